Source: an optimization exercise on an open RTL-to-GDS flow (aim: small area, a short achievable clock period and few clock cycles per item). Production flows keep margins and buffers that such runs may drop.
Where RTL was checked, it was by simulation tests only, not by an equivalence proof against the original.
Order is by start time. A run may have started before the one above it ended, and the first run may already hold edits.
Some runs may be left out. An edit can pass the tests and still lose a function that they never use.
For runs 1 to 7, 17, 19 and 20, only the layout was checked, not whether the RTL still works.
In runs 17 to 20 the design's own scripts or RTL, not TritonCTS, make the clock network.
The clock input has no modelled driver; a real chip could not lean on it and would need a root buffer or a full tree.

===== flow/design.v =====
module bits_mul(
input                   clk,
input                   rst_n,
input           [7:0]   count_a,
input           [7:0]   count_b,
output wire     [15:0]  result
);
reg [7:0]       count_t  [0:7];
wire [15:0]      result_t;
assign result[15:0] = result_t[15:0];   
always@(*)begin
        case(count_b[0])
                1'b1:
                        count_t[0][7:0] = count_a[7:0];
                default:
                        count_t[0][7:0] = 8'h00;
                        endcase
        case(count_b[1])
                1'b1:
                        count_t[1][7:0] = count_a[7:0];
                default:
                        count_t[1][7:0] = 8'h00;
                        endcase
        case(count_b[2])
                1'b1:
                        count_t[2][7:0] = count_a[7:0];
                default:
                        count_t[2][7:0] = 8'h00;
                        endcase
        case(count_b[3])
                1'b1:
                        count_t[3][7:0] = count_a[7:0];
                default:
                        count_t[3][7:0] = 8'h00;
                        endcase
        case(count_b[4])
                1'b1:
                        count_t[4][7:0] = count_a[7:0];
                default:
                        count_t[4][7:0] = 8'h00;
                        endcase
        case(count_b[5])
                1'b1:
                        count_t[5][7:0] = count_a[7:0];
                default:
                        count_t[5][7:0] = 8'h00;
                        endcase
        case(count_b[6])
                1'b1:
                        count_t[6][7:0] = count_a[7:0];
                default:
                        count_t[6][7:0] = 8'h00;
                        endcase
        case(count_b[7])
                1'b1:
                        count_t[7][7:0] = count_a[7:0];
                default:
                        count_t[7][7:0] = 8'h00;
                        endcase
end
assign result_t = {count_t[7],7'h0}  + {count_t[6],6'h0} + {count_t[5],5'h0} + {count_t[4],4'h0}
                                                + {count_t[3],3'h0}  + {count_t[2],2'h0}  + {count_t[1],1'h0} + {count_t[0]};
endmodule
module mul_32bits(
input                   clk,
input                   rst_n,
input wire [31:0]       count_a,
input wire [31:0]       count_b,
output wire [63:0]      result
);
wire [31:0]     count_a_abs;
wire [31:0]     count_b_abs;
wire            sign_a;
wire            sign_b;
wire [15:0]     result_t [0:16];
wire [63:0]     mul_result_t;
wire [30:0]     count_a_t;
wire [30:0]     count_b_t;
reg  [63:0]     mul_result;
assign          count_a_t = count_a - 1'b1;
assign          count_b_t = count_b - 1'b1;
assign          sign_a = 1'b0;
assign          sign_b = 1'b0;
assign          count_a_abs = sign_a ? ~count_a_t : count_a;
assign          count_b_abs = sign_b ? ~count_b_t : count_b;
assign          sign = sign_a + sign_b;
assign          mul_result_t =  {result_t[0] + {result_t[1],8'h0} + {result_t[2],16'h00} + {result_t[3],24'h000}} +
                                {{result_t[4] + {result_t[5],8'h0} + {result_t[6],16'h00} + {result_t[7],24'h000}},8'h0} +
                                {{result_t[8] + {result_t[9],8'h0} + {result_t[10],16'h00} + {result_t[11],24'h000}},16'h00} +
                                {{result_t[12] + {result_t[13],8'h0} + {result_t[14],16'h00} + {result_t[15],24'h000}},24'h00} ;
assign          result = mul_result;
always@(negedge clk or negedge rst_n)
        if(!rst_n)
                mul_result <= 64'h0;
        else if (sign)
                mul_result <= ~mul_result_t +1'b1;
        else 
                mul_result <= mul_result_t;     
bits_mul u_bits1_mul(.clk(clk), .rst_n(rst_n), .count_a(count_a_abs[7:0]), .count_b(count_b_abs[7:0]), .result(result_t[0]));
bits_mul u_bits2_mul(.clk(clk), .rst_n(rst_n), .count_a(count_a_abs[15:8]), .count_b(count_b_abs[7:0]), .result(result_t[1]));
bits_mul u_bits3_mul(.clk(clk), .rst_n(rst_n), .count_a(count_a_abs[23:16]), .count_b(count_b_abs[7:0]), .result(result_t[2]));
bits_mul u_bits4_mul(.clk(clk), .rst_n(rst_n), .count_a(count_a_abs[31:24]), .count_b(count_b_abs[7:0]), .result(result_t[3]));
bits_mul u_bits5_mul(.clk(clk), .rst_n(rst_n), .count_a(count_a_abs[7:0]), .count_b(count_b_abs[15:8]), .result(result_t[4]));
bits_mul u_bits6_mul(.clk(clk), .rst_n(rst_n), .count_a(count_a_abs[15:8]), .count_b(count_b_abs[15:8]), .result(result_t[5]));
bits_mul u_bits7_mul(.clk(clk), .rst_n(rst_n), .count_a(count_a_abs[23:16]), .count_b(count_b_abs[15:8]), .result(result_t[6]));
bits_mul u_bits8_mul(.clk(clk), .rst_n(rst_n), .count_a(count_a_abs[31:24]), .count_b(count_b_abs[15:8]), .result(result_t[7]));
bits_mul u_bits9_mul(.clk(clk), .rst_n(rst_n), .count_a(count_a_abs[7:0]), .count_b(count_b_abs[23:16]), .result(result_t[8]));
bits_mul u_bits10_mul(.clk(clk), .rst_n(rst_n), .count_a(count_a_abs[15:8]), .count_b(count_b_abs[23:16]), .result(result_t[9]));
bits_mul u_bits11_mul(.clk(clk), .rst_n(rst_n), .count_a(count_a_abs[23:16]), .count_b(count_b_abs[23:16]), .result(result_t[10]));
bits_mul u_bits12_mul(.clk(clk), .rst_n(rst_n), .count_a(count_a_abs[31:24]), .count_b(count_b_abs[23:16]), .result(result_t[11]));
bits_mul u_bits13_mul(.clk(clk), .rst_n(rst_n), .count_a(count_a_abs[7:0]), .count_b(count_b_abs[31:24]), .result(result_t[12]));
bits_mul u_bits14_mul(.clk(clk), .rst_n(rst_n), .count_a(count_a_abs[15:8]), .count_b(count_b_abs[31:24]), .result(result_t[13]));
bits_mul u_bits15_mul(.clk(clk), .rst_n(rst_n), .count_a(count_a_abs[23:16]), .count_b(count_b_abs[31:24]), .result(result_t[14]));
bits_mul u_bits16_mul(.clk(clk), .rst_n(rst_n), .count_a(count_a_abs[31:24]), .count_b(count_b_abs[31:24]), .result(result_t[15]));
endmodule
module sqrt #(parameter width=64)
(
input                                       clk,
input                                       rst_n,
input                                       start,
input   [width - 1'b1 : 0]          sqrt_data,
output  [width/2 - 1'b1 : 0]    sqrt_o,
output                          done
);
parameter   IDLE     =6'd0;
parameter   ST_1B    =6'd1;
parameter   ST_2B    =6'd2;
parameter   ST_3B    =6'd3;
parameter   ST_4B    =6'd4;
parameter   ST_5B    =6'd5;
parameter   ST_6B    =6'd6;
parameter   ST_7B    =6'd7;
parameter   ST_8B    =6'd8;
parameter   ST_9B    =6'd9;
parameter   ST_10B   =6'd10;
parameter   ST_11B   =6'd11;
parameter   ST_12B   =6'd12;
parameter   ST_13B   =6'd13;
parameter   ST_14B   =6'd14;
parameter   ST_15B   =6'd15;
parameter   ST_16B   =6'd16;
parameter   ST_17B   =6'd17;
parameter   ST_18B   =6'd18;
parameter   ST_19B   =6'd19;
parameter   ST_20B   =6'd20;
parameter   ST_21B   =6'd21;
parameter   ST_22B   =6'd22;
parameter   ST_23B   =6'd23;
parameter   ST_24B   =6'd24;
parameter   ST_25B   =6'd25;
parameter   ST_26B   =6'd26;
parameter   ST_27B   =6'd27;
parameter   ST_28B   =6'd28;
parameter   ST_29B   =6'd29;
parameter   ST_30B   =6'd30;
parameter   ST_31B   =6'd31;
parameter   ST_32B   =6'd32;
parameter   SQRT_END =6'd33;
reg     [width - 1'b1 : 0]      sqrt_data_r0;
reg     [width/2 - 1'b1: 0]     sqrt_t;
reg     [5:0]                   sqrt_t_wd;
reg     [5:0]                   sqrt_st;
reg     [5:0]                   sqrt_next_st;
reg     [5:0]                   sqrt_st_t;
reg                             done_t;
reg     [2:0]                   cnt;
reg                             sqrt_en;
reg                             sqrt_en_r;
reg     [width/2 - 1'b1: 0]     sqrt_o_t;
wire    [width - 1'b1 : 0]      mul_res;
reg                             busy;
wire                            accept;
assign accept = start & ~busy;
assign done = ~busy;
always @(posedge clk or negedge rst_n) begin
    if(!rst_n)
        busy <= 1'b0;
    else if (accept)
        busy <= 1'b1;
    else if (sqrt_st == SQRT_END && cnt == 3'h1)
        busy <= 1'b0;
end
always @(posedge clk or negedge rst_n) begin
    if(!rst_n)
        sqrt_data_r0 <= 0;
    else if (accept)
        sqrt_data_r0 <= sqrt_data; 
end
always @(posedge clk or negedge rst_n) begin
    if(!rst_n)
        sqrt_en <= 1'b0;
    else
        sqrt_en <= accept;
end
always @(posedge clk or negedge rst_n) 
    if(!rst_n)
        sqrt_en_r <= 1'b0;
    else
        sqrt_en_r <= sqrt_en;
always @(posedge clk or negedge rst_n) begin
    if(!rst_n)
        sqrt_t_wd <= 5'h00;
    else if (sqrt_en)
        if(sqrt_data_r0[63] || sqrt_data_r0[62])
            sqrt_t_wd <= 6'd32;
        else if(sqrt_data_r0[61] || sqrt_data_r0[60])
            sqrt_t_wd <= 6'd31;
        else if(sqrt_data_r0[59] || sqrt_data_r0[58])
            sqrt_t_wd <= 6'd30;
        else if(sqrt_data_r0[57] || sqrt_data_r0[56])
            sqrt_t_wd <= 6'd29;
        else if(sqrt_data_r0[55] || sqrt_data_r0[54])
            sqrt_t_wd <= 6'd28;
        else if(sqrt_data_r0[53] || sqrt_data_r0[52])
            sqrt_t_wd <= 6'd27;
        else if(sqrt_data_r0[51] || sqrt_data_r0[50])
            sqrt_t_wd <= 6'd26;
        else if(sqrt_data_r0[49] || sqrt_data_r0[48])
            sqrt_t_wd <= 6'd25;
        else if(sqrt_data_r0[47] || sqrt_data_r0[46])
            sqrt_t_wd <= 6'd24;
        else if(sqrt_data_r0[45] || sqrt_data_r0[44])
            sqrt_t_wd <= 6'd23;
        else if(sqrt_data_r0[43] || sqrt_data_r0[42])
            sqrt_t_wd <= 6'd22;
        else if(sqrt_data_r0[41] || sqrt_data_r0[40])
            sqrt_t_wd <= 6'd21;
        else if(sqrt_data_r0[39] || sqrt_data_r0[38])
            sqrt_t_wd <= 6'd20;
        else if(sqrt_data_r0[37] || sqrt_data_r0[36])
            sqrt_t_wd <= 6'd19;
        else if(sqrt_data_r0[35] || sqrt_data_r0[34])
            sqrt_t_wd <= 6'd18;
        else if(sqrt_data_r0[33] || sqrt_data_r0[32])
            sqrt_t_wd <= 6'd17;
        else if(sqrt_data_r0[31] || sqrt_data_r0[30])
            sqrt_t_wd <= 6'd16;
        else if(sqrt_data_r0[29] || sqrt_data_r0[28])
            sqrt_t_wd <= 6'd15;
        else if(sqrt_data_r0[27] || sqrt_data_r0[26])
            sqrt_t_wd <= 6'd14;
        else if(sqrt_data_r0[25] || sqrt_data_r0[24])
            sqrt_t_wd <= 6'd13;
        else if(sqrt_data_r0[23] || sqrt_data_r0[22])
            sqrt_t_wd <= 6'd12;
        else if(sqrt_data_r0[21] || sqrt_data_r0[20])
            sqrt_t_wd <= 6'd11;
        else if(sqrt_data_r0[19] || sqrt_data_r0[18])
            sqrt_t_wd <= 6'd10;
        else if(sqrt_data_r0[17] || sqrt_data_r0[16])
            sqrt_t_wd <= 6'd9;
        else if(sqrt_data_r0[15] || sqrt_data_r0[14])
            sqrt_t_wd <= 6'd8;
        else if(sqrt_data_r0[13] || sqrt_data_r0[12])
            sqrt_t_wd <= 6'd7;
        else if(sqrt_data_r0[11] || sqrt_data_r0[10])
            sqrt_t_wd <= 6'd6;
        else if(sqrt_data_r0[9] || sqrt_data_r0[8])
            sqrt_t_wd <= 6'd5;
        else if(sqrt_data_r0[7] || sqrt_data_r0[6])
            sqrt_t_wd <= 6'd4;
        else if(sqrt_data_r0[5] || sqrt_data_r0[4])
            sqrt_t_wd <= 6'd3;
        else if(sqrt_data_r0[3] || sqrt_data_r0[2])
            sqrt_t_wd <= 6'd2;
        else if(sqrt_data_r0[1] || sqrt_data_r0[0])
            sqrt_t_wd <= 6'd1;
        else
            sqrt_t_wd <= 6'd0;
    else
            sqrt_t_wd <= 6'd0;    
end
always @(negedge clk or negedge rst_n)begin
    if(!rst_n)
        sqrt_next_st <= IDLE;
    else if(sqrt_en_r) begin
        case(sqrt_t_wd)
            6'd32 : 
            sqrt_next_st <= ST_32B;
            6'd31 : 
            sqrt_next_st <= ST_31B;
            6'd30 : 
            sqrt_next_st <= ST_30B;
            6'd29 : 
            sqrt_next_st <= ST_29B;
            6'd28 : 
            sqrt_next_st <= ST_28B;
            6'd27 : 
            sqrt_next_st <= ST_27B;
            6'd26 : 
            sqrt_next_st <= ST_26B;
            6'd25 : 
            sqrt_next_st <= ST_25B;
            6'd24 : 
            sqrt_next_st <= ST_24B;
            6'd23 : 
            sqrt_next_st <= ST_23B;
            6'd22 : 
            sqrt_next_st <= ST_22B;
            6'd21 : 
            sqrt_next_st <= ST_21B;
            6'd20 : 
            sqrt_next_st <= ST_20B;
            6'd19 : 
            sqrt_next_st <= ST_19B;
            6'd18 : 
            sqrt_next_st <= ST_18B;
            6'd17 : 
            sqrt_next_st <= ST_17B;
            6'd16 : 
            sqrt_next_st <= ST_16B;
            6'd15 : 
            sqrt_next_st <= ST_15B;
            6'd14 : 
            sqrt_next_st <= ST_14B;
            6'd13 : 
            sqrt_next_st <= ST_13B;
            6'd12 : 
            sqrt_next_st <= ST_12B;
            6'd11 : 
            sqrt_next_st <= ST_11B;
            6'd10 : 
            sqrt_next_st <= ST_10B;
            6'd9 : 
            sqrt_next_st <= ST_9B;
            6'd8 : 
            sqrt_next_st <= ST_8B;
            6'd7 : 
            sqrt_next_st <= ST_7B;
            6'd6 : 
            sqrt_next_st <= ST_6B;
            6'd5 : 
            sqrt_next_st <= ST_5B;
            6'd4 : 
            sqrt_next_st <= ST_4B;
            6'd3 : 
            sqrt_next_st <= ST_3B;
            6'd2 : 
            sqrt_next_st <= ST_2B;
            6'd1 : 
            sqrt_next_st <= ST_1B;
            default :
            sqrt_next_st <= SQRT_END;
        endcase
    end
    else begin
        if(cnt == 3'h1)
        case(sqrt_st)
            ST_32B :
            if(mul_res == sqrt_data_r0)
                sqrt_next_st <= SQRT_END;  
            else           
                sqrt_next_st <= ST_31B;
            ST_31B :  
            if(mul_res == sqrt_data_r0)
                sqrt_next_st <= SQRT_END;  
            else           
                sqrt_next_st <= ST_30B;
            ST_30B :
            if(mul_res == sqrt_data_r0)
                sqrt_next_st <= SQRT_END;  
            else
                sqrt_next_st <= ST_29B;
            ST_29B :
            if(mul_res == sqrt_data_r0)
                sqrt_next_st <= SQRT_END;  
            else 
                sqrt_next_st <= ST_28B;            
            ST_28B : 
            if(mul_res == sqrt_data_r0)
                sqrt_next_st <= SQRT_END;  
            else
                sqrt_next_st <= ST_27B;
            ST_27B : 
            if(mul_res == sqrt_data_r0)
                sqrt_next_st <= SQRT_END;  
            else
                sqrt_next_st <= ST_26B;
            ST_26B : 
            if(mul_res == sqrt_data_r0)
                sqrt_next_st <= SQRT_END;  
            else
                sqrt_next_st <= ST_25B;
            ST_25B : 
            if(mul_res == sqrt_data_r0)
                sqrt_next_st <= SQRT_END;  
            else
                sqrt_next_st <= ST_24B;
            ST_24B : 
            if(mul_res == sqrt_data_r0)
                sqrt_next_st <= SQRT_END;  
            else
                sqrt_next_st <= ST_23B;
            ST_23B : 
            if(mul_res == sqrt_data_r0)
                sqrt_next_st <= SQRT_END;  
            else
                sqrt_next_st <= ST_22B;
            ST_22B : 
            if(mul_res == sqrt_data_r0)
                sqrt_next_st <= SQRT_END;  
            else
                sqrt_next_st <= ST_21B;
            ST_21B : 
            if(mul_res == sqrt_data_r0)
                sqrt_next_st <= SQRT_END;  
            else
                sqrt_next_st <= ST_20B;
            ST_20B : 
            if(mul_res == sqrt_data_r0)
                sqrt_next_st <= SQRT_END;  
            else
                sqrt_next_st <= ST_19B;
            ST_19B : 
            if(mul_res == sqrt_data_r0)
                sqrt_next_st <= SQRT_END;  
            else
                sqrt_next_st <= ST_18B;
            ST_18B : 
            if(mul_res == sqrt_data_r0)
                sqrt_next_st <= SQRT_END;  
            else
                sqrt_next_st <= ST_17B;
            ST_17B : 
            if(mul_res == sqrt_data_r0)
                sqrt_next_st <= SQRT_END;  
            else
                sqrt_next_st <= ST_16B;
            ST_16B : 
            if(mul_res == sqrt_data_r0)
                sqrt_next_st <= SQRT_END;  
            else
                sqrt_next_st <= ST_15B;
            ST_15B : 
            if(mul_res == sqrt_data_r0)
                sqrt_next_st <= SQRT_END;  
            else
                sqrt_next_st <= ST_14B;
            ST_14B : 
            if(mul_res == sqrt_data_r0)
                sqrt_next_st <= SQRT_END;  
            else
                sqrt_next_st <= ST_13B;
            ST_13B : 
            if(mul_res == sqrt_data_r0)
                sqrt_next_st <= SQRT_END;  
            else
                sqrt_next_st <= ST_12B;
            ST_12B : 
            if(mul_res == sqrt_data_r0)
                sqrt_next_st <= SQRT_END;  
            else
                sqrt_next_st <= ST_11B;
            ST_11B : 
            if(mul_res == sqrt_data_r0)
                sqrt_next_st <= SQRT_END;  
            else
                sqrt_next_st <= ST_10B;
            ST_10B : 
            if(mul_res == sqrt_data_r0)
                sqrt_next_st <= SQRT_END;  
            else
                sqrt_next_st <= ST_9B;
            ST_9B : 
            if(mul_res == sqrt_data_r0)
                sqrt_next_st <= SQRT_END;  
            else
                sqrt_next_st <= ST_8B;
            ST_8B : 
            if(mul_res == sqrt_data_r0)
                sqrt_next_st <= SQRT_END;  
            else
                sqrt_next_st <= ST_7B;
            ST_7B : 
            if(mul_res == sqrt_data_r0)
                sqrt_next_st <= SQRT_END;  
            else
                sqrt_next_st <= ST_6B;
            ST_6B : 
            if(mul_res == sqrt_data_r0)
                sqrt_next_st <= SQRT_END;  
            else
                sqrt_next_st <= ST_5B;
            ST_5B : 
            if(mul_res == sqrt_data_r0)
                sqrt_next_st <= SQRT_END;  
            else
                sqrt_next_st <= ST_4B;
            ST_4B : 
            if(mul_res == sqrt_data_r0)
                sqrt_next_st <= SQRT_END;  
            else
                sqrt_next_st <= ST_3B;
            ST_3B : 
            if(mul_res == sqrt_data_r0)
                sqrt_next_st <= SQRT_END;  
            else
                sqrt_next_st <= ST_2B;
            ST_2B : 
            if(mul_res == sqrt_data_r0)
                sqrt_next_st <= SQRT_END;  
            else
                sqrt_next_st <= ST_1B;
            ST_1B : 
            if(mul_res == sqrt_data_r0)
                sqrt_next_st <= SQRT_END;  
            else
                sqrt_next_st <= SQRT_END;
            SQRT_END :
                sqrt_next_st <= IDLE;
            default :
                sqrt_next_st <= IDLE;
        endcase
    end
end
always @(posedge clk or negedge rst_n) 
    if(!rst_n)begin
        sqrt_st <= IDLE;
        sqrt_st_t <= IDLE; 
        end
    else begin
        sqrt_st <= sqrt_next_st;
        sqrt_st_t <= sqrt_st;
        end
assign cnt_en = (sqrt_st == IDLE) ? 1'b0 : 1'b1; 
assign cnt_rst = (sqrt_st == sqrt_next_st) ? 1'b0 : 1'b1; 
always @(posedge clk or negedge rst_n) 
    if(!rst_n)
        cnt <= 3'h0;
    else if (cnt_rst)
        cnt <= 3'h0;
    else if(cnt_en)
        if(cnt < 3'h2)
            cnt <= cnt + 1'b1;
always @(posedge clk or negedge rst_n) begin
    if (!rst_n) begin
        sqrt_t <= 32'h0;
        sqrt_o_t <= 32'h0;
        done_t <= 1'b1;
        end
    else begin
        case(sqrt_st)
            IDLE   :begin
                sqrt_t <= 32'h0;                
                done_t <= 1'b1;
                end
            ST_32B : begin
                if(cnt == 3'h0 )
                sqrt_t <= sqrt_t + 32'h8000_0000;
                done_t <= 1'b0;
                end
            ST_31B : begin
                if(cnt == 3'h0 )
                sqrt_t <= sqrt_t + 32'h4000_0000;
                else if(cnt == 3'h1 )
                    if(mul_res > sqrt_data_r0)
                        sqrt_t <= sqrt_t - 32'h4000_0000;
                done_t <= 1'b0;
                end 
            ST_30B :begin
                if(cnt == 3'h0 )
                sqrt_t <= sqrt_t + 32'h2000_0000;
                else if(cnt == 3'h1  )
                    if(mul_res > sqrt_data_r0)
                        sqrt_t <= sqrt_t - 32'h2000_0000;
                done_t <= 1'b0;
                end                
            ST_29B :begin
                if(cnt == 3'h0 )
                sqrt_t <= sqrt_t + 32'h1000_0000;
                else if(cnt == 3'h1  )
                    if(mul_res > sqrt_data_r0)
                        sqrt_t <= sqrt_t - 32'h1000_0000;
                done_t <= 1'b0;
                end                          
            ST_28B :begin
                if(cnt == 3'h0 )
                sqrt_t <= sqrt_t + 32'h0800_0000;
                else if(cnt == 3'h1  )
                    if(mul_res > sqrt_data_r0)
                        sqrt_t <= sqrt_t - 32'h0800_0000;
                done_t <= 1'b0;
                end                 
            ST_27B :begin
                if(cnt == 3'h0 )
                sqrt_t <= sqrt_t + 32'h0400_0000;
                else if(cnt == 3'h1  )
                    if(mul_res > sqrt_data_r0)
                        sqrt_t <= sqrt_t - 32'h0400_0000;
                done_t <= 1'b0;
                end                 
            ST_26B :begin
                if(cnt == 3'h0 )
                sqrt_t <= sqrt_t + 32'h0200_0000;
                else if(cnt == 3'h1  )
                    if(mul_res > sqrt_data_r0)
                        sqrt_t <= sqrt_t - 32'h0200_0000;
                done_t <= 1'b0;
                end                
            ST_25B :begin
                if(cnt == 3'h0 )
                sqrt_t <= sqrt_t + 32'h0100_0000;
                else if(cnt == 3'h1  )
                    if(mul_res > sqrt_data_r0)
                        sqrt_t <= sqrt_t - 32'h0100_0000;
                done_t <= 1'b0;
                end                 
            ST_24B :begin
                if(cnt == 3'h0 )
                sqrt_t <= sqrt_t + 32'h0080_0000;
                else if(cnt == 3'h1  )
                    if(mul_res > sqrt_data_r0)
                        sqrt_t <= sqrt_t - 32'h0080_0000;
                done_t <= 1'b0;
                end               
            ST_23B :begin
                if(cnt == 3'h0 )
                sqrt_t <= sqrt_t + 32'h0040_0000;
                else if(cnt == 3'h1  )
                    if(mul_res > sqrt_data_r0)
                        sqrt_t <= sqrt_t - 32'h0040_0000;
                done_t <= 1'b0;
                end                 
            ST_22B :begin
                if(cnt == 3'h0 )
                sqrt_t <= sqrt_t + 32'h0020_0000;
                else if(cnt == 3'h1  )
                    if(mul_res > sqrt_data_r0)
                        sqrt_t <= sqrt_t - 32'h0020_0000;
                done_t <= 1'b0;
                end
            ST_21B :begin
                if(cnt == 3'h0 )
                sqrt_t <= sqrt_t + 32'h0010_0000;
                else if(cnt == 3'h1  )
                    if(mul_res > sqrt_data_r0)
                        sqrt_t <= sqrt_t - 32'h0010_0000;
                done_t <= 1'b0;
                end
            ST_20B :begin
                if(cnt == 3'h0 )
                sqrt_t <= sqrt_t + 32'h0008_0000;
                else if(cnt == 3'h1  )
                    if(mul_res > sqrt_data_r0)
                        sqrt_t <= sqrt_t - 32'h0008_0000;
                done_t <= 1'b0;
                end                
            ST_19B :begin
                if(cnt == 3'h0 )
                sqrt_t <= sqrt_t + 32'h0004_0000;
                else if(cnt == 3'h1  )
                    if(mul_res > sqrt_data_r0)
                        sqrt_t <= sqrt_t - 32'h0004_0000;
                done_t <= 1'b0;
                end
            ST_18B :begin
                if(cnt == 3'h0 )
                sqrt_t <= sqrt_t + 32'h0002_0000;
                else if(cnt == 3'h1  )
                    if(mul_res > sqrt_data_r0)
                        sqrt_t <= sqrt_t - 32'h0002_0000;
                done_t <= 1'b0;
                end
            ST_17B :begin
                if(cnt == 3'h0 )
                sqrt_t <= sqrt_t + 32'h0001_0000;
                else if(cnt == 3'h1  )
                    if(mul_res > sqrt_data_r0)
                        sqrt_t <= sqrt_t - 32'h0001_0000;
                done_t <= 1'b0;
                end
            ST_16B :begin
                if(cnt == 3'h0 )
                sqrt_t <= sqrt_t + 32'h0000_8000;
                else if(cnt == 3'h1  )
                    if(mul_res > sqrt_data_r0)
                        sqrt_t <= sqrt_t - 32'h0000_8000;
                done_t <= 1'b0;
                end
            ST_15B :begin
                if(cnt == 3'h0 )
                sqrt_t <= sqrt_t + 32'h0000_4000;
                else if(cnt == 3'h1  )
                    if(mul_res > sqrt_data_r0)
                        sqrt_t <= sqrt_t - 32'h0000_4000;
                done_t <= 1'b0;
                end
            ST_14B : begin
                if(cnt == 3'h0 )
                sqrt_t <= sqrt_t + 32'h0000_2000;
                else if(cnt == 3'h1  )
                    if(mul_res > sqrt_data_r0)
                        sqrt_t <= sqrt_t - 32'h0000_2000;
                done_t <= 1'b0;
                end                
            ST_13B : begin
                if(cnt == 3'h0 )
                sqrt_t <= sqrt_t + 32'h0000_1000;
                else if(cnt == 3'h1  )
                    if(mul_res > sqrt_data_r0)
                        sqrt_t <= sqrt_t - 32'h0000_1000;
                done_t <= 1'b0;
                end                
            ST_12B :begin
                if(cnt == 3'h0 )
                sqrt_t <= sqrt_t + 32'h0000_0800;
                else if(cnt == 3'h1  )
                    if(mul_res > sqrt_data_r0)
                        sqrt_t <= sqrt_t - 32'h0000_0800;
                done_t <= 1'b0;
                end                 
            ST_11B :begin
                if(cnt == 3'h0 )
                sqrt_t <= sqrt_t + 32'h0000_0400;
                else if(cnt == 3'h1  )
                    if(mul_res > sqrt_data_r0)
                        sqrt_t <= sqrt_t - 32'h0000_0400;
                done_t <= 1'b0;
                end                
            ST_10B :begin
                if(cnt == 3'h0 )
                sqrt_t <= sqrt_t + 32'h0000_0200;
                else if(cnt == 3'h1  )
                    if(mul_res > sqrt_data_r0)
                        sqrt_t <= sqrt_t - 32'h0000_0200;
                done_t <= 1'b0;
                end                
            ST_9B :begin
                if(cnt == 3'h0 )
                sqrt_t <= sqrt_t + 32'h0000_0100;
                else if(cnt == 3'h1  )
                    if(mul_res > sqrt_data_r0)
                        sqrt_t <= sqrt_t - 32'h0000_0100;
                done_t <= 1'b0;
                end                 
            ST_8B :begin
                if(cnt == 3'h0 )
                sqrt_t <= sqrt_t + 32'h0000_0080;
                else if(cnt == 3'h1  )
                    if(mul_res > sqrt_data_r0)
                        sqrt_t <= sqrt_t - 32'h0000_0080;
                done_t <= 1'b0;
                end                
            ST_7B :begin
                if(cnt == 3'h0 )
                sqrt_t <= sqrt_t + 32'h0000_0040;
                else if(cnt == 3'h1  )
                    if(mul_res > sqrt_data_r0)
                        sqrt_t <= sqrt_t - 32'h0000_0040;
                done_t <= 1'b0;
                end
            ST_6B :begin
                if(cnt == 3'h0 )
                sqrt_t <= sqrt_t + 32'h0000_0020;
                else if(cnt == 3'h1  )
                    if(mul_res > sqrt_data_r0)
                        sqrt_t <= sqrt_t - 32'h0000_0020;
                done_t <= 1'b0;
                end
            ST_5B :begin
                if(cnt == 3'h0 )
                sqrt_t <= sqrt_t + 32'h0000_0010;
                else if(cnt == 3'h1  )
                    if(mul_res > sqrt_data_r0)
                        sqrt_t <= sqrt_t - 32'h0000_0010;
                done_t <= 1'b0;
                end 
            ST_4B :begin
                if(cnt == 3'h0 )
                sqrt_t <= sqrt_t + 32'h0000_0008;
                else if(cnt == 3'h1  )
                    if(mul_res > sqrt_data_r0)
                        sqrt_t <= sqrt_t - 32'h0000_0008;
                done_t <= 1'b0;
                end
            ST_3B : begin
                if(cnt == 3'h0 )
                sqrt_t <= sqrt_t + 32'h0000_0004;
                else if(cnt == 3'h1  )
                    if(mul_res > sqrt_data_r0)
                        sqrt_t <= sqrt_t - 32'h0000_0004;
                done_t <= 1'b0;
                end
            ST_2B : begin
                if(cnt == 3'h0 )
                sqrt_t <= sqrt_t + 32'h0000_0002;
                else if(cnt == 3'h1  )
                    if(mul_res > sqrt_data_r0)
                        sqrt_t <= sqrt_t - 32'h0000_0002;
                done_t <= 1'b0;
                end
            ST_1B :begin
                if(cnt == 3'h0 )
                sqrt_t <= sqrt_t + 32'h0000_0001;
                else if(cnt == 3'h1  )
                    if(mul_res > sqrt_data_r0)
                        sqrt_t <= sqrt_t - 32'h0000_0001;
                done_t <= 1'b0;
                end                
            SQRT_END : begin
                if(cnt == 3'h1  )begin
                    sqrt_t <= 32'h0;
                    sqrt_o_t <= sqrt_t;
                    done_t <= 1'b1;
                    end
                end
            default :begin
                sqrt_t <= 32'h0;
                sqrt_o_t <= 32'h0;
                done_t <= 1'b1;
                end   
        endcase          
    end
end
assign sqrt_o = sqrt_o_t;
mul_32bits u_mul_32bits(
    .clk    (clk),
    .rst_n  (rst_n),
    .count_a(sqrt_t),
    .count_b(sqrt_t),
    .result (mul_res)
);
endmodule

===== flow/run.sh =====
#!/bin/bash
# synth_recipe.tcl (not shown) runs the flow's synth.tcl, then flattens the netlist and writes it again
# the make line also repeats each setting of config.mk as NAME=value (left out here)
make -C /OpenROAD-flow-scripts/flow DESIGN_CONFIG=/design/flow/config.mk WORK_HOME=/design/flow/orfs CLKGATE_MAP_FILE= SYNTH_SCRIPT=/design/flow/synth_recipe.tcl finish

===== flow/config.mk =====
export PLATFORM = sky130hd
export DESIGN_NAME = sqrt
export DESIGN_NICKNAME = sqrt
export VERILOG_FILES = /design/flow/design.v
export SDC_FILE = /design/flow/constraint.sdc
export NUM_CORES = 4
export LEC_CHECK = 0
export CAP_MARGIN = 20
export CORE_MARGIN = 2
export CORE_UTILIZATION = 40
export SLEW_MARGIN = 20

===== flow/constraint.sdc =====
create_clock -name core_clock -period 30.0 [get_ports {clk}]
set_input_delay 6.0000 -clock core_clock [delete_from_list [all_inputs] [get_ports {clk}]]
set_output_delay 6.0000 -clock core_clock [all_outputs]
set_load 0.01 [all_outputs]

==> impl_results.md, run 1 <==
- Initial antenna violation count: 12
- Asr flop ratio synth: 1.00
- CTS tree: built
- First-pass GRT wire length: 353 mm
- Total track usage: 0.324
- Num CTS Buffers: 29
- GRT Max-Usage Layer: met2
- Antenna Violating Nets Remaining: 0
- Worst Path Arrival: 14.77 ns
- Die area: roughly 140,000 um^2
- Post-cts sizing count: 0
- Grt met2 use: 0.474
- Cts hold-fix bufs: 0
- Die Height: approximately 380 um
- Commonest non-fill, non-tap cell in the layout: ha_1
- Worst reg-to-reg path cell count: 57
- Final Instance Area: 61,100 um^2
- Max incr delay on CP: 0.59 ns
- HPWL after DPL: about 190 mm
- Initial Util: 0.404
- Layout Skew: around 0.056 ns
- Worst Hold Class: register to register
- Req. time, crit path: between 15 and 20 ns
- Maxcap violations: 0
- Worst Path Buf+Inv: 4
- Critical path's slowest cell: fa_1
- M1 GR Usage: 0.450
- M3 GR Usage: 0.0884
- Row count: around 140
- Crit path depth: 57
- CP top delay family: adder cells
- Crit-path most repeated cell: ha_1
- Grt ovf: 0
- Synth Cell Area: around 56,000 um^2
- Vias in the first global route: about 53k
- Root Buffer: clkbuf_16
- GPL Wtd Cong: 1.05
- Number of flops mapped to enable cells by yosys: 0
- Slew Limit Fails: 0
- Setup crit start kind: register
- DRT iter0 DRCs: about 6.2k
- CP Capture Type: register
- DRT Pass-1 Iters: 6
- DP Worst Slack: around 0.52 ns
- Clock latency (worst-skew pair): ~0.68 ns
- Via count: 54.5k
- Area post-placement: roughly 60,000 um^2
- Status: finished clean
- Finish-stage setup viols: 0
- Critical Path Fanout Max: 11
- Worst slew pin tran: 1.34 ns
- Clock-pin transition on the worst setup and hold timing paths: ~0.070 ns
- Fill cell count: ~14k
- I/O pin cnt: 100
- Area grow syn2layout: 8.34%
- Post-CTS Setup Bufs: 0
- Fin nets: about 8.4k
- Most frequent cells in the layout: ha_1, nor2_1, inv_1
- Core box area: between 100,000 and 150,000 um^2
- Routed wire per std cell: 27.2 um
- Synth cell types: between 100 and 150
- H-tree depth: 1
- Largest net degree at the start of global routing: ~130
- Vias per cell: between 6 and 7
- Worst-case clock buffer depth: 3
- Fraction of final layout cells sized beyond drive strength 1: 0.0518
- Drt drc: 0
- Syn. warnings: 8
- Die width: 380 um
- Routed wire length: about 240 mm
- Syn_nets: ~8.5k
- Final hold violation count: 0
- Slew margin rel.: 0.106
- Syn Area/Cell: just over 8 um^2
- CP Class: register to register
- Mapped Cells: 6,973
- Seq/Total Area, Yosys: 0.0954
- Worst hold stages: 2
- Worst Slack Setup Final: 0.683 ns
- # clock sinks: between 200 and 250
- FF+latch count, synth: 215
- Port buffer count: 99
- Top_reg_cell synth: dfrtp_1
-- synth_stat cells (69+ instances only) --
library cell	number	area, um^2
o22ai_1	84	526
xor2_1	116	1020
a21o_1	161	1210
dfrtp_1	146	3650
nand2_1	599	2250
nor3_1	88	440
clkbuf_1	234	878
nand3_1	73	365
o21ai_0	484	2420
ha_1	812	10200
a21oi_1	566	2830
and2_1	70	438
xnor2_1	278	2430
fa_1	600	12000
dfrtn_1	69	1730
nor2_1	763	2860
inv_1	659	2470
o21bai_1	71	533
-- path summary, 6_finish.rpt --
path | slack, ns | endpoint | from
min in group asynchronous | 5.38 | sqrt_data_r0[63] | rst_n
worst max-delay path | 0.68 | u_mul_32bits.mul_result[61] | sqrt_t[0]
worst min register to register | 0.48 | sqrt_o_t[14] | sqrt_o_t[14]
worst max register to register | 0.68 | u_mul_32bits.mul_result[61] | sqrt_t[0]
worst min-delay path | 0.48 | sqrt_o_t[14] | sqrt_o_t[14]
max in group asynchronous | 8.38 | u_mul_32bits.mul_result[0] | rst_n
-- cell type report --
cell class	instances	area [um^2]	share of cell area
well taps	1876	2350	0.0384
flip-flops and latches	215	5380	0.0881
repair buffers	277	2340	0.0384
diodes	3	7.51	0.000123
multi-input cells	5767	47400	0.776
inverters	679	2550	0.0418
clock inverters	23	300	0.00491
clock buffers	31	764	0.0125
-- flip-flops by register name, indices dropped and copies added (netlist names) --
name	count
sqrt_en_r	1
cnt	3
sqrt_st	6
sqrt_en	1
sqrt_o_t	32
sqrt_data_r0	64
sqrt_t	32
sqrt_t_wd	6
busy	1
sqrt_next_st	6
u_mul_32bits.mul_result	63
-- metal layers --
metal / vias to the layer above / wire, um
met1: 26800 / 103000
met3: 598 / 26000
met2: 2764 / 100000
li1: 24300 / -
met4: 8 / 11800
met5: - / 42
-- worst min-delay path, stage by stage (launching register included) --
cell and delay, ns:
dfrtp_1 0.34, nand2_1 0.05, o31ai_1 0.05
-- cell families after synthesis --
kind of cell	Yosys count	synth area share
compound gates	1950	0.217
xor+xnor	394	0.0612
fa+ha+maj	1413	0.393
buf+inv	991	0.0672
flops	215	0.0954
mux	52	0.00992
simple gates	1958	0.156
-- per-stage QoR --
stage | setup TNS [ns] | cells | utilization | hold WS [ns]
floorplan | 0 | 6973 | - | 0.367
global placement | 0 | 8814 | 0.429 | 0.463
detailed placement | 0 | 8814 | 0.429 | 0.470
CTS | 0 | 8868 | 0.437 | 0.484
global route | -0.0101 | 8868 | 0.437 | 0.498
finish | 0 | 8871 | 0.437 | 0.476
Power of run 1 is left out: the tool's default activity adds up to more than one toggle a clock period on the data nets, which glitch-free logic cannot reach.
==> run 2, diff against run 1 <==
==> flow/design.v (replaced) <==
module sqrt #(parameter width=64)
(
input                           clk,
input                           rst_n,
input                           start,
input   [width - 1'b1 : 0]      sqrt_data,
output  [width/2 - 1'b1 : 0]    sqrt_o,
output                          done
);
localparam R  = 2;                   
localparam GW = 2*R;                 
localparam NG = (32 + R - 1) / R;    
localparam XW = NG*GW;
localparam IW = (NG > 1) ? $clog2(NG) : 1;
reg                 idle;        
reg                 first;       
reg  [63:0]         x;           
reg  [IW-1:0]       idx;         
reg  [32:0]         rem;         
reg  [31:0]         root;        
wire busy   = ~idle;
wire accept = start & idle;
wire last   = (idx == {IW{1'b0}});
assign done   = idle;
assign sqrt_o = root;
wire [XW-1:0] din = {{(XW-64){1'b0}}, sqrt_data};
reg  [IW-1:0] lead;
integer i;
always @* begin
    lead = {IW{1'b0}};
    for (i = 0; i < NG; i = i + 1)
        if (|din[i*GW +: GW]) lead = i;
end
wire [XW-1:0] xp = {{(XW-64){1'b0}}, x};
wire [GW-1:0] grp = xp[idx*GW +: GW];
reg  [32:0] rr;
reg  [31:0] qq;
reg  [34:0] rp;
reg  [35:0] d;
integer j;
always @* begin
    rr = rem;
    qq = first ? 32'd0 : root;
    for (j = 0; j < R; j = j + 1) begin
        rp = {rr, grp[GW-1-2*j -: 2]};
        d  = {1'b0, rp} - {2'b00, qq, 2'b01};
        if (!d[35]) begin
            rr = d[32:0];
            qq = {qq[30:0], 1'b1};
        end else begin
            rr = rp[32:0];
            qq = {qq[30:0], 1'b0};
        end
    end
end
always @(posedge clk or negedge rst_n) begin
    if (!rst_n)
        idle <= 1'b1;
    else if (accept)
        idle <= 1'b0;
    else if (last)
        idle <= 1'b1;
end
always @(posedge clk) begin
    first <= idle;
    if (idle) begin
        x    <= sqrt_data;
        idx  <= lead;
        rem  <= 33'd0;
    end else begin
        idx  <= idx - 1'b1;
        rem  <= rr;
        root <= qq;
    end
end
endmodule
==> impl_results.md, run 2 <==
- Fill cell count: 2,149 (-85%)
- CP Capture Type: output port
- Req. time, crit path: 24.00 ns (+8.54 ns)
- HPWL after DPL: 19.6 mm (-90%)
- Syn_nets: 1,096 (-87%)
- Worst reg-to-reg path cell count: 22 (-61%)
- DRT Pass-1 Iters: 5 (-1)
- FF+latch count, synth: 135 (-37%)
- Sequential standard cell area: 3670 um^2 (-32%)
- Routed wire length: 25.5 mm (-89%)
- GPL Wtd Cong: 0.911 (-13%)
- Most frequent cells in the layout: clkdlybuf4s50_1, edfxtp_1, a21oi_1
- CP top delay family: flip-flops
- Initial Util: 0.409 (+0.00542)
- Largest regs: x (64), rem (33), root (32)
- Most common cell in the netlist: edfxtp_1
- Row count: 55 (-60%)
- Final hold violation count: 0 (unchanged)
- Largest register FFs: 64 (unchanged)
- Crit path depth: 1 (-98%)
- Clock latency (worst-skew pair): 0.43 ns (-0.25 ns)
- Crit path time final: 8.17 ns
- Syn. warnings: 1 (-7)
- Vias in the first global route: 7,601 (-86%)
- Worst Hold Class: register to register
- Die Height: 156 um (-59%)
- Slew Limit Fails: 0 (unchanged)
- CP Class: register to output port
- Non-Filler Instances: 1,347 (-85%)
- # diodes: 0 (-3)
- Die area: 24,500 um^2 (-83%)
- Clock-pin transition on the worst setup and hold timing paths: 0.07 ns (about the same)
- Critical path's slowest cell: dfstp_4
- Fin nets: 1,183 (-86%)
- Area contributors post-synth: edfxtp_1, ha_1, dfxtp_1
- Slew margin rel.: 0.479 (+0.373)
- Grt ovf: 0 (unchanged)
- Initial antenna violation count: 0 (-12)
- Asr flop ratio synth: 0.00741 (-0.993)
- Maxcap violations: 0 (unchanged)
- Worst Path Arrival: 2.17 ns (-12.60 ns)
- Post-cts sizing count: 0 (unchanged)
- Finish-stage setup viols: 0 (unchanged)
- Total track usage: 0.216 (-0.108)
- H-tree depth: 4 (+3)
- Root Buffer: clkbuf_16
- Num CTS Buffers: 17 (-41%)
- Layout Skew: 0.0107 ns (-0.0449 ns)
- First-pass GRT wire length: 41.0 mm (-88%)
- Share of the synthesized area in the top cell type: 0.310 (+0.0973)
- Synth area leader: edfxtp_1
- Multi-input logic area: 5220 um^2 (-89%)
- Period utilization: 0.272
- Top_reg_cell synth: edfxtp_1
- Largest net degree at the start of global routing: 58 (-54%)
- Biggest register: x
- Syn Area/Cell: 9.66 um^2 (+19%)
- Commonest non-fill, non-tap cell in the layout: clkdlybuf4s50_1
- Core box area: 22,700 um^2 (-84%)
- Port buffer count: 99 (unchanged)
- Post-CTS Setup Bufs: 0 (unchanged)
- Cts hold-fix bufs: 0 (unchanged)
- Mapped Cells: 962 (-86%)
- DRT iter0 DRCs: 521 (-92%)
- Max incr delay on CP: 1.04 ns (+0.45 ns)
- Worst-path cell chain: clkdlybuf4s50_1
- CTS tree: built
- Vias per cell: 5.80 (-5.7%)
- Die width: 156 um (-59%)
- Drt drc: 0 (unchanged)
- Synth cell count leaders: edfxtp_1, a21oi_1, o21ai_0, nand2_1, ha_1
- Routed wire per std cell: 18.9 um (-30%)
- Worst slew pin tran: 0.778 ns (-0.559 ns)
- Inst Count DP: 1,314 (-85%)
- Fraction of final layout cells sized beyond drive strength 1: 0.0687 (+0.0170)
- Fmax achieved: about 120 MHz
- Area grow syn2layout: 20.3%
- Via count: 7,807 (-86%)
- Antenna Violating Nets Remaining: 0 (unchanged)
- Fin Setup TNS: 0 ns (unchanged)
- Status: finished clean
- Number of flops mapped to enable cells by yosys: 96 (+96)
- Setup crit start kind: register
- # clock sinks: 135 (-37%)
- RSZ-0062 raised after global routing: no
- Synth cell types: 75 (-26%)
- Worst-case clock buffer depth: 2 (-1)
- Worst Path Buf+Inv: 1 (-3)
- I/O pin cnt: 100 (unchanged)
- Critical Path Fanout Max: 57 (+46)
- Seq/Total Area, Yosys: 0.395 (+0.300)
- Synth Cell Area: 9290 um^2 (-84%)
- Worst hold stages: 2 (unchanged)
==> run 2: final timing paths <==
| check | slack (ns) | endpoint | start |
|---|---|---|---|
| setup reg to reg | 22.86 | rem[15] | idx[0] |
| max in group asynchronous | 24.04 | idle | rst_n |
| hold / removal | 0.61 | root[4] | root[2] |
| min in group asynchronous | 5.94 | idle | rst_n |
| hold reg to reg | 0.61 | root[4] | root[2] |
| setup / recovery | 21.83 | done | idle |
==> run 2: final cells by class <==
cell class	count	area share
clock buffers	17	0.0381
clock inverters	15	0.0179
inverters	62	0.0208
flip-flops and latches	135	0.329
multi-input cells	724	0.467
repair buffers	109	0.0960
well taps	285	0.0319
==> run 2: per-layer routing <==
metal	track usage	up-vias	wire length (um)
li1	-	3806	-
met1	0.302	3731	12200
met2	0.339	234	11200
met3	0.0324	36	1460
met4	0.0808	0	636
met5	0	-	0
==> run 2: cell families (layout without fill, tap and decap cells) <==
family	Yosys count	count (layout)	synth area share
compound gates	306	306	0.217
simple gates	271	271	0.152
flops	135	135	0.395
buf+inv	103	203	0.0450
fa+ha+maj	67	67	0.0902
xor+xnor	57	57	0.0537
mux	23	23	0.0475
==> run 2: through the flow <==
stage	instance area, um^2	hold slack [ns]	utilization	worst slack (ns)
floorplan	9290	0.591	-	22.38
global placement	10500	0.603	0.464	21.81
detailed placement	10500	0.598	0.464	21.75
CTS	11200	0.615	0.492	21.82
global route	11200	0.649	0.492	21.77
finish	11200	0.605	0.492	21.83
==> run 2: worst register-to-register path, stage by stage (launching register included) <==
cell and delay [ns]:
dfxtp_1 0.64, buf_4 0.35, mux4_1 0.67, mux2i_1 0.17
mux2_2 0.23, a2111o_2 0.20, nand3_1 0.25, a21boi_4 0.62
buf_4 0.49, o21ai_0 0.28, ha_1 0.41, a21o_1 0.19
a21oi_1 0.18, o21bai_1 0.10, a21oi_1 0.18, o211ai_1 0.12
a21oi_1 0.28, o21ai_0 0.20, a31oi_1 0.26, o211a_1 0.18
buf_4 0.35, nand2_1 0.33, a311oi_1 0.35
Power of run 2 is left out for the same reason.
==> run 3, diff against run 2 <==
==> flow/design.v (replaced) <==
module sqrt #(parameter width=64)
(
input                           clk,
input                           rst_n,
input                           start,
input   [width - 1'b1 : 0]      sqrt_data,
output  [width/2 - 1'b1 : 0]    sqrt_o,
output                          done
);
reg                 busy;        
reg                 done_r;      
reg                 first;       
reg  [63:0]         x;           
reg  [3:0]          idx;         
reg  [30:0]         rem;         
reg  [31:0]         root;        
wire idle   = ~busy;
wire accept = start & idle;
wire last   = (idx == 4'd0);
assign done   = done_r;
assign sqrt_o = root;
wire [15:0] nz;
genvar gi;
generate
    for (gi = 0; gi < 16; gi = gi + 1) begin : g_nz
        assign nz[gi] = |sqrt_data[gi*4 +: 4];
    end
endgenerate
wire [7:0] lv1;
wire [7:0] lp1;
generate
    for (gi = 0; gi < 8; gi = gi + 1) begin : g_l1
        assign lv1[gi] = nz[2*gi+1] | nz[2*gi];
        assign lp1[gi] = nz[2*gi+1];
    end
endgenerate
wire [3:0] lv2;
wire [1:0] lp2 [0:3];
generate
    for (gi = 0; gi < 4; gi = gi + 1) begin : g_l2
        assign lv2[gi] = lv1[2*gi+1] | lv1[2*gi];
        assign lp2[gi] = lv1[2*gi+1] ? {1'b1, lp1[2*gi+1]} : {1'b0, lp1[2*gi]};
    end
endgenerate
wire [1:0] lv3;
wire [2:0] lp3 [0:1];
generate
    for (gi = 0; gi < 2; gi = gi + 1) begin : g_l3
        assign lv3[gi] = lv2[2*gi+1] | lv2[2*gi];
        assign lp3[gi] = lv2[2*gi+1] ? {1'b1, lp2[2*gi+1]} : {1'b0, lp2[2*gi]};
    end
endgenerate
wire [3:0] lead = lv3[1] ? {1'b1, lp3[1]} : {1'b0, lp3[0]};
wire [3:0] grp = x[idx*4 +: 4];
wire [29:0] q0 = first ? 30'd0 : root[29:0];
wire [32:0] rp1 = {rem, grp[3:2]};
wire [33:0] d1  = {1'b0, rp1} - {2'b00, q0, 2'b01};
wire        b1  = d1[33];
wire [31:0] rem1 = b1 ? rp1[31:0] : d1[31:0];
wire [30:0] q1   = {q0, ~b1};
wire [33:0] rp2 = {rem1, grp[1:0]};
wire [34:0] d2  = {1'b0, rp2} - {2'b00, q1, 2'b01};
wire        b2  = d2[34];
wire [30:0] rem2 = b2 ? rp2[30:0] : d2[30:0];
wire idle_nx = accept ? 1'b0 : (idle | last);
always @(posedge clk or negedge rst_n) begin
    if (!rst_n) begin
        busy   <= 1'b0;
        done_r <= 1'b1;
    end else begin
        busy   <= ~idle_nx;
        done_r <= idle_nx;
    end
end
always @(posedge clk) begin
    first <= idle;
    if (idle) begin
        x    <= sqrt_data;
        idx  <= lead;
        rem  <= 31'd0;
    end else begin
        idx  <= idx - 1'b1;
        rem  <= rem2;
        root <= {q1, ~b2};
    end
end
endmodule
==> flow/flow/run.sh (new file) <==
#!/bin/bash
# The standard layout, with each port buffered by a small buf_1 cell instead
# of the cell buffer_ports picks by default (clkdlybuf4s50_1).
set -euo pipefail
export BUFFER_PORTS_ARGS="-buffer_cell sky130_fd_sc_hd__buf_1"
bash standard.sh > standard.log 2>&1
==> flow/standard.sh (new file) <==
#!/bin/bash
# synth_recipe.tcl (not shown) runs the flow's synth.tcl, then flattens the netlist and writes it again
# the make line also repeats each setting of config.mk as NAME=value (left out here)
make -C /OpenROAD-flow-scripts/flow DESIGN_CONFIG=/design/flow/config.mk WORK_HOME=/design/flow/orfs CLKGATE_MAP_FILE= SYNTH_SCRIPT=/design/flow/synth_recipe.tcl "${@:-finish}"
removed: flow/run.sh
==> impl_results.md, run 3 <==
- RSZ-0062 raised after global routing: no
- Fin nets: 1,126 (-4.8%)
- Vias per cell: 5.57 (-3.9%)
- Share of the synthesized area in the top cell type: 0.322 (+0.0118)
- Mux share of post-synthesis cell area: 0.0709 (+0.0233)
- HPWL after DPL: 17.9 mm (-8.5%)
- Post-synthesis compound-gate area fraction: 0.178 (-0.0385)
- GPL Wtd Cong: 0.881 (-3.3%)
- Area post-placement: 9530 um^2 (-9.5%)
- Final Instance Area: 10,200 um^2 (-9.1%)
- DRT Pass-1 Iters: 6 (+1)
- Period utilization: 0.264 (-0.00794)
- Xor and xnor area share after synthesis: 0.0499 (-0.00383)
- Via count: 7,171 (-8.1%)
- Status: finished clean
- # clock sinks: 134 (-0.74%)
- Area grow syn2layout: 13.5%
- Post-cts sizing count: 0 (unchanged)
- Die Height: 154 um (-1.8%)
- Initial antenna violation count: 0 (unchanged)
- Critical Path Fanout Max: 55 (-3.5%)
- Worst Hold Class: register to register
- CP Capture Type: register
- Area contributors post-synth: edfxtp_1, ha_1, dfxtp_1
- Num CTS Buffers: 17 (unchanged)
- Routed wire length: 23.6 mm (-7.4%)
- I/O pin cnt: 100 (unchanged)
- Worst slew pin tran: 1.01 ns (+0.229 ns)
- Worst-case clock buffer depth: 2 (unchanged)
- Row count: 54 (-1.8%)
- Drt drc: 0 (unchanged)
- Synth Area in Adders: 0.0894 (-0.000776)
- Fmax achieved: 126 MHz (+3.0%)
- Die width: 154 um (-1.8%)
- CP Class: register to register
- Synth area leader: edfxtp_1
- Synth cell count leaders: edfxtp_1, nand2_1, a21oi_1, ha_1, nor2_1
- Total track usage: 0.204 (-0.0120)
- # diodes: 0 (unchanged)
- Finish-stage setup viols: 0 (unchanged)
- FF+latch count, synth: 134 (-0.74%)
- Layout Skew: 0.0105 ns (-0.000192 ns)
- Most frequent cells in the layout: buf_1, edfxtp_1, nand2_1
- Simple-Gate Fraction of Synth Area: 0.158 (+0.00645)
- Die area: 23,600 um^2 (-3.6%)
- Asr flop ratio synth: 0.0149 (+0.00752)
- Slew Limit Fails: 0 (unchanged)
- Worst Path Arrival: 8.26 ns (+6.09 ns)
- Number of flops mapped to enable cells by yosys: 96 (unchanged)
- Synth cell types: 76 (+1.3%)
- Syn_nets: 1,038 (-5.3%)
- Syn. warnings: 1 (unchanged)
- Top_reg_cell synth: edfxtp_1
- Port buffer count: 99 (unchanged)
- Fin Setup TNS: 0 ns (unchanged)
- Initial Util: 0.409 (about the same)
- Largest register FFs: 64 (unchanged)
- Largest net degree at the start of global routing: 67 (+16%)
- Final hold violation count: 0 (unchanged)
- Grt ovf: 0 (unchanged)
- Routed wire per std cell: 18.3 um (-3.2%)
- Cts hold-fix bufs: 0 (unchanged)
- Syn Area/Cell: 9.87 um^2 (+2.2%)
- Post-layout util: 0.464 (-0.0281)
- Root Buffer: clkbuf_16
- Slew margin rel.: 0.328 (-0.151)
- Core box area: 21,900 um^2 (-3.6%)
- Biggest register: x
- DRT iter0 DRCs: 644 (+24%)
- First-pass GRT wire length: 38.4 mm (-6.3%)
- Post-CTS Setup Bufs: 0 (unchanged)
- Most common cell in the netlist: edfxtp_1
- Req. time, crit path: 30.33 ns (+6.33 ns)
- Final hold slack: 0.610 ns (+0.00494 ns)
- Clock-pin transition on the worst setup and hold timing paths: 0.07 ns (about the same)
- Commonest non-fill, non-tap cell in the layout: buf_1
- Clock latency (worst-skew pair): 0.43 ns (about the same)
- Fraction of final layout cells sized beyond drive strength 1: 0.0665 (-0.00227)
- Vias in the first global route: 7,020 (-7.6%)
- Crit path time final: 7.93 ns (-0.238 ns)
- Antenna Violating Nets Remaining: 0 (unchanged)
- CTS tree: built
- Largest regs: x (64), root (32), rem (31)
- Seq/Total Area, Yosys: 0.408 (+0.0133)
- Mapped Cells: 907 (-5.7%)
- Setup crit start kind: register
- Synth Cell Area: 8950 um^2 (-3.6%)
- Maxcap violations: 0 (unchanged)
- Largest family of logic cells by synthesized area: compound AO/OA/AOI/OAI gates
- H-tree depth: 4 (unchanged)
[run 3: cells by family after synthesis]
group,count (synthesis)
AO/OA/AOI/OAI,246
XOR/XNOR,51
adder cells (fa/ha/maj),64
buffers and inverters,94
flip-flops,134
multiplexers,36
AND/OR/NAND/NOR,282
[run 3: final timing paths]
check / slack [ns] / from / cells after the start / to
hold / removal: 0.61 / root[22] / 2 / root[24]
hold reg to reg: 0.61 / root[22] / 2 / root[24]
max in group asynchronous: 24.45 / rst_n / 1 / done_r
min in group asynchronous: 5.34 / rst_n / 1 / busy
setup reg to reg: 22.07 / first / 23 / rem[30]
setup / recovery: 22.07 / first / 23 / rem[30]
[run 3: metrics by stage]
step,setup WS [ns],instances
after floorplan,22.63,907
after CTS,22.12,1288
after detailed placement,22.13,1256
after global placement,22.15,1256
final,22.07,1288
after global routing,21.47,1288
[run 3: cell type report]
type / instances / area, um^2
clock inverters: 15 / 201
repair buffers: 103 / 402
clock buffers: 17 / 425
well taps: 280 / 350
multi-input cells: 679 / 4890
inverters: 60 / 229
flip-flops and latches: 134 / 3660
fillers: 2146 / 11700
[run 3: metal layers]
layer	vias up	track usage	wire, um
li1	3547	-	-
met5	-	0	0
met3	29	0.0378	1190
met4	0	0.0485	285
met1	3369	0.293	11500
met2	226	0.321	10600
[run 3: worst max-delay path: stages, from the launching register on]
cell and delay (ns):
dfxtp_1 0.98, nand2b_1 0.28, ha_1 0.23, nand4_1 0.22, or4_1 0.59, nor3_1 0.23
a211oi_1 0.10, o32ai_2 0.44, or2_1 0.58, inv_4 0.37, o21ai_0 0.43, ha_1 0.39
a21oi_1 0.35, a21oi_1 0.18, o211ai_1 0.26, a31oi_1 0.15, a41o_1 0.28, a211o_1 0.31
a211oi_1 0.40, o221ai_4 0.13, buf_4 0.31, inv_2 0.33, nor3_1 0.11, a31o_1 0.20
Power of run 3 is left out for the same reason.
==> run 4, diff against run 3 <==
==> flow/run.sh (new file) <==
#!/bin/bash
# synth_recipe.tcl (not shown) runs the flow's synth.tcl, then flattens the netlist and writes it again
# the make line also repeats each setting of config.mk as NAME=value (left out here)
make -C /OpenROAD-flow-scripts/flow DESIGN_CONFIG=/design/flow/config.mk WORK_HOME=/design/flow/orfs CLKGATE_MAP_FILE= SYNTH_SCRIPT=/design/flow/synth_recipe.tcl finish
removed: flow/flow/run.sh
removed: flow/standard.sh
==> impl_results.md, run 4 <==
- CP Capture Type: register
- R2R Path Start: first
- Post-CTS Setup Bufs: 0 (unchanged)
- Crit path time final: 7.88 ns (-0.0553 ns)
- Critical path's slowest cell: dfxtp_1
- Syn Area/Cell: 9.87 um^2 (unchanged)
- Fraction of final layout cells sized beyond drive strength 1: 0.0665 (unchanged)
- Slew Limit Fails: 0 (unchanged)
- Area contributors post-synth: edfxtp_1, ha_1, dfxtp_1
- Port buffer count: 99 (unchanged)
- Seq/Total Area, Yosys: 0.408 (unchanged)
- Synth cell count leaders: edfxtp_1, nand2_1, a21oi_1, ha_1, nor2_1
- Fin nets: 1,126 (unchanged)
- Largest regs: x (64), root (32), rem (31)
- Critical Path Fanout Max: 55 (unchanged)
- Syn_nets: 1,038 (unchanged)
- Initial Util: 0.409 (unchanged)
- Vias per cell: 5.67 (+1.8%)
- Worst-path cell chain: nand2b_1 > ha_1 > nand4_1 > or4_1 > nor3_1 > a211oi_1 > o32ai_2 > or2_1 > inv_4 > o31ai_1 > ha_1 > a21o_1 > a21o_1 > o211ai_1 > a31oi_1 > a41o_1 > a211o_1 > a211oi_1 > o221ai_4 > buf_4 > inv_2 > nor3_1 > a31o_1
- # diodes: 0 (unchanged)
- GPL Wtd Cong: 0.887 (+0.64%)
- Setup crit start kind: register
- Initial antenna violation count: 0 (unchanged)
- Clock-pin transition on the worst setup and hold timing paths: 0.07 ns (about the same)
- H-tree depth: 4 (unchanged)
- Vias in the first global route: 7,002 (-0.26%)
- Largest net degree at the start of global routing: 95 (+42%)
- Drt drc: 0 (unchanged)
- DRT iter0 DRCs: 559 (-13%)
- Most frequent cells in the layout: clkdlybuf4s50_1, edfxtp_1, nand2_1
- HPWL after DPL: 18.1 mm (+1.4%)
- Antenna Violating Nets Remaining: 0 (unchanged)
- Worst slew pin tran: 1.05 ns (+0.0465 ns)
- Worst Path Buf+Inv: 3 (unchanged)
- Worst hold stages: 3 (+1)
- DRT Pass-1 Iters: 5 (-1)
- Syn. warnings: 1 (unchanged)
- Worst reg-to-reg path cell count: 23 (unchanged)
- Crit path depth: 23 (unchanged)
- Fmax achieved: 127 MHz (+0.70%)
- Root Buffer: clkbuf_16
- Die area: 23,600 um^2 (unchanged)
- First-pass GRT wire length: 37.9 mm (-1.3%)
- CTS tree: built
- CP top delay family: compound AO/OA/AOI/OAI gates
- FF+latch count, synth: 134 (unchanged)
- Worst Path Arrival: 8.20 ns (-0.06 ns)
- Max incr delay on CP: 1.01 ns (+0.03 ns)
- Hold Path End: rem[16]
- Req. time, crit path: 30.32 ns (about the same)
- Most common cell in the netlist: edfxtp_1
- Status: finished clean
- Finish-stage setup viols: 0 (unchanged)
- Top_reg_cell synth: edfxtp_1
- CP Class: register to register
- Routed wire length: 24.1 mm (+1.8%)
- Final hold slack: 0.608 ns (-0.00266 ns)
- Non-Filler Instances: 1,288 (unchanged)
- Commonest non-fill, non-tap cell in the layout: clkdlybuf4s50_1
- Synth cell types: 76 (unchanged)
- Worst Hold Class: register to register
- Final hold violation count: 0 (unchanged)
- Worst-case clock buffer depth: 2 (unchanged)
- I/O pin cnt: 100 (unchanged)
- RSZ-0062 raised after global routing: no
- Inst Count DP: 1,256 (unchanged)
- Num CTS Buffers: 17 (unchanged)
- Maxcap violations: 0 (unchanged)
- Routed wire per std cell: 18.7 um (+1.8%)
- Number of flops mapped to enable cells by yosys: 96 (unchanged)
- Grt ovf: 0 (unchanged)
- Layout Skew: 0.0138 ns (+0.00326 ns)
- Synth area leader: edfxtp_1
- Fin Setup TNS: 0 ns (unchanged)
- Slew margin rel.: 0.297 (-0.0310)
- Synth Cell Area: 8950 um^2 (unchanged)
- Clock latency (worst-skew pair): 0.43 ns (about the same)
- # clock sinks: 134 (unchanged)
- Period utilization: 0.263 (-0.00184)
- Mapped Cells: 907 (unchanged)
- Asr flop ratio synth: 0.0149 (unchanged)
- R2R setup slack: 22.12 ns (+0.06 ns)
- Row count: 54 (unchanged)
- Biggest register: x
- Largest register FFs: 64 (unchanged)
- Share of the synthesized area in the top cell type: 0.322 (unchanged)
- Post-cts sizing count: 0 (unchanged)
- Fill cell count: 2,090 (-2.6%)
- Die width: 154 um (unchanged)
- Sequential standard cell area: 3660 um^2 (unchanged)
- R2R Path End: rem[30]
- Die Height: 154 um (unchanged)
- Area grow syn2layout: 20.4%
- Core box area: 21,900 um^2 (unchanged)
- Multi-input logic area: 4890 um^2 (unchanged)
- Total track usage: 0.204 (+0.000485)
- Via count: 7,301 (+1.8%)
- Hold Crit Start: rem[12]
- Cts hold-fix bufs: 0 (unchanged)
-- run 4: cell types whose count changed in the layout (fill, tap and decap cells not counted), sizes merged --
cell / previous run / this run
clkdlybuf4s50: 0 / 99
clkinv: 4 / 2
buf: 103 / 4
clkinvlp: 0 / 1
inv: 69 / 70
-- run 4: how the worst max path moves through the flow --
stage	start	endpoint	slack [ns]
floorplan	sqrt_data[45]	idx[0]	22.63
global placement	sqrt_data[45]	idx[0]	21.77
global route	first	rem[30]	21.43
detailed placement	sqrt_data[45]	idx[0]	21.78
CTS	first	rem[30]	22.07
finish	first	rem[30]	22.12
-- run 4: kinds of logic (layout without fill, tap and decap cells) --
| logic type | count (synthesis) | in the layout | share of synthesized area |
|---|---|---|---|
| AND/OR/NAND/NOR | 282 | 282 | 0.158 |
| adder cells (fa/ha/maj) | 64 | 64 | 0.0894 |
| AO/OA/AOI/OAI | 246 | 246 | 0.178 |
| XOR/XNOR | 51 | 51 | 0.0499 |
| buffers and inverters | 94 | 195 | 0.0450 |
| flip-flops | 134 | 134 | 0.408 |
| multiplexers | 36 | 36 | 0.0709 |
-- run 4: layout make-up --
| type | instances | area share |
|---|---|---|
| inverters | 60 | 0.0212 |
| multi-input cells | 679 | 0.454 |
| repair buffers | 103 | 0.0951 |
| clock inverters | 15 | 0.0183 |
| clock buffers | 17 | 0.0395 |
| well taps | 280 | 0.0325 |
| flip-flops and latches | 134 | 0.339 |
-- run 4: per-stage QoR --
| step | cell area [um^2] | worst slack, ns | utilization |
|---|---|---|---|
| global placement | 10200 | 21.77 | 0.464 |
| detailed placement | 10200 | 21.78 | 0.464 |
| CTS | 10800 | 22.07 | 0.492 |
| global route | 10800 | 21.43 | 0.492 |
| floorplan | 8950 | 22.63 | - |
| finish | 10800 | 22.12 | 0.492 |
-- run 4: metal layers --
metal	part of all wire	routed length, um	global-route usage	up-vias
li1	-	-	-	3549
met1	0.47	11300	0.288	3504
met2	0.45	10900	0.325	222
met3	0.065	1560	0.0409	26
met4	0.013	316	0.0502	0
met5	0	0	0	-
-- run 4: worst reg2reg max path, stage by stage (launching register included) --
cell	delay (ns)
dfxtp_1	1.01
nand2b_1	0.28
ha_1	0.22
nand4_1	0.21
or4_1	0.58
nor3_1	0.24
a211oi_1	0.10
o32ai_2	0.42
or2_1	0.55
inv_4	0.34
o31ai_1	0.51
ha_1	0.38
a21o_1	0.19
a21o_1	0.24
o211ai_1	0.27
a31oi_1	0.14
a41o_1	0.28
a211o_1	0.31
a211oi_1	0.41
o221ai_4	0.13
buf_4	0.30
inv_2	0.33
nor3_1	0.09
a31o_1	0.21
Power of run 4 is left out for the same reason.
==> run 5, diff against run 4 <==
--- a/flow/design.v
+++ b/flow/design.v
@@ -12,18 +12,18 @@
 reg                 first;       
 reg  [63:0]         x;           
 reg  [3:0]          idx;         
+reg  [3:0]          grp;         
 reg  [30:0]         rem;         
 reg  [31:0]         root;        
 wire idle   = ~busy;
 wire accept = start & idle;
-wire last   = (idx == 4'd0);
 assign done   = done_r;
 assign sqrt_o = root;
 wire [15:0] nz;
 genvar gi;
 generate
     for (gi = 0; gi < 16; gi = gi + 1) begin : g_nz
-        assign nz[gi] = |sqrt_data[gi*4 +: 4];
+        assign nz[gi] = |x[gi*4 +: 4];
     end
 endgenerate
 wire [7:0] lv1;
@@ -51,8 +51,26 @@
     end
 endgenerate
 wire [3:0] lead = lv3[1] ? {1'b1, lp3[1]} : {1'b0, lp3[0]};
-wire [3:0] grp = x[idx*4 +: 4];
-wire [29:0] q0 = first ? 30'd0 : root[29:0];
+wire [3:0] cur  = first ? lead : idx;
+wire [3:0] nidx = cur - 1'b1;
+wire       last = (cur == 4'd0);
+wire [2:0] esel = cur[3:1];
+wire [2:0] osel = cur[0] ? cur[3:1] : cur[3:1] - 1'b1;
+wire [31:0] xe, xo;
+generate
+    for (gi = 0; gi < 8; gi = gi + 1) begin : g_bank
+        assign xe[gi*4 +: 4] = x[(2*gi)*4 +: 4];
+        assign xo[gi*4 +: 4] = x[(2*gi+1)*4 +: 4];
+    end
+endgenerate
+wire [3:0] ge = xe[esel*4 +: 4];
+wire [3:0] go = xo[osel*4 +: 4];
+wire [3:0] gcur = cur[0] ? go : ge;
+wire [3:0] gnxt = cur[0] ? ge : go;
+wire [3:0] g0 = gcur;
+wire [1:0] s0 = (g0 >= 4'd9) ? 2'd3 : (g0 >= 4'd4) ? 2'd2 : (g0 != 4'd0) ? 2'd1 : 2'd0;
+wire [2:0] r0 = g0 - s0 * s0;
+wire [29:0] q0 = root[29:0];
 wire [32:0] rp1 = {rem, grp[3:2]};
 wire [33:0] d1  = {1'b0, rp1} - {2'b00, q0, 2'b01};
 wire        b1  = d1[33];
@@ -74,14 +92,12 @@
 end
 always @(posedge clk) begin
     first <= idle;
-    if (idle) begin
-        x    <= sqrt_data;
-        idx  <= lead;
-        rem  <= 31'd0;
-    end else begin
-        idx  <= idx - 1'b1;
-        rem  <= rem2;
-        root <= {q1, ~b2};
-    end
+    if (idle)
+        x <= sqrt_data;
+    idx <= nidx;
+    grp <= gnxt;
+    rem <= first ? {28'd0, r0} : rem2;
+    if (busy)
+        root <= first ? {30'd0, s0} : {q1, ~b2};
 end
 endmodule
==> flow/flow/run.sh (new file) <==
#!/bin/bash
# The standard layout, with each port buffered by a small buf_1 cell instead
# of the cell buffer_ports picks by default (clkdlybuf4s50_1).
set -euo pipefail
export BUFFER_PORTS_ARGS="-buffer_cell sky130_fd_sc_hd__buf_1"
bash standard.sh > standard.log 2>&1
==> flow/standard.sh (new file) <==
#!/bin/bash
# synth_recipe.tcl (not shown) runs the flow's synth.tcl, then flattens the netlist and writes it again
# the make line also repeats each setting of config.mk as NAME=value (left out here)
make -C /OpenROAD-flow-scripts/flow DESIGN_CONFIG=/design/flow/config.mk WORK_HOME=/design/flow/orfs CLKGATE_MAP_FILE= SYNTH_SCRIPT=/design/flow/synth_recipe.tcl "${@:-finish}"
removed: flow/run.sh
==> impl_results.md, run 5 <==
- Crit path time final: 7.10 ns (-0.775 ns)
- Clock-pin transition on the worst setup and hold timing paths: 0.08 ns (about the same)
- Total track usage: 0.206 (+0.00103)
- Port buffer count: 99 (unchanged)
- Clock latency (worst-skew pair): 0.44 ns (about the same)
- Root Buffer: clkbuf_16
- Synth Cell Area: 9560 um^2 (+6.8%)
- Largest register FFs: 64 (unchanged)
- I/O pin cnt: 100 (unchanged)
- Antenna Violating Nets Remaining: 0 (unchanged)
- Worst Hold Class: register to register
- Fraction of final layout cells sized beyond drive strength 1: 0.0674 (+0.000967)
- # diodes: 0 (unchanged)
- Maxcap violations: 0 (unchanged)
- WL met1: 11.4 mm (+0.71%)
- Die Height: 159 um (+3.2%)
- Worst Path Buf+Inv: 1 (-2)
- Fmax achieved: 141 MHz (+11%)
- Most common cell in the netlist: nor2_1
- Req. time, crit path: 24.00 ns (-6.32 ns)
- Fill cell count: 2,279 (+9.0%)
- Worst Path Arrival: 1.10 ns (-7.10 ns)
- Cts hold-fix bufs: 0 (unchanged)
- # clock sinks: 138 (+3.0%)
- Seq/Total Area, Yosys: 0.391 (-0.0175)
- Inst Count DP: 1,414 (+13%)
- Area contributors post-synth: edfxtp_1, ha_1, dfxtp_1
- Largest net degree at the start of global routing: 73 (-23%)
- Num CTS Buffers: 17 (unchanged)
- Syn Area/Cell: 9.36 um^2 (-5.1%)
- Area grow syn2layout: 13.9%
- Status: finished clean
- Syn. warnings: 1 (unchanged)
- Top sig layer: met4
- Asr flop ratio synth: 0.0145 (-0.000433)
- Grt ovf: 0 (unchanged)
- GPL Wtd Cong: 0.847 (-4.6%)
- Synth cell types: 86 (+13%)
- Biggest register: x
- Fin nets: 1,249 (+11%)
- Non-Filler Instances: 1,446 (+12%)
- Worst-case clock buffer depth: 2 (unchanged)
- Critical path's slowest cell: dfstp_2
- Worst-path cell chain: buf_1
- Most frequent cells in the layout: nor2_1, buf_1, edfxtp_1
- Synth area leader: edfxtp_1
- RSZ-0062 raised after global routing: no
- Met2 WL: 12.0 mm (+10%)
- CP Capture Type: output port
- Share of the synthesized area in the top cell type: 0.302 (-0.0204)
- Critical Path Fanout Max: 1 (-98%)
- DRT Pass-1 Iters: 5 (unchanged)
- Largest regs: x (64), root (32), rem (31)
- H-tree depth: 4 (unchanged)
- Die width: 159 um (+3.2%)
- Metal3 WL: 924 um (-41%)
- Top_reg_cell synth: edfxtp_1
- Slew Limit Fails: 0 (unchanged)
- Row count: 56 (+3.7%)
- Core box area: 23,500 um^2 (+7.2%)
- Die area: 25,200 um^2 (+6.6%)
- Fin Setup TNS: 0 ns (unchanged)
- Setup crit start kind: register
- Layout Skew: 0.0219 ns (+0.00811 ns)
- Routed wire length: 24.7 mm (+2.7%)
- DRT iter0 DRCs: 560 (+0.18%)
- Syn_nets: 1,156 (+11%)
- Finish-stage setup viols: 0 (unchanged)
- CTS tree: built
- FF+latch count, synth: 138 (+3.0%)
- First-pass GRT wire length: 40.5 mm (+6.9%)
- CP top delay family: flip-flops
- Vias in the first global route: 7,856 (+12%)
- Final hold violation count: 0 (unchanged)
- Period utilization: 0.237 (-0.0258)
- Synth cell count leaders: nor2_1, edfxtp_1, a21oi_1, nand2_1, ha_1
- Number of flops mapped to enable cells by yosys: 96 (unchanged)
- Max incr delay on CP: 0.52 ns (-0.49 ns)
- Mapped Cells: 1,021 (+13%)
- Post-cts sizing count: 0 (unchanged)
- HPWL after DPL: 18.3 mm (+0.64%)
- Slew margin rel.: 0.451 (+0.154)
- Worst slew pin tran: 0.823 ns (-0.230 ns)
- Initial antenna violation count: 0 (unchanged)
- Vias per cell: 5.56 (-2.0%)
- Routed wire per std cell: 17.1 um (-8.5%)
- Drt drc: 0 (unchanged)
- Commonest non-fill, non-tap cell in the layout: nor2_1
- CP Class: register to output port
- Initial Util: 0.407 (-0.00170)
- Post-CTS Setup Bufs: 0 (unchanged)
- Via count: 8,036 (+10%)
==> run 5: cell type report <==
class	count	area, um^2	share of cell area
clock buffers	17	425	0.0391
clock inverters	15	199	0.0183
inverters	61	229	0.0210
multi-input cells	789	5460	0.502
flip-flops and latches	138	3740	0.343
well taps	319	399	0.0367
repair buffers	107	432	0.0397
==> run 5: cells by family after synthesis <==
group           synth area share
simple gates               0.180
flops                      0.391
fa+ha+maj                 0.0890
buf+inv                   0.0378
compound gates             0.215
xor+xnor                  0.0385
mux                       0.0492
==> run 5: final timing paths <==
kind	from	endpoint	slack, ns	depth (start not counted)
setup / recovery	done_r	done	22.90	1
hold / removal	first	root[4]	0.59	1
setup reg to reg	root[24]	rem[26]	23.23	22
hold reg to reg	first	root[4]	0.59	1
max in group asynchronous	rst_n	done_r	24.48	1
min in group asynchronous	rst_n	busy	5.31	1
==> run 5: per-stage QoR <==
stage               utilization  hold slack [ns]  cell area [um^2]  worst slack [ns]
CTS                       0.464            0.607             10900             22.88
detailed placement        0.437            0.585             10300             23.26
finish                    0.464            0.592             10900             22.90
floorplan                     -            0.546              9560             23.48
global route              0.464            0.641             10900             22.65
global placement          0.437            0.584             10300             23.35
==> run 5: routing by layer <==
metal / track usage / up-vias
met5: 0 / -
met3: 0.0346 / 33
li1: - / 4040
met2: 0.348 / 203
met1: 0.269 / 3760
met4: 0.0635 / 0
Power of run 5 is left out for the same reason.
==> run 6, diff against run 5 <==
--- a/flow/design.v
+++ b/flow/design.v
@@ -13,7 +13,7 @@
 reg  [63:0]         x;           
 reg  [3:0]          idx;         
 reg  [3:0]          grp;         
-reg  [30:0]         rem;         
+reg  [31:0]         rem;         
 reg  [31:0]         root;        
 wire idle   = ~busy;
 wire accept = start & idle;
@@ -69,17 +69,15 @@
 wire [3:0] gnxt = cur[0] ? ge : go;
 wire [3:0] g0 = gcur;
 wire [1:0] s0 = (g0 >= 4'd9) ? 2'd3 : (g0 >= 4'd4) ? 2'd2 : (g0 != 4'd0) ? 2'd1 : 2'd0;
-wire [2:0] r0 = g0 - s0 * s0;
-wire [29:0] q0 = root[29:0];
-wire [32:0] rp1 = {rem, grp[3:2]};
-wire [33:0] d1  = {1'b0, rp1} - {2'b00, q0, 2'b01};
-wire        b1  = d1[33];
-wire [31:0] rem1 = b1 ? rp1[31:0] : d1[31:0];
-wire [30:0] q1   = {q0, ~b1};
-wire [33:0] rp2 = {rem1, grp[1:0]};
-wire [34:0] d2  = {1'b0, rp2} - {2'b00, q1, 2'b01};
-wire        b2  = d2[34];
-wire [30:0] rem2 = b2 ? rp2[30:0] : d2[30:0];
+wire [3:0] rr0 = g0 - s0 * s0;
+wire [3:0] r0  = s0[0] ? rr0 : rr0 - {s0, 1'b1};
+wire [29:0] q0   = root[29:0];
+wire        neg0 = rem[31];
+wire [32:0] r1   = {rem[30:0], grp[3:2]} + {~neg0, q0 ^ {30{~neg0}}, 2'b11};
+wire        neg1 = r1[32];
+wire [30:0] q1   = {q0, ~neg1};
+wire [33:0] r2   = {r1[31:0], grp[1:0]} + {~neg1, q1 ^ {31{~neg1}}, 2'b11};
+wire        neg2 = r2[33];
 wire idle_nx = accept ? 1'b0 : (idle | last);
 always @(posedge clk or negedge rst_n) begin
     if (!rst_n) begin
@@ -96,8 +94,8 @@
         x <= sqrt_data;
     idx <= nidx;
     grp <= gnxt;
-    rem <= first ? {28'd0, r0} : rem2;
+    rem <= first ? {{28{r0[3]}}, r0} : r2[31:0];
     if (busy)
-        root <= first ? {30'd0, s0} : {q1, ~b2};
+        root <= first ? {30'd0, s0} : {q1, ~neg2};
 end
 endmodule
==> impl_results.md, run 6 <==
- Top sig layer: met4
- Root Buffer: clkbuf_16
- Routed wire per std cell: 16.9 um (-1.2%)
- Top_reg_cell synth: edfxtp_1
- Period utilization: 0.238 (+0.00119)
- Slew margin rel.: 0.372 (-0.0789)
- Critical Path Fanout Max: 32 (+31)
- Share of the synthesized area in the top cell type: 0.309 (+0.00753)
- Synth area leader: edfxtp_1
- Die area: 24,600 um^2 (-2.4%)
- R2R setup slack: 22.86 ns (-0.37 ns)
- Antenna Violating Nets Remaining: 0 (unchanged)
- Most frequent cells in the layout: buf_1, edfxtp_1, ha_1
- Worst-path cell chain: buf_4 > xnor2_1 > ha_1 > a21o_1 > a211oi_1 > nand3b_1 > o211ai_1 > o311ai_1 > a31oi_1 > nor4b_1 > a211o_1 > buf_4 > xor2_1 > ha_1 > and3_1 > nand3_1 > nor2_1 > a211oi_1 > o22a_1 > a211oi_1 > a41o_1 > o41ai_1 > xnor3_1 > mux2i_1
- Row count: 55 (-1.8%)
- DRT iter0 DRCs: 470 (-16%)
- Fmax achieved: 140 MHz (-0.50%)
- Seq/Total Area, Yosys: 0.403 (+0.0119)
- Synth Cell Area: 9330 um^2 (-2.4%)
- Crit-path most repeated cell: a211oi_1
- Cts hold-fix bufs: 0 (unchanged)
- CP Class: register to register
- Area grow syn2layout: 13.5%
- Syn_nets: 1,034 (-11%)
- Grt ovf: 0 (unchanged)
- Vias in the first global route: 6,809 (-13%)
- Number of flops mapped to enable cells by yosys: 96 (unchanged)
- Clock latency (worst-skew pair): 0.43 ns (about the same)
- I/O pin cnt: 100 (unchanged)
- Crit path time final: 7.14 ns (+0.0357 ns)
- CTS tree: built
- Initial Util: 0.409 (+0.00220)
- Req. time, crit path: 30.28 ns (+6.28 ns)
- Worst-case clock buffer depth: 2 (unchanged)
- Finish-stage setup viols: 0 (unchanged)
- Worst Hold Class: register to register
- Biggest register: x
- Clock-pin transition on the worst setup and hold timing paths: 0.07 ns (about the same)
- Final hold violation count: 0 (unchanged)
- GPL Wtd Cong: 0.876 (+3.5%)
- Fin Setup TNS: 0 ns (unchanged)
- Worst Path Arrival: 7.42 ns (+6.32 ns)
- Total track usage: 0.186 (-0.0195)
- Largest register FFs: 64 (unchanged)
- Critical path's slowest cell: buf_4
- Die Height: 157 um (-1.2%)
- Num CTS Buffers: 17 (unchanged)
- Core box area: 22,800 um^2 (-3.0%)
- Post-cts sizing count: 0 (unchanged)
- Initial antenna violation count: 0 (unchanged)
- Fraction of final layout cells sized beyond drive strength 1: 0.0939 (+0.0265)
- Worst slew pin tran: 0.941 ns (+0.118 ns)
- Mapped Cells: 897 (-12%)
- Largest net degree at the start of global routing: 72 (-1.4%)
- Synth cell types: 73 (-15%)
- Most common cell in the netlist: edfxtp_1
- Routed wire length: 22.2 mm (-10%)
- Synth cell count leaders: edfxtp_1, ha_1, xnor2_1, a21oi_1, xor2_1
- # clock sinks: 139 (+0.72%)
- WL met1: 10.2 mm (-10%)
- Max incr delay on CP: 0.46 ns (-0.06 ns)
- Layout Skew: 0.0106 ns (-0.0113 ns)
- Syn. warnings: 1 (unchanged)
- Port buffer count: 99 (unchanged)
- First-pass GRT wire length: 35.9 mm (-11%)
- CP Capture Type: register
- DRT Pass-1 Iters: 5 (unchanged)
- # diodes: 0 (unchanged)
- Maxcap violations: 0 (unchanged)
- Drt drc: 0 (unchanged)
- Met2 WL: 10.8 mm (-9.6%)
- Largest regs: x (64), rem (32), root (32)
- Fin nets: 1,125 (-9.9%)
- Asr flop ratio synth: 0.0144 (-0.000104)
- Metal3 WL: 872 um (-5.6%)
- Area contributors post-synth: edfxtp_1, ha_1, dfxtp_1
- Setup crit start kind: register
- Slew Limit Fails: 0 (unchanged)
- Status: finished clean
- Syn Area/Cell: 10.4 um^2 (+11%)
- Via count: 7,015 (-13%)
- Commonest non-fill, non-tap cell in the layout: buf_1
- HPWL after DPL: 16.2 mm (-11%)
- H-tree depth: 4 (unchanged)
- Vias per cell: 5.34 (-3.9%)
- RSZ-0062 raised after global routing: no
- Post-CTS Setup Bufs: 0 (unchanged)
- Die width: 157 um (-1.2%)
- FF+latch count, synth: 139 (+0.72%)
run 6: changes by cell type after synthesis, moves of 10 or more:
| cell | before | now |
|---|---|---|
| nand2_1 | 84 | 36 |
| nor3_1 | 25 | 14 |
| xnor2_1 | 28 | 62 |
| inv_1 | 58 | 35 |
| a21o_1 | 36 | 26 |
| a21oi_1 | 88 | 57 |
| xor2_1 | 14 | 57 |
| clkbuf_1 | 23 | 13 |
| nor2_1 | 120 | 37 |
| o21ai_0 | 32 | 51 |
| mux2i_1 | 10 | 23 |
| nor2b_1 | 10 | 35 |
| a211oi_1 | 23 | 10 |
run 6: routing by layer:
metal / vias to the layer above / global-route usage
li1: 3526 / -
met1: 3311 / 0.242
met2: 157 / 0.321
met3: 21 / 0.0327
met4: 0 / 0.0446
met5: - / 0
run 6: path summary, 6_finish.rpt:
path	from	endpoint	cells after the start
max	rem[31]	root[0]	24
min	grp[0]	rem[0]	1
max reg2reg	rem[31]	root[0]	24
min reg2reg	grp[0]	rem[0]	1
max in group asynchronous	rst_n	done_r	1
min in group asynchronous	rst_n	busy	1
run 6: cell type report:
type	count	area, um^2
clock buffers	17	425
fillers	2140	12200
flip-flops and latches	139	3760
multi-input cells	689	5260
repair buffers	106	424
clock inverters	15	190
well taps	313	392
inverters	35	131
run 6: cells by family after synthesis:
| group | after synthesis | synth area share |
|---|---|---|
| AO/OA/AOI/OAI | 237 | 0.171 |
| AND/OR/NAND/NOR | 225 | 0.138 |
| flip-flops | 139 | 0.403 |
| XOR/XNOR | 120 | 0.114 |
| adder cells (fa/ha/maj) | 70 | 0.0939 |
| buffers and inverters | 69 | 0.0330 |
| multiplexers | 37 | 0.0476 |
run 6: critical path, delay by kind of cell, from the launching register on:
family,cells,cell delay (ns)
compound gates,11,3.18
xor+xnor,3,0.69
fa+ha+maj,2,0.76
buf+inv,2,0.91
flops,1,0.31
mux,1,0.14
simple gates,5,0.94
run 6: metrics by stage:
step	hold slack [ns]	instance area (um^2)	utilization	setup WS (ns)	instances
after global routing	0.506	10600	0.465	22.31	1314
after floorplan	0.435	9330	-	23.48	897
after global placement	0.488	9970	0.438	23.04	1282
after detailed placement	0.478	9970	0.438	22.94	1282
final	0.487	10600	0.465	22.86	1314
after CTS	0.494	10600	0.465	22.85	1314
Power of run 6 is left out for the same reason.
==> run 7, diff against run 6 <==
--- a/flow/design.v
+++ b/flow/design.v
@@ -7,17 +7,17 @@
 output  [width/2 - 1'b1 : 0]    sqrt_o,
 output                          done
 );
-reg                 busy;        
-reg                 done_r;      
+reg                 idle;        
+reg                 busy_o;      
 reg                 first;       
 reg  [63:0]         x;           
 reg  [3:0]          idx;         
 reg  [3:0]          grp;         
 reg  [31:0]         rem;         
 reg  [31:0]         root;        
-wire idle   = ~busy;
+wire busy   = ~idle;
 wire accept = start & idle;
-assign done   = done_r;
+assign done   = ~busy_o;
 assign sqrt_o = root;
 wire [15:0] nz;
 genvar gi;
@@ -81,11 +81,11 @@
 wire idle_nx = accept ? 1'b0 : (idle | last);
 always @(posedge clk or negedge rst_n) begin
     if (!rst_n) begin
-        busy   <= 1'b0;
-        done_r <= 1'b1;
+        idle   <= 1'b1;
+        busy_o <= 1'b0;
     end else begin
-        busy   <= ~idle_nx;
-        done_r <= idle_nx;
+        idle   <= idle_nx;
+        busy_o <= ~idle_nx;
     end
 end
 always @(posedge clk) begin
--- a/flow/config.mk
+++ b/flow/config.mk
@@ -5,6 +5,7 @@
 export SDC_FILE = /design/flow/constraint.sdc
 export NUM_CORES = 4
 export LEC_CHECK = 0
+export ABC_AREA = 1
 export CAP_MARGIN = 20
 export CORE_MARGIN = 2
 export CORE_UTILIZATION = 40
==> impl_results.md, run 7 <==
- Status: finished clean
- Fin nets: 1,380 (+23%)
- Synth Cell Area: 9460 um^2 (+1.5%)
- R2R Path End: rem[30]
- Syn Area/Cell: 8.27 um^2 (-21%)
- Post-CTS Setup Bufs: 0 (unchanged)
- Critical path's slowest cell: edfxtp_1
- Most frequent cells in the layout: nand2_1, inv_1, nor2_1, a21oi_1, buf_1
- FF+latch count, synth: 139 (unchanged)
- M3 GR Usage: 0.0293 (-0.00339)
- Root Buffer: clkbuf_16
- Routed wire per std cell: 15.2 um (-9.8%)
- Largest net degree at the start of global routing: 60 (-17%)
- Drt drc: 0 (unchanged)
- Layout Skew: 0.0137 ns (+0.00307 ns)
- Grt met2 use: 0.340 (+0.0186)
- Cts hold-fix bufs: 0 (unchanged)
- CTS tree: built
- Worst-path cell chain: buf_1
- Area grow syn2layout: 13.7%
- Fraction of final layout cells sized beyond drive strength 1: 0.0725 (-0.0215)
- H-tree depth: 4 (unchanged)
- Initial Util: 0.406 (-0.00383)
- I/O pin cnt: 100 (unchanged)
- Asr flop ratio synth: 0.0144 (unchanged)
- Synth cell count leaders: nand2_1, inv_1, a21oi_1, nor2_1, edfxtp_1
- Initial antenna violation count: 0 (unchanged)
- Antenna Violating Nets Remaining: 0 (unchanged)
- DRT iter0 DRCs: 542 (+15%)
- DP Worst Slack: 23.38 ns (+0.440 ns)
- GRT Max-Usage Layer: met2
- Die area: 24,900 um^2 (+1.4%)
- RSZ-0062 raised after global routing: no
- Crit. Startpoint: root[24]
- Worst Hold Class: register to register
- Largest register FFs: 64 (unchanged)
- Setup crit end: sqrt_o[24]
- Max incr delay on CP: 0.48 ns (+0.02 ns)
- Largest regs: x (64), rem (32), root (32)
- Routed wire length: 24.0 mm (+8.1%)
- Slew margin rel.: 0.516 (+0.144)
- Synth area leader: edfxtp_1
- Clock latency (worst-skew pair): 0.44 ns (about the same)
- Seq/Total Area, Yosys: 0.397 (-0.00585)
- Vias in the first global route: 7,836 (+15%)
- Multi-input logic area: 5110 um^2 (-2.9%)
- Sequential standard cell area: 3760 um^2 (about the same)
- Worst slew pin tran: 0.726 ns (-0.216 ns)
- Hold Crit Start: grp[0]
- Final hold slack: 0.617 ns (+0.130 ns)
- Core box area: 23,300 um^2 (+2.4%)
- Worst Path Arrival: 1.08 ns (-6.34 ns)
- Finish-stage setup viols: 0 (unchanged)
- # clock sinks: 139 (unchanged)
- Crit path time final: 7.08 ns (-0.0563 ns)
- Biggest register: x
- Syn_nets: 1,282 (+24%)
- GPL Wtd Cong: 0.896 (+2.3%)
- Req. time, crit path: 24.00 ns (-6.28 ns)
- Fin Setup TNS: 0 ns (unchanged)
- Grt ovf: 0 (unchanged)
- Final hold violation count: 0 (unchanged)
- Synth cell types: 51 (-30%)
- Worst-case clock buffer depth: 2 (unchanged)
- CP top delay family: flip-flops
- Vias per cell: 5.05 (-5.3%)
- First-pass GRT wire length: 38.8 mm (+8.1%)
- Crit path depth: 1 (-96%)
- Maxcap violations: 0 (unchanged)
- Worst Slack Setup Final: 22.92 ns (+0.0563 ns)
- Die Height: 158 um (+0.72%)
- R2R Path Start: rem[31]
- Worst reg-to-reg path cell count: 26 (+8.3%)
- Share of the synthesized area in the top cell type: 0.305 (-0.00450)
- Non-Filler Instances: 1,575 (+20%)
- Area contributors post-synth: edfxtp_1, nand2_1, ha_1
- Total track usage: 0.200 (+0.0135)
- Mapped Cells: 1,145 (+28%)
- Port buffer count: 99 (unchanged)
- HPWL after DPL: 18.2 mm (+12%)
- R2R setup slack: 23.68 ns (+0.82 ns)
- Die width: 158 um (+0.72%)
- CP Class: register to output port
- Most common cell in the netlist: nand2_1
- Inst Count DP: 1,543 (+20%)
- Commonest non-fill, non-tap cell in the layout: nand2_1
- Syn. warnings: 1 (unchanged)
- Critical Path Fanout Max: 4 (-88%)
- # diodes: 0 (unchanged)
- Clock-pin transition on the worst setup and hold timing paths: 0.07 ns (about the same)
- Row count: 56 (+1.8%)
- Via count: 7,959 (+13%)
- Post-cts sizing count: 0 (unchanged)
- Setup crit start kind: register
- CP Capture Type: output port
- Period utilization: 0.236 (-0.00188)
- Fmax achieved: 141 MHz (+0.79%)
- Slew Limit Fails: 0 (unchanged)
- M1 GR Usage: 0.252 (+0.0102)
- Num CTS Buffers: 17 (unchanged)
- DRT Pass-1 Iters: 5 (unchanged)
- Fill cell count: 2,359 (+10%)
- Worst Path Buf+Inv: 1 (-1)
- Top_reg_cell synth: edfxtp_1
- Number of flops mapped to enable cells by yosys: 96 (unchanged)
run 7: changes by cell type in the layout (fill, tap and decap cells not counted), moves of 10 or more:
cell      change
nor2b_1      -35
a21o_1       -19
inv_1        +78
a21oi_1      +44
nand2_1     +202
nand3_1      +33
o21ai_0      +21
a211oi_1     -10
nand2b_1     -12
xnor2_1      -21
nor2_1       +64
nand2_2      +19
and3_1       -12
mux2i_1      -17
run 7: through the flow:
step | area, um^2 | utilization
5_1_grt | 10800 | 0.461
2_1_floorplan | 9460 | -
4_1_cts | 10800 | 0.461
3_5_place_dp | 10100 | 0.434
3_3_place_gp | 10100 | 0.434
6_report | 10800 | 0.461
run 7: cell type report:
class | instances | area share
sequential | 139 | 0.349
timing repair buffer | 105 | 0.0387
multi-input combinational | 862 | 0.475
clock buffer | 17 | 0.0395
clock inverter | 15 | 0.0185
tap | 319 | 0.0371
inverter | 118 | 0.0416
run 7: logic make-up after synthesis:
logic type / after synthesis / synth area share
flops: 139 / 0.397
simple gates: 462 / 0.216
buf+inv: 144 / 0.0632
xor+xnor: 97 / 0.0898
mux: 6 / 0.00635
fa+ha+maj: 70 / 0.0925
compound gates: 227 / 0.135
run 7: worst min-delay path by stage:
stage / endpoint / cells after the start / slack, ns
floorplan: rem[0] / 3 / 0.50
global placement: rem[0] / 3 / 0.61
detailed placement: rem[0] / 3 / 0.61
CTS: rem[0] / 3 / 0.63
global route: rem[0] / 3 / 0.68
finish: rem[0] / 3 / 0.62
run 7: routing by layer:
layer  vias up  part of all wire
met5         -                 0
met4         0             0.032
met3        49             0.040
met2       193              0.48
met1      3647              0.45
li1       4070                 -
Power of run 7 is left out for the same reason.
==> run 8, diff against run 7 <==
--- a/flow/design.v
+++ b/flow/design.v
@@ -73,10 +73,12 @@
 wire [3:0] r0  = s0[0] ? rr0 : rr0 - {s0, 1'b1};
 wire [29:0] q0   = root[29:0];
 wire        neg0 = rem[31];
-wire [32:0] r1   = {rem[30:0], grp[3:2]} + {~neg0, q0 ^ {30{~neg0}}, 2'b11};
+wire [32:0] r1;
+bk_add #(.W(33)) u_add1 (.a({rem[30:0], grp[3:2]}), .b({~neg0, q0 ^ {30{~neg0}}, 2'b11}), .s(r1));
 wire        neg1 = r1[32];
 wire [30:0] q1   = {q0, ~neg1};
-wire [33:0] r2   = {r1[31:0], grp[1:0]} + {~neg1, q1 ^ {31{~neg1}}, 2'b11};
+wire [33:0] r2;
+bk_add #(.W(34)) u_add2 (.a({r1[31:0], grp[1:0]}), .b({~neg1, q1 ^ {31{~neg1}}, 2'b11}), .s(r2));
 wire        neg2 = r2[33];
 wire idle_nx = accept ? 1'b0 : (idle | last);
 always @(posedge clk or negedge rst_n) begin
@@ -99,3 +101,30 @@
         root <= first ? {30'd0, s0} : {q1, ~neg2};
 end
 endmodule
+module bk_add #(parameter W=33)
+(
+input   [W-1:0] a,
+input   [W-1:0] b,
+output  [W-1:0] s
+);
+wire [W-1:0] g = a & b;
+wire [W-1:0] p = a ^ b;
+reg  [W-1:0] G, P;
+integer i, k;
+always @* begin
+    G = g;
+    P = p;
+    for (k = 1; k < W; k = k*2)
+        for (i = 2*k-1; i < W; i = i + 2*k) begin
+            G[i] = G[i] | (P[i] & G[i-k]);
+            P[i] = P[i] & P[i-k];
+        end
+    for (k = 32; k >= 1; k = k/2)
+        if (2*k < W)
+            for (i = 3*k-1; i < W; i = i + 2*k) begin
+                G[i] = G[i] | (P[i] & G[i-k]);
+                P[i] = P[i] & P[i-k];
+            end
+end
+assign s = p ^ {G[W-2:0], 1'b0};
+endmodule
--- a/flow/config.mk
+++ b/flow/config.mk
@@ -9,4 +9,6 @@
 export CAP_MARGIN = 20
 export CORE_MARGIN = 2
 export CORE_UTILIZATION = 40
+export CTS_CLUSTER_DIAMETER = 150
+export CTS_CLUSTER_SIZE = 40
 export SLEW_MARGIN = 20
==> impl_results.md, run 8 <==
- Status: finished clean
- Final hold violation count: 0 (unchanged)
- Number of flops mapped to enable cells by yosys: 96 (unchanged)
- Worst Hold Class: register to register
- Most frequent cells in the layout: inv_1, nand2_1, buf_1
- Syn Area/Cell: 9.58 um^2 (+16%)
- Clock latency (worst-skew pair): 0.43 ns (about the same)
- DRT iter0 DRCs: 339 (-37%)
- Maxcap violations: 0 (unchanged)
- Die area: 23,700 um^2 (-5.0%)
- Area post-placement: 9610 um^2 (-5.2%)
- Layout Skew: 0.0149 ns (+0.00118 ns)
- Via count: 6,487 (-18%)
- CTS tree: built
- Syn. warnings: 3 (+2)
- Fraction of final layout cells sized beyond drive strength 1: 0.0916 (+0.0192)
- Worst reg-to-reg path cell count: 28 (+7.7%)
- Worst-path cell chain: buf_1
- Antenna Violating Nets Remaining: 0 (unchanged)
- Worst Path Arrival: 1.06 ns (-0.02 ns)
- Synth area leader: edfxtp_1
- Biggest register: x
- CP top delay family: flip-flops
- # clock sinks: 139 (unchanged)
- Worst-case clock buffer depth: 2 (unchanged)
- Setup crit start kind: register
- Vias per cell: 4.88 (-3.3%)
- Root Buffer: clkbuf_16
- Worst Path Buf+Inv: 1 (unchanged)
- Clock-pin transition on the worst setup and hold timing paths: 0.07 ns (about the same)
- Largest register FFs: 64 (unchanged)
- Fin Setup TNS: 0 ns (unchanged)
- Core box area: 22,000 um^2 (-5.9%)
- H-tree depth: 4 (unchanged)
- Synth cell types: 50 (-2.0%)
- Slew margin rel.: 0.305 (-0.211)
- Total track usage: 0.176 (-0.0236)
- RSZ-0062 raised after global routing: no
- Routed wire length: 19.5 mm (-19%)
- Syn_nets: 1,105 (-14%)
- First-pass GRT wire length: 32.9 mm (-15%)
- Worst slew pin tran: 1.04 ns (+0.313 ns)
- CP Class: register to output port
- Critical path's slowest cell: edfxtp_1
- Port buffer count: 99 (unchanged)
- Seq/Total Area, Yosys: 0.418 (+0.0214)
- Req. time, crit path: 24.00 ns (about the same)
- Post-CTS Setup Bufs: 0 (unchanged)
- Cts hold-fix bufs: 0 (unchanged)
- Initial Util: 0.409 (+0.00333)
- Drt drc: 0 (unchanged)
- Period utilization: 0.235 (-0.000777)
- I/O pin cnt: 100 (unchanged)
- Finish-stage setup viols: 0 (unchanged)
- Row count: 54 (-3.6%)
- Routed wire per std cell: 14.7 um (-3.4%)
- FF+latch count, synth: 139 (unchanged)
- Most common cell in the netlist: inv_1
- Post-cts sizing count: 0 (unchanged)
- Die Height: 154 um (-2.5%)
- Slew Limit Fails: 0 (unchanged)
- DRT Pass-1 Iters: 7 (+2)
- Worst hold stages: 3 (unchanged)
- Area grow syn2layout: 13.6% (about the same)
- Grt ovf: 0 (unchanged)
- Crit path time final: 7.06 ns (-0.0233 ns)
- Fin nets: 1,203 (-13%)
- Largest net degree at the start of global routing: 67 (+12%)
- Crit path depth: 1 (unchanged)
- CP Capture Type: output port
- Mapped Cells: 937 (-18%)
- HPWL after DPL: 14.5 mm (-20%)
- Commonest non-fill, non-tap cell in the layout: inv_1
- Vias in the first global route: 6,684 (-15%)
- Share of the synthesized area in the top cell type: 0.321 (+0.0164)
- Synth Cell Area: 8980 um^2 (-5.1%)
- Final Instance Area: 10,200 um^2 (-5.2%)
- Largest regs: x (64), rem (32), root (32)
- Fmax achieved: 142 MHz (+0.33%)
- Critical Path Fanout Max: 4 (unchanged)
- Num CTS Buffers: 17 (unchanged)
- Area contributors post-synth: edfxtp_1, ha_1, dfxtp_1
- Top_reg_cell synth: edfxtp_1
- Asr flop ratio synth: 0.0144 (unchanged)
- GPL Wtd Cong: 0.819 (-8.6%)
- Synth cell count leaders: inv_1, nand2_1, edfxtp_1, nor2_1, ha_1
- Die width: 154 um (-2.5%)
- # diodes: 0 (unchanged)
- Initial antenna violation count: 0 (unchanged)
- Max incr delay on CP: 0.47 ns (about the same)
[run 8: cell types whose count changed in the layout (fill, tap and decap cells not counted), moves of 5 or more]
cell	previous run	this run
fa_1	0	29
o211ai_1	14	3
nor2_1	101	86
nand2_2	20	25
o21ai_0	72	44
nand2_1	238	107
nand3b_1	1	7
a21oi_1	101	42
inv_1	112	123
xnor2_1	41	31
[run 8: stage by stage]
stage / utilization / worst slack (ns) / hold WS [ns] / cells
CTS: 0.465 / 22.92 / 0.506 / 1328
global route: 0.465 / 22.70 / 0.559 / 1328
global placement: 0.437 / 23.40 / 0.483 / 1296
finish: 0.465 / 22.94 / 0.498 / 1328
detailed placement: 0.437 / 23.39 / 0.491 / 1296
floorplan: - / 23.55 / 0.458 / 937
[run 8: logic make-up (layout without fill, tap and decap cells)]
| kind of cell | Yosys count | in the layout | share of synthesized area |
|---|---|---|---|
| xor gates and xnor gates | 84 | 84 | 0.0819 |
| DFF | 139 | 139 | 0.418 |
| and+or+nand+nor | 320 | 320 | 0.171 |
| adders and majority gates | 101 | 101 | 0.165 |
| muxes | 8 | 8 | 0.00892 |
| AOI/OAI and AO/OA | 132 | 132 | 0.0862 |
| buffers and inverters | 153 | 264 | 0.0687 |
[run 8: area by class of cell]
class	count	area (um^2)
Clock buffer	17	425
Inverter	129	487
Timing Repair Buffer	103	402
Tap cell	280	350
Clock inverter	15	170
Fill cell	2118	11800
Sequential cell	139	3760
Multi-Input combinational cell	645	4610
[run 8: path summary, 6_finish.rpt]
kind | startpoint | endpoint | slack, ns
max in group asynchronous | rst_n | idle | 24.46
min | grp[0] | rem[0] | 0.50
max reg2reg | x[57] | rem[22] | 23.44
min reg2reg | grp[0] | rem[0] | 0.50
min in group asynchronous | rst_n | busy_o | 5.33
max | root[6] | sqrt_o[6] | 22.94
[run 8: worst min-delay path: stages, from the launching register on]
cell and delay, ns:
dfxtp_1 0.30, inv_1 0.06, nand2_1 0.05, o21ai_0 0.06
[run 8: per-layer routing]
metal,share of wire,GRT usage,vias up
met1,0.47,0.231,2990
met3,0.039,0.0318,27
met5,0,0,-
li1,-,-,3329
met2,0.47,0.295,141
met4,0.019,0.0574,0
Testbench counts for the RTL of run 8, summed over its fixed seeds: cycles 44,815, ops 4,800.
Power of run 8 is left out for the same reason.
==> run 9, diff against run 8 <==
--- a/flow/config.mk
+++ b/flow/config.mk
@@ -9,6 +9,4 @@
 export CAP_MARGIN = 20
 export CORE_MARGIN = 2
 export CORE_UTILIZATION = 40
-export CTS_CLUSTER_DIAMETER = 150
-export CTS_CLUSTER_SIZE = 40
 export SLEW_MARGIN = 20
==> impl_results.md, run 9 <==
- Status: finished clean
- Fin nets: 1,203 (unchanged)
- Largest regs: x (64), rem (32), root (32)
- Seq/Total Area, Yosys: 0.418 (unchanged)
- First-pass GRT wire length: 32.9 mm (unchanged)
- Syn Area/Cell: 9.58 um^2 (unchanged)
- Mapped Cells: 937 (unchanged)
- Largest register FFs: 64 (unchanged)
- Vias per cell: 4.88 (unchanged)
- HPWL after DPL: 14.5 mm (unchanged)
- Synth cell types: 50 (unchanged)
- CP Capture Type: output port
- Biggest register: x
- Number of flops mapped to enable cells by yosys: 96 (unchanged)
- Core box area: 22,000 um^2 (unchanged)
- Post-cts sizing count: 0 (unchanged)
- Worst-path cell chain: buf_1
- Routed wire length: 19.5 mm (unchanged)
- RSZ-0062 raised after global routing: no
- Synth cell count leaders: inv_1, nand2_1, edfxtp_1, nor2_1, ha_1
- Drt drc: 0 (unchanged)
- DRT iter0 DRCs: 339 (unchanged)
- Worst Path Buf+Inv: 1 (unchanged)
- Setup crit start kind: register
- Commonest non-fill, non-tap cell in the layout: inv_1
- Synth Cell Area: 8980 um^2 (unchanged)
- # diodes: 0 (unchanged)
- Die Height: 154 um (unchanged)
- Worst Path Arrival: 1.06 ns (about the same)
- Finish-stage setup viols: 0 (unchanged)
- Multi-input logic area: 4610 um^2 (unchanged)
- Critical path's slowest cell: edfxtp_1
- Crit path time final: 7.06 ns (unchanged)
- Layout Skew: 0.0149 ns (unchanged)
- Slew margin rel.: 0.305 (unchanged)
- Largest net degree at the start of global routing: 67 (unchanged)
- Final hold violation count: 0 (unchanged)
- Initial Util: 0.409 (unchanged)
- Antenna Violating Nets Remaining: 0 (unchanged)
- # clock sinks: 139 (unchanged)
- FF+latch count, synth: 139 (unchanged)
- Non-Filler Instances: 1,328 (unchanged)
- Clock latency (worst-skew pair): 0.43 ns (about the same)
- Asr flop ratio synth: 0.0144 (unchanged)
- CP top delay family: flip-flops
- H-tree depth: 4 (unchanged)
- Slew Limit Fails: 0 (unchanged)
- Initial antenna violation count: 0 (unchanged)
- Area grow syn2layout: 13.6% (unchanged)
- Root Buffer: clkbuf_16
- Syn_nets: 1,105 (unchanged)
- Row count: 54 (unchanged)
- Total track usage: 0.176 (unchanged)
- Most frequent cells in the layout: inv_1, nand2_1, buf_1
- Port buffer count: 99 (unchanged)
- Post-CTS Setup Bufs: 0 (unchanged)
- Fraction of final layout cells sized beyond drive strength 1: 0.0916 (unchanged)
- Die width: 154 um (unchanged)
- Die area: 23,700 um^2 (unchanged)
- Most common cell in the netlist: inv_1
- Routed wire per std cell: 14.7 um (unchanged)
- Post-layout util: 0.465 (unchanged)
- Synth area leader: edfxtp_1
- Grt ovf: 0 (unchanged)
- Maxcap violations: 0 (unchanged)
- CP Class: register to output port
- I/O pin cnt: 100 (unchanged)
- DRT Pass-1 Iters: 7 (unchanged)
- Clock-pin transition on the worst setup and hold timing paths: 0.07 ns (about the same)
- Share of the synthesized area in the top cell type: 0.321 (unchanged)
- Vias in the first global route: 6,684 (unchanged)
- Req. time, crit path: 24.00 ns (about the same)
- Inst Count DP: 1,296 (unchanged)
- Worst Hold Class: register to register
- Fmax achieved: 142 MHz (unchanged)
- Worst-case clock buffer depth: 2 (unchanged)
- Critical Path Fanout Max: 4 (unchanged)
- Fin Setup TNS: 0 ns (unchanged)
- Top_reg_cell synth: edfxtp_1
- Worst slew pin tran: 1.04 ns (unchanged)
- Max incr delay on CP: 0.47 ns (about the same)
- GPL Wtd Cong: 0.819 (unchanged)
- Sequential standard cell area: 3760 um^2 (unchanged)
- Via count: 6,487 (unchanged)
- CTS tree: built
- Cts hold-fix bufs: 0 (unchanged)
- Num CTS Buffers: 17 (unchanged)
- Syn. warnings: 3 (unchanged)
- Period utilization: 0.235 (unchanged)
- Area contributors post-synth: edfxtp_1, ha_1, dfxtp_1
- Fill cell count: 2,118 (unchanged)
run 9: cell counts in the layout (fill, tap and decap cells not counted):
Identical to the previous run, type by type.
run 9: kinds of logic (layout without fill, tap and decap cells):
group | Yosys count | count (layout) | synth area share
AO/OA/AOI/OAI | 132 | 132 | 0.0862
AND/OR/NAND/NOR | 320 | 320 | 0.171
multiplexers | 8 | 8 | 0.00892
adder cells (fa/ha/maj) | 101 | 101 | 0.165
XOR/XNOR | 84 | 84 | 0.0819
buffers and inverters | 153 | 264 | 0.0687
flip-flops | 139 | 139 | 0.418
run 9: path summary, 6_finish.rpt:
kind                        endpoint  slack, ns  cells past startpoint    start
hold reg to reg               rem[0]       0.50                      3   grp[0]
max in group asynchronous       idle      24.46                      1    rst_n
setup reg to reg             rem[22]      23.44                     28    x[57]
setup / recovery           sqrt_o[6]      22.94                      1  root[6]
hold / removal                rem[0]       0.50                      3   grp[0]
min in group asynchronous     busy_o       5.33                      1    rst_n
run 9: layout make-up:
cell class	instances	share of cell area
Multi-Input combinational cell	645	0.452
Inverter	129	0.0477
Clock buffer	17	0.0417
Sequential cell	139	0.368
Tap cell	280	0.0343
Clock inverter	15	0.0167
Timing Repair Buffer	103	0.0394
run 9: metrics by stage:
stage	hold WS, ns	instance area (um^2)	worst slack [ns]
after CTS	0.506	10200	22.92
final	0.498	10200	22.94
after detailed placement	0.491	9610	23.39
after global placement	0.483	9610	23.40
after global routing	0.559	10200	22.70
after floorplan	0.458	8980	23.55
run 9: per-layer routing:
layer	track usage	wire length, um
met5	0	0
met4	0.0574	379
met3	0.0318	770
met2	0.295	9200
met1	0.231	9180
Power of run 9 is left out for the same reason.
==> run 10, diff against run 9 <==
--- a/flow/config.mk
+++ b/flow/config.mk
@@ -9,4 +9,5 @@
 export CAP_MARGIN = 20
 export CORE_MARGIN = 2
 export CORE_UTILIZATION = 40
+export CTS_BUF_LIST = sky130_fd_sc_hd__clkbuf_8 sky130_fd_sc_hd__clkbuf_16
 export SLEW_MARGIN = 20
==> impl_results.md, run 10 <==
- DRT Pass-1 Iters: 7 (unchanged)
- Largest regs: x (64), rem (32), root (32)
- RSZ-0062 raised after global routing: no
- Worst reg-to-reg path cell count: 28 (unchanged)
- Finish-stage setup viols: 0 (unchanged)
- CP Capture Type: output port
- CP Class: register to output port
- R2R setup slack: 23.44 ns (about the same)
- Root Buffer: clkbuf_16
- Initial Util: 0.409 (unchanged)
- R2R Path Start: x[57]
- Number of flops mapped to enable cells by yosys: 96 (unchanged)
- Hold Crit Start: grp[0]
- R2R Path End: rem[22]
- Drt drc: 0 (unchanged)
- FF+latch count, synth: 139 (unchanged)
- # diodes: 0 (unchanged)
- CTS tree: built
- Seq/Total Area, Yosys: 0.418 (unchanged)
- Row count: 54 (unchanged)
- Fill cell count: 2,118 (unchanged)
- Largest family of logic cells by synthesized area: simple AND/OR/NAND/NOR gates
- Most frequent cells in the layout: inv_1, nand2_1, buf_1
- Routed wire per std cell: 14.7 um (unchanged)
- Worst Hold Class: register to register
- Vias in the first global route: 6,684 (unchanged)
- Hold Path End: rem[0]
- Xor and xnor area share after synthesis: 0.0819 (unchanged)
- Worst-case clock buffer depth: 2 (unchanged)
- Initial antenna violation count: 0 (unchanged)
- Maxcap violations: 0 (unchanged)
- Worst hold stages: 3 (unchanged)
- Worst-path cell chain: buf_1
- Fin Setup TNS: 0 ns (unchanged)
- Fmax achieved: 142 MHz (unchanged)
- Final hold violation count: 0 (unchanged)
- Vias per cell: 4.88 (unchanged)
- Routed wire length: 19.5 mm (unchanged)
- First-pass GRT wire length: 32.9 mm (unchanged)
- Area grow syn2layout: 13.6% (unchanged)
- Post-CTS Setup Bufs: 0 (unchanged)
- Req. time, crit path: 24.00 ns (about the same)
- Slew Limit Fails: 0 (unchanged)
- Fraction of final layout cells sized beyond drive strength 1: 0.0916 (unchanged)
- Synth area leader: edfxtp_1
- HPWL after DPL: 14.5 mm (unchanged)
- Setup crit start kind: register
- Crit path time final: 7.06 ns (unchanged)
- Clock-pin transition on the worst setup and hold timing paths: 0.07 ns (about the same)
- Area contributors post-synth: edfxtp_1, ha_1, dfxtp_1
- Synth cell count leaders: inv_1, nand2_1, edfxtp_1, nor2_1, ha_1
- Max incr delay on CP: 0.47 ns (about the same)
- DRT iter0 DRCs: 339 (unchanged)
- Antenna Violating Nets Remaining: 0 (unchanged)
- Synth Area in Adders: 0.165 (unchanged)
- Via count: 6,487 (unchanged)
- I/O pin cnt: 100 (unchanged)
- GPL Wtd Cong: 0.819 (unchanged)
- Syn Area/Cell: 9.58 um^2 (unchanged)
- Status: finished clean
- Share of the synthesized area in the top cell type: 0.321 (unchanged)
- Port buffer count: 99 (unchanged)
- Critical Path Fanout Max: 4 (unchanged)
- Num CTS Buffers: 17 (unchanged)
- H-tree depth: 4 (unchanged)
- Fin nets: 1,203 (unchanged)
- Total track usage: 0.176 (unchanged)
- Largest register FFs: 64 (unchanged)
- Most common cell in the netlist: inv_1
- Largest net degree at the start of global routing: 67 (unchanged)
- Grt ovf: 0 (unchanged)
- Period utilization: 0.235 (unchanged)
- # clock sinks: 139 (unchanged)
- Commonest non-fill, non-tap cell in the layout: inv_1
- Simple-Gate Fraction of Synth Area: 0.171 (unchanged)
- Core box area: 22,000 um^2 (unchanged)
- Worst Path Buf+Inv: 1 (unchanged)
- Synth Cell Area: 8980 um^2 (unchanged)
- Top_reg_cell synth: edfxtp_1
- Critical path's slowest cell: edfxtp_1
- Cts hold-fix bufs: 0 (unchanged)
- Syn. warnings: 3 (unchanged)
- Slew margin rel.: 0.305 (unchanged)
- Worst Path Arrival: 1.06 ns (about the same)
- Syn_nets: 1,105 (unchanged)
- Mux share of post-synthesis cell area: 0.00892 (unchanged)
- Asr flop ratio synth: 0.0144 (unchanged)
- Die width: 154 um (unchanged)
- Crit path depth: 1 (unchanged)
- Synth cell types: 50 (unchanged)
- Clock latency (worst-skew pair): 0.43 ns (about the same)
- Mapped Cells: 937 (unchanged)
- Post-cts sizing count: 0 (unchanged)
- Layout Skew: 0.0149 ns (unchanged)
- Die Height: 154 um (unchanged)
- Post-synthesis compound-gate area fraction: 0.0862 (unchanged)
- CP top delay family: flip-flops
- Worst slew pin tran: 1.04 ns (unchanged)
- Die area: 23,700 um^2 (unchanged)
- Biggest register: x
==> run 10: cell counts in the layout (fill, tap and decap cells not counted) <==
Identical to the previous run, type by type.
==> run 10: final cells by class <==
| type | instances | area (um^2) | area share |
|---|---|---|---|
| sequential | 139 | 3760 | 0.368 |
| inverter | 129 | 487 | 0.0477 |
| timing repair buffer | 103 | 402 | 0.0394 |
| clock buffer | 17 | 425 | 0.0417 |
| multi-input combinational | 645 | 4610 | 0.452 |
| clock inverter | 15 | 170 | 0.0167 |
| tap | 280 | 350 | 0.0343 |
==> run 10: how the worst max path moves through the flow <==
| stage | start | end | slack [ns] |
|---|---|---|---|
| 2_1_floorplan | root[0] | sqrt_o[0] | 23.55 |
| 3_3_place_gp | root[0] | sqrt_o[0] | 23.40 |
| 3_5_place_dp | root[23] | sqrt_o[23] | 23.39 |
| 4_1_cts | root[6] | sqrt_o[6] | 22.92 |
| 5_1_grt | x[53] | rem[16] | 22.70 |
| 6_report | root[6] | sqrt_o[6] | 22.94 |
==> run 10: cells by family after synthesis <==
family,Yosys count
flops,139
buf+inv,153
simple gates,320
fa+ha+maj,101
xor+xnor,84
compound gates,132
mux,8
==> run 10: stage by stage <==
step	setup slack (ns)	util	hold slack, ns	std cells	instance area [um^2]
floorplan	23.55	-	0.458	937	8980
CTS	22.92	0.465	0.506	1328	10200
detailed placement	23.39	0.437	0.491	1296	9610
global route	22.70	0.465	0.559	1328	10200
global placement	23.40	0.437	0.483	1296	9610
finish	22.94	0.465	0.498	1328	10200
==> run 10: worst reg2reg max path, delay by kind of cell, from the launching register on <==
| kind | cells | cell delay [ns] |
|---|---|---|
| adders and majority gates | 5 | 1.66 |
| and+or+nand+nor | 14 | 2.41 |
| buffers and inverters | 3 | 0.75 |
| DFF | 1 | 0.39 |
| AOI/OAI and AO/OA | 6 | 1.25 |
==> run 10: layer usage <==
metal / GRT usage / share of wire / routed length [um] / vias up
met4: 0.0574 / 0.019 / 379 / 0
met5: 0 / 0 / 0 / -
li1: - / - / - / 3329
met1: 0.231 / 0.47 / 9180 / 2990
met3: 0.0318 / 0.039 / 770 / 27
met2: 0.295 / 0.47 / 9200 / 141
Power of run 10 is left out for the same reason.
==> run 11, diff against run 10 <==
--- a/flow/config.mk
+++ b/flow/config.mk
@@ -9,5 +9,5 @@
 export CAP_MARGIN = 20
 export CORE_MARGIN = 2
 export CORE_UTILIZATION = 40
-export CTS_BUF_LIST = sky130_fd_sc_hd__clkbuf_8 sky130_fd_sc_hd__clkbuf_16
+export CTS_BUF_LIST = sky130_fd_sc_hd__clkbuf_8
 export SLEW_MARGIN = 20
==> impl_results.md, run 11 <==
- Fill cell count: 2,129 (+0.52%)
- M1 GR Usage: 0.231 (-0.000637)
- # diodes: 0 (unchanged)
- Antenna Violating Nets Remaining: 0 (unchanged)
- Synth area leader: edfxtp_1
- Initial antenna violation count: 0 (unchanged)
- Routed wire per std cell: 14.5 um (-1.2%)
- Num CTS Buffers: 17 (unchanged)
- Worst-path cell chain: buf_1
- Req. time, crit path: 24.00 ns (about the same)
- Largest regs: x (64), rem (32), root (32)
- Via count: 6,505 (+0.28%)
- DRT iter0 DRCs: 316 (-6.8%)
- Commonest non-fill, non-tap cell in the layout: inv_1
- Biggest register: x
- Worst Path Arrival: 1.10 ns (+0.04 ns)
- Syn_nets: 1,105 (unchanged)
- CP top delay family: flip-flops
- Crit path time final: 7.10 ns (+0.0356 ns)
- Top_reg_cell synth: edfxtp_1
- Synth cell count leaders: inv_1, nand2_1, edfxtp_1, nor2_1, ha_1
- Layout Skew: 0.0190 ns (+0.00413 ns)
- Critical path's slowest cell: edfxtp_1
- Row count: 54 (unchanged)
- M3 GR Usage: 0.0316 (-0.000282)
- Syn Area/Cell: 9.58 um^2 (unchanged)
- Mapped Cells: 937 (unchanged)
- FF+latch count, synth: 139 (unchanged)
- I/O pin cnt: 100 (unchanged)
- CP Capture Type: output port
- Slew Limit Fails: 0 (unchanged)
- Synth Cell Area: 8980 um^2 (unchanged)
- Crit path depth: 1 (unchanged)
- Die Height: 154 um (unchanged)
- Worst-case clock buffer depth: 2 (unchanged)
- Number of flops mapped to enable cells by yosys: 96 (unchanged)
- DRT Pass-1 Iters: 5 (-2)
- Critical Path Fanout Max: 4 (unchanged)
- Largest register FFs: 64 (unchanged)
- First-pass GRT wire length: 32.6 mm (-0.92%)
- Worst reg-to-reg path cell count: 28 (unchanged)
- Vias per cell: 4.90 (+0.28%)
- Share of the synthesized area in the top cell type: 0.321 (unchanged)
- H-tree depth: 4 (unchanged)
- Area contributors post-synth: edfxtp_1, ha_1, dfxtp_1
- Finish-stage setup viols: 0 (unchanged)
- Max incr delay on CP: 0.48 ns (about the same)
- Worst slew pin tran: 1.05 ns (+0.00781 ns)
- Worst Slack Setup Final: 22.90 ns (-0.0356 ns)
- Post-cts sizing count: 0 (unchanged)
- CTS tree: built
- Drt drc: 0 (unchanged)
- Post-layout util: 0.456 (-0.00872)
- Fin Setup TNS: 0 ns (unchanged)
- Post-CTS Setup Bufs: 0 (unchanged)
- Vias in the first global route: 6,707 (+0.34%)
- Fraction of final layout cells sized beyond drive strength 1: 0.0916 (unchanged)
- Period utilization: 0.237 (+0.00119)
- Synth cell types: 50 (unchanged)
- Final hold violation count: 0 (unchanged)
- Clock latency (worst-skew pair): 0.45 ns (+0.02 ns)
- CP Class: register to output port
- Initial Util: 0.409 (unchanged)
- Die width: 154 um (unchanged)
- Cts hold-fix bufs: 0 (unchanged)
- RSZ-0062 raised after global routing: no
- HPWL after DPL: 14.5 mm (unchanged)
- Most common cell in the netlist: inv_1
- Routed wire length: 19.3 mm (-1.2%)
- Worst hold stages: 3 (unchanged)
- Asr flop ratio synth: 0.0144 (unchanged)
- Core box area: 22,000 um^2 (unchanged)
- Worst Hold Class: register to register
- Slew margin rel.: 0.300 (-0.00522)
- Syn. warnings: 3 (unchanged)
- Largest net degree at the start of global routing: 67 (unchanged)
- Clock-pin transition on the worst setup and hold timing paths: 0.10 ns (+0.03 ns)
- Most frequent cells in the layout: inv_1, nand2_1, buf_1
- Area grow syn2layout: 11.5%
- GRT Max-Usage Layer: met2
- Port buffer count: 99 (unchanged)
- Die area: 23,700 um^2 (unchanged)
- Worst Path Buf+Inv: 1 (unchanged)
- GPL Wtd Cong: 0.819 (unchanged)
- Maxcap violations: 0 (unchanged)
- Setup crit start kind: register
- Total track usage: 0.174 (-0.00210)
- Grt ovf: 0 (unchanged)
- DP Worst Slack: 23.39 ns (unchanged)
- Fin nets: 1,203 (unchanged)
- Grt met2 use: 0.287 (-0.00751)
- # clock sinks: 139 (unchanged)
- Fmax achieved: 141 MHz (-0.50%)
- Seq/Total Area, Yosys: 0.418 (unchanged)
- Status: finished clean
- Root Buffer: clkbuf_8
## run 11: area by class of cell
cell class                 count  area (um^2)  share of cell area
inverter                     129          487              0.0486
multi-input combinational    645         4610               0.461
tap                          280          350              0.0350
clock buffer                  17          234              0.0234
clock inverter                15          170              0.0170
timing repair buffer         103          402              0.0401
sequential                   139         3760               0.375
## run 11: kinds of logic after synthesis
kind of cell    count (synthesis)  share of synthesized area
compound gates                132                     0.0862
xor+xnor                       84                     0.0819
fa+ha+maj                     101                      0.165
buf+inv                       153                     0.0687
flops                         139                      0.418
mux                             8                    0.00892
simple gates                  320                      0.171
## run 11: worst paths after layout
| path | from | to | slack, ns |
|---|---|---|---|
| worst min-delay path | grp[0] | rem[0] | 0.50 |
| max in group asynchronous | rst_n | idle | 24.50 |
| worst min register to register | grp[0] | rem[0] | 0.50 |
| worst max-delay path | root[6] | sqrt_o[6] | 22.90 |
| worst max register to register | x[57] | rem[22] | 23.42 |
| min in group asynchronous | rst_n | busy_o | 5.30 |
## run 11: routing by layer
metal  vias up  routed length (um)
met2       155                9040
met1      3009                9110
li1       3319                   -
met5         -                   0
met4         0                 352
met3        22                 787
## run 11: metrics by stage
stage / instances / instance area [um^2] / hold WS (ns)
6_report: 1328 / 10000 / 0.504
3_5_place_dp: 1296 / 9610 / 0.491
2_1_floorplan: 937 / 8980 / 0.458
5_1_grt: 1328 / 10000 / 0.565
4_1_cts: 1328 / 10000 / 0.511
3_3_place_gp: 1296 / 9610 / 0.483
Power of run 11 is left out for the same reason.
==> run 12, diff against run 11 <==
--- a/flow/design.v
+++ b/flow/design.v
@@ -11,7 +11,7 @@
 reg                 busy_o;      
 reg                 first;       
 reg  [63:0]         x;           
-reg  [3:0]          idx;         
+reg  [3:0]          n;           
 reg  [3:0]          grp;         
 reg  [31:0]         rem;         
 reg  [31:0]         root;        
@@ -51,26 +51,287 @@
     end
 endgenerate
 wire [3:0] lead = lv3[1] ? {1'b1, lp3[1]} : {1'b0, lp3[0]};
-wire [3:0] cur  = first ? lead : idx;
-wire [3:0] nidx = cur - 1'b1;
-wire       last = (cur == 4'd0);
-wire [2:0] esel = cur[3:1];
-wire [2:0] osel = cur[0] ? cur[3:1] : cur[3:1] - 1'b1;
-wire [31:0] xe, xo;
-generate
-    for (gi = 0; gi < 8; gi = gi + 1) begin : g_bank
-        assign xe[gi*4 +: 4] = x[(2*gi)*4 +: 4];
-        assign xo[gi*4 +: 4] = x[(2*gi+1)*4 +: 4];
-    end
-endgenerate
-wire [3:0] ge = xe[esel*4 +: 4];
-wire [3:0] go = xo[osel*4 +: 4];
-wire [3:0] gcur = cur[0] ? go : ge;
-wire [3:0] gnxt = cur[0] ? ge : go;
-wire [3:0] g0 = gcur;
-wire [1:0] s0 = (g0 >= 4'd9) ? 2'd3 : (g0 >= 4'd4) ? 2'd2 : (g0 != 4'd0) ? 2'd1 : 2'd0;
-wire [3:0] rr0 = g0 - s0 * s0;
-wire [3:0] r0  = s0[0] ? rr0 : rr0 - {s0, 1'b1};
+wire [3:0] lead1 = {lead[3:1], lead[0] | (lead[3:1] == 3'd0)};
+wire [3:0] c    = first ? lead1 : n;
+wire       last = (c[3:1] == 3'd0);
+wire [3:0] bo [0:3];
+generate
+    for (gi = 0; gi < 4; gi = gi + 1) begin : g_bank
+        wire [15:0] bank = {x[(12+gi)*4 +: 4], x[(8+gi)*4 +: 4], x[(4+gi)*4 +: 4], x[gi*4 +: 4]};
+        wire [1:0]  bsel = c[3:2] - (gi > c[1:0]);
+        assign bo[gi] = bank[bsel*4 +: 4];
+    end
+endgenerate
+wire [1:0] c0 = c[1:0];
+wire [1:0] c1 = c[1:0] - 2'd1;
+wire [1:0] c2 = c[1:0] - 2'd2;
+wire [3:0] ghi  = bo[c0];
+wire [3:0] glo  = bo[c1];
+wire [3:0] gpre = bo[c2];
+wire [7:0] v8 = {ghi, glo};
+reg  [3:0] s8;
+reg  [5:0] r0;
+always @* begin
+    case (v8)
+        8'd0: {s8, r0} = {4'd0, 6'd63};
+        8'd1: {s8, r0} = {4'd1, 6'd0};
+        8'd2: {s8, r0} = {4'd1, 6'd1};
+        8'd3: {s8, r0} = {4'd1, 6'd2};
+        8'd4: {s8, r0} = {4'd2, 6'd59};
+        8'd5: {s8, r0} = {4'd2, 6'd60};
+        8'd6: {s8, r0} = {4'd2, 6'd61};
+        8'd7: {s8, r0} = {4'd2, 6'd62};
+        8'd8: {s8, r0} = {4'd2, 6'd63};
+        8'd9: {s8, r0} = {4'd3, 6'd0};
+        8'd10: {s8, r0} = {4'd3, 6'd1};
+        8'd11: {s8, r0} = {4'd3, 6'd2};
+        8'd12: {s8, r0} = {4'd3, 6'd3};
+        8'd13: {s8, r0} = {4'd3, 6'd4};
+        8'd14: {s8, r0} = {4'd3, 6'd5};
+        8'd15: {s8, r0} = {4'd3, 6'd6};
+        8'd16: {s8, r0} = {4'd4, 6'd55};
+        8'd17: {s8, r0} = {4'd4, 6'd56};
+        8'd18: {s8, r0} = {4'd4, 6'd57};
+        8'd19: {s8, r0} = {4'd4, 6'd58};
+        8'd20: {s8, r0} = {4'd4, 6'd59};
+        8'd21: {s8, r0} = {4'd4, 6'd60};
+        8'd22: {s8, r0} = {4'd4, 6'd61};
+        8'd23: {s8, r0} = {4'd4, 6'd62};
+        8'd24: {s8, r0} = {4'd4, 6'd63};
+        8'd25: {s8, r0} = {4'd5, 6'd0};
+        8'd26: {s8, r0} = {4'd5, 6'd1};
+        8'd27: {s8, r0} = {4'd5, 6'd2};
+        8'd28: {s8, r0} = {4'd5, 6'd3};
+        8'd29: {s8, r0} = {4'd5, 6'd4};
+        8'd30: {s8, r0} = {4'd5, 6'd5};
+        8'd31: {s8, r0} = {4'd5, 6'd6};
+        8'd32: {s8, r0} = {4'd5, 6'd7};
+        8'd33: {s8, r0} = {4'd5, 6'd8};
+        8'd34: {s8, r0} = {4'd5, 6'd9};
+        8'd35: {s8, r0} = {4'd5, 6'd10};
+        8'd36: {s8, r0} = {4'd6, 6'd51};
+        8'd37: {s8, r0} = {4'd6, 6'd52};
+        8'd38: {s8, r0} = {4'd6, 6'd53};
+        8'd39: {s8, r0} = {4'd6, 6'd54};
+        8'd40: {s8, r0} = {4'd6, 6'd55};
+        8'd41: {s8, r0} = {4'd6, 6'd56};
+        8'd42: {s8, r0} = {4'd6, 6'd57};
+        8'd43: {s8, r0} = {4'd6, 6'd58};
+        8'd44: {s8, r0} = {4'd6, 6'd59};
+        8'd45: {s8, r0} = {4'd6, 6'd60};
+        8'd46: {s8, r0} = {4'd6, 6'd61};
+        8'd47: {s8, r0} = {4'd6, 6'd62};
+        8'd48: {s8, r0} = {4'd6, 6'd63};
+        8'd49: {s8, r0} = {4'd7, 6'd0};
+        8'd50: {s8, r0} = {4'd7, 6'd1};
+        8'd51: {s8, r0} = {4'd7, 6'd2};
+        8'd52: {s8, r0} = {4'd7, 6'd3};
+        8'd53: {s8, r0} = {4'd7, 6'd4};
+        8'd54: {s8, r0} = {4'd7, 6'd5};
+        8'd55: {s8, r0} = {4'd7, 6'd6};
+        8'd56: {s8, r0} = {4'd7, 6'd7};
+        8'd57: {s8, r0} = {4'd7, 6'd8};
+        8'd58: {s8, r0} = {4'd7, 6'd9};
+        8'd59: {s8, r0} = {4'd7, 6'd10};
+        8'd60: {s8, r0} = {4'd7, 6'd11};
+        8'd61: {s8, r0} = {4'd7, 6'd12};
+        8'd62: {s8, r0} = {4'd7, 6'd13};
+        8'd63: {s8, r0} = {4'd7, 6'd14};
+        8'd64: {s8, r0} = {4'd8, 6'd47};
+        8'd65: {s8, r0} = {4'd8, 6'd48};
+        8'd66: {s8, r0} = {4'd8, 6'd49};
+        8'd67: {s8, r0} = {4'd8, 6'd50};
+        8'd68: {s8, r0} = {4'd8, 6'd51};
+        8'd69: {s8, r0} = {4'd8, 6'd52};
+        8'd70: {s8, r0} = {4'd8, 6'd53};
+        8'd71: {s8, r0} = {4'd8, 6'd54};
+        8'd72: {s8, r0} = {4'd8, 6'd55};
+        8'd73: {s8, r0} = {4'd8, 6'd56};
+        8'd74: {s8, r0} = {4'd8, 6'd57};
+        8'd75: {s8, r0} = {4'd8, 6'd58};
+        8'd76: {s8, r0} = {4'd8, 6'd59};
+        8'd77: {s8, r0} = {4'd8, 6'd60};
+        8'd78: {s8, r0} = {4'd8, 6'd61};
+        8'd79: {s8, r0} = {4'd8, 6'd62};
+        8'd80: {s8, r0} = {4'd8, 6'd63};
+        8'd81: {s8, r0} = {4'd9, 6'd0};
+        8'd82: {s8, r0} = {4'd9, 6'd1};
+        8'd83: {s8, r0} = {4'd9, 6'd2};
+        8'd84: {s8, r0} = {4'd9, 6'd3};
+        8'd85: {s8, r0} = {4'd9, 6'd4};
+        8'd86: {s8, r0} = {4'd9, 6'd5};
+        8'd87: {s8, r0} = {4'd9, 6'd6};
+        8'd88: {s8, r0} = {4'd9, 6'd7};
+        8'd89: {s8, r0} = {4'd9, 6'd8};
+        8'd90: {s8, r0} = {4'd9, 6'd9};
+        8'd91: {s8, r0} = {4'd9, 6'd10};
+        8'd92: {s8, r0} = {4'd9, 6'd11};
+        8'd93: {s8, r0} = {4'd9, 6'd12};
+        8'd94: {s8, r0} = {4'd9, 6'd13};
+        8'd95: {s8, r0} = {4'd9, 6'd14};
+        8'd96: {s8, r0} = {4'd9, 6'd15};
+        8'd97: {s8, r0} = {4'd9, 6'd16};
+        8'd98: {s8, r0} = {4'd9, 6'd17};
+        8'd99: {s8, r0} = {4'd9, 6'd18};
+        8'd100: {s8, r0} = {4'd10, 6'd43};
+        8'd101: {s8, r0} = {4'd10, 6'd44};
+        8'd102: {s8, r0} = {4'd10, 6'd45};
+        8'd103: {s8, r0} = {4'd10, 6'd46};
+        8'd104: {s8, r0} = {4'd10, 6'd47};
+        8'd105: {s8, r0} = {4'd10, 6'd48};
+        8'd106: {s8, r0} = {4'd10, 6'd49};
+        8'd107: {s8, r0} = {4'd10, 6'd50};
+        8'd108: {s8, r0} = {4'd10, 6'd51};
+        8'd109: {s8, r0} = {4'd10, 6'd52};
+        8'd110: {s8, r0} = {4'd10, 6'd53};
+        8'd111: {s8, r0} = {4'd10, 6'd54};
+        8'd112: {s8, r0} = {4'd10, 6'd55};
+        8'd113: {s8, r0} = {4'd10, 6'd56};
+        8'd114: {s8, r0} = {4'd10, 6'd57};
+        8'd115: {s8, r0} = {4'd10, 6'd58};
+        8'd116: {s8, r0} = {4'd10, 6'd59};
+        8'd117: {s8, r0} = {4'd10, 6'd60};
+        8'd118: {s8, r0} = {4'd10, 6'd61};
+        8'd119: {s8, r0} = {4'd10, 6'd62};
+        8'd120: {s8, r0} = {4'd10, 6'd63};
+        8'd121: {s8, r0} = {4'd11, 6'd0};
+        8'd122: {s8, r0} = {4'd11, 6'd1};
+        8'd123: {s8, r0} = {4'd11, 6'd2};
+        8'd124: {s8, r0} = {4'd11, 6'd3};
+        8'd125: {s8, r0} = {4'd11, 6'd4};
+        8'd126: {s8, r0} = {4'd11, 6'd5};
+        8'd127: {s8, r0} = {4'd11, 6'd6};
+        8'd128: {s8, r0} = {4'd11, 6'd7};
+        8'd129: {s8, r0} = {4'd11, 6'd8};
+        8'd130: {s8, r0} = {4'd11, 6'd9};
+        8'd131: {s8, r0} = {4'd11, 6'd10};
+        8'd132: {s8, r0} = {4'd11, 6'd11};
+        8'd133: {s8, r0} = {4'd11, 6'd12};
+        8'd134: {s8, r0} = {4'd11, 6'd13};
+        8'd135: {s8, r0} = {4'd11, 6'd14};
+        8'd136: {s8, r0} = {4'd11, 6'd15};
+        8'd137: {s8, r0} = {4'd11, 6'd16};
+        8'd138: {s8, r0} = {4'd11, 6'd17};
+        8'd139: {s8, r0} = {4'd11, 6'd18};
+        8'd140: {s8, r0} = {4'd11, 6'd19};
+        8'd141: {s8, r0} = {4'd11, 6'd20};
+        8'd142: {s8, r0} = {4'd11, 6'd21};
+        8'd143: {s8, r0} = {4'd11, 6'd22};
+        8'd144: {s8, r0} = {4'd12, 6'd39};
+        8'd145: {s8, r0} = {4'd12, 6'd40};
+        8'd146: {s8, r0} = {4'd12, 6'd41};
+        8'd147: {s8, r0} = {4'd12, 6'd42};
+        8'd148: {s8, r0} = {4'd12, 6'd43};
+        8'd149: {s8, r0} = {4'd12, 6'd44};
+        8'd150: {s8, r0} = {4'd12, 6'd45};
+        8'd151: {s8, r0} = {4'd12, 6'd46};
+        8'd152: {s8, r0} = {4'd12, 6'd47};
+        8'd153: {s8, r0} = {4'd12, 6'd48};
+        8'd154: {s8, r0} = {4'd12, 6'd49};
+        8'd155: {s8, r0} = {4'd12, 6'd50};
+        8'd156: {s8, r0} = {4'd12, 6'd51};
+        8'd157: {s8, r0} = {4'd12, 6'd52};
+        8'd158: {s8, r0} = {4'd12, 6'd53};
+        8'd159: {s8, r0} = {4'd12, 6'd54};
+        8'd160: {s8, r0} = {4'd12, 6'd55};
+        8'd161: {s8, r0} = {4'd12, 6'd56};
+        8'd162: {s8, r0} = {4'd12, 6'd57};
+        8'd163: {s8, r0} = {4'd12, 6'd58};
+        8'd164: {s8, r0} = {4'd12, 6'd59};
+        8'd165: {s8, r0} = {4'd12, 6'd60};
+        8'd166: {s8, r0} = {4'd12, 6'd61};
+        8'd167: {s8, r0} = {4'd12, 6'd62};
+        8'd168: {s8, r0} = {4'd12, 6'd63};
+        8'd169: {s8, r0} = {4'd13, 6'd0};
+        8'd170: {s8, r0} = {4'd13, 6'd1};
+        8'd171: {s8, r0} = {4'd13, 6'd2};
+        8'd172: {s8, r0} = {4'd13, 6'd3};
+        8'd173: {s8, r0} = {4'd13, 6'd4};
+        8'd174: {s8, r0} = {4'd13, 6'd5};
+        8'd175: {s8, r0} = {4'd13, 6'd6};
+        8'd176: {s8, r0} = {4'd13, 6'd7};
+        8'd177: {s8, r0} = {4'd13, 6'd8};
+        8'd178: {s8, r0} = {4'd13, 6'd9};
+        8'd179: {s8, r0} = {4'd13, 6'd10};
+        8'd180: {s8, r0} = {4'd13, 6'd11};
+        8'd181: {s8, r0} = {4'd13, 6'd12};
+        8'd182: {s8, r0} = {4'd13, 6'd13};
+        8'd183: {s8, r0} = {4'd13, 6'd14};
+        8'd184: {s8, r0} = {4'd13, 6'd15};
+        8'd185: {s8, r0} = {4'd13, 6'd16};
+        8'd186: {s8, r0} = {4'd13, 6'd17};
+        8'd187: {s8, r0} = {4'd13, 6'd18};
+        8'd188: {s8, r0} = {4'd13, 6'd19};
+        8'd189: {s8, r0} = {4'd13, 6'd20};
+        8'd190: {s8, r0} = {4'd13, 6'd21};
+        8'd191: {s8, r0} = {4'd13, 6'd22};
+        8'd192: {s8, r0} = {4'd13, 6'd23};
+        8'd193: {s8, r0} = {4'd13, 6'd24};
+        8'd194: {s8, r0} = {4'd13, 6'd25};
+        8'd195: {s8, r0} = {4'd13, 6'd26};
+        8'd196: {s8, r0} = {4'd14, 6'd35};
+        8'd197: {s8, r0} = {4'd14, 6'd36};
+        8'd198: {s8, r0} = {4'd14, 6'd37};
+        8'd199: {s8, r0} = {4'd14, 6'd38};
+        8'd200: {s8, r0} = {4'd14, 6'd39};
+        8'd201: {s8, r0} = {4'd14, 6'd40};
+        8'd202: {s8, r0} = {4'd14, 6'd41};
+        8'd203: {s8, r0} = {4'd14, 6'd42};
+        8'd204: {s8, r0} = {4'd14, 6'd43};
+        8'd205: {s8, r0} = {4'd14, 6'd44};
+        8'd206: {s8, r0} = {4'd14, 6'd45};
+        8'd207: {s8, r0} = {4'd14, 6'd46};
+        8'd208: {s8, r0} = {4'd14, 6'd47};
+        8'd209: {s8, r0} = {4'd14, 6'd48};
+        8'd210: {s8, r0} = {4'd14, 6'd49};
+        8'd211: {s8, r0} = {4'd14, 6'd50};
+        8'd212: {s8, r0} = {4'd14, 6'd51};
+        8'd213: {s8, r0} = {4'd14, 6'd52};
+        8'd214: {s8, r0} = {4'd14, 6'd53};
+        8'd215: {s8, r0} = {4'd14, 6'd54};
+        8'd216: {s8, r0} = {4'd14, 6'd55};
+        8'd217: {s8, r0} = {4'd14, 6'd56};
+        8'd218: {s8, r0} = {4'd14, 6'd57};
+        8'd219: {s8, r0} = {4'd14, 6'd58};
+        8'd220: {s8, r0} = {4'd14, 6'd59};
+        8'd221: {s8, r0} = {4'd14, 6'd60};
+        8'd222: {s8, r0} = {4'd14, 6'd61};
+        8'd223: {s8, r0} = {4'd14, 6'd62};
+        8'd224: {s8, r0} = {4'd14, 6'd63};
+        8'd225: {s8, r0} = {4'd15, 6'd0};
+        8'd226: {s8, r0} = {4'd15, 6'd1};
+        8'd227: {s8, r0} = {4'd15, 6'd2};
+        8'd228: {s8, r0} = {4'd15, 6'd3};
+        8'd229: {s8, r0} = {4'd15, 6'd4};
+        8'd230: {s8, r0} = {4'd15, 6'd5};
+        8'd231: {s8, r0} = {4'd15, 6'd6};
+        8'd232: {s8, r0} = {4'd15, 6'd7};
+        8'd233: {s8, r0} = {4'd15, 6'd8};
+        8'd234: {s8, r0} = {4'd15, 6'd9};
+        8'd235: {s8, r0} = {4'd15, 6'd10};
+        8'd236: {s8, r0} = {4'd15, 6'd11};
+        8'd237: {s8, r0} = {4'd15, 6'd12};
+        8'd238: {s8, r0} = {4'd15, 6'd13};
+        8'd239: {s8, r0} = {4'd15, 6'd14};
+        8'd240: {s8, r0} = {4'd15, 6'd15};
+        8'd241: {s8, r0} = {4'd15, 6'd16};
+        8'd242: {s8, r0} = {4'd15, 6'd17};
+        8'd243: {s8, r0} = {4'd15, 6'd18};
+        8'd244: {s8, r0} = {4'd15, 6'd19};
+        8'd245: {s8, r0} = {4'd15, 6'd20};
+        8'd246: {s8, r0} = {4'd15, 6'd21};
+        8'd247: {s8, r0} = {4'd15, 6'd22};
+        8'd248: {s8, r0} = {4'd15, 6'd23};
+        8'd249: {s8, r0} = {4'd15, 6'd24};
+        8'd250: {s8, r0} = {4'd15, 6'd25};
+        8'd251: {s8, r0} = {4'd15, 6'd26};
+        8'd252: {s8, r0} = {4'd15, 6'd27};
+        8'd253: {s8, r0} = {4'd15, 6'd28};
+        8'd254: {s8, r0} = {4'd15, 6'd29};
+        8'd255: {s8, r0} = {4'd15, 6'd30};
+        default: {s8, r0} = 10'd0;
+    endcase
+end
 wire [29:0] q0   = root[29:0];
 wire        neg0 = rem[31];
 wire [32:0] r1;
@@ -94,11 +355,11 @@
     first <= idle;
     if (idle)
         x <= sqrt_data;
-    idx <= nidx;
-    grp <= gnxt;
-    rem <= first ? {{28{r0[3]}}, r0} : r2[31:0];
+    n   <= c - 1'b1;
+    grp <= gpre;
+    rem <= first ? {{26{r0[5]}}, r0} : r2[31:0];
     if (busy)
-        root <= first ? {30'd0, s0} : {q1, ~neg2};
+        root <= first ? {28'd0, s8} : {q1, ~neg2};
 end
 endmodule
 module bk_add #(parameter W=33)
==> impl_results.md, run 12 <==
- Largest register FFs: 64 (unchanged)
- Area grow syn2layout: 11.1%
- Crit. Startpoint: root[0]
- Slew Limit Fails: 0 (unchanged)
- Non-Filler Instances: 1,465 (+10%)
- Largest net degree at the start of global routing: 67 (unchanged)
- Status: finished clean
- CP Class: register to output port
- Mapped Cells: 1,038 (+11%)
- Synth cell count leaders: nand2_1, inv_1, nand3_1, edfxtp_1, nor2_1
- Initial Util: 0.410 (+0.000652)
- Asr flop ratio synth: 0.0144 (unchanged)
- Synth area leader: edfxtp_1
- HPWL after DPL: 16.6 mm (+14%)
- Maxcap violations: 0 (unchanged)
- Grt ovf: 0 (unchanged)
- Worst Hold Class: register to register
- Initial antenna violation count: 0 (unchanged)
- Fmax achieved: 141 MHz (-0.29%)
- Routed wire per std cell: 14.8 um (+2.1%)
- Period utilization: 0.237 (+0.000697)
- First-pass GRT wire length: 36.3 mm (+11%)
- Routed wire length: 21.7 mm (+13%)
- Layout Skew: 0.0188 ns (-0.000182 ns)
- Drt drc: 0 (unchanged)
- Biggest register: x
- Root Buffer: clkbuf_8
- Inst Count DP: 1,433 (+11%)
- Most frequent cells in the layout: nand2_1, buf_1, inv_1, nand3_1, edfxtp_1
- Setup crit start kind: register
- Crit path time final: 7.12 ns (+0.0209 ns)
- Vias in the first global route: 7,391 (+10%)
- Worst Path Arrival: 1.12 ns (+0.02 ns)
- FF+latch count, synth: 139 (unchanged)
- CP top delay family: flip-flops
- Worst-case clock buffer depth: 2 (unchanged)
- Worst slew pin tran: 1.03 ns (-0.0202 ns)
- Final hold violation count: 0 (unchanged)
- Finish-stage setup viols: 0 (unchanged)
- H-tree depth: 4 (unchanged)
- Max incr delay on CP: 0.48 ns (about the same)
- Worst Slack Setup Final: 22.88 ns (-0.0209 ns)
- RSZ-0062 raised after global routing: no
- Syn_nets: 1,210 (+9.5%)
- Critical path's slowest cell: edfxtp_1
- CP Capture Type: output port
- Final hold slack: 0.449 ns (-0.0542 ns)
- Commonest non-fill, non-tap cell in the layout: nand2_1
- Clock latency (worst-skew pair): 0.45 ns (about the same)
- Clock-pin transition on the worst setup and hold timing paths: 0.10 ns (about the same)
- R2R Path Start: rem[31]
- Post-CTS Setup Bufs: 0 (unchanged)
- CTS tree: built
- Antenna Violating Nets Remaining: 0 (unchanged)
- I/O pin cnt: 100 (unchanged)
- Port buffer count: 99 (unchanged)
- Fin Setup TNS: 0 ns (unchanged)
- Synth cell types: 56 (+12%)
- Top_reg_cell synth: edfxtp_1
- Synth Cell Area: 9640 um^2 (+7.4%)
- Hold Crit Start: grp[0]
- Seq/Total Area, Yosys: 0.389 (-0.0288)
- Worst reg-to-reg path cell count: 30 (+7.1%)
- Die Height: 159 um (+3.5%)
- Most common cell in the netlist: nand2_1
- Syn Area/Cell: 9.29 um^2 (-3.1%)
- GPL Wtd Cong: 0.865 (+5.6%)
- Fraction of final layout cells sized beyond drive strength 1: 0.101 (+0.00962)
- Cts hold-fix bufs: 0 (unchanged)
- # diodes: 0 (unchanged)
- Worst hold stages: 1 (-2)
- # clock sinks: 139 (unchanged)
- DRT Pass-1 Iters: 5 (unchanged)
- Via count: 7,258 (+12%)
- Num CTS Buffers: 17 (unchanged)
- Die width: 159 um (+3.5%)
- Vias per cell: 4.95 (+1.1%)
- Worst-path cell chain: buf_1
- Core box area: 23,500 um^2 (+7.2%)
- Slew margin rel.: 0.316 (+0.0160)
- Largest regs: x (64), rem (32), root (32)
- Syn. warnings: 3 (unchanged)
- Row count: 56 (+3.7%)
- Total track usage: 0.178 (+0.00378)
- Req. time, crit path: 24.00 ns (about the same)
- DP Worst Slack: 23.13 ns (-0.257 ns)
- Post-cts sizing count: 0 (unchanged)
- Critical Path Fanout Max: 4 (unchanged)
- DRT iter0 DRCs: 451 (+43%)
- Crit path depth: 1 (unchanged)
- Share of the synthesized area in the top cell type: 0.299 (-0.0221)
- Die area: 25,400 um^2 (+7.2%)
- Fin nets: 1,305 (+8.5%)
- Number of flops mapped to enable cells by yosys: 96 (unchanged)
- Worst Path Buf+Inv: 1 (unchanged)
- Area contributors post-synth: edfxtp_1, ha_1, dfxtp_1
[run 12: per-stage QoR]
stage / cell area [um^2] / utilization
floorplan: 9640 / -
global placement: 10300 / 0.437
detailed placement: 10300 / 0.437
CTS: 10700 / 0.455
global route: 10700 / 0.455
finish: 10700 / 0.455
[run 12: final cells by class]
class / instances / area [um^2]
timing repair buffer: 104 / 409
tap: 319 / 399
multi-input combinational: 769 / 5340
inverter: 102 / 383
clock inverter: 15 / 195
sequential: 139 / 3760
fill: 2319 / 12800
clock buffer: 17 / 234
[run 12: path summary, 6_finish.rpt]
check | to | slack (ns)
worst max-delay path | sqrt_o[0] | 22.88
worst min-delay path | rem[0] | 0.45
worst max register to register | rem[30] | 23.18
worst min register to register | rem[0] | 0.45
max in group asynchronous | idle | 24.46
min in group asynchronous | busy_o | 5.33
[run 12: per-layer routing]
metal / global-route usage / wire [um] / vias to the layer above
li1: - / - / 3693
met2: 0.314 / 11000 / 167
met5: 0 / 0 / -
met1: 0.220 / 9650 / 3373
met3: 0.0302 / 690 / 25
met4: 0.0583 / 403 / 0
[run 12: kinds of logic after synthesis]
group                      synth area share
AOI/OAI and AO/OA                    0.0824
xor gates and xnor gates             0.0718
adders and majority gates             0.159
buffers and inverters                0.0575
DFF                                   0.389
muxes                                0.0240
and+or+nand+nor                       0.216
Testbench counts for the RTL of run 12, summed over its fixed seeds: cycles 40,378, ops 4,800.
Power of run 12 is left out for the same reason.
==> run 13, diff against run 12 <==
--- a/flow/config.mk
+++ b/flow/config.mk
@@ -8,6 +8,6 @@
 export ABC_AREA = 1
 export CAP_MARGIN = 20
 export CORE_MARGIN = 2
-export CORE_UTILIZATION = 40
+export CORE_UTILIZATION = 65
 export CTS_BUF_LIST = sky130_fd_sc_hd__clkbuf_8
 export SLEW_MARGIN = 20
==> impl_results.md, run 13 <==
- Grt ovf: 0 (unchanged)
- Syn. warnings: 3 (unchanged)
- Initial antenna violation count: 0 (unchanged)
- Met2 WL: 10.3 mm (-6.0%)
- Total track usage: 0.272 (+0.0943)
- Fmax achieved: 139 MHz (-0.86%)
- Port buffer count: 99 (unchanged)
- # diodes: 0 (unchanged)
- Area grow syn2layout: 9.29%
- Routed wire per std cell: 15.6 um (+5.2%)
- Final hold violation count: 0 (unchanged)
- Fin nets: 1,305 (unchanged)
- DP Worst Slack: 22.95 ns (-0.184 ns)
- Slew margin rel.: 0.453 (+0.137)
- CP Class: register to output port
- Status: finished clean
- GPL Wtd Cong: 0.925 (+6.8%)
- First-pass GRT wire length: 34.2 mm (-5.9%)
- Fin Setup TNS: 0 ns (unchanged)
- Maxcap violations: 0 (unchanged)
- Synth area leader: edfxtp_1
- Req. time, crit path: 24.00 ns (about the same)
- Vias in the first global route: 7,372 (-0.26%)
- Most common cell in the netlist: nand2_1
- Die area: 15,800 um^2 (-38%)
- Crit path time final: 7.18 ns (+0.0614 ns)
- Drt drc: 0 (unchanged)
- Max incr delay on CP: 0.48 ns (about the same)
- Routed wire length: 20.7 mm (-4.5%)
- Biggest register: x
- Top_reg_cell synth: edfxtp_1
- Critical path's slowest cell: edfxtp_1
- Multi-input logic area: 5330 um^2 (about the same)
- CP top delay family: flip-flops
- Finish-stage setup viols: 0 (unchanged)
- Slew Limit Fails: 0 (unchanged)
- Synth cell count leaders: nand2_1, inv_1, nand3_1, edfxtp_1, nor2_1
- Worst-path cell chain: buf_1
- Layout Skew: 0.0130 ns (-0.00585 ns)
- Largest net degree at the start of global routing: 67 (unchanged)
- Worst Path Buf+Inv: 1 (unchanged)
- Largest register FFs: 64 (unchanged)
- RSZ-0062 raised after global routing: no
- Sequential standard cell area: 3760 um^2 (unchanged)
- Worst Slack Setup Final: 22.82 ns (-0.0614 ns)
- WL met1: 8.73 mm (-9.5%)
- Worst Hold Class: register to register
- Core box area: 14,500 um^2 (-38%)
- Antenna Violating Nets Remaining: 0 (unchanged)
- Cts hold-fix bufs: 0 (unchanged)
- HPWL after DPL: 15.8 mm (-4.3%)
- Worst slew pin tran: 0.820 ns (-0.206 ns)
- Commonest non-fill, non-tap cell in the layout: nand2_1
- Seq/Total Area, Yosys: 0.389 (unchanged)
- DRT Pass-1 Iters: 4 (-1)
- Clock latency (worst-skew pair): 0.46 ns (about the same)
- Inst Count DP: 1,298 (-9.4%)
- Via count: 7,460 (+2.8%)
- Critical Path Fanout Max: 4 (unchanged)
- Fraction of final layout cells sized beyond drive strength 1: 0.0995 (-0.00175)
- Metal3 WL: 818 um (+19%)
- Post-cts sizing count: 0 (unchanged)
- Post-CTS Setup Bufs: 0 (unchanged)
- Row count: 44 (-21%)
- Area contributors post-synth: edfxtp_1, ha_1, dfxtp_1
- Number of flops mapped to enable cells by yosys: 96 (unchanged)
- CP Capture Type: output port
- Syn Area/Cell: 9.29 um^2 (unchanged)
- Vias per cell: 5.61 (+13%)
- Initial Util: 0.663 (+0.254)
- I/O pin cnt: 100 (unchanged)
- Worst-case clock buffer depth: 2 (unchanged)
- CTS tree: built
- Die width: 126 um (-21%)
- Non-Filler Instances: 1,330 (-9.2%)
- H-tree depth: 4 (unchanged)
- Die Height: 126 um (-21%)
- Mapped Cells: 1,038 (unchanged)
- Top sig layer: met4
- FF+latch count, synth: 139 (unchanged)
- Setup crit start kind: register
- Share of the synthesized area in the top cell type: 0.299 (unchanged)
- Period utilization: 0.239 (+0.00205)
- Clock-pin transition on the worst setup and hold timing paths: 0.09 ns (about the same)
- Asr flop ratio synth: 0.0144 (unchanged)
- Largest regs: x (64), rem (32), root (32)
- Worst Path Arrival: 1.18 ns (+0.06 ns)
- DRT iter0 DRCs: 507 (+12%)
- # clock sinks: 139 (unchanged)
- Most frequent cells in the layout: nand2_1, buf_1, inv_1
- Num CTS Buffers: 17 (unchanged)
- Syn_nets: 1,210 (unchanged)
- Root Buffer: clkbuf_8
- Synth cell types: 56 (unchanged)
- Synth Cell Area: 9640 um^2 (unchanged)
- Fill cell count: 1,120 (-52%)
-- run 13: through the flow --
| stage | hold slack (ns) | utilization | cell area [um^2] |
|---|---|---|---|
| 2_1_floorplan | 0.411 | - | 9640 |
| 3_3_place_gp | 0.422 | 0.696 | 10100 |
| 3_5_place_dp | 0.444 | 0.696 | 10100 |
| 4_1_cts | 0.463 | 0.725 | 10500 |
| 5_1_grt | 0.457 | 0.725 | 10500 |
| 6_report | 0.461 | 0.725 | 10500 |
-- run 13: routing by layer --
| layer | vias to the layer above | track usage |
|---|---|---|
| li1 | 3707 | - |
| met1 | 3491 | 0.321 |
| met2 | 202 | 0.481 |
| met3 | 60 | 0.0527 |
| met4 | 0 | 0.125 |
| met5 | - | 0 |
-- run 13: cells by family after synthesis --
logic type,count (synthesis),synth area share
adders and majority gates,105,0.159
muxes,23,0.0240
buffers and inverters,130,0.0575
and+or+nand+nor,440,0.216
xor gates and xnor gates,79,0.0718
AOI/OAI and AO/OA,122,0.0824
DFF,139,0.389
-- run 13: worst paths after layout --
check / from / to / slack [ns] / cells past startpoint
max: root[1] / sqrt_o[1] / 22.82 / 1
min: grp[0] / rem[0] / 0.46 / 1
max in group asynchronous: rst_n / idle / 24.48 / 1
max reg2reg: rem[31] / rem[30] / 22.92 / 33
min reg2reg: grp[0] / rem[0] / 0.46 / 1
min in group asynchronous: rst_n / busy_o / 5.31 / 1
-- run 13: final cells by class --
| class | instances | area share |
|---|---|---|
| clock inverter | 15 | 0.0182 |
| sequential | 139 | 0.357 |
| clock buffer | 17 | 0.0222 |
| inverter | 102 | 0.0363 |
| multi-input combinational | 769 | 0.506 |
| timing repair buffer | 104 | 0.0388 |
| tap | 184 | 0.0218 |
Power of run 13 is left out for the same reason.
==> run 14, diff against run 13 <==
--- a/flow/config.mk
+++ b/flow/config.mk
@@ -8,6 +8,6 @@
 export ABC_AREA = 1
 export CAP_MARGIN = 20
 export CORE_MARGIN = 2
-export CORE_UTILIZATION = 65
+export CORE_UTILIZATION = 30
 export CTS_BUF_LIST = sky130_fd_sc_hd__clkbuf_8
 export SLEW_MARGIN = 20
==> impl_results.md, run 14 <==
- RSZ-0062 raised after global routing: no
- CP top delay family: flip-flops
- Fin Setup TNS: 0 ns (unchanged)
- Post-cts sizing count: 0 (unchanged)
- Crit path time final: 7.20 ns (+0.0229 ns)
- Fill cell count: 3,280 (+190%)
- Finish-stage setup viols: 0 (unchanged)
- Syn. warnings: 3 (unchanged)
- Root Buffer: clkbuf_8
- Largest register FFs: 64 (unchanged)
- # clock sinks: 139 (unchanged)
- Syn Area/Cell: 9.29 um^2 (unchanged)
- Area grow syn2layout: 11.6%
- Fraction of final layout cells sized beyond drive strength 1: 0.0995 (unchanged)
- Die width: 183 um (+46%)
- Total track usage: 0.147 (-0.125)
- Worst-path cell chain: buf_1
- Req. time, crit path: 24.00 ns (about the same)
- Vias in the first global route: 7,336 (-0.49%)
- Final Instance Area: 10,800 um^2 (+2.1%)
- Die Height: 183 um (+46%)
- Post-CTS Setup Bufs: 0 (unchanged)
- First-pass GRT wire length: 38.6 mm (+13%)
- Final hold slack: 0.442 ns (-0.0195 ns)
- Maxcap violations: 0 (unchanged)
- GPL Wtd Cong: 0.849 (-8.1%)
- Mapped Cells: 1,038 (unchanged)
- I/O pin cnt: 100 (unchanged)
- Synth cell count leaders: nand2_1, inv_1, nand3_1, edfxtp_1, nor2_1
- Port buffer count: 99 (unchanged)
- H-tree depth: 4 (unchanged)
- Metal3 WL: 1.06 mm (+30%)
- Max incr delay on CP: 0.44 ns (-0.04 ns)
- Antenna Violating Nets Remaining: 0 (unchanged)
- DRT Pass-1 Iters: 5 (+1)
- # diodes: 0 (unchanged)
- WL met1: 10.9 mm (+24%)
- Routed wire length: 23.5 mm (+13%)
- FF+latch count, synth: 139 (unchanged)
- DRT iter0 DRCs: 367 (-28%)
- Sequential standard cell area: 3760 um^2 (unchanged)
- Row count: 65 (+48%)
- Setup crit start kind: register
- Commonest non-fill, non-tap cell in the layout: nand2_1
- Die area: 33,600 um^2 (+110%)
- Clock latency (worst-skew pair): 0.48 ns (+0.02 ns)
- Worst Path Arrival: 1.20 ns (+0.02 ns)
- Worst Path Buf+Inv: 1 (unchanged)
- Area post-placement: 10,400 um^2 (+2.7%)
- Slew margin rel.: 0.309 (-0.144)
- Drt drc: 0 (unchanged)
- Synth area leader: edfxtp_1
- Largest net degree at the start of global routing: 67 (unchanged)
- Top_reg_cell synth: edfxtp_1
- Slew Limit Fails: 0 (unchanged)
- Synth cell types: 56 (unchanged)
- Vias per cell: 4.75 (-15%)
- Via count: 7,348 (-1.5%)
- Fin nets: 1,305 (unchanged)
- Biggest register: x
- Area contributors post-synth: edfxtp_1, ha_1, dfxtp_1
- Routed wire per std cell: 15.2 um (-2.6%)
- Asr flop ratio synth: 0.0144 (unchanged)
- Worst slew pin tran: 1.04 ns (+0.216 ns)
- Top sig layer: met4
- Most frequent cells in the layout: nand2_1, buf_1, inv_1
- Worst Hold Class: register to register
- Num CTS Buffers: 17 (unchanged)
- Layout Skew: 0.0143 ns (+0.00129 ns)
- Fmax achieved: 139 MHz (-0.32%)
- Period utilization: 0.240 (+0.000763)
- Worst-case clock buffer depth: 2 (unchanged)
- Critical path's slowest cell: edfxtp_1
- Met2 WL: 11.1 mm (+7.6%)
- Cts hold-fix bufs: 0 (unchanged)
- Initial Util: 0.305 (-0.359)
- Status: finished clean
- Clock-pin transition on the worst setup and hold timing paths: 0.09 ns (about the same)
- Seq/Total Area, Yosys: 0.389 (unchanged)
- Grt ovf: 0 (unchanged)
- Number of flops mapped to enable cells by yosys: 96 (unchanged)
- Most common cell in the netlist: nand2_1
- Largest regs: x (64), rem (32), root (32)
- CP Class: register to output port
- HPWL after DPL: 18.1 mm (+14%)
- CP Capture Type: output port
- Share of the synthesized area in the top cell type: 0.299 (unchanged)
- Critical Path Fanout Max: 4 (unchanged)
- Initial antenna violation count: 0 (unchanged)
- Core box area: 31,600 um^2 (+120%)
- CTS tree: built
- Syn_nets: 1,210 (unchanged)
- Multi-input logic area: 5330 um^2 (unchanged)
- Synth Cell Area: 9640 um^2 (unchanged)
- Final hold violation count: 0 (unchanged)
run 14: cell counts after synthesis:
Identical to the previous run, type by type.
run 14: kinds of logic after synthesis:
group | Yosys count | share of synthesized area
simple gates | 440 | 0.216
xor+xnor | 79 | 0.0718
compound gates | 122 | 0.0824
buf+inv | 130 | 0.0575
flops | 139 | 0.389
mux | 23 | 0.0240
fa+ha+maj | 105 | 0.159
run 14: stage by stage:
| stage | setup WS, ns | utilization | cells |
|---|---|---|---|
| 6_report | 22.80 | 0.340 | 1548 |
| 5_1_grt | 22.59 | 0.340 | 1548 |
| 4_1_cts | 22.77 | 0.340 | 1548 |
| 3_5_place_dp | 23.31 | 0.328 | 1516 |
| 3_3_place_gp | 23.30 | 0.328 | 1516 |
| 2_1_floorplan | 23.55 | - | 1038 |
run 14: path summary, 6_finish.rpt:
path	slack [ns]	from	cells past startpoint	end
hold reg to reg	0.44	grp[0]	1	rem[0]
setup reg to reg	23.38	rem[31]	29	rem[30]
min in group asynchronous	5.28	rst_n	1	busy_o
hold / removal	0.44	grp[0]	1	rem[0]
max in group asynchronous	24.51	rst_n	1	idle
setup / recovery	22.80	root[0]	1	sqrt_o[0]
run 14: area by class of cell:
| class | instances | share of cell area |
|---|---|---|
| repair buffers | 104 | 0.0380 |
| inverters | 102 | 0.0356 |
| clock inverters | 15 | 0.0133 |
| well taps | 402 | 0.0467 |
| multi-input cells | 769 | 0.496 |
| flip-flops and latches | 139 | 0.349 |
| clock buffers | 17 | 0.0217 |
run 14: metal layers:
metal / up-vias / global-route usage
li1: 3697 / -
met1: 3462 / 0.191
met2: 156 / 0.243
met3: 33 / 0.0330
met4: 0 / 0.0486
met5: - / 0
Power of run 14 is left out for the same reason.
==> run 15, diff against run 14 <==
--- a/flow/config.mk
+++ b/flow/config.mk
@@ -8,6 +8,6 @@
 export ABC_AREA = 1
 export CAP_MARGIN = 20
 export CORE_MARGIN = 2
-export CORE_UTILIZATION = 30
-export CTS_BUF_LIST = sky130_fd_sc_hd__clkbuf_8
+export CORE_UTILIZATION = 40
+export CTS_BUF_LIST = sky130_fd_sc_hd__clkbuf_4 sky130_fd_sc_hd__clkbuf_8
 export SLEW_MARGIN = 20
==> impl_results.md, run 15 <==
- Hold Crit Start: grp[0]
- Xor and xnor area share after synthesis: 0.0718 (unchanged)
- Area contributors post-synth: edfxtp_1, ha_1, dfxtp_1
- Crit path time final: 7.12 ns (-0.0843 ns)
- Fmax achieved: 141 MHz (+1.2%)
- Slew margin rel.: 0.316 (+0.00745)
- Most frequent cells in the layout: nand2_1, buf_1, inv_1, nand3_1, edfxtp_1
- Routed wire length: 21.7 mm (-7.6%)
- Vias per cell: 4.95 (+4.4%)
- Synth Cell Area: 9640 um^2 (unchanged)
- Finish-stage setup viols: 0 (unchanged)
- Layout Skew: 0.0188 ns (+0.00456 ns)
- Root Buffer: clkbuf_8
- Critical Path Fanout Max: 4 (unchanged)
- Syn_nets: 1,210 (unchanged)
- Maxcap violations: 0 (unchanged)
- Vias in the first global route: 7,391 (+0.75%)
- Largest net degree at the start of global routing: 67 (unchanged)
- First-pass GRT wire length: 36.3 mm (-5.7%)
- Worst Hold Class: register to register
- Largest register FFs: 64 (unchanged)
- R2R Path Start: rem[31]
- Die width: 159 um (-13%)
- Core box area: 23,500 um^2 (-26%)
- Crit path depth: 1 (unchanged)
- DRT Pass-1 Iters: 5 (unchanged)
- Syn Area/Cell: 9.29 um^2 (unchanged)
- Most common cell in the netlist: nand2_1
- Seq/Total Area, Yosys: 0.389 (unchanged)
- Fin Setup TNS: 0 ns (unchanged)
- Critical path's slowest cell: edfxtp_1
- Mux share of post-synthesis cell area: 0.0240 (unchanged)
- Antenna Violating Nets Remaining: 0 (unchanged)
- Synth cell count leaders: nand2_1, inv_1, nand3_1, edfxtp_1, nor2_1
- Req. time, crit path: 24.00 ns (about the same)
- Cts hold-fix bufs: 0 (unchanged)
- Number of flops mapped to enable cells by yosys: 96 (unchanged)
- Via count: 7,258 (-1.2%)
- # diodes: 0 (unchanged)
- Die area: 25,400 um^2 (-24%)
- Die Height: 159 um (-13%)
- Area grow syn2layout: 11.1%
- Syn. warnings: 3 (unchanged)
- I/O pin cnt: 100 (unchanged)
- Commonest non-fill, non-tap cell in the layout: nand2_1
- Post-cts sizing count: 0 (unchanged)
- Clock-pin transition on the worst setup and hold timing paths: 0.10 ns (about the same)
- Post-CTS Setup Bufs: 0 (unchanged)
- Total track usage: 0.178 (+0.0305)
- Simple-Gate Fraction of Synth Area: 0.216 (unchanged)
- Final hold violation count: 0 (unchanged)
- Fraction of final layout cells sized beyond drive strength 1: 0.101 (+0.00175)
- R2R setup slack: 23.18 ns (-0.20 ns)
- # clock sinks: 139 (unchanged)
- Mapped Cells: 1,038 (unchanged)
- Worst hold stages: 1 (unchanged)
- FF+latch count, synth: 139 (unchanged)
- R2R Path End: rem[30]
- Num CTS Buffers: 17 (unchanged)
- Initial Util: 0.410 (+0.105)
- CP top delay family: flip-flops
- Biggest register: x
- CP Capture Type: output port
- Worst reg-to-reg path cell count: 30 (+3.4%)
- Worst-path cell chain: buf_1
- DRT iter0 DRCs: 451 (+23%)
- Port buffer count: 99 (unchanged)
- HPWL after DPL: 16.6 mm (-8.6%)
- RSZ-0062 raised after global routing: no
- Slew Limit Fails: 0 (unchanged)
- Hold Path End: rem[0]
- Period utilization: 0.237 (-0.00281)
- Grt ovf: 0 (unchanged)
- Worst slew pin tran: 1.03 ns (-0.0100 ns)
- Row count: 56 (-14%)
- Drt drc: 0 (unchanged)
- Initial antenna violation count: 0 (unchanged)
- Worst-case clock buffer depth: 2 (unchanged)
- Largest family of logic cells by synthesized area: simple AND/OR/NAND/NOR gates
- Worst Path Buf+Inv: 1 (unchanged)
- Synth cell types: 56 (unchanged)
- GPL Wtd Cong: 0.865 (+1.9%)
- Worst Path Arrival: 1.12 ns (-0.08 ns)
- Post-synthesis compound-gate area fraction: 0.0824 (unchanged)
- Synth Area in Adders: 0.159 (unchanged)
- Status: finished clean
- H-tree depth: 4 (unchanged)
- CP Class: register to output port
- Setup crit start kind: register
- Share of the synthesized area in the top cell type: 0.299 (unchanged)
- Routed wire per std cell: 14.8 um (-2.4%)
- Fin nets: 1,305 (unchanged)
- Synth area leader: edfxtp_1
- Largest regs: x (64), rem (32), root (32)
- Top_reg_cell synth: edfxtp_1
- CTS tree: built
- Clock latency (worst-skew pair): 0.45 ns (-0.03 ns)
- Asr flop ratio synth: 0.0144 (unchanged)
- Max incr delay on CP: 0.48 ns (+0.04 ns)
run 15: cell counts after synthesis:
Identical to the previous run, type by type.
run 15: cell type report:
| type | instances | area [um^2] |
|---|---|---|
| fill | 2319 | 12800 |
| multi-input combinational | 769 | 5340 |
| sequential | 139 | 3760 |
| timing repair buffer | 104 | 409 |
| tap | 319 | 399 |
| inverter | 102 | 383 |
| clock buffer | 17 | 234 |
| clock inverter | 15 | 195 |
run 15: cell families after synthesis:
logic type / after synthesis
simple gates: 440
flops: 139
mux: 23
fa+ha+maj: 105
compound gates: 122
buf+inv: 130
xor+xnor: 79
run 15: worst register-to-register path: cells and delay by family, from the launching register on:
| kind | cells | cell delay, ns |
|---|---|---|
| simple gates | 16 | 2.03 |
| compound gates | 7 | 1.95 |
| fa+ha+maj | 3 | 1.13 |
| flops | 1 | 1.02 |
| xor+xnor | 2 | 0.49 |
| buf+inv | 2 | 0.13 |
run 15: per-layer routing:
| layer | part of all wire | vias to the layer above | global-route usage |
|---|---|---|---|
| li1 | - | 3693 | - |
| met2 | 0.51 | 167 | 0.314 |
| met3 | 0.032 | 25 | 0.0302 |
| met4 | 0.019 | 0 | 0.0583 |
| met1 | 0.44 | 3373 | 0.220 |
| met5 | 0 | - | 0 |
run 15: per-stage QoR:
step | worst slack [ns] | cells | util | hold WS, ns | area (um^2)
2_1_floorplan | 23.55 | 1038 | - | 0.411 | 9640
3_3_place_gp | 23.26 | 1433 | 0.437 | 0.440 | 10300
3_5_place_dp | 23.13 | 1433 | 0.437 | 0.451 | 10300
4_1_cts | 22.85 | 1465 | 0.455 | 0.455 | 10700
5_1_grt | 22.52 | 1465 | 0.455 | 0.464 | 10700
6_report | 22.88 | 1465 | 0.455 | 0.449 | 10700
run 15: worst max path at each step:
| stage | to | slack (ns) | from |
|---|---|---|---|
| 4_1_cts | sqrt_o[10] | 22.85 | root[10] |
| 3_3_place_gp | rem[30] | 23.26 | rem[31] |
| 6_report | sqrt_o[0] | 22.88 | root[0] |
| 5_1_grt | rem[30] | 22.52 | rem[31] |
| 2_1_floorplan | sqrt_o[1] | 23.55 | root[1] |
| 3_5_place_dp | rem[30] | 23.13 | rem[31] |
Power of run 15 is left out for the same reason.
==> run 16, diff against run 15 <==
--- a/flow/design.v
+++ b/flow/design.v
@@ -335,11 +335,13 @@
 wire [29:0] q0   = root[29:0];
 wire        neg0 = rem[31];
 wire [32:0] r1;
-bk_add #(.W(33)) u_add1 (.a({rem[30:0], grp[3:2]}), .b({~neg0, q0 ^ {30{~neg0}}, 2'b11}), .s(r1));
+wire [29:0] qx0  = q0 ^ {30{~neg0}};
+bk_add #(.W(33)) u_add1 (.a({rem[30:0], grp[3:2]}), .b({~neg0, qx0, 2'b11}), .s(r1));
 wire        neg1 = r1[32];
 wire [30:0] q1   = {q0, ~neg1};
 wire [33:0] r2;
-bk_add #(.W(34)) u_add2 (.a({r1[31:0], grp[1:0]}), .b({~neg1, q1 ^ {31{~neg1}}, 2'b11}), .s(r2));
+wire        t1   = neg0 ^ neg1;
+bk_add #(.W(34)) u_add2 (.a({r1[31:0], grp[1:0]}), .b({~neg1, qx0 ^ {30{t1}}, 3'b011}), .s(r2));
 wire        neg2 = r2[33];
 wire idle_nx = accept ? 1'b0 : (idle | last);
 always @(posedge clk or negedge rst_n) begin
--- a/flow/config.mk
+++ b/flow/config.mk
@@ -9,5 +9,5 @@
 export CAP_MARGIN = 20
 export CORE_MARGIN = 2
 export CORE_UTILIZATION = 40
-export CTS_BUF_LIST = sky130_fd_sc_hd__clkbuf_4 sky130_fd_sc_hd__clkbuf_8
+export CTS_BUF_LIST = sky130_fd_sc_hd__clkbuf_8
 export SLEW_MARGIN = 20
==> impl_results.md, run 16 <==
- Status: finished clean
- Synth cell count leaders: nand2_1, edfxtp_1, inv_1, nand3_1, nor2_1
- # diodes: 0 (unchanged)
- Total track usage: 0.183 (+0.00503)
- Initial Util: 0.409 (-0.00106)
- RSZ-0062 raised after global routing: no
- Synth Cell Area: 9620 um^2 (-0.26%)
- Initial antenna violation count: 0 (unchanged)
- Die width: 159 um (-0.13%)
- Worst slew pin tran: 0.810 ns (-0.216 ns)
- Grt ovf: 0 (unchanged)
- Clock-pin transition on the worst setup and hold timing paths: 0.09 ns (about the same)
- Num CTS Buffers: 17 (unchanged)
- Area grow syn2layout: 11.5%
- Vias in the first global route: 7,366 (-0.34%)
- Slew Limit Fails: 0 (unchanged)
- Finish-stage setup viols: 0 (unchanged)
- GPL Wtd Cong: 0.896 (+3.5%)
- Drt drc: 0 (unchanged)
- Worst Hold Class: register to register
- Fin Setup TNS: 0 ns (unchanged)
- Port buffer count: 99 (unchanged)
- Fill cell count: 2,331 (+0.52%)
- Syn Area/Cell: 9.31 um^2 (+0.22%)
- Critical path's slowest cell: edfxtp_1
- Routed wire per std cell: 15.4 um (+3.5%)
- GRT Max-Usage Layer: met2
- Multi-input logic area: 5350 um^2 (+0.16%)
- Crit path time final: 7.08 ns (-0.0388 ns)
- Synth cell types: 55 (-1.8%)
- Slew margin rel.: 0.460 (+0.144)
- Syn. warnings: 3 (unchanged)
- Seq/Total Area, Yosys: 0.390 (+0.00101)
- Worst Path Arrival: 1.08 ns (-0.04 ns)
- Syn_nets: 1,205 (-0.41%)
- Post-CTS Setup Bufs: 0 (unchanged)
- Die Height: 159 um (-0.13%)
- M3 GR Usage: 0.0302 (unchanged)
- FF+latch count, synth: 139 (unchanged)
- Final hold violation count: 0 (unchanged)
- Largest register FFs: 64 (unchanged)
- Synth area leader: edfxtp_1
- DRT Pass-1 Iters: 5 (unchanged)
- Most common cell in the netlist: nand2_1
- Period utilization: 0.236 (-0.00129)
- Worst-case clock buffer depth: 2 (unchanged)
- CP top delay family: flip-flops
- Antenna Violating Nets Remaining: 0 (unchanged)
- DRT iter0 DRCs: 459 (+1.8%)
- Fmax achieved: 141 MHz (+0.55%)
- Req. time, crit path: 24.00 ns (about the same)
- Worst Path Buf+Inv: 1 (unchanged)
- Commonest non-fill, non-tap cell in the layout: nand2_1
- CTS tree: built
- Worst-path cell chain: buf_1
- Area contributors post-synth: edfxtp_1, ha_1, dfxtp_1
- Core box area: 23,500 um^2 (unchanged)
- Biggest register: x
- Maxcap violations: 0 (unchanged)
- Row count: 56 (unchanged)
- Via count: 7,400 (+2.0%)
- Setup crit start kind: register
- Largest net degree at the start of global routing: 67 (unchanged)
- Share of the synthesized area in the top cell type: 0.300 (+0.000778)
- Mapped Cells: 1,033 (-0.48%)
- CP Class: register to output port
- Largest regs: x (64), rem (32), root (32)
- Routed wire length: 22.4 mm (+3.3%)
- I/O pin cnt: 100 (unchanged)
- Grt met2 use: 0.308 (-0.00593)
- Layout Skew: 0.0220 ns (+0.00314 ns)
- Most frequent cells in the layout: nand2_1, buf_1, inv_1, nand3_1, edfxtp_1
- Post-cts sizing count: 0 (unchanged)
- M1 GR Usage: 0.241 (+0.0212)
- Fraction of final layout cells sized beyond drive strength 1: 0.104 (+0.00289)
- Sequential standard cell area: 3760 um^2 (unchanged)
- Critical Path Fanout Max: 3 (-1)
- Max incr delay on CP: 0.46 ns (-0.02 ns)
- Cts hold-fix bufs: 0 (unchanged)
- Asr flop ratio synth: 0.0144 (unchanged)
- CP Capture Type: output port
- Root Buffer: clkbuf_8
- HPWL after DPL: 17.1 mm (+3.5%)
- H-tree depth: 4 (unchanged)
- Top_reg_cell synth: edfxtp_1
- First-pass GRT wire length: 37.0 mm (+1.9%)
- Die area: 25,300 um^2 (-0.25%)
- Clock latency (worst-skew pair): 0.47 ns (+0.02 ns)
- # clock sinks: 139 (unchanged)
- Vias per cell: 5.06 (+2.2%)
- Number of flops mapped to enable cells by yosys: 96 (unchanged)
- Fin nets: 1,302 (-0.23%)
[run 16: cell types whose count changed after synthesis, sizes merged, moves of 3 or more]
cell | previous run | this run
nand3 | 105 | 108
a21oi | 38 | 46
a31o | 5 | 2
o21ai | 39 | 35
nand2 | 207 | 202
clkbuf | 10 | 7
xnor2 | 31 | 60
xor2 | 48 | 20
nor2 | 103 | 98
a21o | 8 | 4
[run 16: area by class of cell]
cell class              count  share of cell area
inverters                 101              0.0356
repair buffers            105              0.0389
flip-flops and latches    139               0.350
well taps                 319              0.0372
clock inverters            15              0.0176
clock buffers              17              0.0218
multi-input cells         766               0.498
[run 16: cell families (layout without fill, tap and decap cells)]
logic type / Yosys count / after routing / share of synthesized area
simple gates: 436 / 436 / 0.220
flops: 139 / 139 / 0.390
buf+inv: 128 / 238 / 0.0558
compound gates: 120 / 120 / 0.0757
fa+ha+maj: 105 / 105 / 0.159
xor+xnor: 80 / 80 / 0.0729
mux: 25 / 25 / 0.0261
[run 16: metal layers]
metal,share of wire,wire length (um)
met1,0.46,10300
met2,0.48,10800
met3,0.044,984
met4,0.017,372
met5,0,0
[run 16: final timing paths]
path                             endpoint  slack [ns]     from  depth (start not counted)
worst min register to register     rem[0]        0.44   grp[0]                          1
worst min-delay path               rem[0]        0.44   grp[0]                          1
max in group asynchronous            idle       24.49    rst_n                          1
worst max register to register    rem[31]       23.21  rem[31]                         32
min in group asynchronous          busy_o        5.30    rst_n                          1
worst max-delay path            sqrt_o[2]       22.92  root[2]                          1
[run 16: per-stage QoR]
step           hold slack, ns  instances  cell area (um^2)  setup WS, ns   util
6_report                0.444       1462             10700         22.92  0.455
5_1_grt                 0.470       1462             10700         22.54  0.455
4_1_cts                 0.446       1462             10700         22.88  0.455
3_5_place_dp            0.435       1430             10300         23.16  0.438
3_3_place_gp            0.424       1430             10300         23.21  0.438
2_1_floorplan           0.411       1033              9620         23.57      -
Testbench counts for the RTL of run 16, summed over its fixed seeds: cycles 40,378, ops 4,800.
Power of run 16 is left out for the same reason.
==> run 17, diff against run 16 <==
--- a/flow/design.v
+++ b/flow/design.v
@@ -14,6 +14,7 @@
 reg  [3:0]          n;           
 reg  [3:0]          grp;         
 reg  [31:0]         rem;         
+reg                 neg_b;       
 reg  [31:0]         root;        
 wire busy   = ~idle;
 wire accept = start & idle;
@@ -335,7 +336,7 @@
 wire [29:0] q0   = root[29:0];
 wire        neg0 = rem[31];
 wire [32:0] r1;
-wire [29:0] qx0  = q0 ^ {30{~neg0}};
+wire [29:0] qx0  = q0 ^ {{15{~neg_b}}, {15{~neg0}}};
 bk_add #(.W(33)) u_add1 (.a({rem[30:0], grp[3:2]}), .b({~neg0, qx0, 2'b11}), .s(r1));
 wire        neg1 = r1[32];
 wire [30:0] q1   = {q0, ~neg1};
@@ -360,6 +361,7 @@
     n   <= c - 1'b1;
     grp <= gpre;
     rem <= first ? {{26{r0[5]}}, r0} : r2[31:0];
+    neg_b <= first ? r0[5] : r2[33];
     if (busy)
         root <= first ? {28'd0, s8} : {q1, ~neg2};
 end
==> flow/flow/run.sh (replaced) <==
#!/bin/bash
# The standard layout, except for two steps:
#  - each port is buffered by a small buf_1 cell instead of the cell that
#    buffer_ports picks by default (clkdlybuf4s50_1);
#  - the clock tree is built by flow/my_cts.tcl instead of TritonCTS: the
#    clock port drives 4 clkbuf_8 cells, each at the centre of a quarter of
#    the flip-flops, and each of them drives 2 clkbuf_16 leaf buffers at the
#    centres of smaller clusters.
# Each step's output goes to a log file of its own in this folder.
set -euo pipefail
export BUFFER_PORTS_ARGS="-buffer_cell sky130_fd_sc_hd__buf_1"
RES=orfs/results/${FLOW_PLATFORM}/sqrt/base
bash standard.sh place > standard_place.log 2>&1
RES=$RES CTS_NSUB=2 CTS_L1=sky130_fd_sc_hd__clkbuf_8 CTS_BUF=sky130_fd_sc_hd__clkbuf_16 \
  LIB=$(ls ${FLOW_HOME}/platforms/${FLOW_PLATFORM}/lib/sky130_fd_sc_hd__tt_025C_1v80.lib) \
  PLATFORM_DIR=${FLOW_HOME}/platforms/${FLOW_PLATFORM} \
  openroad -no_init -exit flow/my_cts.tcl > my_cts.log 2>&1
cp $RES/4_1_cts.odb $RES/4_cts.odb
touch $RES/4_cts.sdc
bash standard.sh > standard_finish.log 2>&1
==> flow/flow/my_cts.tcl (new file) <==
# A two-level clock tree built by hand: the clock port drives 4 buffers
# (CTS_L1), each at the centre of a quarter of the flip-flops; each of them
# drives CTS_NSUB leaf buffers (CTS_BUF) at the centres of smaller clusters.
# Reads RES/3_place.odb and RES/3_place.sdc, writes RES/4_1_cts.odb and
# RES/4_cts.sdc.
set res  $::env(RES)
set nsub $::env(CTS_NSUB)
read_db $res/3_place.odb
read_liberty $::env(LIB)
read_sdc $res/3_place.sdc
source $::env(PLATFORM_DIR)/setRC.tcl

# k-means with a size limit; pts is a list of {x y}; returns the cluster
# index of each point and the centres
proc kmeans {pts nb} {
  set n [llength $pts]
  set order [lsort -real -indices [lmap p $pts {expr {[lindex $p 0] + 2 * [lindex $p 1]}}]]
  set cs {}
  for {set k 0} {$k < $nb} {incr k} {
    lappend cs [lindex $pts [lindex $order [expr {int(($k + 0.5) * $n / $nb)}]]]
  }
  set cap [expr {int(ceil(1.1 * $n / $nb))}]
  for {set iter 0} {$iter < 30} {incr iter} {
    set pairs {}
    for {set i 0} {$i < $n} {incr i} {
      lassign [lindex $pts $i] x y
      for {set k 0} {$k < $nb} {incr k} {
        lassign [lindex $cs $k] cx cy
        lappend pairs [list [expr {abs($x - $cx) + abs($y - $cy)}] $i $k]
      }
    }
    set cnt [lrepeat $nb 0]
    set asg [lrepeat $n -1]
    foreach p [lsort -real -index 0 $pairs] {
      lassign $p d i k
      if {[lindex $asg $i] >= 0 || [lindex $cnt $k] >= $cap} continue
      lset asg $i $k
      lset cnt $k [expr {[lindex $cnt $k] + 1}]
    }
    set sx [lrepeat $nb 0.0]; set sy [lrepeat $nb 0.0]
    for {set i 0} {$i < $n} {incr i} {
      set k [lindex $asg $i]
      lassign [lindex $pts $i] x y
      lset sx $k [expr {[lindex $sx $k] + $x}]
      lset sy $k [expr {[lindex $sy $k] + $y}]
    }
    for {set k 0} {$k < $nb} {incr k} {
      if {[lindex $cnt $k] > 0} {
        lset cs $k [list [expr {[lindex $sx $k] / [lindex $cnt $k]}] [expr {[lindex $sy $k] / [lindex $cnt $k]}]]
      }
    }
  }
  return [list $asg $cs $cnt]
}

set block [ord::get_db_block]
set clknet [$block findNet clk]
set sinks {}
set pts {}
foreach it [$clknet getITerms] {
  if {![$it isInputSignal]} continue
  lappend sinks $it
  set b [[$it getInst] getBBox]
  lappend pts [list [expr {([$b xMin] + [$b xMax]) / 2.0}] [expr {([$b yMin] + [$b yMax]) / 2.0}]]
}
puts "clock sinks: [llength $sinks]"

proc add_buf {block name master x y in_net} {
  set inst [odb::dbInst_create $block $master $name]
  $inst setLocation [expr {int($x)}] [expr {int($y)}]
  $inst setPlacementStatus PLACED
  set net [odb::dbNet_create $block "net_$name"]
  $net setSigType CLOCK
  [$inst findITerm A] connect $in_net
  [$inst findITerm X] connect $net
  return $net
}

set m1 [[ord::get_db] findMaster $::env(CTS_L1)]
set m2 [[ord::get_db] findMaster $::env(CTS_BUF)]
lassign [kmeans $pts 4] asg cs cnt
puts "level 1 clusters: $cnt"
for {set k 0} {$k < 4} {incr k} {
  set idx {}
  set sub {}
  for {set i 0} {$i < [llength $sinks]} {incr i} {
    if {[lindex $asg $i] == $k} { lappend idx $i; lappend sub [lindex $pts $i] }
  }
  lassign [lindex $cs $k] x y
  set n1 [add_buf $block "clkbuf_l1_$k" $m1 $x $y $clknet]
  lassign [kmeans $sub $nsub] asg2 cs2 cnt2
  puts "  level 2 clusters of $k: $cnt2"
  for {set j 0} {$j < $nsub} {incr j} {
    lassign [lindex $cs2 $j] x2 y2
    set leaf($j) [add_buf $block "clkbuf_l2_${k}_$j" $m2 $x2 $y2 $n1]
  }
  for {set t 0} {$t < [llength $idx]} {incr t} {
    set it [lindex $sinks [lindex $idx $t]]
    $it disconnect
    $it connect $leaf([lindex $asg2 $t])
  }
}
$clknet setSigType CLOCK
detailed_placement
check_placement -verbose
estimate_parasitics -placement
set_propagated_clock [all_clocks]
report_clock_latency
puts "worst setup [worst_slack -max] hold [worst_slack -min]"
write_db $res/4_1_cts.odb
unset_propagated_clock [all_clocks]
write_sdc $res/4_cts.sdc
--- a/flow/config.mk
+++ b/flow/config.mk
@@ -9,5 +9,4 @@
 export CAP_MARGIN = 20
 export CORE_MARGIN = 2
 export CORE_UTILIZATION = 40
-export CTS_BUF_LIST = sky130_fd_sc_hd__clkbuf_8
 export SLEW_MARGIN = 20
==> impl_results.md, run 17 <==
- Maxcap violations: 0 (unchanged)
- M3 GR Usage: 0.0134 (-0.0168)
- Total track usage: 0.169 (-0.0132)
- Syn Area/Cell: 9.30 um^2 (about the same)
- CP Class: register to output port
- M1 GR Usage: 0.231 (-0.0105)
- DP Worst Slack: 23.09 ns (-0.0747 ns)
- Routed wire length: 21.8 mm (-3.0%)
- Non-Filler Instances: 1,467 (+0.34%)
- Number of flops mapped to enable cells by yosys: 96 (unchanged)
- Synth area leader: edfxtp_1
- Synth Cell Area: 9800 um^2 (+1.9%)
- Final hold violation count: 0 (unchanged)
- Fill cell count: 2,380 (+2.1%)
- Mapped Cells: 1,053 (+1.9%)
- Asr flop ratio synth: 0.0143 (-0.000103)
- GRT Max-Usage Layer: met2
- Drt drc: 0 (unchanged)
- Worst Path Arrival: 0.99 ns (-0.09 ns)
- Sequential standard cell area: 3780 um^2 (+0.50%)
- Fin Setup TNS: 0 ns (unchanged)
- Biggest register: x
- HPWL after DPL: 16.8 mm (-1.9%)
- Grt ovf: 0 (unchanged)
- Worst-path cell chain: buf_1
- FF+latch count, synth: 140 (+0.72%)
- Max incr delay on CP: 0.50 ns (+0.04 ns)
- DRT iter0 DRCs: 393 (-14%)
- Row count: 57 (+1.8%)
- Req. time, crit path: 24.00 ns (about the same)
- Syn. warnings: 3 (unchanged)
- Period utilization: 0.233 (-0.00303)
- Core box area: 24,200 um^2 (+2.7%)
- Worst Path Buf+Inv: 1 (unchanged)
- Area post-placement: 10,500 um^2 (+1.5%)
- Clock-pin transition on the worst setup and hold timing paths: 0.09 ns (about the same)
- Vias in the first global route: 7,135 (-3.1%)
- Die area: 25,800 um^2 (+1.8%)
- Seq/Total Area, Yosys: 0.385 (-0.00514)
- Largest regs: x (64), rem (32), root (32)
- Inst Count DP: 1,455 (+1.7%)
- Grt met2 use: 0.298 (-0.0105)
- Port buffer count: 99 (unchanged)
- I/O pin cnt: 100 (unchanged)
- Worst slew pin tran: 1.03 ns (+0.219 ns)
- Multi-input logic area: 5460 um^2 (+2.1%)
- First-pass GRT wire length: 36.1 mm (-2.6%)
- Setup crit start kind: register
- CP Capture Type: output port
- Clock latency (worst-skew pair): 0.31 ns (-0.16 ns)
- Fmax achieved: 143 MHz (+1.3%)
- Final Instance Area: 10,700 um^2 (about the same)
- Slew Limit Fails: 0 (unchanged)
- Area grow syn2layout: 9.35%
- Synth cell types: 59 (+7.3%)
- Share of the synthesized area in the top cell type: 0.294 (-0.00551)
- Commonest non-fill, non-tap cell in the layout: nand2_1
- Vias per cell: 4.97 (-1.8%)
- Area contributors post-synth: edfxtp_1, ha_1, dfxtp_1
- Die Height: 161 um (+0.91%)
- CP top delay family: flip-flops
- Syn_nets: 1,225 (+1.7%)
- Status: finished clean
- Antenna Violating Nets Remaining: 0 (unchanged)
- GPL Wtd Cong: 0.883 (-1.4%)
- # diodes: 0 (unchanged)
- Via count: 7,291 (-1.5%)
- Finish-stage setup viols: 0 (unchanged)
- Critical path's slowest cell: edfxtp_1
- DRT Pass-1 Iters: 5 (unchanged)
- Routed wire per std cell: 14.8 um (-3.4%)
- Worst Slack Setup Final: 23.01 ns (+0.0908 ns)
- Worst Hold Class: register to register
- RSZ-0062 raised after global routing: no
- Critical Path Fanout Max: 3 (unchanged)
- Fin nets: 1,317 (+1.2%)
- Synth cell count leaders: nand2_1, inv_1, edfxtp_1, nand3_1, nor2_1
- Largest net degree at the start of global routing: 67 (unchanged)
- Top_reg_cell synth: edfxtp_1
- Layout Skew: 0.0309 ns (+0.00894 ns)
- Crit path time final: 6.99 ns (-0.0908 ns)
- Initial antenna violation count: 0 (unchanged)
- Most frequent cells in the layout: nand2_1, inv_1, buf_1
- Most common cell in the netlist: nand2_1
- Fraction of final layout cells sized beyond drive strength 1: 0.104 (unchanged)
- Largest register FFs: 64 (unchanged)
- Slew margin rel.: 0.313 (-0.147)
- Die width: 161 um (+0.91%)
- Initial Util: 0.405 (-0.00327)
==> run 17: per-layer routing <==
metal | up-vias | wire length [um]
met1 | 3365 | 9940
met4 | 0 | 440
met5 | - | 0
met3 | 30 | 903
met2 | 177 | 10500
li1 | 3719 | -
==> run 17: cell type report <==
| class | instances | area share |
|---|---|---|
| Multi-Input combinational cell | 781 | 0.509 |
| Timing Repair Buffer | 105 | 0.0389 |
| Inverter | 105 | 0.0376 |
| Tap cell | 324 | 0.0378 |
| Sequential cell | 140 | 0.352 |
| Buffer | 12 | 0.0238 |
==> run 17: cell families (layout without fill, tap and decap cells) <==
| family | count (synthesis) | in the layout | synth area share |
|---|---|---|---|
| AO/OA/AOI/OAI | 128 | 128 | 0.0757 |
| AND/OR/NAND/NOR | 448 | 448 | 0.231 |
| adder cells (fa/ha/maj) | 105 | 105 | 0.156 |
| flip-flops | 140 | 140 | 0.385 |
| XOR/XNOR | 79 | 79 | 0.0706 |
| multiplexers | 21 | 21 | 0.0216 |
| buffers and inverters | 132 | 222 | 0.0596 |
==> run 17: stage by stage <==
step / hold WS, ns / util
2_1_floorplan: 0.411 / -
3_3_place_gp: 0.444 / 0.433
3_5_place_dp: 0.446 / 0.433
5_1_grt: 0.469 / 0.443
6_report: 0.424 / 0.443
==> run 17: final timing paths <==
path	slack (ns)	cells past startpoint	to	startpoint
setup / recovery	23.01	1	sqrt_o[0]	root[0]
hold / removal	0.42	1	rem[0]	grp[0]
setup reg to reg	23.14	33	rem[31]	rem[31]
hold reg to reg	0.42	1	rem[0]	grp[0]
max in group asynchronous	24.29	1	idle	rst_n
min in group asynchronous	5.50	1	busy_o	rst_n
Power of run 17 is left out for the same reason.
==> run 18, diff against run 17 <==
--- a/flow/design.v
+++ b/flow/design.v
@@ -15,6 +15,7 @@
 reg  [3:0]          grp;         
 reg  [31:0]         rem;         
 reg                 neg_b;       
+reg                 neg_c;
 reg  [31:0]         root;        
 wire busy   = ~idle;
 wire accept = start & idle;
@@ -336,7 +337,7 @@
 wire [29:0] q0   = root[29:0];
 wire        neg0 = rem[31];
 wire [32:0] r1;
-wire [29:0] qx0  = q0 ^ {{15{~neg_b}}, {15{~neg0}}};
+wire [29:0] qx0  = q0 ^ {{10{~neg_c}}, {10{~neg_b}}, {10{~neg0}}};
 bk_add #(.W(33)) u_add1 (.a({rem[30:0], grp[3:2]}), .b({~neg0, qx0, 2'b11}), .s(r1));
 wire        neg1 = r1[32];
 wire [30:0] q1   = {q0, ~neg1};
@@ -362,6 +363,7 @@
     grp <= gpre;
     rem <= first ? {{26{r0[5]}}, r0} : r2[31:0];
     neg_b <= first ? r0[5] : r2[33];
+    neg_c <= first ? r0[5] : r2[32];
     if (busy)
         root <= first ? {28'd0, s8} : {q1, ~neg2};
 end
==> impl_results.md, run 18 <==
- Vias per cell: 4.99 (+0.39%)
- Worst-path cell chain: buf_1
- Seq/Total Area, Yosys: 0.395 (+0.00966)
- Antenna Violating Nets Remaining: 0 (unchanged)
- Top_reg_cell synth: edfxtp_1
- Syn_nets: 1,205 (-1.6%)
- Clock-pin transition on the worst setup and hold timing paths: 0.09 ns (about the same)
- Area post-placement: 10,200 um^2 (-2.0%)
- Synth cell types: 58 (-1.7%)
- Initial Util: 0.408 (+0.00289)
- Finish-stage setup viols: 0 (unchanged)
- Fin Setup TNS: 0 ns (unchanged)
- Commonest non-fill, non-tap cell in the layout: nand2_1
- Synth Cell Area: 9610 um^2 (-1.9%)
- I/O pin cnt: 100 (unchanged)
- CP top delay family: flip-flops
- Share of the synthesized area in the top cell type: 0.300 (+0.00578)
- Grt ovf: 0 (unchanged)
- Req. time, crit path: 24.00 ns (about the same)
- Largest register FFs: 64 (unchanged)
- Worst hold stages: 1 (unchanged)
- Most frequent cells in the layout: nand2_1, buf_1, edfxtp_1
- Crit. Startpoint: root[3]
- Drt drc: 0 (unchanged)
- Slew margin rel.: 0.350 (+0.0368)
- DP Worst Slack: 23.10 ns (+0.0128 ns)
- Maxcap violations: 0 (unchanged)
- Worst Path Arrival: 0.99 ns (about the same)
- R2R setup slack: 23.11 ns (-0.03 ns)
- DRT Pass-1 Iters: 5 (unchanged)
- Hold Path End: rem[0]
- Worst slew pin tran: 0.975 ns (-0.0549 ns)
- Worst Hold Class: register to register
- # diodes: 0 (unchanged)
- Mapped Cells: 1,033 (-1.9%)
- GPL Wtd Cong: 0.916 (+3.7%)
- Critical path's slowest cell: edfxtp_1
- Number of flops mapped to enable cells by yosys: 96 (unchanged)
- Clock latency (worst-skew pair): 0.31 ns (about the same)
- Die width: 159 um (-0.94%)
- Fmax achieved: 143 MHz (about the same)
- CP Class: register to output port
- First-pass GRT wire length: 36.9 mm (+2.4%)
- Most common cell in the netlist: nand2_1
- Routed wire length: 22.2 mm (+2.0%)
- Worst reg-to-reg path cell count: 36 (+9.1%)
- Total track usage: 0.176 (+0.00625)
- Area contributors post-synth: edfxtp_1, ha_1, dfxtp_1
- DRT iter0 DRCs: 370 (-5.9%)
- Critical Path Fanout Max: 3 (unchanged)
- Fin nets: 1,293 (-1.8%)
- Worst Path Buf+Inv: 1 (unchanged)
- R2R Path Start: rem[31]
- Vias in the first global route: 7,320 (+2.6%)
- Biggest register: x
- Area grow syn2layout: 9.32% (about the same)
- Via count: 7,175 (-1.6%)
- Status: finished clean
- Syn Area/Cell: 9.30 um^2 (about the same)
- Slew Limit Fails: 0 (unchanged)
- Die area: 25,300 um^2 (-1.9%)
- Initial antenna violation count: 0 (unchanged)
- Synth area leader: edfxtp_1
- Routed wire per std cell: 15.4 um (+4.1%)
- Layout Skew: 0.0360 ns (+0.00515 ns)
- FF+latch count, synth: 141 (+0.71%)
- Port buffer count: 99 (unchanged)
- RSZ-0062 raised after global routing: no
- Largest regs: x (64), rem (32), root (32)
- Largest net degree at the start of global routing: 67 (unchanged)
- Asr flop ratio synth: 0.0142 (-0.000101)
- Core box area: 23,500 um^2 (-2.6%)
- Fraction of final layout cells sized beyond drive strength 1: 0.0786 (-0.0255)
- Die Height: 159 um (-0.94%)
- Crit path time final: 6.99 ns (+0.00680 ns)
- Synth cell count leaders: nand2_1, edfxtp_1, nand3_1, nor2_1, inv_1
- Row count: 56 (-1.8%)
- HPWL after DPL: 17.0 mm (+0.93%)
- Setup crit start kind: register
- R2R Path End: root[0]
- Hold Crit Start: grp[0]
- Max incr delay on CP: 0.51 ns (about the same)
- Worst Slack Setup Final: 23.01 ns (-0.00680 ns)
- Syn. warnings: 3 (unchanged)
- Final Instance Area: 10,500 um^2 (-1.9%)
- Final hold violation count: 0 (unchanged)
- Period utilization: 0.233 (about the same)
- CP Capture Type: output port
run 18: cell types whose count changed in the layout (fill, tap and decap cells not counted), sizes merged, moves of 4 or more:
| cell | before | now |
|---|---|---|
| nand3 | 102 | 107 |
| inv | 104 | 93 |
| nor3 | 5 | 1 |
| o21ai | 45 | 40 |
| nand2 | 219 | 212 |
| nor2 | 100 | 96 |
| a21oi | 49 | 42 |
| mux2i | 20 | 24 |
| o22ai | 6 | 1 |
run 18: metrics by stage:
step	hold WS, ns	utilization	instances
after floorplan	0.411	-	1033
after global routing	0.471	0.446	1438
after global placement	0.424	0.435	1426
final	0.439	0.446	1438
after detailed placement	0.433	0.435	1426
run 18: logic make-up (layout without fill, tap and decap cells):
group / Yosys count / count (layout) / share of synthesized area
xor gates and xnor gates: 81 / 81 / 0.0738
muxes: 25 / 25 / 0.0262
DFF: 141 / 141 / 0.395
adders and majority gates: 105 / 105 / 0.160
buffers and inverters: 122 / 208 / 0.0539
AOI/OAI and AO/OA: 117 / 117 / 0.0740
and+or+nand+nor: 442 / 442 / 0.217
run 18: layout make-up:
class | count | area (um^2)
Fill cell | 2356 | 13000
Timing Repair Buffer | 103 | 402
Multi-Input combinational cell | 770 | 5300
Sequential cell | 141 | 3800
Buffer | 12 | 255
Inverter | 93 | 349
Tap cell | 319 | 399
run 18: worst max path at each step:
stage          slack [ns]        end  cells after the start
2_1_floorplan       23.57  sqrt_o[1]                      0
3_3_place_gp        23.23    root[0]                     37
3_5_place_dp        23.10    root[0]                     36
5_1_grt             22.32    root[0]                     36
6_report            23.01  sqrt_o[3]                      1
run 18: metal layers:
metal	vias up	part of all wire	GRT usage
li1	3657	-	-
met1	3344	0.44	0.227
met2	147	0.50	0.326
met3	27	0.037	0.0143
met4	0	0.020	0.0289
met5	-	0	0
Testbench counts for the RTL of run 18, summed over its fixed seeds: cycles 40,378, ops 4,800.
Power of run 18 is left out for the same reason.
==> run 19, diff against run 18 <==
--- a/flow/design.v
+++ b/flow/design.v
@@ -342,8 +342,10 @@
 wire        neg1 = r1[32];
 wire [30:0] q1   = {q0, ~neg1};
 wire [33:0] r2;
-wire        t1   = neg0 ^ neg1;
-bk_add #(.W(34)) u_add2 (.a({r1[31:0], grp[1:0]}), .b({~neg1, qx0 ^ {30{t1}}, 3'b011}), .s(r2));
+wire        t1a  = neg0  ^ neg1;
+wire        t1b  = neg_b ^ neg1;
+wire        t1c  = neg_c ^ neg1;
+bk_add #(.W(34)) u_add2 (.a({r1[31:0], grp[1:0]}), .b({~neg1, qx0 ^ {{10{t1c}}, {10{t1b}}, {10{t1a}}}, 3'b011}), .s(r2));
 wire        neg2 = r2[33];
 wire idle_nx = accept ? 1'b0 : (idle | last);
 always @(posedge clk or negedge rst_n) begin
==> impl_results.md, run 19 <==
- CP top delay family: simple AND/OR/NAND/NOR gates
- M3 GR Usage: 0.0143 (unchanged)
- Routed wire length: 21.2 mm (-4.7%)
- Worst reg-to-reg path cell count: 40 (+11%)
- Area contributors post-synth: edfxtp_1, ha_1, dfxtp_1
- Die width: 160 um (+0.36%)
- Clock-pin transition on the worst setup and hold timing paths: 0.09 ns (about the same)
- Core box area: 23,600 um^2 (+0.30%)
- Synth area leader: edfxtp_1
- Period utilization: 0.248 (+0.0151)
- Synth cell count leaders: nand2_1, edfxtp_1, inv_1, nand3_1, nor2_1
- Maxcap violations: 0 (unchanged)
- RSZ-0062 raised after global routing: no
- # diodes: 0 (unchanged)
- Synth Cell Area: 9680 um^2 (+0.74%)
- Seq/Total Area, Yosys: 0.392 (-0.00291)
- Row count: 56 (unchanged)
- Slew margin rel.: 0.473 (+0.123)
- Crit path time final: 7.45 ns (+0.453 ns)
- Largest regs: x (64), rem (32), root (32)
- Routed wire per std cell: 14.6 um (-5.3%)
- Share of the synthesized area in the top cell type: 0.298 (-0.00221)
- First-pass GRT wire length: 35.4 mm (-4.0%)
- Crit path depth: 40 (+39)
- Fill cell count: 2,305 (-2.2%)
- FF+latch count, synth: 141 (unchanged)
- Crit-path most repeated cell: nand2_1
- Mapped Cells: 1,038 (+0.48%)
- CP Capture Type: register
- Initial Util: 0.410 (+0.00181)
- Synth cell types: 54 (-6.9%)
- Inst Count DP: 1,435 (+0.63%)
- R2R Path End: root[0]
- Asr flop ratio synth: 0.0142 (unchanged)
- Worst Path Arrival: 7.50 ns (+6.51 ns)
- Most common cell in the netlist: nand2_1
- Vias per cell: 4.89 (-2.0%)
- Fmax achieved: 134 MHz (-6.1%)
- Number of flops mapped to enable cells by yosys: 96 (unchanged)
- HPWL after DPL: 16.3 mm (-4.0%)
- Setup crit start kind: register
- Die Height: 160 um (+0.36%)
- Grt ovf: 0 (unchanged)
- Layout Skew: 0.0224 ns (-0.0136 ns)
- GPL Wtd Cong: 0.890 (-2.8%)
- Syn Area/Cell: 9.33 um^2 (+0.26%)
- M1 GR Usage: 0.220 (-0.00714)
- Critical path's slowest cell: dfxtp_1
- Max incr delay on CP: 0.83 ns (+0.32 ns)
- Die area: 25,500 um^2 (+0.72%)
- Via count: 7,073 (-1.4%)
- Vias in the first global route: 7,110 (-2.9%)
- Final hold violation count: 0 (unchanged)
- R2R setup slack: 22.55 ns (-0.56 ns)
- Largest net degree at the start of global routing: 67 (unchanged)
- Syn. warnings: 3 (unchanged)
- I/O pin cnt: 100 (unchanged)
- Worst Hold Class: register to register
- Finish-stage setup viols: 0 (unchanged)
- Req. time, crit path: 30.05 ns (+6.05 ns)
- CP Class: register to register
- R2R Path Start: rem[31]
- Setup crit end: root[0]
- Worst slew pin tran: 0.791 ns (-0.184 ns)
- Syn_nets: 1,210 (+0.41%)
- Largest register FFs: 64 (unchanged)
- Area grow syn2layout: 9.53%
- Most frequent cells in the layout: nand2_1, buf_1, edfxtp_1
- Clock latency (worst-skew pair): 0.30 ns (about the same)
- DRT iter0 DRCs: 282 (-24%)
- Total track usage: 0.166 (-0.00918)
- Antenna Violating Nets Remaining: 0 (unchanged)
- Sequential standard cell area: 3800 um^2 (unchanged)
- Biggest register: x
- Slew Limit Fails: 0 (unchanged)
- Fin nets: 1,302 (+0.70%)
- Critical Path Fanout Max: 12 (+9)
- Initial antenna violation count: 1 (+1)
- Drt drc: 0 (unchanged)
- Fraction of final layout cells sized beyond drive strength 1: 0.0816 (+0.00292)
- Post-layout util: 0.449 (+0.00281)
- Worst Path Buf+Inv: 3 (+2)
- DRT Pass-1 Iters: 7 (+2)
- Crit. Startpoint: rem[31]
- Commonest non-fill, non-tap cell in the layout: nand2_1
- Status: finished clean
- Grt met2 use: 0.299 (-0.0264)
- Non-Filler Instances: 1,447 (+0.63%)
- Port buffer count: 99 (unchanged)
- Multi-input logic area: 5360 um^2 (+1.1%)
- GRT Max-Usage Layer: met2
- Top_reg_cell synth: edfxtp_1
- Fin Setup TNS: 0 ns (unchanged)
## run 19: cells by family after synthesis
group / count (synthesis) / share of synthesized area
AND/OR/NAND/NOR: 434 / 0.216
flip-flops: 141 / 0.392
AO/OA/AOI/OAI: 127 / 0.0772
buffers and inverters: 126 / 0.0539
adder cells (fa/ha/maj): 105 / 0.159
XOR/XNOR: 84 / 0.0799
multiplexers: 21 / 0.0218
## run 19: metal layers
metal | wire [um] | vias to the layer above
li1 | - | 3669
met1 | 9480 | 3228
met2 | 10500 | 144
met3 | 798 | 32
met4 | 401 | 0
met5 | 0 | -
## run 19: worst min-delay path by stage
stage | depth (start not counted) | end | slack, ns | from
2_1_floorplan | 1 | rem[0] | 0.41 | grp[0]
3_3_place_gp | 1 | rem[0] | 0.42 | grp[0]
3_5_place_dp | 1 | rem[0] | 0.43 | grp[0]
5_1_grt | 1 | rem[0] | 0.50 | grp[0]
6_report | 1 | rem[0] | 0.42 | grp[0]
## run 19: worst register-to-register path: cells and delay by family (launching register included)
kind                       cells  cell delay [ns]
DFF                            1             0.83
adders and majority gates      3             0.87
and+or+nand+nor               23             2.72
buffers and inverters          3             0.18
AOI/OAI and AO/OA              7             1.64
xor gates and xnor gates       4             0.99
## run 19: final cells by class
cell class | count | share of cell area
Multi-Input combinational cell | 771 | 0.506
Buffer | 12 | 0.0241
Inverter | 99 | 0.0350
Tap cell | 319 | 0.0376
Sequential cell | 141 | 0.358
Timing Repair Buffer | 105 | 0.0393
## run 19: stage by stage
step                worst slack [ns]  hold WS (ns)  instance area (um^2)
floorplan                      23.32         0.411                  9680
global placement               22.72         0.423                 10300
detailed placement             22.49         0.428                 10300
global route                   21.52         0.498                 10600
finish                         22.55         0.419                 10600
Power of run 19 is left out for the same reason.
==> run 20, diff against run 19 <==
--- a/flow/design.v
+++ b/flow/design.v
@@ -53,9 +53,9 @@
     end
 endgenerate
 wire [3:0] lead = lv3[1] ? {1'b1, lp3[1]} : {1'b0, lp3[0]};
-wire [3:0] lead1 = {lead[3:1], lead[0] | (lead[3:1] == 3'd0)};
-wire [3:0] c    = first ? lead1 : n;
-wire       last = (c[3:1] == 3'd0);
+wire [3:0] lead2 = (lead[3:1] == 3'd0) ? 4'd2 : lead;
+wire [3:0] c    = first ? lead2 : n;
+wire       last = first ? (lead <= 4'd2) : (c[3:1] == 3'd0);
 wire [3:0] bo [0:3];
 generate
     for (gi = 0; gi < 4; gi = gi + 1) begin : g_bank
@@ -67,9 +67,11 @@
 wire [1:0] c0 = c[1:0];
 wire [1:0] c1 = c[1:0] - 2'd1;
 wire [1:0] c2 = c[1:0] - 2'd2;
+wire [1:0] c3 = c[1:0] - 2'd3;
 wire [3:0] ghi  = bo[c0];
 wire [3:0] glo  = bo[c1];
-wire [3:0] gpre = bo[c2];
+wire [3:0] g3   = bo[c2];
+wire [3:0] gpre = first ? bo[c3] : bo[c2];
 wire [7:0] v8 = {ghi, glo};
 reg  [3:0] s8;
 reg  [5:0] r0;
@@ -334,6 +336,13 @@
         default: {s8, r0} = 10'd0;
     endcase
 end
+wire       fn0  = r0[5];
+wire [8:0] f1   = {r0[5], r0, g3[3:2]} + {~fn0, ~fn0, fn0 ? {1'b0, s8} : ~{1'b0, s8}, 2'b11};
+wire       fn1  = f1[8];
+wire [4:0] fq1  = {s8, ~fn1};
+wire [8:0] f2   = {f1[6:0], g3[1:0]} + {~fn1, fn1 ? {1'b0, fq1} : ~{1'b0, fq1}, 2'b11};
+wire       fn2  = f2[8];
+wire [5:0] fq2  = {fq1, ~fn2};
 wire [29:0] q0   = root[29:0];
 wire        neg0 = rem[31];
 wire [32:0] r1;
@@ -342,10 +351,8 @@
 wire        neg1 = r1[32];
 wire [30:0] q1   = {q0, ~neg1};
 wire [33:0] r2;
-wire        t1a  = neg0  ^ neg1;
-wire        t1b  = neg_b ^ neg1;
-wire        t1c  = neg_c ^ neg1;
-bk_add #(.W(34)) u_add2 (.a({r1[31:0], grp[1:0]}), .b({~neg1, qx0 ^ {{10{t1c}}, {10{t1b}}, {10{t1a}}}, 3'b011}), .s(r2));
+wire        t1   = neg0 ^ neg1;
+bk_add #(.W(34)) u_add2 (.a({r1[31:0], grp[1:0]}), .b({~neg1, qx0 ^ {30{t1}}, 3'b011}), .s(r2));
 wire        neg2 = r2[33];
 wire idle_nx = accept ? 1'b0 : (idle | last);
 always @(posedge clk or negedge rst_n) begin
@@ -361,13 +368,13 @@
     first <= idle;
     if (idle)
         x <= sqrt_data;
-    n   <= c - 1'b1;
+    n   <= first ? c - 2'd2 : c - 1'b1;
     grp <= gpre;
-    rem <= first ? {{26{r0[5]}}, r0} : r2[31:0];
-    neg_b <= first ? r0[5] : r2[33];
-    neg_c <= first ? r0[5] : r2[32];
+    rem <= first ? {{23{f2[8]}}, f2} : r2[31:0];
+    neg_b <= first ? f2[8] : r2[33];
+    neg_c <= first ? f2[8] : r2[32];
     if (busy)
-        root <= first ? {28'd0, s8} : {q1, ~neg2};
+        root <= first ? {26'd0, fq2} : {q1, ~neg2};
 end
 endmodule
 module bk_add #(parameter W=33)
==> impl_results.md, run 20 <==
- Vias in the first global route: 7,938 (+12%)
- Syn Area/Cell: 8.65 um^2 (-7.2%)
- Via count: 8,186 (+16%)
- Synth cell types: 62 (+15%)
- Vias per cell: 5.04 (+3.1%)
- Die area: 27,400 um^2 (+7.5%)
- Most frequent cells in the layout: nand2_1, inv_1, buf_1
- Largest net degree at the start of global routing: 69 (+3.0%)
- HPWL after DPL: 18.1 mm (+11%)
- Synth area leader: edfxtp_1
- Port buffer count: 99 (unchanged)
- Drt drc: 0 (unchanged)
- Finish-stage setup viols: 0 (unchanged)
- Clock latency (worst-skew pair): 0.30 ns (about the same)
- Area grow syn2layout: 8.83%
- Fraction of final layout cells sized beyond drive strength 1: 0.0605 (-0.0210)
- R2R setup slack: 21.17 ns (-1.38 ns)
- DRT iter0 DRCs: 471 (+67%)
- Core box area: 25,800 um^2 (+9.4%)
- Simple-Gate Fraction of Synth Area: 0.222 (+0.00530)
- Maxcap violations: 0 (unchanged)
- I/O pin cnt: 100 (unchanged)
- Crit-path most repeated cell: nand2_1
- DRT Pass-1 Iters: 6 (-1)
- Routed wire per std cell: 14.4 um (-1.8%)
- GPL Wtd Cong: 0.900 (+1.2%)
- Slew Limit Fails: 0 (unchanged)
- Req. time, crit path: 30.16 ns (+0.11 ns)
- Max incr delay on CP: 0.53 ns (-0.30 ns)
- Worst Path Arrival: 8.99 ns (+1.49 ns)
- Clock-pin transition on the worst setup and hold timing paths: 0.09 ns (about the same)
- FF+latch count, synth: 141 (unchanged)
- Fin Setup TNS: 0 ns (unchanged)
- Xor and xnor area share after synthesis: 0.0764 (-0.00343)
- Critical Path Fanout Max: 26 (+14)
- Biggest register: x
- Setup crit start kind: register
- Initial Util: 0.404 (-0.00644)
- RSZ-0062 raised after global routing: no
- Slew margin rel.: 0.452 (-0.0203)
- # diodes: 0 (unchanged)
- Mapped Cells: 1,205 (+16%)
- Period utilization: 0.294 (+0.0462)
- Routed wire length: 23.3 mm (+10%)
- Most common cell in the netlist: nand2_1
- Number of flops mapped to enable cells by yosys: 96 (unchanged)
- CP Class: register to register
- Row count: 59 (+5.4%)
- Syn. warnings: 3 (unchanged)
- Synth Cell Area: 10,400 um^2 (+7.7%)
- Fmax achieved: 113 MHz (-16%)
- Worst slew pin tran: 0.820 ns (+0.0294 ns)
- Critical path's slowest cell: a21oi_1
- Fill cell count: 2,587 (+12%)
- First-pass GRT wire length: 38.7 mm (+9.2%)
- Syn_nets: 1,390 (+15%)
- Area contributors post-synth: edfxtp_1, nand2_1, ha_1
- Total track usage: 0.173 (+0.00669)
- Largest register FFs: 64 (unchanged)
- Largest family of logic cells by synthesized area: simple AND/OR/NAND/NOR gates
- Seq/Total Area, Yosys: 0.364 (-0.0280)
- Final hold violation count: 0 (unchanged)
- Synth cell count leaders: nand2_1, inv_1, edfxtp_1, ha_1, nor2_1
- Die width: 165 um (+3.7%)
- Post-synthesis compound-gate area fraction: 0.100 (+0.0229)
- Fin nets: 1,476 (+13%)
- Worst Hold Class: register to register
- Synth Area in Adders: 0.163 (+0.00423)
- Initial antenna violation count: 1 (unchanged)
- Top_reg_cell synth: edfxtp_1
- Multi-input logic area: 6040 um^2 (+13%)
- Grt ovf: 0 (unchanged)
- Commonest non-fill, non-tap cell in the layout: nand2_1
- Crit path time final: 8.83 ns (+1.38 ns)
- Antenna Violating Nets Remaining: 0 (unchanged)
- Sequential standard cell area: 3800 um^2 (unchanged)
- Share of the synthesized area in the top cell type: 0.276 (-0.0213)
- Die Height: 165 um (+3.7%)
- Mux share of post-synthesis cell area: 0.0167 (-0.00516)
- Post-layout util: 0.439 (-0.00985)
- Layout Skew: 0.0170 ns (-0.00541 ns)
- Status: finished clean
- Asr flop ratio synth: 0.0142 (unchanged)
- Largest regs: x (64), rem (32), root (32)
- CP Capture Type: register
-- run 20: layout make-up --
cell class	instances	share of cell area
well taps	335	0.0369
flip-flops and latches	141	0.335
multi-input cells	919	0.533
repair buffers	103	0.0354
inverters	114	0.0379
plain buffers	12	0.0225
-- run 20: per-layer routing --
| metal | part of all wire | vias up | wire length, um | GRT usage |
|---|---|---|---|---|
| li1 | - | 4201 | - | - |
| met1 | 0.44 | 3766 | 10200 | 0.224 |
| met4 | 0.021 | 2 | 497 | 0.0341 |
| met2 | 0.50 | 183 | 11600 | 0.317 |
| met3 | 0.042 | 34 | 973 | 0.0132 |
| met5 | 0.00056 | - | 13 | 0 |
-- run 20: path summary, 6_finish.rpt --
check	from	endpoint	depth (start not counted)
max in group asynchronous	rst_n	idle	1
worst min-delay path	grp[0]	rem[0]	1
worst max-delay path	x[62]	rem[27]	48
worst min register to register	grp[0]	rem[0]	1
min in group asynchronous	rst_n	busy_o	1
worst max register to register	x[62]	rem[27]	48
-- run 20: logic make-up (layout without fill, tap and decap cells) --
group / Yosys count / in the layout
and+or+nand+nor: 527 / 527
AOI/OAI and AO/OA: 166 / 166
muxes: 17 / 17
adders and majority gates: 118 / 118
DFF: 141 / 141
xor gates and xnor gates: 91 / 91
buffers and inverters: 145 / 229
-- run 20: worst max-delay path: cells and delay by family, from the launching register on --
family          cells  cell delay, ns
mux                 1            0.38
buf+inv             4            0.61
xor+xnor            1            0.13
simple gates       27            3.38
compound gates     10            2.08
flops               1            0.41
fa+ha+maj           5            1.69
-- run 20: stage by stage --
step	setup slack, ns	std cells	hold WS [ns]	area, um^2
2_1_floorplan	22.58	1205	0.411	10400
3_3_place_gp	21.27	1612	0.428	11100
3_5_place_dp	21.17	1612	0.439	11100
5_1_grt	20.06	1624	0.488	11300
6_report	21.17	1624	0.457	11300
Power of run 20 is left out for the same reason.

## re-timing with driven ports
The flow's constraints put no driver on any port. The routed layouts listed below were extracted and timed again, unchanged, in two steps. Step 1: set_driving_cell puts a clkbuf_16 on clk and a buf_2 on each other input, an assumption about the parent block. Step 2 adds t to the input delays and takes it off the output delays; t is the mean of the earliest and latest rising clock arrival at the registers after step 1. Input paths then give back, and output paths get back, about the clock's delay inside the block. Three values: no drivers, after step 1, after step 2; two values: the first two.
run	t, ns	slack for setup (ns)	pins driven straight from the clock port
run 2	0.474	21.828 / 21.779 / 21.737	1
run 3	0.472	22.066 / 22.066 / 22.066	1
run 4	0.466	22.121 / 22.121 / 21.792	1
run 5	0.478	22.896 / 22.853 / 23.227	1
run 6	0.472	22.861 / 22.844 / 22.861	1
run 7	0.477	22.917 / 22.873 / 23.350	1
run 8	0.467	22.940 / 22.896 / 23.362	1
run 9	0.467	22.940 / 22.896 / 23.362	1
run 10	0.467	22.940 / 22.896 / 23.362	1
run 11	0.486	22.905 / 22.864 / 23.350	1
run 12	0.481	22.884 / 22.844 / 23.182	1
run 13	0.490	22.822 / 22.783 / 22.919	1
run 14	0.516	22.799 / 22.759 / 23.275	1
run 15	0.481	22.884 / 22.844 / 23.182	1
run 16	0.493	22.923 / 22.884 / 23.210	1
run 17	0.382	23.013 / 22.924 / 23.144	4
run 18	0.372	23.007 / 22.925 / 23.113	4
run 19	0.372	22.554 / 22.554 / 22.554	4
run 20	0.381	21.169 / 21.169 / 21.169	4
After both steps setup and hold are still met in every run listed. The setup slack of run 4, which loses most, moves by 0.000 ns with the drivers and by -0.329 ns with both steps.
